Source: an optimization exercise on an open RTL-to-GDS flow (aim: a short achievable clock period and few clock cycles). Production flows keep margins and buffers that such runs may drop.
RTL that was checked went through simulation tests only; none was proved equivalent to the original.
Runs are listed by start time; runs that overlapped did not see each other's results, and the first one shown may already differ from the original design.
The series may have gaps, and a smaller design here may also do less where the tests do not look.
The RTL of runs 3, 4, 6 and 7 was laid out without a check of its function.
Power and IR drop assume default switching activity.

==> flow/design.v <==
`timescale 1ns / 1ps
module ALU(
    input signed [31:0]a,b,
    input signed[3:0]s,
    output reg [31:0]y,
    output zero
    );
    parameter AND=4'b0000;
    parameter OR=4'b0001;
    parameter ADD=4'b0010;
    parameter SUB=4'b0110;
    parameter SLT=4'b0111;
    parameter NOR=4'b1100;
    parameter XOR=4'b1101;
    always @ (*)
    begin
        case(s)
            ADD:y=a+b;
            SUB:y=a+~b+1;
            AND:y=a&b;
            OR:y=a|b;
            XOR:y=a^b;
            NOR:y=~(a|b);
            SLT:y=(a<b)?1:0;
            default:y=0;
        endcase
    end
    assign zero = (y == 0) ? 1:0;
endmodule
`timescale 1ns / 1ps
module Control_Unit(
    input [5:0]op,
    input [5:0]funct,
    input [2:0]state,
    output PCWriteCond_E,PCWriteCond_NE,PCWrite,IorD,MemWrite,MemToReg,IRWrite,
    output [1:0]PCSource,
    output [3:0]ALUOp,
    output [1:0]ALUSrcB,
    output ALUSrcA,RegWrite,RegDst
    );
    parameter I=3'b000;
    parameter II=3'b001;
    parameter III=3'b010;
    parameter IV=3'b011;
    parameter V=3'b100;
    parameter AND=4'b0000;
    parameter OR=4'b0001;
    parameter ADD=4'b0010;
    parameter SUB=4'b0110;
    parameter SLT=4'b0111;
    parameter NOR=4'b1100;
    parameter XOR=4'b1101;
    parameter ADD_f=6'b100000;
    parameter AND_f=6'b100100;
    parameter NOR_f=6'b100111;
    parameter OR_f=6'b100101;
    parameter SLT_f=6'b101010;
    parameter XOR_f=6'b100110;
    parameter SUB_f=6'b100010;
    parameter SW=6'b101011;
    parameter LW=6'b100011;
    parameter Rtype=6'b000000;
    parameter BEQ=6'b000100;
    parameter BNE=6'b000101;
    parameter J=6'b000010;
    parameter ADDI=6'b001000;
    parameter ANDI=6'b001100;
    parameter ORI=6'b001101;
    parameter XORI=6'b001110;
    parameter SLTI=6'b001010;
    parameter Imm=3'b001;
    reg  [17:0]signal;
    assign {PCWriteCond_E,PCWriteCond_NE,PCWrite,IorD,MemWrite,MemToReg,IRWrite,ALUSrcA,RegWrite,RegDst,PCSource,ALUOp,ALUSrcB}=signal;
    always @ (*)
    begin
        if (state==I)
        begin
            signal=18'b001000100000001001;
        end
        else if (state==II)
        begin
            signal=18'b000000000000001011;
        end
        else if (state==III)
        begin
            if (op == LW || op == SW)
            begin
                signal=18'b000000010000001010;
            end
            else if (op[5:3]==Imm) 
            begin
                case(op)
                    ADDI:signal=18'b000000010000001010;
                    ANDI:signal=18'b000000010000000010;
                    ORI:signal=18'b000000010000000110;
                    XORI:signal=18'b000000010000110110;
                    SLTI:signal=18'b000000010000011110;
                    default:signal=18'd0;
                endcase
            end
            else if (op == Rtype)
            begin
                case(funct)
                    ADD_f:signal=18'b000000010000001000;
                    AND_f:signal=18'b000000010000000000;
                    NOR_f:signal=18'b000000010000110000;
                    OR_f:signal=18'b000000010000000100;
                    SLT_f:signal=18'b000000010000011100;
                    SUB_f:signal=18'b000000010000011000;
                    XOR_f:signal=18'b000000010000110100;
                    default:signal=18'd0;
                endcase
            end
            else if (op == BEQ)
            begin
                signal=18'b100000010001011000;
            end
            else if (op == BNE)
            begin
                signal=18'b010000010001011000;
            end
            else if (op == J) 
            begin
                signal=18'b001000000010001000;
            end
            else 
            begin
                signal=18'd0;
            end
        end
        else if (state==IV)
        begin
            if (op == LW)
            begin
                signal=18'b000100000000001000;
            end
            else if (op == SW)
            begin
                signal=18'b000110000000001000;
            end
            else if (op == Rtype) 
            begin
                signal=18'b000000001100001000;
            end
            else if (op[5:3] ==Imm) 
            begin
                signal=18'b000000001000001000;
            end
            else 
            begin
                signal=18'd0;
            end
        end
        else if (state==V)
        begin
            if (op == LW)
            begin
                signal=18'b000001001000001000;
            end
            else 
            begin
                signal=18'd0;
            end
        end
        else
        begin
            signal=18'd0;
        end
    end
endmodule
`timescale 1ns / 1ps
module Mux_2_5bits(
    input [4:0]in0,in1,
    input select,
    output [4:0]out
    );
    assign out = (select == 0) ? in0 : in1;
endmodule
`timescale 1ns / 1ps
module Mux_2(
    input [31:0]in0,in1,
    input select,
    output [31:0]out
    );
    assign out = (select == 0) ? in0 : in1;
endmodule
`timescale 1ns / 1ps
module Mux_4(
    input [31:0]in0,in1,in2,in3,
    input [1:0]select,
    output reg [31:0]out
    );
    always @ (*)
    begin
        case (select)
            2'b00:out=in0;
            2'b01:out=in1;
            2'b10:out=in2;
            2'b11:out=in3;
        endcase
    end
endmodule
`timescale 1ns / 1ps
module Reg_File(
    input [4:0]ra0,ra1,wa,
    input [31:0]wd,
    input we,rst,clk,
    output [31:0]rd0,rd1
    );
    reg [31:0]rf[31:0];
    always @ (posedge clk or posedge rst)
    begin
        if (rst)
        begin
            rf[0]=0;
            rf[1]=0;
            rf[2]=0;
            rf[3]=0;
            rf[4]=0;
            rf[5]=0;
            rf[6]=0;
            rf[7]=0;
            rf[8]=0;
            rf[9]=0;
            rf[10]=0;
            rf[11]=0;
            rf[12]=0;
            rf[13]=0;
            rf[14]=0;
            rf[15]=0;
            rf[16]=0;
            rf[17]=0;
            rf[18]=0;
            rf[19]=0;
            rf[20]=0;
            rf[21]=0;
            rf[22]=0;
            rf[23]=0;
            rf[24]=0;
            rf[25]=0;
            rf[26]=0;
            rf[27]=0;
            rf[28]=0;
            rf[29]=0;
            rf[30]=0;
            rf[31]=0;
        end
        else
        begin
            if (we)
            begin
                rf[wa]=wd;
                rf[0]=0;
            end
        end
    end
    assign rd0=rf[ra0];
    assign rd1=rf[ra1];
endmodule
`timescale 1ns / 1ps
module Register #(parameter WIDTH=32)(
    input [WIDTH-1:0]in,
    input clk,rst,we,
    output reg [WIDTH-1:0]out
    );
    always @ (posedge clk or posedge rst)
    begin
        if (rst)
            out<=0;
        else
        begin
            if (we)
                out<=in;
        end        
    end
endmodule
`timescale 1ns / 1ps
module SignExtend_Unit(
    input [15:0]in,
    output [31:0]out
    );
    assign out=(in[15]==0)?{16'h0000,in}:{16'hffff,in};
endmodule
`timescale 1ns / 1ps
module State_Machine(
    input clk,rst,
    output reg [2:0]state
    );
    always @ (posedge clk or posedge rst)
    begin
        if (rst)
            state<=3'b000;
        else
        begin
            if(state == 3'b100)
                state<=3'b000;
            else
                state<=state+1;
        end
    end
endmodule
`timescale 1ns / 1ps
module CPU(
    input clk,rst,
    input [31:0]mem_rdata,
    output [7:0]mem_addr,
    output [31:0]mem_wdata,
    output mem_we
    );
    wire PCWriteCond_E,PCWriteCond_NE,PCWrite,IorD,MemWrite,MemtoReg,IRWrite;
    wire [1:0]PCSource,ALUSrcB;
    wire [3:0]ALUOp;
    wire ALUSrcA,RegWrite,RegDst;
    wire zero,PC_WE;
    wire [31:0]ALU_out,PC_out,MEM_out,IR_out,DR_out;
    wire [31:0]RF1_out,RF2_out,A_out,B_out;
    wire [31:0]ALU_res;
    wire [31:0]PC_mux_out,ALUSrcA_mux_out;
    wire [31:0]Writedata,WriteData_mux_out,SignExtend_out,ALUSrcB_mux_out,PCSource_mux_out;
    wire [4:0]WriteReg_mux_out;
    wire [2:0]state;
    assign PC_WE=(((zero & PCWriteCond_E) | (~zero & PCWriteCond_NE)) | PCWrite);
    assign MEM_out=mem_rdata;
    assign mem_addr=PC_mux_out[7:0];
    assign mem_wdata=B_out;
    assign mem_we=MemWrite;
    Register PC (PCSource_mux_out,clk,rst,PC_WE,PC_out);
    Register IR (MEM_out,clk,rst,IRWrite,IR_out);
    Register DR (MEM_out,clk,rst,1,DR_out);
    Register A (RF1_out,clk,rst,1,A_out);
    Register B (RF2_out,clk,rst,1,B_out);
    Register ALUOut (ALU_res,clk,rst,1,ALU_out);
    Mux_2 PC_mux (PC_out,ALU_out,IorD,PC_mux_out);
    Mux_2 ALUSrcA_mux (PC_out,A_out,ALUSrcA,ALUSrcA_mux_out);
    Mux_2 WriteData_mux (ALU_out,DR_out,MemtoReg,WriteData_mux_out);
    Mux_2_5bits WriteRegister_mux (IR_out[20:16],IR_out[15:11],RegDst,WriteReg_mux_out);
    Mux_4 ALUSrcB_mux (B_out,1,SignExtend_out,SignExtend_out,ALUSrcB,ALUSrcB_mux_out);
    Mux_4 PCSource_mux (ALU_res,ALU_out,{PC_out[31:26],IR_out[25:0]},0,PCSource,PCSource_mux_out);
    State_Machine SM (clk,rst,state);
    Control_Unit CU (IR_out[31:26],IR_out[5:0],state,PCWriteCond_E,PCWriteCond_NE,PCWrite,IorD,MemWrite,MemtoReg,IRWrite,PCSource,ALUOp,ALUSrcB,ALUSrcA,RegWrite,RegDst); 
    Reg_File RF (IR_out[25:21],IR_out[20:16],WriteReg_mux_out,WriteData_mux_out,RegWrite,rst,clk,RF1_out,RF2_out);
    ALU alu (ALUSrcA_mux_out,ALUSrcB_mux_out,ALUOp,ALU_res,zero);
    SignExtend_Unit SEU (IR_out[15:0],SignExtend_out);
endmodule
==> flow/run.sh <==
#!/bin/bash
# synth_recipe.tcl (not shown) runs the flow's synth.tcl, then flattens the netlist and writes it again
# the make line also repeats each setting of config.mk as NAME=value (left out here)
make -C /OpenROAD-flow-scripts/flow DESIGN_CONFIG=/design/flow/config.mk WORK_HOME=/design/flow/orfs CLKGATE_MAP_FILE= SYNTH_SCRIPT=/design/flow/synth_recipe.tcl finish
==> flow/config.mk <==
export PLATFORM = sky130hd
export DESIGN_NAME = CPU
export DESIGN_NICKNAME = CPU
export VERILOG_FILES = /design/flow/design.v
export SDC_FILE = /design/flow/constraint.sdc
export NUM_CORES = 8
export LEC_CHECK = 0
export CAP_MARGIN = 20
export CORE_MARGIN = 2
export CORE_UTILIZATION = 30
export SLEW_MARGIN = 20
==> flow/constraint.sdc <==
create_clock -name core_clock -period 9.0 [get_ports {clk}]
set_input_delay 1.8000 -clock core_clock [delete_from_list [all_inputs] [get_ports {clk}]]
set_output_delay 1.8000 -clock core_clock [all_outputs]
set_load 0.01 [all_outputs]
==> run notes, run 1 <==
result of the run complete, no violations; antenna viol nets, final 0; routability congestion estimate about 0.96; # Max-Cap Violations 0; clk_skew 50.74 ps; IO Count 75; worst-path maximum fanout 26; Slew Viols, Final 0; post-CTS setup buffers 0; Die W approximately 450 µm; Final Hold Vio Count 0; Seq/Total Area, Yosys 0.4942; count of cell types in the netlist 100; RSZ-0062 raised after global routing no; syn avg cell area 9.197 µm²; number of synthesized flops with an enable pin 0; Crit Path Category flip-flop to flip-flop; power consumption 13.47 mW; core box area roughly 200000 µm²; DR vias/cell between 6 and 7; initial antenna violation count 22; post_cts resized 0; Combinational Power Share 0.145; worst min path class flip-flop to flip-flop; Pint around 9.5 mW; Final nets between 6000 and 7000; fraction of layout cells with a size suffix above 1 0.1002; Clk pwr share 0.419; total gr overflow 0; Routed wire per std cell between 30 and 40 µm; Synth async-reset ratio 1.000; synthesis-to-layout area growth 15.10%; # hold bufs at CTS 0; largest net degree at the start of global routing 164; switching power about 4 mW; H-tree Lvls 4; Pleak 30.04 nW; initial cell density of the core 0.3013; clk sinks between 1000 and 1500; number of setup violations in the final report 0; Switching Share 0.2969; synthesized flop and latch total approximately 1200; syn nets approximately 6700; crit path launch SM.state[0]; Reg-to-Reg Start SM.state[0]; hpwl dp ~180000 µm; clock tree from TritonCTS yes; hold wc startpoint SM.state[0]; worst hold slack a little over 500 ps; sequential share of power 0.436; die area between 200000 and 250000 µm²; WP data arrival 8860 ps; Syn. warnings 11; Vias just under 60000; Mapped Cells approximately 6500; clock latency on the worst-skew pair about 800 ps; IO Port Bufs 74; row count approximately 160; ys flop type dfrtp_1; First-pass DRT Iterations 13; CP Capture Type flip-flop; cell taking the most area after synthesis dfrtp_1; clock period minus final worst setup slack slightly above 8000 ps; die height ~450 µm; top cells by area, synth dfrtp_1, a22oi_1, a21oi_1; startpoint types flip-flop; Cell Area, Synth approximately 60000 µm²; top cell type's share of synthesized area 0.4942; vias in the first global route roughly 55000; Final TNS setup 0 ps; Max Freq roughly 120 MHz; final worst path period share 0.9124; initial DRC count 10180; All-Layer GR Usage 0.2944; Worst EP required about 9700 ps; Max Buffers Root-to-Sink 3; Num CTS Buffers ~130; Worst-path clk slew 60 ps; worst vdd ir about 200 µV; worst slew pin tran around 1300 ps; Slew headroom 0.1357; Root Driver clkbuf_16; Post-route DRC 0; Cell Pwr Density about 200 nW/µm²; final wirelength around 310000 µm; first-pass GRT wire length about 430000 µm
-- sequential cells by signal, summed over array words and instances (netlist names) --
name,count
A.out,32
B.out,32
RF.rf,992
PC.out,32
IR.out,32
SM.state,3
DR.out,32
ALUOut.out,32
-- through the flow --
stage            util  area [µm²]  instances  worst slack (ps)
2_1_floorplan       -       60100       6535             -9194
3_3_place_gp   0.3229       64410       8867              1159
3_5_place_dp   0.3230       64430       8868              1077
4_1_cts        0.3453       68870       9104              1007
5_1_grt        0.3465       69120       9120             471.3
6_report       0.3468       69180       9143             788.0
-- power groups by stage --
stage / combinational [mW] / sequential, mW / clock [mW]
global placement: 1.85 / 5.96 / 0
floorplan: 1.17 / 5.86 / 0
finish: 1.95 / 5.88 / 5.64
detailed placement: 1.85 / 5.96 / 0
CTS: 1.86 / 5.86 / 5.64
global route: 2.06 / 5.90 / 5.85
-- kinds of logic after synthesis --
family | count (synthesis) | share of synthesized area
xor gates and xnor gates | 25 | 0.003643
and+or+nand+nor | 1973 | 0.1448
adders and majority gates | 121 | 0.02544
muxes | 115 | 0.02165
DFF | 1187 | 0.4942
AOI/OAI and AO/OA | 2411 | 0.2651
buffers and inverters | 703 | 0.04518
-- final timing paths --
check | cells after the start | slack [ps] | end
setup / recovery | 23 | 790 | PC.out[20]
hold / removal | 1 | 500 | SM.state[0]
setup reg to reg | 23 | 790 | PC.out[20]
hold reg to reg | 1 | 500 | SM.state[0]
max in group asynchronous | 4 | 5840 | RF.rf[2][18]
min in group asynchronous | 2 | 1310 | DR.out[25]
-- per-layer routing --
layer  track usage  wire, µm  vias to the layer above
met2        0.4202    127300                     5331
met5      0.009328       276                        -
met3        0.1292     47040                     1624
met4        0.1782     24290                       24
li1              -         -                    23700
met1        0.3635    111500                    28850
-- Yosys cell counts (11+ instances only) --
master and number:
a211oi_1 22, a21o_1 16, a21oi_1 909, a221oi_1 170, a222oi_1 64, a22o_1 179, a22oi_1 609, a31oi_1 17
and3_1 12, buf_1 34, clkbuf_1 528, dfrtp_1 1187, ha_1 119, inv_1 126, mux2_2 40, mux2_4 20
mux2i_1 55, nand2_1 453, nand2b_1 23, nand3_1 197, nand4_1 112, nor2_1 964, nor2b_1 15, nor3_1 48
o211ai_1 14, o21ai_0 266, o22ai_1 11, o31ai_1 11, or3_1 30, or4_1 50, xnor2_1 22
-- layout make-up --
| cell class | instances | area, µm² |
|---|---|---|
| flip-flops and latches | 1187 | 29700 |
| multi-input cells | 4645 | 28730 |
| well taps | 2656 | 3323 |
| clock buffers | 182 | 3815 |
| fillers | 20180 | 130300 |
| clock inverters | 54 | 626.9 |
| inverters | 126 | 476.7 |
| repair buffers | 263 | 2427 |
| diodes | 30 | 75.07 |
-- critical path, stage by stage, from the launching register on --
cell and delay [ps]:
dfrtp_1 400, inv_1 90, ha_1 370, or4b_1 760, a21oi_4 330, buf_4 300
buf_4 310, mux2_2 410, ha_1 490, buf_4 220, nand4_1 250, nor3_1 400
nand4_1 360, nand3_1 200, nand2_1 120, o21bai_1 190, mux2_2 350, a221oi_1 800
inv_1 160, nor2_1 550, nand3_4 130, a31oi_4 220, buf_12 240, mux2_2 370
-- cell usage in the layout, fill, tap and decap left out, types with 40 or more instances in the layout --
cell type,n
inv_1,125
dfrtp_1,1187
a21oi_1,906
nor3_1,44
clkdlybuf4s50_1,74
buf_4,171
nand4_1,112
or4_1,50
mux2_2,40
a22o_1,179
ha_1,119
nor2_1,884
a221oi_1,170
clkbuf_16,135
a22oi_1,609
o21ai_0,266
nand2_1,450
nor2_4,77
nand3_1,195
a222oi_1,64
Testbench counts, summed over its fixed seeds: cycles 373,098.
==> inputs of run 2 (changes only) <==
==> flow/design.v (replaced) <==
`timescale 1ns / 1ps
module CPU(
    input clk,rst,
    input [31:0]mem_rdata,
    output [7:0]mem_addr,
    output [31:0]mem_wdata,
    output mem_we
    );
    reg  [7:0]  fpc;                  
    reg         vD;
    reg  [31:0] irD;
    reg  [7:0]  pcD;
    reg         ptD;                  
    reg         hitD;
    reg  [1:0]  ctrD;
    reg         x_add, x_sub, x_and, x_or, x_xor, x_nor, x_slt;
    reg         x_ld, x_st, x_beq, x_bne, x_j;
    reg  [31:1] x_wen;                
    reg         x_imm;                
    reg  [31:0] immX;
    reg  [31:0] aX, bX;
    reg         fwdA, fwdB;
    reg  [7:0]  pcX, tgtX, pc1X;
    reg         ptX;                  
    reg         hitX;
    reg  [1:0]  ctrX;
    reg  [31:0] lw_val;               
    wire [31:0] rf_wd;
    wire [32*32-1:0] rf_flat;
    assign rf_flat[31:0] = 32'd0;
    genvar g;
    generate
        for (g = 1; g < 32; g = g + 1) begin : R
            reg [31:0] r;
            always @(posedge clk or posedge rst)
                if (rst) r <= 32'd0;
                else if (x_wen[g]) r <= rf_wd;
            assign rf_flat[g*32 +: 32] = r;
        end
    endgenerate
    reg         btb_v   [0:31];
    reg  [2:0]  btb_tag [0:31];
    reg  [7:0]  btb_tgt [0:31];
    reg  [1:0]  btb_ctr [0:31];
    wire [4:0]  fidx = fpc[4:0];
    wire        f_hit = btb_v[fidx] && (btb_tag[fidx] == fpc[7:5]);
    wire [1:0]  f_ctr = btb_ctr[fidx];
    wire        f_pt  = f_hit && f_ctr[1];
    wire [7:0]  f_tgt = btb_tgt[fidx];
    wire [31:0] opA = fwdA ? lw_val : aX;
    wire [31:0] opBr = fwdB ? lw_val : bX;
    wire [31:0] opB = x_imm ? immX : opBr;
    wire [31:0] sum  = opA + (x_sub | x_slt ? ~opB : opB) + {31'd0, x_sub | x_slt};
    wire        lt   = (opA[31] != opB[31]) ? opA[31] : sum[31];
    wire [31:0] alu_res =
          ({32{x_add | x_sub}} & sum)
        | ({32{x_and}} & (opA & opB))
        | ({32{x_or }} & (opA | opB))
        | ({32{x_xor}} & (opA ^ opB))
        | ({32{x_nor}} & ~(opA | opB))
        | ({32{x_slt}} & {31'd0, lt});
    wire        x_mem = x_ld | x_st;
    wire [7:0]  daddr = opA[7:0] + immX[7:0];
    assign rf_wd = x_ld ? mem_rdata : alu_res;
    wire        x_wr = |x_wen;
    wire        eq = (opA == opBr);
    wire        x_br = x_beq | x_bne;
    wire        taken = (x_beq & eq) | (x_bne & ~eq);
    wire        x_redir = x_br & (taken != ptX);
    wire [7:0]  x_rtgt = taken ? tgtX : pc1X;
    assign mem_addr  = x_mem ? daddr : fpc;
    assign mem_wdata = opBr;
    assign mem_we    = x_st;
    wire [5:0]  op = irD[31:26];
    wire [5:0]  fn = irD[5:0];
    wire [4:0]  rs = irD[25:21];
    wire [4:0]  rt = irD[20:16];
    wire [4:0]  rd = irD[15:11];
    wire [31:0] imm = {{16{irD[15]}}, irD[15:0]};
    wire d_r    = (op == 6'h00);
    wire d_add  = (d_r & (fn == 6'h20)) | (op == 6'h08);
    wire d_sub  = (d_r & (fn == 6'h22));
    wire d_and  = (d_r & (fn == 6'h24)) | (op == 6'h0c);
    wire d_or   = (d_r & (fn == 6'h25)) | (op == 6'h0d);
    wire d_xor  = (d_r & (fn == 6'h26)) | (op == 6'h0e);
    wire d_nor  = (d_r & (fn == 6'h27));
    wire d_slt  = (d_r & (fn == 6'h2a)) | (op == 6'h0a);
    wire d_ld   = (op == 6'h23);
    wire d_st   = (op == 6'h2b);
    wire d_beq  = (op == 6'h04);
    wire d_bne  = (op == 6'h05);
    wire d_j    = (op == 6'h02);
    wire d_immop = (op == 6'h08) | (op == 6'h0c) | (op == 6'h0d) | (op == 6'h0e) | (op == 6'h0a);
    wire d_ralu = d_r & ((fn == 6'h20) | (fn == 6'h22) | (fn == 6'h24) | (fn == 6'h25) |
                         (fn == 6'h26) | (fn == 6'h27) | (fn == 6'h2a));
    wire [4:0] d_dst = d_ralu ? rd : rt;
    wire       d_wr  = d_ralu | d_immop | d_ld;
    wire [7:0] d_pc1 = pcD + 8'd1;
    wire [7:0] d_btgt = d_pc1 + irD[7:0];
    wire [7:0] d_jtgt = irD[7:0];
    wire [7:0] d_tgt = d_j ? d_jtgt : d_btgt;
    wire d_br = d_beq | d_bne;
    wire d_wantt = d_j | (d_br & irD[15]) | (d_br & ptD);
    wire d_redir = vD & (d_wantt != ptD);
    wire [7:0] d_rtgt = d_wantt ? d_tgt : d_pc1;
    wire [4:0] x_dst_now;
    function [4:0] enc32;
        input [31:1] v;
        integer k;
        begin
            enc32 = 5'd0;
            for (k = 1; k < 32; k = k + 1)
                if (v[k]) enc32 = enc32 | k[4:0];
        end
    endfunction
    assign x_dst_now = enc32(x_wen);
    wire [31:0] rf_a = rf_flat[rs*32 +: 32];
    wire [31:0] rf_b = rf_flat[rt*32 +: 32];
    wire fetch = ~x_mem;              
    wire [7:0] f_next = f_pt ? f_tgt : fpc + 8'd1;
    integer i;
    always @(posedge clk or posedge rst) begin
        if (rst) begin
            fpc  <= 8'd0;
            vD   <= 1'b0;
            {x_add, x_sub, x_and, x_or, x_xor, x_nor, x_slt} <= 7'd0;
            {x_ld, x_st, x_beq, x_bne, x_j} <= 5'd0;
            x_wen <= 31'd0;
            for (i = 0; i < 32; i = i + 1) btb_v[i] <= 1'b0;
        end else begin
            if (x_redir) begin
                fpc <= x_rtgt;
                vD  <= 1'b0;
            end else if (d_redir) begin
                fpc <= d_rtgt;
                vD  <= 1'b0;
            end else if (fetch) begin
                fpc <= f_next;
                vD  <= 1'b1;
            end else begin
                vD  <= 1'b0;
            end
            if (vD & ~x_redir) begin
                {x_add, x_sub, x_and, x_or, x_xor, x_nor, x_slt} <= {d_add, d_sub, d_and, d_or, d_xor, d_nor, d_slt};
                {x_ld, x_st, x_beq, x_bne, x_j} <= {d_ld, d_st, d_beq, d_bne, d_j};
                for (i = 1; i < 32; i = i + 1) x_wen[i] <= d_wr & (d_dst == i);
            end else begin
                {x_add, x_sub, x_and, x_or, x_xor, x_nor, x_slt} <= 7'd0;
                {x_ld, x_st, x_beq, x_bne, x_j} <= 5'd0;
                x_wen <= 31'd0;
            end
            if ((x_br & taken) | x_j)
                btb_v[pcX[4:0]] <= 1'b1;
        end
    end
    always @(posedge clk) begin
        if (fetch) begin
            irD  <= mem_rdata;
            pcD  <= fpc;
            ptD  <= f_pt;
            hitD <= f_hit;
            ctrD <= f_ctr;
        end
        x_imm <= d_immop | d_ld | d_st;
        immX  <= imm;
        aX    <= rf_a;
        bX    <= rf_b;
        fwdA  <= x_wr & (x_dst_now == rs);
        fwdB  <= x_wr & (x_dst_now == rt);
        pcX   <= pcD;
        tgtX  <= d_tgt;
        pc1X  <= d_pc1;
        ptX   <= d_wantt;
        hitX  <= hitD;
        ctrX  <= ctrD;
        if (x_wr)
            lw_val <= rf_wd;
        if ((x_br & taken) | x_j) begin
            btb_tag[pcX[4:0]] <= pcX[7:5];
            btb_tgt[pcX[4:0]] <= tgtX;
            btb_ctr[pcX[4:0]] <= x_j ? 2'd3 : (hitX ? (ctrX == 2'd3 ? 2'd3 : ctrX + 2'd1) : 2'd2);
        end else if (x_br & hitX) begin
            btb_ctr[pcX[4:0]] <= (ctrX == 2'd0) ? 2'd0 : ctrX - 2'd1;
        end
    end
endmodule
==> run 2 against run 1 <==
Critical path type is now flip-flop to output port. Synthesized area up 42%. Final cell count up 6.4%. Critical endpoint is now mem_addr[7]. Design area up 39%. Highest routed layer unchanged. Still clean. Register-to-register slack better by 2900 ps. Flip-flop and latch count up 492.
==> run notes, run 2 <==
initial antenna violation count 15 (was 22); ys flop type dfrtp_1 (unchanged); initial DRC count 5621 (was 10180); IO Count 75 (unchanged); final worst path period share 0.7524 (was 0.9124); Pint 14.70 mW (was 9.470 mW); Post-route DRC 0 (unchanged); RSZ-0062 raised after global routing no (unchanged); syn nets 6129 (was 6690); initial cell density of the core 0.3018 (was 0.3013); Die W 537.1 µm (was 451.6 µm); row count 195 (was 164); clk sinks 1679 (was 1187); clock latency on the worst-skew pair 860 ps (was 820 ps); Crit-path slowest cell clkdlybuf4s50_1 (was a221oi_1); most numerous cell in the Yosys netlist dfrtp_1 (unchanged); Cell Area, Synth 85270 µm² (was 60100 µm²); clock tree from TritonCTS yes (unchanged); CP cell instances buf_4, mux2i_1, inv_1, ha_1, inv_1, o21bai_1, a21oi_1, nor2_1, o21ai_0, nand2b_1, xnor2_1, o21ai_0, clkdlybuf4s50_1 (was inv_1, ha_1, or4b_1, a21oi_4, buf_4, buf_4, mux2_2, ha_1, buf_4, nand4_1, nor3_1, nand4_1, nand3_1, nand2_1, o21bai_1, mux2_2, a221oi_1, inv_1, nor2_1, nand3_4, a31oi_4, buf_12, mux2_2); first-pass GRT wire length 389300 µm (was 431600 µm); most common cell after layout, fill and taps aside dfrtp_1 (unchanged); Synth async-reset ratio 0.6409 (was 1.000); Max Buffers Root-to-Sink 3 (unchanged); fin util 0.3408 (was 0.3468); CP Capture Type output port (was flip-flop); largest net degree at the start of global routing 172 (was 164); top cells by area, synth dfrtp_1, mux4_2, edfxtp_1 (was dfrtp_1, a22oi_1, a21oi_1); vias in the first global route 55000 (was 55360); final wirelength 266400 µm (was 310400 µm); Root Driver clkbuf_16 (unchanged); synthesized flop and latch total 1679 (was 1187); Num CTS Buffers 182 (was 131); switching power 6.068 mW (was 3.998 mW); Final Hold Vio Count 0 (unchanged); syn avg cell area 14.28 µm² (was 9.197 µm²); fill count 27130 (was 20180); Clk pwr share 0.377 (was 0.419); number of synthesized flops with an enable pin 492 (was 0); post_cts resized 0 (unchanged); sequential share of power 0.433 (was 0.436); count of cell types in the netlist 100 (unchanged); worst hold stages 0 (was 1); H-tree Lvls 4 (unchanged); worst vdd ir 167.8 µV (was 203.0 µV); core box area 282500 µm² (was 199500 µm²); max reg flops 992 (unchanged); power consumption 20.77 mW (was 13.47 mW); fraction of layout cells with a size suffix above 1 0.3571 (was 0.1002); die area 288500 µm² (was 203900 µm²); Switching Share 0.2921 (was 0.2969); total gr overflow 0 (unchanged); Worst-path clk slew 60 ps (about the same); routability congestion estimate 0.8921 (was 0.9557); Finished Layout Cells 9728 (was 9143); worst min path class flip-flop to flip-flop (unchanged); CP max stage delay 680 ps (was 800 ps); Slew headroom 0.2193 (was 0.1357); # Max-Cap Violations 0 (unchanged); IO Port Bufs 74 (unchanged); Post-synth top cells dfrtp_1, mux2_2, mux4_2, edfxtp_1, clkbuf_1 (was dfrtp_1, nor2_1, a21oi_1, a22oi_1, clkbuf_1); DR vias/cell 5.538 (was 6.511); number of setup violations in the final report 0 (unchanged); Worst EP required 7200 ps (was 9650 ps); hpwl dp 160600 µm (was 177000 µm); Crit Path Category flip-flop to output port (was flip-flop to flip-flop); Seq/Total Area, Yosys 0.5151 (was 0.4942); result of the run complete, no violations (unchanged); clock period minus final worst setup slack 6772 ps (was 8212 ps); R2R depth 15 (was 23); Slew Viols, Final 0 (unchanged); Pleak 37.98 nW (was 30.04 nW); most frequent cells in the layout dfrtp_1, mux2_2, mux4_2 (was dfrtp_1, a21oi_1, nor2_1); Combinational Power Share 0.190 (was 0.145); antenna viol nets, final 0 (unchanged); cell taking the most area after synthesis dfrtp_1 (unchanged); die height 537.1 µm (was 451.6 µm); WP data arrival 4970 ps (was 8860 ps); # hold bufs at CTS 0 (unchanged); clk_skew 88.91 ps (was 50.74 ps); worst-path maximum fanout 33 (was 26); DP Cell Count 9375 (was 8868); Vias 53870 (was 59530); worst hold slack 296.7 ps (was 504.4 ps); worst slew pin tran 1171 ps (was 1292 ps); Cell Pwr Density 215.8 nW/µm² (was 194.7 nW/µm²); top cell type's share of synthesized area 0.3158 (was 0.4942); All-Layer GR Usage 0.1831 (was 0.2944); Routed wire per std cell 27.39 µm (was 33.95 µm); synthesis-to-layout area growth 12.91% (was 15.10%); post-CTS setup buffers 0 (unchanged); Final TNS setup 0 ps (unchanged); startpoint types flip-flop (unchanged); First-pass DRT Iterations 8 (was 13); Syn. warnings 2 (was 11); Mapped Cells 5972 (was 6535); Max Freq 147.7 MHz (was 121.8 MHz); Final nets 5975 (was 6509)
==> run 2: metal layers <==
layer,GRT usage,vias up,part of all wire
li1,-,22430,-
met1,0.2415,28750,0.41
met2,0.2961,2138,0.47
met3,0.02681,555,0.068
met4,0.08789,4,0.052
met5,0,-,0.000079
==> run 2: critical path, delay by kind of cell (launching register included) <==
| family | cells | cell delay (ps) |
|---|---|---|
| XOR/XNOR | 1 | 130 |
| AND/OR/NAND/NOR | 2 | 180 |
| multiplexers | 1 | 400 |
| buffers and inverters | 4 | 1530 |
| flip-flops | 1 | 420 |
| adder cells (fa/ha/maj) | 1 | 300 |
| AO/OA/AOI/OAI | 4 | 1140 |
==> run 2: kinds of logic (layout without fill, tap and decap cells) <==
group,after synthesis,after routing,share of synthesized area
AO/OA/AOI/OAI,789,789,0.06324
XOR/XNOR,157,157,0.01613
adder cells (fa/ha/maj),124,124,0.01843
buffers and inverters,720,726,0.03324
flip-flops,1679,1679,0.5151
multiplexers,1638,1638,0.3083
other,0,7,0
AND/OR/NAND/NOR,865,865,0.04556
==> run 2: path summary, 6_finish.rpt <==
path	slack (ps)	from	to
worst max-delay path	2230	fwdA	mem_addr[7]
worst min-delay path	300	ctrD[1]	ctrX[1]
worst max register to register	3700	fwdB	R[6].r[26]
worst min register to register	300	ctrD[1]	ctrX[1]
max in group asynchronous	5410	rst	R[20].r[31]
min in group asynchronous	1470	rst	R[8].r[20]
==> run 2: area by class of cell <==
type	count	area, µm²	area share
clock buffer	248	5096	0.05293
antenna	7	17.52	0.0001819
tap	3743	4683	0.04864
clock inverter	96	1175	0.01220
multi-input combinational	3573	38680	0.4018
timing repair buffer	203	1892	0.01965
inverter	179	675.6	0.007018
sequential	1679	44060	0.4576
==> run 2: power groups by stage <==
| stage | clock (mW) | combinational (mW) | sequential (mW) |
|---|---|---|---|
| CTS | 7.97 | 3.96 | 8.99 |
| finish | 7.83 | 3.95 | 8.99 |
| floorplan | 0 | 2.73 | 8.97 |
| global placement | 0 | 3.89 | 9.10 |
| global route | 8.28 | 4.22 | 9.05 |
| detailed placement | 0 | 3.95 | 9.13 |
==> run 2: stage by stage <==
stage | cell area, µm² | worst slack (ps)
after CTS | 96190 | 2151
after floorplan | 85270 | -7641
final | 96280 | 2228
after global placement | 89910 | 3006
after global routing | 96260 | 2004
after detailed placement | 89920 | 3102
Testbench counts for the RTL of run 2, summed over its fixed seeds: cycles 104,039.
==> inputs of run 3 (changes only) <==
==> flow/design.v (replaced) <==
`timescale 1ns / 1ps
module CPU(
    input clk,rst,
    input [31:0]mem_rdata,
    output [7:0]mem_addr,
    output [31:0]mem_wdata,
    output mem_we
    );
    reg  [7:0]  maddr;                
    reg         mwe;                  
    reg  [31:0] mwdata;
    reg         dcyc;                 
    reg  [7:0]  fpc;                  
    assign mem_addr  = maddr;
    assign mem_we    = mwe;
    assign mem_wdata = mwdata;
    reg         vD;
    reg  [31:0] irD;
    reg  [7:0]  pcD;
    reg         ptD;                  
    reg         hitD;
    reg  [1:0]  ctrD;
    reg         x_add, x_sub, x_and, x_or, x_xor, x_nor, x_slt;    
    reg         x_ld, x_beq, x_bne, x_j, x_wr;                     
    reg  [4:0]  x_dst;
    reg  [31:0] aX, bX;               
    reg  [7:0]  pcX, tgtX, pc1X;
    reg         ptX, hitX;
    reg  [1:0]  ctrX;
    reg         w_wr;
    reg  [4:0]  w_dst;
    reg  [31:0] resW;
    wire [32*32-1:0] rf_flat;
    assign rf_flat[31:0] = 32'd0;
    genvar g;
    generate
        for (g = 1; g < 32; g = g + 1) begin : R
            reg [31:0] r;
            always @(posedge clk or posedge rst)
                if (rst) r <= 32'd0;
                else if (w_wr && w_dst == g) r <= resW;
            assign rf_flat[g*32 +: 32] = r;
        end
    endgenerate
    reg         btb_v   [0:31];
    reg  [2:0]  btb_tag [0:31];
    reg  [7:0]  btb_tgt [0:31];
    reg  [1:0]  btb_ctr [0:31];
    wire [4:0]  fidx  = maddr[4:0];
    wire        f_hit = btb_v[fidx] && (btb_tag[fidx] == maddr[7:5]);
    wire [1:0]  f_ctr = btb_ctr[fidx];
    wire        f_pt  = f_hit && f_ctr[1];
    wire [7:0]  f_npc = f_pt ? btb_tgt[fidx] : maddr + 8'd1;
    wire        x_inv = x_sub | x_slt;
    wire [31:0] sum   = aX + bX + {31'd0, x_inv};
    wire        b31   = bX[31] ^ x_inv;                  
    wire        lt    = (aX[31] != b31) ? aX[31] : sum[31];
    wire [31:0] logic_res =
          ({32{x_and}} & (aX & bX))
        | ({32{x_or }} & (aX | bX))
        | ({32{x_xor}} & (aX ^ bX))
        | ({32{x_nor}} & ~(aX | bX))
        | ({32{x_slt}} & {31'd0, lt});
    wire [31:0] alu_res = ({32{x_add | x_sub}} & sum) | logic_res;
    wire [7:0]  sum8  = aX[7:0] + bX[7:0] + {7'd0, x_inv};
    wire [7:0]  alu8  = ({8{x_add | x_sub}} & sum8) | logic_res[7:0];
    wire [31:0] xres  = x_ld ? mem_rdata : alu_res;
    wire        eq    = (aX == bX);
    wire        x_br  = x_beq | x_bne;
    wire        taken = (x_beq & eq) | (x_bne & ~eq);
    wire        x_redir = x_br & (taken != ptX);
    wire [7:0]  x_rtgt  = taken ? tgtX : pc1X;
    wire [5:0]  op = irD[31:26];
    wire [5:0]  fn = irD[5:0];
    wire [4:0]  rs = irD[25:21];
    wire [4:0]  rt = irD[20:16];
    wire [4:0]  rd = irD[15:11];
    wire [31:0] imm = {{16{irD[15]}}, irD[15:0]};
    wire d_r    = (op == 6'h00);
    wire d_add  = (d_r & (fn == 6'h20)) | (op == 6'h08);
    wire d_sub  = (d_r & (fn == 6'h22));
    wire d_and  = (d_r & (fn == 6'h24)) | (op == 6'h0c);
    wire d_or   = (d_r & (fn == 6'h25)) | (op == 6'h0d);
    wire d_xor  = (d_r & (fn == 6'h26)) | (op == 6'h0e);
    wire d_nor  = (d_r & (fn == 6'h27));
    wire d_slt  = (d_r & (fn == 6'h2a)) | (op == 6'h0a);
    wire d_ld   = (op == 6'h23);
    wire d_st   = (op == 6'h2b);
    wire d_beq  = (op == 6'h04);
    wire d_bne  = (op == 6'h05);
    wire d_j    = (op == 6'h02);
    wire d_immop = (op == 6'h08) | (op == 6'h0c) | (op == 6'h0d) | (op == 6'h0e) | (op == 6'h0a);
    wire d_ralu = d_add | d_sub | d_and | d_or | d_xor | d_nor | d_slt;
    wire d_rtype = d_r & d_ralu;
    wire [4:0] d_dst = d_rtype ? rd : rt;
    wire       d_wr  = (d_ralu | d_ld) & (d_dst != 5'd0);
    wire       d_mem = d_ld | d_st;
    wire [7:0] d_pc1  = pcD + 8'd1;
    wire [7:0] d_btgt = d_pc1 + irD[7:0];
    wire [7:0] d_tgt  = d_j ? irD[7:0] : d_btgt;
    wire d_br    = d_beq | d_bne;
    wire d_wantt = d_j | (d_br & (irD[15] | ptD));
    wire d_redir = vD & (d_wantt != ptD);
    wire [7:0] d_rtgt = d_wantt ? d_tgt : d_pc1;
    wire fxa = x_wr & (x_dst == rs);
    wire fxb = x_wr & (x_dst == rt);
    wire fwa = w_wr & (w_dst == rs);
    wire fwb = w_wr & (w_dst == rt);
    wire [31:0] rf_a = rf_flat[rs*32 +: 32];
    wire [31:0] rf_b = rf_flat[rt*32 +: 32];
    wire [31:0] a_nx = fwa ? resW : rf_a;                
    wire [31:0] b_nx = fwb ? resW : rf_b;
    wire [31:0] valA = fxa ? xres : a_nx;
    wire [31:0] valB = fxb ? xres : b_nx;
    wire        d_inv = d_sub | d_slt;
    wire [31:0] b_sel = d_immop ? imm : valB;
    wire        stall = vD & d_mem & x_ld & fxa;
    wire [7:0]  base8 = (x_wr & (x_dst == rs) & ~x_ld) ? alu8 : a_nx[7:0];
    wire [7:0]  daddr = base8 + irD[7:0];
    wire fetch  = ~dcyc;
    wire go_mem = vD & d_mem & ~stall & ~x_redir;         
    wire [7:0] nf = x_redir ? x_rtgt :
                    d_redir ? d_rtgt :
                    fetch   ? f_npc  : fpc;
    wire x_next = vD & ~stall & ~x_redir;                 
    integer i;
    always @(posedge clk or posedge rst) begin
        if (rst) begin
            maddr <= 8'd0;
            mwe   <= 1'b0;
            dcyc  <= 1'b0;
            fpc   <= 8'd0;
            vD    <= 1'b0;
            {x_add, x_sub, x_and, x_or, x_xor, x_nor, x_slt} <= 7'd0;
            {x_ld, x_beq, x_bne, x_j, x_wr} <= 5'd0;
            w_wr  <= 1'b0;
            for (i = 0; i < 32; i = i + 1) btb_v[i] <= 1'b0;
        end else begin
            fpc   <= nf;
            maddr <= go_mem ? daddr : nf;
            mwe   <= go_mem & d_st;
            dcyc  <= go_mem;
            if (stall)
                vD <= 1'b1;
            else
                vD <= fetch & ~x_redir & ~d_redir;
            if (x_next) begin
                {x_add, x_sub, x_and, x_or, x_xor, x_nor, x_slt} <= {d_add, d_sub, d_and, d_or, d_xor, d_nor, d_slt};
                {x_ld, x_beq, x_bne, x_j, x_wr} <= {d_ld, d_beq, d_bne, d_j, d_wr};
            end else begin
                {x_add, x_sub, x_and, x_or, x_xor, x_nor, x_slt} <= 7'd0;
                {x_ld, x_beq, x_bne, x_j, x_wr} <= 5'd0;
            end
            w_wr <= x_wr;
            if ((x_br & taken) | x_j)
                btb_v[pcX[4:0]] <= 1'b1;
        end
    end
    always @(posedge clk) begin
        if (fetch & ~stall) begin
            irD  <= mem_rdata;
            pcD  <= maddr;
            ptD  <= f_pt;
            hitD <= f_hit;
            ctrD <= f_ctr;
        end
        mwdata <= valB;
        x_dst <= d_dst;
        aX    <= valA;
        bX    <= b_sel ^ {32{d_inv}};
        pcX   <= pcD;
        tgtX  <= d_tgt;
        pc1X  <= d_pc1;
        ptX   <= d_wantt;
        hitX  <= hitD;
        ctrX  <= ctrD;
        w_dst <= x_dst;
        resW  <= xres;
        if ((x_br & taken) | x_j) begin
            btb_tag[pcX[4:0]] <= pcX[7:5];
            btb_tgt[pcX[4:0]] <= tgtX;
            btb_ctr[pcX[4:0]] <= x_j ? 2'd3 : (hitX ? (ctrX == 2'd3 ? 2'd3 : ctrX + 2'd1) : 2'd2);
        end else if (x_br & hitX) begin
            btb_ctr[pcX[4:0]] <= (ctrX == 2'd0) ? 2'd0 : ctrX - 2'd1;
        end
    end
endmodule
--- a/flow/config.mk
+++ b/flow/config.mk
@@ -7,2 +7,3 @@
 export LEC_CHECK = 0
+export ABC_CLOCK_PERIOD_IN_PS = 3000
 export CAP_MARGIN = 20
@@ -10,2 +11,3 @@
 export CORE_UTILIZATION = 30
+export SETUP_SLACK_MARGIN = 5
 export SLEW_MARGIN = 20
==> run 3 against run 2 <==
Power down 5.2%. Sequential share of layout area down 0.58 points. First-iteration DRC count down 0.80%. Flip-flop and latch count up 3. Utilization up 0.50 points. Die area down 1.3%. Final cell count down 2.4%. Setup slack better by 2400 ps. Maximum frequency up 54%. Largest power group unchanged.
==> run notes, run 3 <==
Post-synth top cells mux2_2, dfrtp_1, mux4_2, edfxtp_1, clkbuf_1 (was dfrtp_1, mux2_2, mux4_2, edfxtp_1, clkbuf_1); fraction of layout cells with a size suffix above 1 0.4208 (was 0.3571); first-pass GRT wire length 391100 µm (was 389300 µm); worst vdd ir 173.9 µV (was 167.8 µV); Max Freq 227.7 MHz (was 147.7 MHz); All-Layer GR Usage 0.1863 (was 0.1831); Root Driver clkbuf_16 (unchanged); worst-path maximum fanout 7 (was 33); fin util 0.3457 (was 0.3408); DP Cell Count 9097 (was 9375); clk sinks 1682 (was 1679); Seq/Total Area, Yosys 0.5176 (was 0.5151); largest family of logic cells by synthesized area multiplexers (unchanged); storage element area 43610 µm² (was 44060 µm²); H-tree Lvls 4 (unchanged); RSZ-0062 raised after global routing yes (was no); # hold bufs at CTS 0 (unchanged); First-pass DRT Iterations 9 (was 8); DR vias/cell 5.589 (was 5.538); Worst EP required 9750 ps (was 7200 ps); Vias 53090 (was 53870); most frequent cells in the layout mux2_2, dfrtp_1, mux4_2 (was dfrtp_1, mux2_2, mux4_2); synthesis-to-layout area growth 14.67% (was 12.91%); Final nets 5740 (was 5975); clock tree from TritonCTS yes (unchanged); clk_skew 75.14 ps (was 88.91 ps); GR Util met3 0.03835 (was 0.02681); worst hold slack 343.4 ps (was 296.7 ps); Crit Path Category flip-flop to flip-flop (was flip-flop to output port); post-synthesis mux area share 0.3451 (was 0.3083); met1 global-route usage 0.2511 (was 0.2415); worst setup margin 4608 ps (was 2228 ps); Max Buffers Root-to-Sink 3 (unchanged); Crit-path slowest cell a2111oi_1 (was clkdlybuf4s50_1); Slew headroom 0.2309 (was 0.2193); M2 GR Usage 0.2964 (was 0.2961); clock period minus final worst setup slack 4392 ps (was 6772 ps); antenna viol nets, final 0 (unchanged); synthesized flop and latch total 1682 (was 1679); die height 533.7 µm (was 537.1 µm); row count 194 (was 195); Final TNS setup 0 ps (unchanged); initial DRC count 5576 (was 5621); syn nets 5790 (was 6129); most common cell after layout, fill and taps aside mux2_2 (was dfrtp_1); xor and xnor area share after synthesis 0.008741 (was 0.01613); vias in the first global route 53610 (was 55000); Final Hold Vio Count 0 (unchanged); worst slack at placement 3905 ps (was 3102 ps); Cell Pwr Density 204.0 nW/µm² (was 215.8 nW/µm²); initial antenna violation count 16 (was 15); Syn. warnings 2 (unchanged); Post-route DRC 0 (unchanged); fill count 26600 (was 27130); post-synthesis simple-gate area fraction 0.03975 (was 0.04556); top cell type's share of synthesized area 0.3140 (was 0.3158); syn avg cell area 14.85 µm² (was 14.28 µm²); routability congestion estimate 0.8745 (was 0.8921); Finished Layout Cells 9498 (was 9728); most numerous cell in the Yosys netlist mux2_2 (was dfrtp_1); result of the run complete, no violations (unchanged); Mapped Cells 5667 (was 5972); startpoint types flip-flop (unchanged); clock latency on the worst-skew pair 890 ps (was 860 ps); die area 284800 µm² (was 288500 µm²); Cell Area, Synth 84170 µm² (was 85270 µm²); CP cell instances inv_1, ha_1, a2111oi_1, o21ai_2, and3b_2, o2111ai_4, a21oi_2, or2_4, xor2_2, a211oi_2, a21oi_1, ha_2, a21o_1, a21oi_2, nor2b_1, o21a_1, o41ai_2, xnor2_1, xnor2_1, mux2_4 (was buf_4, mux2i_1, inv_1, ha_1, inv_1, o21bai_1, a21oi_1, nor2_1, o21ai_0, nand2b_1, xnor2_1, o21ai_0, clkdlybuf4s50_1); final worst path period share 0.4880 (was 0.7524); CP max stage delay 520 ps (was 680 ps); ys flop type dfrtp_1 (unchanged); WP data arrival 5140 ps (was 4970 ps); initial cell density of the core 0.3015 (was 0.3018); IO Count 75 (unchanged); total gr overflow 0 (unchanged); complex-gate fraction of the synthesized area 0.04637 (was 0.06324); Adder-Cell Fraction of Synth Area 0.01359 (was 0.01843); Worst-path clk slew 60 ps (about the same); worst min path class flip-flop to flip-flop (unchanged); Slew Viols, Final 0 (unchanged); Die W 533.7 µm (was 537.1 µm); Pleak 40.32 nW (was 37.98 nW); largest net degree at the start of global routing 174 (was 172); count of cell types in the netlist 82 (was 100); hpwl dp 159200 µm (was 160600 µm); CP Capture Type flip-flop (was output port); final wirelength 272300 µm (was 266400 µm); Routed wire per std cell 28.67 µm (was 27.39 µm); # Max-Cap Violations 0 (unchanged); layer with the highest usage met2 (unchanged); worst slew pin tran 1154 ps (was 1171 ps); max reg flops 992 (unchanged); IO Port Bufs 74 (unchanged); Num CTS Buffers 184 (was 182); Multi-input gate area 38890 µm² (was 38680 µm²); top cells by area, synth dfrtp_1, mux4_2, edfxtp_1 (unchanged); number of setup violations in the final report 0 (unchanged); Synth async-reset ratio 0.6278 (was 0.6409); core box area 279100 µm² (was 282500 µm²); cell taking the most area after synthesis dfrtp_1 (unchanged); number of synthesized flops with an enable pin 460 (was 492)
-- run 3: what timing repair did --
action | in CTS | in global routing
cloned | 4 | 6
setup endpoints to repair | 256 | 281
gates resized for setup | 81 | 56
buffers inserted | 21 | 24
pin swaps | 14 | 15
-- run 3: metal layers --
layer / part of all wire / vias up / routed length (µm)
li1: - / 21740 / -
met1: 0.41 / 28560 / 112900
met2: 0.47 / 2262 / 127500
met3: 0.077 / 520 / 20950
met4: 0.040 / 4 / 11010
met5: 0.000084 / - / 23
-- run 3: cell type report --
cell class	instances	area share
diodes	6	0.0001556
clock buffers	272	0.05384
clock inverters	65	0.01020
inverters	105	0.004123
multi-input cells	3377	0.4029
flip-flops and latches	1682	0.4518
well taps	3724	0.04828
repair buffers	267	0.02863
-- run 3: worst max-delay path: cells and delay by family, from the launching register on --
family | cells | cell delay (ps)
AO/OA/AOI/OAI | 10 | 2070
buffers and inverters | 1 | 50
adder cells (fa/ha/maj) | 2 | 590
multiplexers | 1 | 260
flip-flops | 1 | 340
XOR/XNOR | 3 | 410
AND/OR/NAND/NOR | 3 | 590
-- run 3: report_power, final --
group          total, mW  internal (mW)  switching, mW
Clock               7.69           4.37           3.33
Combinational       3.34           1.31           2.03
Sequential          8.65           8.33          0.321
-- run 3: final timing paths --
kind	start	to	slack, ps	depth (start not counted)
max in group asynchronous	rst	R[17].r[31]	5560	5
max	aX[6]	maddr[7]	4610	20
min in group asynchronous	rst	R[16].r[9]	1360	2
min reg2reg	ctrD[1]	ctrX[1]	340	0
max reg2reg	aX[6]	maddr[7]	4610	20
min	ctrD[1]	ctrX[1]	340	0
-- run 3: kinds of logic (layout without fill, tap and decap cells) --
| family | count (synthesis) | after routing |
|---|---|---|
| xor+xnor | 84 | 84 |
| mux | 1938 | 1938 |
| fa+ha+maj | 89 | 89 |
| flops | 1682 | 1682 |
| compound gates | 572 | 572 |
| buf+inv | 611 | 709 |
| simple gates | 691 | 694 |
| other cells | 0 | 6 |
-- run 3: through the flow --
step                      power, mW  instance area [µm²]
after floorplan               10.78                84240
after global placement        11.87                89080
after detailed placement      11.91                89090
after CTS                     19.72                95930
after global routing          20.34                96500
final                         19.69                96510
==> inputs of run 4 (changes only) <==
--- a/flow/design.v
+++ b/flow/design.v
@@ -48,7 +48,15 @@
     reg  [1:0]  btb_ctr [0:31];
-    wire [4:0]  fidx  = maddr[4:0];
-    wire        f_hit = btb_v[fidx] && (btb_tag[fidx] == maddr[7:5]);
+    wire [4:0]  fidx  = fpc[4:0];
+    wire        f_hit = btb_v[fidx] && (btb_tag[fidx] == fpc[7:5]);
     wire [1:0]  f_ctr = btb_ctr[fidx];
     wire        f_pt  = f_hit && f_ctr[1];
-    wire [7:0]  f_npc = f_pt ? btb_tgt[fidx] : maddr + 8'd1;
+    wire [7:0]  f_npc = f_pt ? btb_tgt[fidx] : fpc + 8'd1;
+    localparam CB = 5;
+    localparam CN = 1 << CB;
+    reg         ic_v   [0:CN-1];
+    reg  [7-CB:0] ic_tag [0:CN-1];
+    reg  [31:0] ic_d   [0:CN-1];
+    wire [CB-1:0] cidx = fpc[CB-1:0];
+    wire        c_hit = ic_v[cidx] && (ic_tag[cidx] == fpc[7:CB]);
+    wire [31:0] f_inst = dcyc ? ic_d[cidx] : mem_rdata;
     wire        x_inv = x_sub | x_slt;
@@ -119,3 +127,3 @@
     wire [7:0]  daddr = base8 + irD[7:0];
-    wire fetch  = ~dcyc;
+    wire fetch  = (~dcyc | c_hit) & ~stall;
     wire go_mem = vD & d_mem & ~stall & ~x_redir;         
@@ -137,2 +145,3 @@
             for (i = 0; i < 32; i = i + 1) btb_v[i] <= 1'b0;
+            for (i = 0; i < CN; i = i + 1) ic_v[i] <= 1'b0;
         end else begin
@@ -142,2 +151,3 @@
             dcyc  <= go_mem;
+            if (~dcyc) ic_v[cidx] <= 1'b1;
             if (stall)
@@ -159,5 +169,9 @@
     always @(posedge clk) begin
-        if (fetch & ~stall) begin
-            irD  <= mem_rdata;
-            pcD  <= maddr;
+        if (~dcyc) begin
+            ic_d[cidx]   <= mem_rdata;
+            ic_tag[cidx] <= fpc[7:CB];
+        end
+        if (fetch) begin
+            irD  <= f_inst;
+            pcD  <= fpc;
             ptD  <= f_pt;
==> run 4 against run 3 <==
Synthesized area is 52% higher. Final cell count rose by 43%. Critical path type unchanged. Synthesized cell count increased by 33%. Critical endpoint unchanged. Die area up 52%.
==> run notes, run 4 <==
result of the run complete, no violations (unchanged); initial DRC count 8140 (was 5576); CP max stage delay 490 ps (was 520 ps); routability congestion estimate 0.8551 (was 0.8745); Multi-input gate area 48240 µm² (was 38890 µm²); top cell type's share of synthesized area 0.3710 (was 0.3140); clock latency on the worst-skew pair 940 ps (was 890 ps); post-synthesis mux area share 0.2862 (was 0.3451); row count 239 (was 194); hold wc startpoint ctrD[0] (was ctrD[1]); final wirelength 391000 µm (was 272300 µm); number of setup violations in the final report 0 (unchanged); worst slack at placement 3449 ps (was 3905 ps); initial cell density of the core 0.3016 (was 0.3015); Slew headroom 0.2546 (was 0.2309); Synth async-reset ratio 0.3839 (was 0.6278); WP data arrival 5140 ps (about the same); All-Layer GR Usage 0.1768 (was 0.1863); family with the most delay on the worst path compound AO/OA/AOI/OAI gates (unchanged); Cell Area, Synth 127900 µm² (was 84170 µm²); worst hold stages 0 (unchanged); complex-gate fraction of the synthesized area 0.03588 (was 0.04637); post-layout instance area 148500 µm² (was 96510 µm²); worst-path maximum fanout 19 (was 7); fraction of layout cells with a size suffix above 1 0.4019 (was 0.4208); die area 431600 µm² (was 284800 µm²); hpwl dp 218500 µm (was 159200 µm); Reg2Reg Setup Slack 4670 ps (was 4610 ps); Cell Pwr Density 254.7 nW/µm² (was 204.0 nW/µm²); post-synthesis simple-gate area fraction 0.03100 (was 0.03975); clock tree from TritonCTS yes (unchanged); CP cell instances buf_12, buf_4, mux4_2, mux4_2, mux2i_1, nor2_1, a21oi_1, a21oi_2, ha_2, a21o_1, a21oi_2, nor2b_1, o21a_1, o41ai_2, xnor2_1, xnor2_1, o21ai_1, a22o_1 (was inv_1, ha_1, a2111oi_1, o21ai_2, and3b_2, o2111ai_4, a21oi_2, or2_4, xor2_2, a211oi_2, a21oi_1, ha_2, a21o_1, a21oi_2, nor2b_1, o21a_1, o41ai_2, xnor2_1, xnor2_1, mux2_4); IO Count 75 (unchanged); syn avg cell area 16.97 µm² (was 14.85 µm²); initial antenna violation count 23 (was 16); total gr overflow 0 (unchanged); max reg flops 1024 (was 992); worst vdd ir 215.5 µV (was 173.9 µV); Crit-path slowest cell mux4_2 (was a2111oi_1); most frequent cells in the layout edfxtp_1, mux2_2, dfrtp_1 (was mux2_2, dfrtp_1, mux4_2); Die W 656.9 µm (was 533.7 µm); die height 656.9 µm (was 533.7 µm); worst min path class flip-flop to flip-flop (unchanged); Slew Viols, Final 0 (unchanged); synthesis-to-layout area growth 16.13% (was 14.67%); CP Capture Type flip-flop (unchanged); cell taking the most area after synthesis edfxtp_1 (was dfrtp_1); IO Port Bufs 74 (unchanged); RR Endpoint maddr[7] (unchanged); fill count 39920 (was 26600); Post-synth top cells edfxtp_1, dfrtp_1, mux2_2, mux4_2, clkbuf_1 (was mux2_2, dfrtp_1, mux4_2, edfxtp_1, clkbuf_1); worst setup margin 4667 ps (was 4608 ps); RSZ-0062 raised after global routing yes (unchanged); Syn. warnings 3 (was 2); DP Cell Count 12870 (was 9097); ys flop type edfxtp_1 (was dfrtp_1); Seq/Total Area, Yosys 0.6098 (was 0.5176); antenna viol nets, final 0 (unchanged); most numerous cell in the Yosys netlist edfxtp_1 (was mux2_2); final worst path period share 0.4814 (was 0.4880); Crit Path Category flip-flop to flip-flop (unchanged); First-pass DRT Iterations 8 (was 9); clk_skew 81.28 ps (was 75.14 ps); Routed wire per std cell 28.82 µm (was 28.67 µm); core box area 424000 µm² (was 279100 µm²); vias in the first global route 76030 (was 53610); # hold bufs at CTS 0 (unchanged); synthesized flop and latch total 2834 (was 1682); Adder-Cell Fraction of Synth Area 0.008941 (was 0.01359); storage element area 78050 µm² (was 43610 µm²); top cells by area, synth edfxtp_1, dfrtp_1, mux4_2 (was dfrtp_1, mux4_2, edfxtp_1); worst slew pin tran 1118 ps (was 1154 ps); Cell Area, Placed 135700 µm² (was 89090 µm²); worst min-delay path endpoint ctrX[0] (was ctrX[1]); Root Driver clkbuf_16 (unchanged); CP Buf/Inv Count 2 (was 1); # Max-Cap Violations 0 (unchanged); Finished Layout Cells 13570 (was 9498); Reg-to-Reg Start irD[21] (was aX[6]); largest net degree at the start of global routing 161 (was 174); Max Buffers Root-to-Sink 4 (was 3); most common cell after layout, fill and taps aside edfxtp_1 (was mux2_2); Final nets 7768 (was 5740); Pleak 56.42 nW (was 40.32 nW); Worst EP required 9810 ps (was 9750 ps); H-tree Lvls 5 (was 4); clk sinks 2834 (was 1682); Post-route DRC 0 (unchanged); Final Hold Vio Count 0 (unchanged); Max Freq 230.8 MHz (was 227.7 MHz); Num CTS Buffers 308 (was 184); Worst-path clk slew 60 ps (about the same); power consumption 37.83 mW (was 19.69 mW); startpoint types flip-flop (unchanged); largest family of logic cells by synthesized area multiplexers (unchanged); number of synthesized flops with an enable pin 1580 (was 460); DR vias/cell 5.445 (was 5.589); xor and xnor area share after synthesis 0.005752 (was 0.008741); Final TNS setup 0 ps (unchanged); clock period minus final worst setup slack 4333 ps (was 4392 ps); count of cell types in the netlist 83 (was 82); Vias 73870 (was 53090); R2R depth 18 (was 20); syn nets 7660 (was 5790); first-pass GRT wire length 561600 µm (was 391100 µm); Mapped Cells 7537 (was 5667)
## run 4: power breakdown
part	switching, mW	leakage, nW	total, mW	internal [mW]
clock	5.35	5.02	12.9	7.59
sequential	0.669	30.6	15.7	15.1
combinational	5.37	20.8	9.16	3.79
total	11.4	56.4	37.8	26.4
## run 4: layout make-up
class                   count  area share
flip-flops and latches   2834      0.5255
repair buffers            400     0.02911
clock inverters           141     0.01079
multi-input cells        3985      0.3248
diodes                     13   0.0002190
well taps                5663     0.04771
inverters                 115    0.003218
repair inverters            1  0.00005897
clock buffers             414     0.05858
## run 4: routing by layer
metal | part of all wire | track usage | vias to the layer above | wire length [µm]
li1 | - | - | 30020 | -
met1 | 0.40 | 0.2333 | 39860 | 154700
met2 | 0.49 | 0.2971 | 3253 | 191500
met3 | 0.073 | 0.02426 | 742 | 28500
met4 | 0.042 | 0.06486 | 2 | 16340
met5 | 0.000033 | 0 | - | 13
## run 4: worst register-to-register path: stages (launching register included)
cell and delay [ps]:
edfxtp_1 410, buf_12 220, buf_4 160, mux4_2 490
mux4_2 470, mux2i_1 400, nor2_1 80, a21oi_1 310
a21oi_2 110, ha_2 190, a21o_1 160, a21oi_2 150
nor2b_1 60, o21a_1 190, o41ai_2 250, xnor2_1 180
xnor2_1 150, o21ai_1 80, a22o_1 190
## run 4: cells by family after synthesis
group,count (synthesis)
AOI/OAI and AO/OA,679
adders and majority gates,89
xor gates and xnor gates,84
muxes,2272
and+or+nand+nor,857
buffers and inverters,722
DFF,2834
## run 4: how the worst max path moves through the flow
| stage | from | endpoint | depth (start not counted) |
|---|---|---|---|
| 2_1_floorplan | rst | R[10].r[0] | 1 |
| 3_3_place_gp | irD[21] | maddr[7] | 17 |
| 3_5_place_dp | irD[21] | maddr[7] | 17 |
| 4_1_cts | x_sub | maddr[7] | 21 |
| 5_1_grt | x_sub | maddr[7] | 26 |
| 6_report | irD[21] | maddr[7] | 18 |
## run 4: what timing repair did
| item | CTS | global route |
|---|---|---|
| endpoints found under the setup margin | 1049 | 102 |
| pin swaps | 33 | 24 |
| resized for setup | 146 | 78 |
| buffers inserted | 84 | 23 |
| cloned | 13 | 6 |
## run 4: stage by stage
stage,util,hold WS (ps)
2_1_floorplan,-,323.3
3_3_place_gp,0.3199,328.1
3_5_place_dp,0.3200,329.4
4_1_cts,0.3487,351.1
5_1_grt,0.3502,360.3
6_report,0.3503,343.8
==> inputs of run 5 (changes only) <==
--- a/flow/design.v
+++ b/flow/design.v
@@ -8,2 +8,5 @@
     );
+    localparam CB  = 6;          
+    localparam CN  = 1 << CB;
+    localparam PFL = 48;          
     reg  [7:0]  maddr;                
@@ -12,3 +15,5 @@
     reg         dcyc;                 
+    reg         pfetch;               
     reg  [7:0]  fpc;                  
+    reg  [7:0]  pf;                   
     assign mem_addr  = maddr;
@@ -52,11 +57,20 @@
     wire        f_pt  = f_hit && f_ctr[1];
-    wire [7:0]  f_npc = f_pt ? btb_tgt[fidx] : fpc + 8'd1;
-    localparam CB = 5;
-    localparam CN = 1 << CB;
-    reg         ic_v   [0:CN-1];
+    wire [7:0]  f_tgt = btb_tgt[fidx];
+    wire [7:0]  f_seq = fpc + 8'd1;
+    wire [7:0]  f_npc = f_pt ? f_tgt : f_seq;
+    reg           ic_v   [0:CN-1];
     reg  [7-CB:0] ic_tag [0:CN-1];
-    reg  [31:0] ic_d   [0:CN-1];
-    wire [CB-1:0] cidx = fpc[CB-1:0];
-    wire        c_hit = ic_v[cidx] && (ic_tag[cidx] == fpc[7:CB]);
-    wire [31:0] f_inst = dcyc ? ic_d[cidx] : mem_rdata;
+    reg  [31:0]   ic_d   [0:CN-1];
+    function lookup;
+        input [7:0] a;
+        lookup = ic_v[a[CB-1:0]] && (ic_tag[a[CB-1:0]] == a[7:CB]);
+    endfunction
+    wire        c_hit  = lookup(fpc);
+    wire [31:0] f_inst = pfetch ? mem_rdata : ic_d[fpc[CB-1:0]];
+    wire        h_seq  = lookup(f_seq);
+    wire        h_btb  = lookup(f_tgt);
+    wire        h_pf   = lookup(pf);
+    wire        m_hit  = lookup(maddr);
+    wire [7:0]  pf_dist = pf - fpc;
+    wire        pf_ok  = (pf_dist < PFL);
     wire        x_inv = x_sub | x_slt;
@@ -125,5 +139,5 @@
     wire        stall = vD & d_mem & x_ld & fxa;
-    wire [7:0]  base8 = (x_wr & (x_dst == rs) & ~x_ld) ? alu8 : a_nx[7:0];
+    wire [7:0]  base8 = (fxa & ~x_ld) ? alu8 : a_nx[7:0];
     wire [7:0]  daddr = base8 + irD[7:0];
-    wire fetch  = (~dcyc | c_hit) & ~stall;
+    wire fetch  = (pfetch | c_hit) & ~stall;               
     wire go_mem = vD & d_mem & ~stall & ~x_redir;         
@@ -133,2 +147,12 @@
     wire x_next = vD & ~stall & ~x_redir;                 
+    wire h_xt = lookup(tgtX);
+    wire h_xp = lookup(pc1X);
+    wire h_dt = lookup(d_tgt);
+    wire h_dp = lookup(d_pc1);
+    wire nf_hit = x_redir ? (taken ? h_xt : h_xp) :
+                  d_redir ? (d_wantt ? h_dt : h_dp) :
+                  fetch   ? (f_pt ? h_btb : h_seq) : c_hit;
+    wire [7:0] pf_lead = pf - nf;                          
+    wire do_pre = ~go_mem & nf_hit & pf_ok & ~h_pf;       
+    wire ic_we  = ~dcyc | (mwe & m_hit);
     integer i;
@@ -136,10 +160,12 @@
         if (rst) begin
-            maddr <= 8'd0;
-            mwe   <= 1'b0;
-            dcyc  <= 1'b0;
-            fpc   <= 8'd0;
-            vD    <= 1'b0;
+            maddr  <= 8'd0;
+            mwe    <= 1'b0;
+            dcyc   <= 1'b0;
+            pfetch <= 1'b1;
+            fpc    <= 8'd0;
+            pf     <= 8'd0;
+            vD     <= 1'b0;
             {x_add, x_sub, x_and, x_or, x_xor, x_nor, x_slt} <= 7'd0;
             {x_ld, x_beq, x_bne, x_j, x_wr} <= 5'd0;
-            w_wr  <= 1'b0;
+            w_wr   <= 1'b0;
             for (i = 0; i < 32; i = i + 1) btb_v[i] <= 1'b0;
@@ -147,7 +173,13 @@
         end else begin
-            fpc   <= nf;
-            maddr <= go_mem ? daddr : nf;
-            mwe   <= go_mem & d_st;
-            dcyc  <= go_mem;
-            if (~dcyc) ic_v[cidx] <= 1'b1;
+            fpc    <= nf;
+            maddr  <= go_mem ? daddr : do_pre ? pf : nf;
+            mwe    <= go_mem & d_st;
+            dcyc   <= go_mem;
+            pfetch <= ~go_mem & ~do_pre;
+            if (~go_mem & ~nf_hit & ((pf_lead == 8'd0) | (pf_lead > PFL)))
+                pf <= nf + 8'd1;
+            else if (nf_hit & pf_ok & (do_pre | h_pf))
+                pf <= pf + 8'd1;
+            if (ic_we)
+                ic_v[maddr[CB-1:0]] <= 1'b1;
             if (stall)
@@ -169,5 +201,5 @@
     always @(posedge clk) begin
-        if (~dcyc) begin
-            ic_d[cidx]   <= mem_rdata;
-            ic_tag[cidx] <= fpc[7:CB];
+        if (ic_we) begin
+            ic_d[maddr[CB-1:0]]   <= dcyc ? mwdata : mem_rdata;
+            ic_tag[maddr[CB-1:0]] <= maddr[7:CB];
         end
==> run 5 against run 4 <==
Utilization rose by 2.9 points. Register-to-register slack worse by 2800 ps. Via count increased by 72%. Sequential power increased by 45%. Synthesized area is 45% higher. Global-route usage rose by 6.0 points. Largest cell class unchanged. Highest routed layer unchanged.
==> run notes, run 5 <==
Routed wire per std cell 39.03 µm (was 28.82 µm); initial antenna violation count 92 (was 23); final worst path period share 0.7958 (was 0.4814); DR vias/cell 6.207 (was 5.445); Final Hold Vio Count 0 (unchanged); hpwl dp 387200 µm (was 218500 µm); Clk pwr share 0.229 (was 0.342); fraction of layout cells with a size suffix above 1 0.4436 (was 0.4019); IO Count 75 (unchanged); row count 288 (was 239); Combinational Power Share 0.476 (was 0.242); final wirelength 800200 µm (was 391000 µm); Worst-path clk slew 70 ps (was 60 ps); Crit-path slowest cell dfrtp_4 (was mux4_2); # hold bufs at CTS 0 (unchanged); Final nets 12100 (was 7768); Switching Share 0.4004 (was 0.3010); Mapped Cells 10940 (was 7537); Vias 127300 (was 73870); most numerous cell in the Yosys netlist edfxtp_1 (unchanged); initial cell density of the core 0.3016 (about the same); DP Cell Count 18650 (was 12870); CP Capture Type flip-flop (unchanged); vias in the first global route 119000 (was 76030); IO Port Bufs 74 (unchanged); worst-path maximum fanout 6 (was 19); WP data arrival 8150 ps (was 5140 ps); Worst EP required 9980 ps (was 9810 ps); total gr overflow 0 (unchanged); Crit Path Category flip-flop to flip-flop (unchanged); Die W 790.8 µm (was 656.9 µm); syn nets 11090 (was 7660); number of synthesized flops with an enable pin 2636 (was 1580); Slew Viols, Final 0 (unchanged); worst vdd ir 449.7 µV (was 215.5 µV); worst slack at placement 652.0 ps (was 3449 ps); # Max-Cap Violations 0 (unchanged); top cells by area, synth edfxtp_1, mux4_2, dfrtp_1 (was edfxtp_1, dfrtp_1, mux4_2); worst min path class flip-flop to flip-flop (unchanged); All-Layer GR Usage 0.2365 (was 0.1768); synthesis-to-layout area growth 25.87% (was 16.13%); startpoint types flip-flop (unchanged); Finished Layout Cells 20500 (was 13570); syn avg cell area 16.97 µm² (about the same); RSZ-0062 raised after global routing yes (unchanged); Syn. warnings 3 (unchanged); clk_skew 135.5 ps (was 81.28 ps); first-pass GRT wire length 1033000 µm (was 561600 µm); sequential share of power 0.295 (was 0.416); clock period minus final worst setup slack 7162 ps (was 4333 ps); First-pass DRT Iterations 28 (was 8); Num CTS Buffers 404 (was 308); most frequent cells in the layout edfxtp_1, mux4_2, mux2_2 (was edfxtp_1, mux2_2, dfrtp_1); routability congestion estimate 1.026 (was 0.8551); Pint 46.29 mW (was 26.44 mW); initial DRC count 21330 (was 8140); Slew headroom 0.1975 (was 0.2546); Pleak 85.18 nW (was 56.42 nW); die height 790.8 µm (was 656.9 µm); worst slew pin tran 1202 ps (was 1118 ps); synthesized flop and latch total 3931 (was 2834); clock latency on the worst-skew pair 1170 ps (was 940 ps); max reg flops 2048 (was 1024); count of cell types in the netlist 110 (was 83); Max Buffers Root-to-Sink 4 (unchanged); clk sinks 3931 (was 2834); H-tree Lvls 5 (unchanged); worst setup margin 1838 ps (was 4667 ps); Cell Pwr Density 330.2 nW/µm² (was 254.7 nW/µm²); CP most frequent cell buf_4; CP max stage delay 500 ps (was 490 ps); most common cell after layout, fill and taps aside edfxtp_1 (unchanged); antenna viol nets, final 0 (unchanged); Root Driver clkbuf_16 (unchanged); Synth async-reset ratio 0.2872 (was 0.3839); largest net degree at the start of global routing 150 (was 161); ys flop type edfxtp_1 (unchanged); switching power 30.90 mW (was 11.39 mW); result of the run complete, no violations (unchanged); number of setup violations in the final report 0 (unchanged); Post-synth top cells edfxtp_1, mux4_2, mux2_2, dfrtp_1, clkbuf_1 (was edfxtp_1, dfrtp_1, mux2_2, mux4_2, clkbuf_1); Cell Area, Synth 185700 µm² (was 127900 µm²); Seq/Total Area, Yosys 0.5963 (was 0.6098); cell taking the most area after synthesis edfxtp_1 (unchanged); core box area 615800 µm² (was 424000 µm²); Post-route DRC 0 (unchanged); Max Freq 139.6 MHz (was 230.8 MHz); clock tree from TritonCTS yes (unchanged); top cell type's share of synthesized area 0.4262 (was 0.3710); die area 625300 µm² (was 431600 µm²); power consumption 77.19 mW (was 37.83 mW)
[run 5: cell count changes in the layout (fill, tap and decap cells not counted), moves of 85 or more]
cell	previous run	this run
buf_6	16	220
clkbuf_16	325	465
buf_12	35	329
buf_4	238	451
a22oi_1	28	113
edfxtp_1	1580	2636
buf_16	14	319
mux4_2	998	1631
[run 5: final cells by class]
type,count,area [µm²]
timing repair buffer,1540,24950
clock inverter,231,2512
clock buffer,521,11010
sequential,3931,110900
tap,8120,10160
antenna,84,210.2
inverter,171,696.9
fill,55090,382100
multi-input combinational,5905,73350
[run 5: routing by layer]
| layer | part of all wire | routed length [µm] | global-route usage |
|---|---|---|---|
| met5 | 0.0016 | 1251 | 0.01038 |
| met4 | 0.090 | 71650 | 0.1462 |
| met3 | 0.15 | 118500 | 0.09229 |
| met2 | 0.43 | 340300 | 0.3512 |
| met1 | 0.34 | 268400 | 0.2885 |
[run 5: metrics by stage]
step	hold WS (ps)	area (µm²)	util	TNS [ps]
2_1_floorplan	323.3	185700	-	-9458610
3_3_place_gp	335.3	197400	0.3206	0
3_5_place_dp	340.4	197700	0.3211	0
4_1_cts	354.8	228600	0.3712	0
5_1_grt	361.0	233600	0.3794	0
6_report	357.5	233800	0.3796	0
[run 5: power groups by stage]
stage / clock network (mW) / logic (mW) / registers, mW
6_report: 17.7 / 36.7 / 22.7
3_3_place_gp: 0 / 27.3 / 22.9
2_1_floorplan: 0 / 17.9 / 22.0
3_5_place_dp: 0 / 27.3 / 23.0
4_1_cts: 17.5 / 32.4 / 22.5
5_1_grt: 18.4 / 36.8 / 22.8
[run 5: logic make-up after synthesis]
family | count (synthesis) | share of synthesized area
buffers and inverters | 1114 | 0.02400
adders and majority gates | 109 | 0.007492
DFF | 3931 | 0.5963
and+or+nand+nor | 1320 | 0.03503
xor gates and xnor gates | 121 | 0.005821
muxes | 3083 | 0.2841
AOI/OAI and AO/OA | 1266 | 0.04733
[run 5: worst max-delay path: cells and delay by family, from the launching register on]
family	cells	cell delay [ps]
AOI/OAI and AO/OA	14	2530
adders and majority gates	2	390
buffers and inverters	8	1160
DFF	1	500
muxes	3	1100
and+or+nand+nor	7	1330
[run 5: worst paths after layout]
kind	from	end	slack [ps]	cells after the start
worst min-delay path	ctrD[0]	ctrX[0]	360	0
min in group asynchronous	rst	pf[5]	1150	2
worst max register to register	fpc[0]	pf[2]	1840	34
worst min register to register	ctrD[0]	ctrX[0]	360	0
max in group asynchronous	rst	R[19].r[23]	5950	4
worst max-delay path	fpc[0]	pf[2]	1840	34
[run 5: repair_timing]
item	CTS	global route
gates cloned	243	53
pin swaps	105	151
setup endpoints to repair	2867	2786
resized for setup	1346	453
buffers inserted	528	193
Testbench counts for the RTL of run 5, summed over its fixed seeds: cycles 86,014.
==> inputs of run 6 (changes only) <==
--- a/flow/design.v
+++ b/flow/design.v
@@ -76,3 +76,4 @@
     wire        x_inv = x_sub | x_slt;
-    wire [31:0] sum   = aX + bX + {31'd0, x_inv};
+    wire [31:0] sum;
+    ks_add #(32) u_add (.a(aX), .b(bX), .cin(x_inv), .s(sum));
     wire        b31   = bX[31] ^ x_inv;                  
@@ -86,4 +87,7 @@
     wire [31:0] alu_res = ({32{x_add | x_sub}} & sum) | logic_res;
-    wire [7:0]  sum8  = aX[7:0] + bX[7:0] + {7'd0, x_inv};
-    wire [7:0]  alu8  = ({8{x_add | x_sub}} & sum8) | logic_res[7:0];
+    wire [7:0]  logic8 =
+          ({8{x_and}} & (aX[7:0] & bX[7:0]))
+        | ({8{x_or }} & (aX[7:0] | bX[7:0]))
+        | ({8{x_xor}} & (aX[7:0] ^ bX[7:0]))
+        | ({8{x_nor}} & ~(aX[7:0] | bX[7:0]));
     wire [31:0] xres  = x_ld ? mem_rdata : alu_res;
@@ -138,5 +142,12 @@
     wire [31:0] b_sel = d_immop ? imm : valB;
-    wire        stall = vD & d_mem & x_ld & fxa;
-    wire [7:0]  base8 = (fxa & ~x_ld) ? alu8 : a_nx[7:0];
-    wire [7:0]  daddr = base8 + irD[7:0];
+    wire        stall = vD & d_mem & (x_ld | x_slt) & fxa;
+    wire [7:0]  imm8  = irD[7:0];
+    wire [7:0]  ad_nx, ad_lg, ad_as;
+    ks_add #(8) u_anx (.a(a_nx[7:0]), .b(imm8), .cin(1'b0), .s(ad_nx));
+    ks_add #(8) u_alg (.a(logic8), .b(imm8), .cin(1'b0), .s(ad_lg));
+    wire [7:0]  csa_s = aX[7:0] ^ bX[7:0] ^ imm8;
+    wire [7:0]  csa_c = (aX[7:0] & bX[7:0]) | (aX[7:0] & imm8) | (bX[7:0] & imm8);
+    ks_add #(8) u_aas (.a(csa_s), .b({csa_c[6:0], x_inv}), .cin(1'b0), .s(ad_as));
+    wire        x_as  = x_add | x_sub;
+    wire [7:0]  daddr = ~fxa ? ad_nx : x_as ? ad_as : ad_lg;
     wire fetch  = (pfetch | c_hit) & ~stall;               
@@ -233 +244,27 @@
 endmodule
+module ks_add #(parameter W = 32) (
+    input  [W-1:0] a, b,
+    input          cin,
+    output [W-1:0] s
+    );
+    localparam L = $clog2(W + 1);
+    wire [W:0] g [0:L];
+    wire [W:0] p [0:L];
+    assign g[0] = {a & b, cin};
+    assign p[0] = {a ^ b, 1'b0};
+    genvar k, i;
+    generate
+        for (k = 0; k < L; k = k + 1) begin : lv
+            for (i = 0; i <= W; i = i + 1) begin : bt
+                if (i >= (1 << k)) begin : c
+                    assign g[k+1][i] = g[k][i] | (p[k][i] & g[k][i - (1 << k)]);
+                    assign p[k+1][i] = p[k][i] & p[k][i - (1 << k)];
+                end else begin : n
+                    assign g[k+1][i] = g[k][i];
+                    assign p[k+1][i] = p[k][i];
+                end
+            end
+        end
+    endgenerate
+    assign s = p[0][W:1] ^ g[L][W-1:0];
+endmodule
==> run 6 against run 5 <==
Still clean. Non-clock buffer count rose by 37. Via count rose by 0.28%. Design area rose by 0.74%. Maximum frequency fell by 1.9%. Synthesized area rose by 0.66%. Worst hold slack got worse by 15 ps. Synthesized cell count rose by 2.3%. Clock-buffer cell count rose by 29. Global-route usage rose by 0.29 points. Clock power barely moved. Critical endpoint is now pf[6]. Largest power group unchanged. Highest routed layer unchanged.
==> run notes, run 6 <==
Crit Path Category flip-flop to flip-flop (unchanged); clock tree from TritonCTS yes (unchanged); DR vias/cell 6.101 (was 6.207); most common cell after layout, fill and taps aside edfxtp_1 (unchanged); Post-route DRC 0 (unchanged); max reg flops 2048 (unchanged); first-pass GRT wire length 1050000 µm (was 1033000 µm); xor and xnor area share after synthesis 0.006653 (was 0.005821); startpoint types flip-flop (unchanged); fill count 55650 (was 55090); CP Capture Type flip-flop (unchanged); number of synthesized flops with an enable pin 2636 (unchanged); largest family of logic cells by synthesized area multiplexers (unchanged); WP data arrival 8220 ps (was 8150 ps); count of cell types in the netlist 111 (was 110); vias in the first global route 120800 (was 119000); Pleak 85.84 nW (was 85.18 nW); # Max-Cap Violations 0 (unchanged); routability congestion estimate 1.015 (was 1.026); final worst path period share 0.8111 (was 0.7958); IO Port Bufs 74 (unchanged); top cells by area, synth edfxtp_1, mux4_2, dfrtp_1 (unchanged); row count 289 (was 288); synthesis-to-layout area growth 25.98% (was 25.87%); storage element area 110900 µm² (about the same); Post-synth top cells edfxtp_1, mux4_2, mux2_2, dfrtp_1, clkbuf_1 (unchanged); top cell type's share of synthesized area 0.4235 (was 0.4262); total gr overflow 0 (unchanged); post-synthesis mux area share 0.2797 (was 0.2841); hpwl dp 394000 µm (was 387200 µm); Die W 793.4 µm (was 790.8 µm); most numerous cell in the Yosys netlist edfxtp_1 (unchanged); Worst EP required 9920 ps (was 9980 ps); H-tree Lvls 5 (unchanged); Syn. warnings 5 (was 3); initial cell density of the core 0.3014 (was 0.3016); Vias 127600 (was 127300); initial antenna violation count 89 (was 92); worst setup margin 1700 ps (was 1838 ps); CP max stage delay 550 ps (was 500 ps); antenna viol nets, final 0 (unchanged); final wirelength 802400 µm (was 800200 µm); Multi-input gate area 74610 µm² (was 73350 µm²); Slew Viols, Final 0 (unchanged); worst min path class flip-flop to flip-flop (unchanged); complex-gate fraction of the synthesized area 0.04941 (was 0.04733); Adder-Cell Fraction of Synth Area 0.009237 (was 0.007492); synthesized flop and latch total 3931 (unchanged); cell taking the most area after synthesis edfxtp_1 (unchanged); number of setup violations in the final report 0 (unchanged); Worst-path clk slew 60 ps (was 70 ps); worst slew pin tran 1349 ps (was 1202 ps); fraction of layout cells with a size suffix above 1 0.4350 (was 0.4436); Root Driver clkbuf_16 (unchanged); IO Count 75 (unchanged); Final Hold Vio Count 0 (unchanged); Mapped Cells 11200 (was 10940); Crit-path slowest cell mux4_2 (was dfrtp_4); Max Buffers Root-to-Sink 4 (unchanged); initial DRC count 21920 (was 21330); ys flop type edfxtp_1 (unchanged); clk sinks 3931 (unchanged); Finished Layout Cells 20920 (was 20500); Cell Area, Placed 199800 µm² (was 197700 µm²); worst-path maximum fanout 7 (was 6); Seq/Total Area, Yosys 0.5924 (was 0.5963); largest net degree at the start of global routing 164 (was 150); clock period minus final worst setup slack 7300 ps (was 7162 ps); post-synthesis simple-gate area fraction 0.03783 (was 0.03503); most frequent cells in the layout edfxtp_1, mux4_2, mux2_2 (unchanged); First-pass DRT Iterations 14 (was 28); core box area 620100 µm² (was 615800 µm²); worst slack at placement 731.3 ps (was 652.0 ps); DP Cell Count 19100 (was 18650); power consumption 79.20 mW (was 77.19 mW); die height 793.4 µm (was 790.8 µm); die area 629400 µm² (was 625300 µm²); CP most frequent cell mux4_2 (was buf_4); post-layout instance area 235500 µm² (was 233800 µm²); Final nets 12390 (was 12100); clock latency on the worst-skew pair 1160 ps (was 1170 ps); Num CTS Buffers 407 (was 404); Routed wire per std cell 38.36 µm (was 39.03 µm); syn nets 11370 (was 11090); Cell Area, Synth 186900 µm² (was 185700 µm²); syn avg cell area 16.69 µm² (was 16.97 µm²); RSZ-0062 raised after global routing yes (unchanged); Slew headroom 0.09875 (was 0.1975); worst vdd ir 422.3 µV (was 449.7 µV); result of the run complete, no violations (unchanged); Synth async-reset ratio 0.2872 (unchanged); All-Layer GR Usage 0.2394 (was 0.2365); Max Freq 137.0 MHz (was 139.6 MHz); clk_skew 176.9 ps (was 135.5 ps); Cell Pwr Density 336.3 nW/µm² (was 330.2 nW/µm²)
## run 6: cells by family after synthesis
logic type,after synthesis
muxes,3045
adders and majority gates,131
DFF,3931
buffers and inverters,1157
AOI/OAI and AO/OA,1324
xor gates and xnor gates,142
and+or+nand+nor,1471
## run 6: final cells by class
type | instances | share of cell area
Tap cell | 8293 | 0.04406
Clock buffer | 550 | 0.04752
Clock inverter | 202 | 0.01006
Sequential cell | 3931 | 0.4708
Timing Repair Buffer | 1577 | 0.1066
Timing Repair inverter | 4 | 0.0001966
Inverter | 187 | 0.003310
Antenna cell | 60 | 0.0006376
Multi-Input combinational cell | 6114 | 0.3168
## run 6: timing repair
| action | CTS | global route |
|---|---|---|
| gates resized for setup | 1390 | 396 |
| endpoints found under the hold margin | 0 | 0 |
| hold buffers | 0 | 0 |
| pin swaps | 129 | 127 |
| gates cloned | 232 | 40 |
| setup buffers | 547 | 182 |
| endpoints found under the setup margin | 2880 | 2378 |
## run 6: metrics by stage
stage	setup TNS (ps)	utilization	hold slack, ps
2_1_floorplan	-9458580	-	323.3
5_1_grt	0	0.3795	359.5
3_5_place_dp	0	0.3222	330.7
3_3_place_gp	0	0.3214	346.0
4_1_cts	0	0.3723	343.6
6_report	0	0.3797	342.7
## run 6: worst max-delay path: cells and delay by family, from the launching register on
family	cells	cell delay, ps
buffers and inverters	6	940
DFF	1	520
AOI/OAI and AO/OA	6	1430
muxes	3	1540
adders and majority gates	2	510
and+or+nand+nor	10	2130
xor gates and xnor gates	1	140
## run 6: metal layers
layer  track usage  vias up  wire (µm)
li1              -    47450          -
met1        0.2879    66100     267400
met2        0.3561    10710     343100
met3       0.08561     3307     110800
met4        0.1714       48      80070
met5      0.004009        -       1013
## run 6: power by group
group	switching [mW]	leakage, nW	internal [mW]	total [mW]
logic	22.6	38.4	16.1	38.6
registers	1.59	40.8	21.2	22.8
clock network	7.80	6.62	10.0	17.8
## run 6: worst paths after layout
path                          endpoint    start  slack [ps]  cells after the start
setup reg to reg                 pf[6]   fpc[0]        1700                     28
hold reg to reg                ctrX[0]  ctrD[0]         340                      0
max in group asynchronous  R[10].r[25]      rst        5670                      4
setup / recovery                 pf[6]   fpc[0]        1700                     28
hold / removal                 ctrX[0]  ctrD[0]         340                      0
min in group asynchronous   R[21].r[5]      rst        1340                      2
==> inputs of run 7 (changes only) <==
--- a/flow/design.v
+++ b/flow/design.v
@@ -53,2 +53,6 @@
     reg  [1:0]  btb_ctr [0:31];
+    reg         btb_lp  [0:31];
+    reg         btb_lv  [0:31];
+    reg  [3:0]  btb_ltrip [0:31];
+    reg  [3:0]  btb_lcnt  [0:31];
     wire [4:0]  fidx  = fpc[4:0];
@@ -56,6 +60,6 @@
     wire [1:0]  f_ctr = btb_ctr[fidx];
-    wire        f_pt  = f_hit && f_ctr[1];
+    wire        f_lexit = btb_lp[fidx] && btb_lv[fidx] && (btb_lcnt[fidx] == btb_ltrip[fidx]);
+    wire        f_pt  = f_hit && f_ctr[1] && !f_lexit;
     wire [7:0]  f_tgt = btb_tgt[fidx];
     wire [7:0]  f_seq = fpc + 8'd1;
-    wire [7:0]  f_npc = f_pt ? f_tgt : f_seq;
     reg           ic_v   [0:CN-1];
@@ -73,5 +77,15 @@
     wire        m_hit  = lookup(maddr);
+    wire [5:0]  f_op   = f_inst[31:26];
+    wire        f_j    = (f_op == 6'h02);
+    wire        f_beq  = (f_op == 6'h04);
+    wire        f_bne  = (f_op == 6'h05);
+    wire        f_same = (f_inst[25:21] == f_inst[20:16]);
+    wire        f_st   = ~f_hit & (f_j | (f_beq & (f_inst[15] | f_same)) | (f_bne & (f_inst[15] | ~f_same)));
+    wire [7:0]  f_stgt = f_j ? f_inst[7:0] : f_seq + f_inst[7:0];
+    wire        f_ptk  = f_pt | f_st;                      
+    wire [7:0]  f_npc  = f_pt ? f_tgt : f_st ? f_stgt : f_seq;
     wire [7:0]  pf_dist = pf - fpc;
-    wire        pf_ok  = (pf_dist < PFL);
+    wire        pf_ok  = (pf_dist != 8'd0) & (pf_dist <= PFL);    
     wire        x_inv = x_sub | x_slt;
+    wire        x_as  = x_add | x_sub;
     wire [31:0] sum;
@@ -98,2 +112,3 @@
     wire [7:0]  x_rtgt  = taken ? tgtX : pc1X;
+    wire [3:0]  x_lcnt  = btb_lcnt[pcX[4:0]];
     wire [5:0]  op = irD[31:26];
@@ -127,5 +142,2 @@
     wire d_br    = d_beq | d_bne;
-    wire d_wantt = d_j | (d_br & (irD[15] | ptD));
-    wire d_redir = vD & (d_wantt != ptD);
-    wire [7:0] d_rtgt = d_wantt ? d_tgt : d_pc1;
     wire fxa = x_wr & (x_dst == rs);
@@ -142,2 +154,19 @@
     wire [31:0] b_sel = d_immop ? imm : valB;
+    wire [31:0] zk    = {aX[30:0] | bX[30:0], x_inv};
+    wire        xz_as = ~|(aX ^ bX ^ zk);                 
+    wire        xz_lg = ~|logic_res;
+    wire        wz    = ~|resW;
+    wire        x_asl = x_add | x_sub | x_and | x_or | x_xor | x_nor;
+    wire        xz    = x_as ? xz_as : xz_lg;
+    wire        d_same = (rs == rt);
+    wire        zo_a  = (rt == 5'd0);                     
+    wire        zo_b  = (rs == 5'd0);
+    wire        o_x   = zo_a ? fxa : fxb;
+    wire        o_w   = zo_a ? fwa : fwb;
+    wire        d_res = d_same | ((zo_a | zo_b) & (o_x ? x_asl : o_w));
+    wire        d_eq  = d_same | (o_x ? xz : wz);
+    wire        d_tk  = d_beq ? d_eq : ~d_eq;
+    wire d_wantt = d_j | (d_br & (d_res ? d_tk : ptD));
+    wire d_redir = vD & (d_wantt != ptD);
+    wire [7:0] d_rtgt = d_wantt ? d_tgt : d_pc1;
     wire        stall = vD & d_mem & (x_ld | x_slt) & fxa;
@@ -150,3 +179,2 @@
     ks_add #(8) u_aas (.a(csa_s), .b({csa_c[6:0], x_inv}), .cin(1'b0), .s(ad_as));
-    wire        x_as  = x_add | x_sub;
     wire [7:0]  daddr = ~fxa ? ad_nx : x_as ? ad_as : ad_lg;
@@ -164,4 +192,3 @@
                   d_redir ? (d_wantt ? h_dt : h_dp) :
-                  fetch   ? (f_pt ? h_btb : h_seq) : c_hit;
-    wire [7:0] pf_lead = pf - nf;                          
+                  fetch   ? (f_pt ? h_btb : ~f_st & h_seq) : c_hit;
     wire do_pre = ~go_mem & nf_hit & pf_ok & ~h_pf;       
@@ -189,3 +216,3 @@
             pfetch <= ~go_mem & ~do_pre;
-            if (~go_mem & ~nf_hit & ((pf_lead == 8'd0) | (pf_lead > PFL)))
+            if (~go_mem & ~nf_hit & ~pf_ok)
                 pf <= nf + 8'd1;
@@ -219,3 +246,3 @@
             pcD  <= fpc;
-            ptD  <= f_pt;
+            ptD  <= f_ptk;
             hitD <= f_hit;
@@ -235,3 +262,14 @@
         resW  <= xres;
+        if (x_br & (hitX | taken)) begin
+            if (taken) begin
+                btb_lcnt[pcX[4:0]] <= hitX ? (x_lcnt == 4'd15 ? 4'd15 : x_lcnt + 4'd1) : 4'd1;
+                if (~hitX) btb_lv[pcX[4:0]] <= 1'b0;
+            end else begin
+                btb_lcnt[pcX[4:0]]  <= 4'd0;
+                btb_ltrip[pcX[4:0]] <= x_lcnt;
+                btb_lv[pcX[4:0]]    <= 1'b1;
+            end
+        end
         if ((x_br & taken) | x_j) begin
+            btb_lp[pcX[4:0]]  <= x_br & (tgtX <= pcX);
             btb_tag[pcX[4:0]] <= pcX[7:5];
--- a/flow/config.mk
+++ b/flow/config.mk
@@ -11,3 +11,4 @@
 export CORE_UTILIZATION = 30
-export SETUP_SLACK_MARGIN = 5
+export SETUP_SLACK_MARGIN = 4.5
 export SLEW_MARGIN = 20
+export TNS_END_PERCENT = 20
==> run 7 against run 6 <==
First-iteration DRC count shrank 14%. Clock power hardly changed. Design area is 0.93% higher. Final cell count up 5.8%. Register-to-register slack improved by 1400 ps. Clock skew decreased by 26 ps. Critical path depth down 3. Critical path type unchanged.
==> run notes, run 7 <==
synthesized flop and latch total 4251 (was 3931); CP Capture Type flip-flop (unchanged); ys flop type edfxtp_1 (unchanged); vias in the first global route 125800 (was 120800); initial cell density of the core 0.3010 (was 0.3014); largest net degree at the start of global routing 165 (was 164); clock period minus final worst setup slack 5932 ps (was 7300 ps); Crit Path Category flip-flop to flip-flop (unchanged); RSZ-0062 raised after global routing yes (unchanged); Post-route DRC 0 (unchanged); power consumption 79.59 mW (was 79.20 mW); # Max-Cap Violations 0 (unchanged); Die W 825.0 µm (was 793.4 µm); antenna viol nets, final 0 (unchanged); Worst-path clk slew 60 ps (about the same); Vias 130300 (was 127600); Synth async-reset ratio 0.2656 (was 0.2872); fraction of layout cells with a size suffix above 1 0.3728 (was 0.4350); Num CTS Buffers 431 (was 407); top cell type's share of synthesized area 0.4389 (was 0.4235); Cell Area, Synth 202200 µm² (was 186900 µm²); syn nets 12650 (was 11370); Slew headroom 0.1739 (was 0.09875); Worst EP required 9880 ps (was 9920 ps); result of the run complete, no violations (unchanged); number of setup violations in the final report 0 (unchanged); Final nets 12970 (was 12390); IO Count 75 (unchanged); clk_skew 151.2 ps (was 176.9 ps); worst slew pin tran 1228 ps (was 1349 ps); synthesis-to-layout area growth 17.53% (was 25.98%); Finished Layout Cells 22130 (was 20920); Cell Pwr Density 334.9 nW/µm² (was 336.3 nW/µm²); final worst path period share 0.6591 (was 0.8111); Seq/Total Area, Yosys 0.5951 (was 0.5924); initial DRC count 18890 (was 21920); worst min path class flip-flop to flip-flop (unchanged); crit path launch fpc[1] (was fpc[0]); DP Cell Count 20920 (was 19100); routability congestion estimate 0.9773 (was 1.015); most frequent cells in the layout edfxtp_1, mux4_2, mux2_2 (unchanged); first-pass GRT wire length 1028000 µm (was 1050000 µm); count of cell types in the netlist 113 (was 111); worst-path maximum fanout 36 (was 7); All-Layer GR Usage 0.2118 (was 0.2394); RR Endpoint pf[6] (unchanged); Reg-to-Reg Start fpc[1] (was fpc[0]); First-pass DRT Iterations 8 (was 14); Slew Viols, Final 0 (unchanged); clock latency on the worst-skew pair 1120 ps (was 1160 ps); DR vias/cell 5.890 (was 6.101); Pleak 85.56 nW (was 85.84 nW); cell taking the most area after synthesis edfxtp_1 (unchanged); worst setup margin 3068 ps (was 1700 ps); initial antenna violation count 57 (was 89); Max Freq 168.6 MHz (was 137.0 MHz); startpoint types flip-flop (unchanged); most numerous cell in the Yosys netlist edfxtp_1 (unchanged); Final Hold Vio Count 0 (unchanged); Syn. warnings 5 (unchanged); R2R depth 25 (was 28); worst slack at placement 1073 ps (was 731.3 ps); clk sinks 4251 (was 3931); Mapped Cells 12480 (was 11200); H-tree Lvls 5 (unchanged); Worst Setup EP pf[6] (unchanged); max reg flops 2048 (unchanged); Routed wire per std cell 34.05 µm (was 38.36 µm); syn avg cell area 16.21 µm² (was 16.69 µm²); # hold bufs at CTS 0 (unchanged); number of synthesized flops with an enable pin 2956 (was 2636); IO Port Bufs 74 (unchanged); total gr overflow 0 (unchanged); most common cell after layout, fill and taps aside edfxtp_1 (unchanged); top cells by area, synth edfxtp_1, mux4_2, dfrtp_1 (unchanged); clock tree from TritonCTS yes (unchanged); core box area 671900 µm² (was 620100 µm²); die height 825.0 µm (was 793.4 µm); final wirelength 753300 µm (was 802400 µm); Reg2Reg Setup Slack 3070 ps (was 1700 ps); Post-synth top cells edfxtp_1, mux4_2, mux2_2, dfrtp_1, clkbuf_1 (unchanged); hpwl dp 440500 µm (was 394000 µm); worst vdd ir 365.6 µV (was 422.3 µV); Root Driver clkbuf_16 (unchanged); Max Buffers Root-to-Sink 4 (unchanged); row count 301 (was 289); WP data arrival 6820 ps (was 8220 ps); die area 680700 µm² (was 629400 µm²); worst hold slack 346.2 ps (was 342.7 ps)
## run 7: cell types whose count changed after synthesis, sizes merged, moves of 54 or more
cell    change
a211oi     +63
a22oi      +69
mux2i     +101
nor2      +121
nand2     +181
edfxtp    +320
buf        +75
nand3      +54
and3       +80
## run 7: worst min path at each step
stage	from	endpoint	slack [ps]	depth (start not counted)
2_1_floorplan	ctrD[0]	ctrX[0]	320	0
3_3_place_gp	ctrD[0]	ctrX[0]	330	0
3_5_place_dp	hitD	hitX	330	0
4_1_cts	ctrD[1]	ctrX[1]	350	0
5_1_grt	hitD	hitX	360	0
6_report	ctrD[1]	ctrX[1]	350	0
## run 7: layout make-up
| class | count | area, µm² |
|---|---|---|
| Fill cell | 63070 | 434200 |
| Sequential cell | 4251 | 120400 |
| Multi-Input combinational cell | 6960 | 79820 |
| Clock buffer | 573 | 11700 |
| Timing Repair Buffer | 938 | 11210 |
| Tap cell | 8938 | 11180 |
| Clock inverter | 214 | 2355 |
| Inverter | 214 | 862.1 |
| Antenna cell | 37 | 92.59 |
| Timing Repair inverter | 1 | 8.758 |
## run 7: kinds of logic after synthesis
family / count (synthesis) / synth area share
AND/OR/NAND/NOR: 1954 / 0.04599
XOR/XNOR: 193 / 0.008359
flip-flops: 4251 / 0.5951
AO/OA/AOI/OAI: 1530 / 0.05299
buffers and inverters: 1270 / 0.02624
multiplexers: 3134 / 0.2620
adder cells (fa/ha/maj): 143 / 0.009306
## run 7: where the power goes
| part | switching [mW] | internal (mW) | leakage, nW |
|---|---|---|---|
| logic | 21.9 | 14.7 | 35.2 |
| clock network | 8.01 | 10.1 | 6.79 |
| registers | 1.78 | 23.0 | 43.6 |
| total | 31.7 | 47.9 | 85.6 |
## run 7: repair_timing
item                        CTS  global route
setup endpoints to repair  2585          2183
setup buffers               202           113
pin swaps                   108            96
resized for setup           510           217
gates cloned                 51            20
## run 7: routing by layer
metal  vias to the layer above  routed length (µm)  track usage  part of all wire
met1                     68870              282100       0.2778              0.37
met5                         -                 168            0           0.00022
li1                      50730                   -            -                 -
met3                      2164               87420      0.05697              0.12
met2                      8528              332500       0.3215              0.44
met4                        24               51090       0.1118             0.068
## run 7: stage by stage
step	instance area, µm²	util	TNS [ps]
after floorplan	202200	-	-9458580
after global placement	215200	0.3203	0
after detailed placement	215300	0.3204	0
after CTS	235100	0.3500	0
after global routing	237600	0.3536	0
final	237700	0.3537	0
## run 7: worst max-delay path, cell delays in order, from the launching register on
cell and delay, ps:
dfrtp_4 540, buf_12 190, buf_16 130, ha_4 130, buf_4 400, nor2b_2 530, a221oi_1 190, a31oi_1 200
o22a_1 160, a211oi_1 90, a211oi_2 360, o21ai_1 100, buf_4 190, nor2_4 320, nand4b_1 180, mux2i_2 250
o221ai_4 240, buf_6 190, a21o_4 220, and2_4 170, o21ai_4 150, ha_4 180, inv_2 50, o22ai_2 180
nor4b_2 240, o311ai_1 110
==> inputs of run 8 (changes only) <==
--- a/flow/design.v
+++ b/flow/design.v
@@ -8,6 +8,8 @@
     );
-    localparam CB  = 6;          
+    localparam CB  = 6;               
     localparam CN  = 1 << CB;
-    localparam PFL = 48;          
+    localparam PFL = 48;              
     reg  [7:0]  maddr;                
+    reg  [7:0]  maddr_n;              
+    wire [7:0]  ma = ~maddr_n;
     reg         mwe;                  
@@ -18,2 +20,3 @@
     reg  [7:0]  pf;                   
+    reg         pf_rst;               
     assign mem_addr  = maddr;
@@ -23,2 +26,3 @@
     reg  [31:0] irD;
+    reg  [31:1] rsD_oh, rtD_oh;       
     reg  [7:0]  pcD;
@@ -28,3 +32,3 @@
     reg         x_add, x_sub, x_and, x_or, x_xor, x_nor, x_slt;    
-    reg         x_ld, x_beq, x_bne, x_j, x_wr;                     
+    reg         x_ld, x_beq, x_bne, x_wr;                          
     reg  [4:0]  x_dst;
@@ -49,17 +53,31 @@
     endgenerate
-    reg         btb_v   [0:31];
-    reg  [2:0]  btb_tag [0:31];
-    reg  [7:0]  btb_tgt [0:31];
-    reg  [1:0]  btb_ctr [0:31];
-    reg         btb_lp  [0:31];
-    reg         btb_lv  [0:31];
-    reg  [3:0]  btb_ltrip [0:31];
-    reg  [3:0]  btb_lcnt  [0:31];
-    wire [4:0]  fidx  = fpc[4:0];
-    wire        f_hit = btb_v[fidx] && (btb_tag[fidx] == fpc[7:5]);
-    wire [1:0]  f_ctr = btb_ctr[fidx];
-    wire        f_lexit = btb_lp[fidx] && btb_lv[fidx] && (btb_lcnt[fidx] == btb_ltrip[fidx]);
-    wire        f_pt  = f_hit && f_ctr[1] && !f_lexit;
-    wire [7:0]  f_tgt = btb_tgt[fidx];
-    wire [7:0]  f_seq = fpc + 8'd1;
+    reg         bh_v     [0:31];
+    reg  [2:0]  bh_tag   [0:31];
+    reg  [1:0]  bh_ctr   [0:31];
+    reg         bh_lp    [0:31];
+    reg         bh_lv    [0:31];
+    reg  [3:0]  bh_ltrip [0:31];
+    reg  [3:0]  bh_lcnt  [0:31];
+    wire [4:0]  fidx    = fpc[4:0];
+    wire        f_hit   = bh_v[fidx] && (bh_tag[fidx] == fpc[7:5]);
+    wire [1:0]  f_ctr   = bh_ctr[fidx];
+    wire        f_lexit = bh_lp[fidx] && bh_lv[fidx] && (bh_lcnt[fidx] == bh_ltrip[fidx]);
+    wire [7:0]  f_seq   = fpc + 8'd1;
+    function [11:0] predecode;
+        input [31:0] w;
+        input [7:0]  a;
+        reg j, br, beq, bne, same, bk, st;
+        reg [7:0] a1;
+        begin
+            j    = (w[31:26] == 6'h02);
+            beq  = (w[31:26] == 6'h04);
+            bne  = (w[31:26] == 6'h05);
+            br   = beq | bne;
+            same = (w[25:21] == w[20:16]);
+            a1   = a + 8'd1;
+            bk   = j ? (w[7:0] <= a) : w[15];
+            st   = j | (beq & (bk | same)) | (bne & (bk | ~same));
+            predecode = {j, br, st, bk, j ? w[7:0] : a1 + w[7:0]};
+        end
+    endfunction
     reg           ic_v   [0:CN-1];
@@ -67,2 +85,3 @@
     reg  [31:0]   ic_d   [0:CN-1];
+    reg  [11:0]   ic_pd  [0:CN-1];
     function lookup;
@@ -73,17 +92,16 @@
     wire [31:0] f_inst = pfetch ? mem_rdata : ic_d[fpc[CB-1:0]];
+    wire [11:0] f_pd   = pfetch ? predecode(mem_rdata, fpc) : ic_pd[fpc[CB-1:0]];
+    wire        f_j    = f_pd[11];
+    wire        f_br   = f_pd[10];
+    wire        f_st   = f_pd[9];
+    wire        f_bk   = f_pd[8];
+    wire [7:0]  f_tgt  = f_pd[7:0];
+    wire        f_ptk  = f_j | (f_br & (f_hit ? (f_ctr[1] & ~f_lexit) : f_st));
+    wire [7:0]  f_npc  = f_ptk ? f_tgt : f_seq;
     wire        h_seq  = lookup(f_seq);
-    wire        h_btb  = lookup(f_tgt);
-    wire        h_pf   = lookup(pf);
-    wire        m_hit  = lookup(maddr);
-    wire [5:0]  f_op   = f_inst[31:26];
-    wire        f_j    = (f_op == 6'h02);
-    wire        f_beq  = (f_op == 6'h04);
-    wire        f_bne  = (f_op == 6'h05);
-    wire        f_same = (f_inst[25:21] == f_inst[20:16]);
-    wire        f_st   = ~f_hit & (f_j | (f_beq & (f_inst[15] | f_same)) | (f_bne & (f_inst[15] | ~f_same)));
-    wire [7:0]  f_stgt = f_j ? f_inst[7:0] : f_seq + f_inst[7:0];
-    wire        f_ptk  = f_pt | f_st;                      
-    wire [7:0]  f_npc  = f_pt ? f_tgt : f_st ? f_stgt : f_seq;
+    reg         sw_p;
+    reg  [7:0]  sw_a;
+    wire        sw_hit = sw_p & lookup(sw_a);
     wire [7:0]  pf_dist = pf - fpc;
-    wire        pf_ok  = (pf_dist != 8'd0) & (pf_dist <= PFL);    
+    wire        pf_ok  = ~pf_rst & (pf_dist != 8'd0) & (pf_dist <= PFL);    
     wire        x_inv = x_sub | x_slt;
@@ -91,3 +109,3 @@
     wire [31:0] sum;
-    ks_add #(32) u_add (.a(aX), .b(bX), .cin(x_inv), .s(sum));
+    ks_add #(32, 6) u_add (.a(aX), .b(bX), .cin(x_inv), .s(sum));
     wire        b31   = bX[31] ^ x_inv;                  
@@ -100,3 +118,3 @@
         | ({32{x_slt}} & {31'd0, lt});
-    wire [31:0] alu_res = ({32{x_add | x_sub}} & sum) | logic_res;
+    wire [31:0] alu_res = ({32{x_as}} & sum) | logic_res;
     wire [7:0]  logic8 =
@@ -112,3 +130,3 @@
     wire [7:0]  x_rtgt  = taken ? tgtX : pc1X;
-    wire [3:0]  x_lcnt  = btb_lcnt[pcX[4:0]];
+    wire [3:0]  x_lcnt  = bh_lcnt[pcX[4:0]];
     wire [5:0]  op = irD[31:26];
@@ -138,2 +156,3 @@
     wire       d_mem = d_ld | d_st;
+    wire       d_br  = d_beq | d_bne;
     wire [7:0] d_pc1  = pcD + 8'd1;
@@ -141,3 +160,2 @@
     wire [7:0] d_tgt  = d_j ? irD[7:0] : d_btgt;
-    wire d_br    = d_beq | d_bne;
     wire fxa = x_wr & (x_dst == rs);
@@ -146,4 +164,12 @@
     wire fwb = w_wr & (w_dst == rt);
-    wire [31:0] rf_a = rf_flat[rs*32 +: 32];
-    wire [31:0] rf_b = rf_flat[rt*32 +: 32];
+    reg  [31:0] rf_a, rf_b;
+    integer q;
+    always @(*) begin
+        rf_a = 32'd0;
+        rf_b = 32'd0;
+        for (q = 1; q < 32; q = q + 1) begin
+            rf_a = rf_a | ({32{rsD_oh[q]}} & rf_flat[q*32 +: 32]);
+            rf_b = rf_b | ({32{rtD_oh[q]}} & rf_flat[q*32 +: 32]);
+        end
+    end
     wire [31:0] a_nx = fwa ? resW : rf_a;                
@@ -158,3 +184,3 @@
     wire        wz    = ~|resW;
-    wire        x_asl = x_add | x_sub | x_and | x_or | x_xor | x_nor;
+    wire        x_asl = x_as | x_and | x_or | x_xor | x_nor;
     wire        xz    = x_as ? xz_as : xz_lg;
@@ -174,7 +200,7 @@
     wire [7:0]  ad_nx, ad_lg, ad_as;
-    ks_add #(8) u_anx (.a(a_nx[7:0]), .b(imm8), .cin(1'b0), .s(ad_nx));
-    ks_add #(8) u_alg (.a(logic8), .b(imm8), .cin(1'b0), .s(ad_lg));
+    ks_add #(8, 4) u_anx (.a(a_nx[7:0]), .b(imm8), .cin(1'b0), .s(ad_nx));
+    ks_add #(8, 4) u_alg (.a(logic8), .b(imm8), .cin(1'b0), .s(ad_lg));
     wire [7:0]  csa_s = aX[7:0] ^ bX[7:0] ^ imm8;
     wire [7:0]  csa_c = (aX[7:0] & bX[7:0]) | (aX[7:0] & imm8) | (bX[7:0] & imm8);
-    ks_add #(8) u_aas (.a(csa_s), .b({csa_c[6:0], x_inv}), .cin(1'b0), .s(ad_as));
+    ks_add #(8, 4) u_aas (.a(csa_s), .b({csa_c[6:0], x_inv}), .cin(1'b0), .s(ad_as));
     wire [7:0]  daddr = ~fxa ? ad_nx : x_as ? ad_as : ad_lg;
@@ -186,11 +212,7 @@
     wire x_next = vD & ~stall & ~x_redir;                 
-    wire h_xt = lookup(tgtX);
-    wire h_xp = lookup(pc1X);
-    wire h_dt = lookup(d_tgt);
-    wire h_dp = lookup(d_pc1);
-    wire nf_hit = x_redir ? (taken ? h_xt : h_xp) :
-                  d_redir ? (d_wantt ? h_dt : h_dp) :
-                  fetch   ? (f_pt ? h_btb : ~f_st & h_seq) : c_hit;
-    wire do_pre = ~go_mem & nf_hit & pf_ok & ~h_pf;       
-    wire ic_we  = ~dcyc | (mwe & m_hit);
+    wire nf_hit = (x_redir | d_redir) ? 1'b0 :
+                  fetch ? (f_ptk ? f_bk : h_seq) : c_hit;
+    wire do_pre = ~go_mem & nf_hit & pf_ok;               
+    wire ic_we  = ~dcyc;                                  
+    wire [31:0] ic_wd = mem_rdata;
     integer i;
@@ -199,2 +221,3 @@
             maddr  <= 8'd0;
+            maddr_n <= 8'hff;
             mwe    <= 1'b0;
@@ -204,7 +227,9 @@
             pf     <= 8'd0;
+            pf_rst <= 1'b1;
+            sw_p   <= 1'b0;
             vD     <= 1'b0;
             {x_add, x_sub, x_and, x_or, x_xor, x_nor, x_slt} <= 7'd0;
-            {x_ld, x_beq, x_bne, x_j, x_wr} <= 5'd0;
+            {x_ld, x_beq, x_bne, x_wr} <= 4'd0;
             w_wr   <= 1'b0;
-            for (i = 0; i < 32; i = i + 1) btb_v[i] <= 1'b0;
+            for (i = 0; i < 32; i = i + 1) bh_v[i] <= 1'b0;
             for (i = 0; i < CN; i = i + 1) ic_v[i] <= 1'b0;
@@ -213,2 +238,3 @@
             maddr  <= go_mem ? daddr : do_pre ? pf : nf;
+            maddr_n <= ~(go_mem ? daddr : do_pre ? pf : nf);
             mwe    <= go_mem & d_st;
@@ -216,8 +242,12 @@
             pfetch <= ~go_mem & ~do_pre;
-            if (~go_mem & ~nf_hit & ~pf_ok)
-                pf <= nf + 8'd1;
-            else if (nf_hit & pf_ok & (do_pre | h_pf))
+            pf_rst <= ~go_mem & ~nf_hit & ~pf_ok;
+            if (pf_rst)
+                pf <= f_seq;
+            else if (do_pre)
                 pf <= pf + 8'd1;
+            sw_p <= mwe;
+            if (sw_hit)
+                ic_v[sw_a[CB-1:0]] <= 1'b0;
             if (ic_we)
-                ic_v[maddr[CB-1:0]] <= 1'b1;
+                ic_v[ma[CB-1:0]] <= 1'b1;
             if (stall)
@@ -228,10 +258,10 @@
                 {x_add, x_sub, x_and, x_or, x_xor, x_nor, x_slt} <= {d_add, d_sub, d_and, d_or, d_xor, d_nor, d_slt};
-                {x_ld, x_beq, x_bne, x_j, x_wr} <= {d_ld, d_beq, d_bne, d_j, d_wr};
+                {x_ld, x_beq, x_bne, x_wr} <= {d_ld, d_beq, d_bne, d_wr};
             end else begin
                 {x_add, x_sub, x_and, x_or, x_xor, x_nor, x_slt} <= 7'd0;
-                {x_ld, x_beq, x_bne, x_j, x_wr} <= 5'd0;
+                {x_ld, x_beq, x_bne, x_wr} <= 4'd0;
             end
             w_wr <= x_wr;
-            if ((x_br & taken) | x_j)
-                btb_v[pcX[4:0]] <= 1'b1;
+            if (x_br)
+                bh_v[pcX[4:0]] <= 1'b1;
         end
@@ -239,5 +269,7 @@
     always @(posedge clk) begin
+        sw_a <= ma;
         if (ic_we) begin
-            ic_d[maddr[CB-1:0]]   <= dcyc ? mwdata : mem_rdata;
-            ic_tag[maddr[CB-1:0]] <= maddr[7:CB];
+            ic_d[ma[CB-1:0]]   <= ic_wd;
+            ic_pd[ma[CB-1:0]]  <= predecode(ic_wd, ma);
+            ic_tag[ma[CB-1:0]] <= ma[7:CB];
         end
@@ -245,2 +277,6 @@
             irD  <= f_inst;
+            for (i = 1; i < 32; i = i + 1) begin
+                rsD_oh[i] <= (f_inst[25:21] == i);
+                rtD_oh[i] <= (f_inst[20:16] == i);
+            end
             pcD  <= fpc;
@@ -262,23 +298,22 @@
         resW  <= xres;
-        if (x_br & (hitX | taken)) begin
+        if (x_br) begin
+            bh_tag[pcX[4:0]] <= pcX[7:5];
+            bh_lp[pcX[4:0]]  <= (tgtX <= pcX);
+            if (hitX)
+                bh_ctr[pcX[4:0]] <= taken ? (ctrX == 2'd3 ? 2'd3 : ctrX + 2'd1)
+                                          : (ctrX == 2'd0 ? 2'd0 : ctrX - 2'd1);
+            else
+                bh_ctr[pcX[4:0]] <= taken ? 2'd2 : 2'd1;
             if (taken) begin
-                btb_lcnt[pcX[4:0]] <= hitX ? (x_lcnt == 4'd15 ? 4'd15 : x_lcnt + 4'd1) : 4'd1;
-                if (~hitX) btb_lv[pcX[4:0]] <= 1'b0;
+                bh_lcnt[pcX[4:0]] <= ~hitX ? 4'd1 : (x_lcnt == 4'd15) ? 4'd15 : x_lcnt + 4'd1;
+                if (~hitX) bh_lv[pcX[4:0]] <= 1'b0;
             end else begin
-                btb_lcnt[pcX[4:0]]  <= 4'd0;
-                btb_ltrip[pcX[4:0]] <= x_lcnt;
-                btb_lv[pcX[4:0]]    <= 1'b1;
+                bh_lcnt[pcX[4:0]]  <= 4'd0;
+                bh_ltrip[pcX[4:0]] <= x_lcnt;
+                bh_lv[pcX[4:0]]    <= hitX;
             end
         end
-        if ((x_br & taken) | x_j) begin
-            btb_lp[pcX[4:0]]  <= x_br & (tgtX <= pcX);
-            btb_tag[pcX[4:0]] <= pcX[7:5];
-            btb_tgt[pcX[4:0]] <= tgtX;
-            btb_ctr[pcX[4:0]] <= x_j ? 2'd3 : (hitX ? (ctrX == 2'd3 ? 2'd3 : ctrX + 2'd1) : 2'd2);
-        end else if (x_br & hitX) begin
-            btb_ctr[pcX[4:0]] <= (ctrX == 2'd0) ? 2'd0 : ctrX - 2'd1;
-        end
     end
 endmodule
-module ks_add #(parameter W = 32) (
+module ks_add #(parameter W = 32, parameter L = 6) (
     input  [W-1:0] a, b,
@@ -287,3 +322,2 @@
     );
-    localparam L = $clog2(W + 1);
     wire [W:0] g [0:L];
--- a/flow/config.mk
+++ b/flow/config.mk
@@ -11,4 +11,4 @@
 export CORE_UTILIZATION = 30
-export SETUP_SLACK_MARGIN = 4.5
+export SETUP_SLACK_MARGIN = 5
 export SLEW_MARGIN = 20
-export TNS_END_PERCENT = 20
+export TNS_END_PERCENT = 100
==> run 8 against run 7 <==
Still clean on timing, DRC and antenna. Worst hold slack got worse by 31 ps. Global-route usage up 0.52 points. Critical path depth is 10 lower. Maximum frequency grew 25%. Largest cell class unchanged.
==> run notes, run 8 <==
hpwl dp 431800 µm (was 440500 µm); Pint 50.86 mW (was 47.85 mW); initial antenna violation count 69 (was 57); result of the run complete, no violations (unchanged); Num CTS Buffers 526 (was 431); Cell Pwr Density 324.1 nW/µm² (was 334.9 nW/µm²); H-tree Lvls 6 (was 5); most frequent cells in the layout edfxtp_1, mux4_2, dfrtp_1 (was edfxtp_1, mux4_2, mux2_2); final worst path period share 0.5284 (was 0.6591); clk sinks 4842 (was 4251); Vias 134300 (was 130300); post-layout instance area 246100 µm² (was 237700 µm²); Clk pwr share 0.272 (was 0.227); antenna viol nets, final 0 (unchanged); CP Buf/Inv Count 2 (was 6); vias in the first global route 128900 (was 125800); CP max stage delay 930 ps (was 540 ps); storage element area 138000 µm² (was 120400 µm²); Max Freq 210.3 MHz (was 168.6 MHz); Worst EP required 9980 ps (was 9880 ps); worst min path class flip-flop to flip-flop (unchanged); Crit-path slowest cell edfxtp_1 (was dfrtp_4); clock period minus final worst setup slack 4756 ps (was 5932 ps); Pleak 86.73 nW (was 85.56 nW); Die W 837.4 µm (was 825.0 µm); total gr overflow 0 (unchanged); worst min-delay path endpoint w_dst[2] (was ctrX[1]); Combinational Power Share 0.369 (was 0.461); worst slack at placement 2122 ps (was 1073 ps); top cell type's share of synthesized area 0.5087 (was 0.4389); Final nets 12920 (was 12970); IO Port Bufs 74 (unchanged); ys flop type edfxtp_1 (unchanged); DR vias/cell 5.984 (was 5.890); most common cell after layout, fill and taps aside edfxtp_1 (unchanged); Post-synth top cells edfxtp_1, dfrtp_1, mux4_2, mux2_2, clkbuf_1 (was edfxtp_1, mux4_2, mux2_2, dfrtp_1, clkbuf_1); IO Count 75 (unchanged); top cells by area, synth edfxtp_1, dfrtp_1, mux4_2 (was edfxtp_1, mux4_2, dfrtp_1); family with the most delay on the worst path compound AO/OA/AOI/OAI gates (unchanged); die area 701300 µm² (was 680700 µm²); number of synthesized flops with an enable pin 3530 (was 2956); die height 837.4 µm (was 825.0 µm); row count 306 (was 301); final wirelength 793100 µm (was 753300 µm); clock tree from TritonCTS yes (unchanged); count of cell types in the netlist 98 (was 113); synthesis-to-layout area growth 18.08% (was 17.53%); syn avg cell area 17.05 µm² (was 16.21 µm²); Root Driver clkbuf_16 (unchanged); cell taking the most area after synthesis edfxtp_1 (unchanged); Seq/Total Area, Yosys 0.6621 (was 0.5951); Slew headroom 0.1927 (was 0.1739); Mapped Cells 12220 (was 12480); fin util 0.3549 (was 0.3537); max reg flops 2048 (unchanged); CP cell instances buf_4, buf_4, a22oi_1, nand3_1, nor3_2, a21oi_2, ha_1, a21oi_1, o21bai_1, a21oi_1, xnor2_1, nand2_1, o31ai_1, o22ai_1, a41o_1; WP data arrival 5730 ps (was 6820 ps); worst slew pin tran 1211 ps (was 1228 ps); R2R depth 15 (was 25); Switching Share 0.3621 (was 0.3988); sequential share of power 0.359 (was 0.312); Final TNS setup 0 ps (unchanged); clk_skew 118.7 ps (was 151.2 ps); CP Capture Type flip-flop (unchanged); fill count 64520 (was 63070); # Max-Cap Violations 0 (unchanged); worst setup margin 4244 ps (was 3068 ps); Max Buffers Root-to-Sink 4 (unchanged); RR Endpoint maddr[7] (was pf[6]); number of setup violations in the final report 0 (unchanged); core box area 693400 µm² (was 671900 µm²); worst vdd ir 251.6 µV (was 365.6 µV); initial DRC count 23290 (was 18890); Worst-path clk slew 60 ps (about the same); largest net degree at the start of global routing 148 (was 165); RSZ-0062 raised after global routing yes (unchanged); most numerous cell in the Yosys netlist edfxtp_1 (unchanged); Reg2Reg Setup Slack 4240 ps (was 3070 ps); Routed wire per std cell 35.33 µm (was 34.05 µm); worst hold stages 0 (unchanged); Post-route DRC 0 (unchanged); initial cell density of the core 0.3005 (was 0.3010); syn nets 12420 (was 12650); Cell Area, Synth 208400 µm² (was 202200 µm²); Cell Area, Placed 221600 µm² (was 215300 µm²); first-pass GRT wire length 1078000 µm (was 1028000 µm); fraction of layout cells with a size suffix above 1 0.3245 (was 0.3728); clock latency on the worst-skew pair 1110 ps (was 1120 ps); Reg-to-Reg Start rsD_oh[1] (was fpc[1]); First-pass DRT Iterations 9 (was 8); hold wc startpoint x_dst[2] (was ctrD[1]); Synth async-reset ratio 0.2350 (was 0.2656); synthesized flop and latch total 4842 (was 4251); Final Hold Vio Count 0 (unchanged); routability congestion estimate 0.9276 (was 0.9773); All-Layer GR Usage 0.2170 (was 0.2118); Crit Path Category flip-flop to flip-flop (unchanged); switching power 28.88 mW (was 31.74 mW); startpoint types flip-flop (unchanged); worst-path maximum fanout 20 (was 36); Multi-input gate area 68760 µm² (was 79820 µm²); Slew Viols, Final 0 (unchanged); worst hold slack 315.0 ps (was 346.2 ps); Syn. warnings 5 (unchanged)
run 8: cell count changes after synthesis, moves of 67 or more:
| cell | delta |
|---|---|
| a211oi_1 | -73 |
| a21oi_1 | -109 |
| a221oi_1 | +299 |
| a222oi_1 | +68 |
| a22o_1 | +244 |
| a22oi_1 | +152 |
| clkbuf_1 | -67 |
| edfxtp_1 | +574 |
| mux2_2 | -124 |
| mux2i_1 | -260 |
| mux4_2 | -487 |
| nand2_1 | -176 |
| nand4_1 | +117 |
| nor2_1 | -113 |
run 8: how the worst max path moves through the flow:
stage / from / to / slack [ps] / depth (start not counted)
after global routing: fpc[0] / maddr_n[2] / 4340 / 21
after CTS: fpc[0] / maddr[3] / 4560 / 19
after detailed placement: mem_rdata[29] / maddr[4] / 2120 / 17
after global placement: mem_rdata[29] / maddr[4] / 1580 / 17
final: rsD_oh[1] / maddr[7] / 4240 / 15
after floorplan: rst / R[10].r[0] / -8500 / 1
run 8: power by group through the flow:
stage / Clock [mW] / Combinational [mW] / Sequential [mW]
2_1_floorplan: 0 / 15.2 / 28.4
6_report: 21.7 / 29.4 / 28.6
5_1_grt: 22.8 / 30.0 / 28.7
4_1_cts: 21.9 / 27.7 / 28.6
3_5_place_dp: 0 / 24.3 / 29.1
3_3_place_gp: 0 / 24.2 / 29.1
run 8: timing repair:
action                      CTS  global route
setup endpoints to repair  1142           499
gates cloned                 59            16
hold buffers                  0             0
setup buffers               147            64
pin swaps                    71            84
resized for setup           515           211
run 8: routing by layer:
layer  global-route usage  wire (µm)  vias to the layer above
met5            0.0002710        286                        -
met4               0.1108      50760                       38
met3              0.06554     102400                     2481
met2               0.3197     341200                    10220
met1               0.2899     298400                    70590
li1                     -          -                    50990
run 8: worst register-to-register path: stages, from the launching register on:
cell and delay (ps):
edfxtp_1 930, buf_4 390, buf_4 600, a22oi_1 210, nand3_1 140, nor3_2 70
a21oi_2 500, ha_1 390, a21oi_1 240, o21bai_1 100, a21oi_1 180, xnor2_1 130
nand2_1 70, o31ai_1 200, o22ai_1 210, a41o_1 250
run 8: kinds of logic (layout without fill, tap and decap cells):
family,Yosys count,in the layout,synth area share
other,0,64,0
AOI/OAI and AO/OA,2014,2017,0.07318
xor gates and xnor gates,179,179,0.007523
buffers and inverters,1099,2012,0.02268
and+or+nand+nor,1632,1635,0.03766
adders and majority gates,161,161,0.01017
DFF,4842,4842,0.6621
muxes,2296,2296,0.1867
run 8: layout make-up:
class	count	area share
inverters	189	0.003239
flip-flops and latches	4842	0.5610
multi-input cells	6288	0.2795
diodes	64	0.0006509
clock buffers	692	0.05802
repair buffers	872	0.03906
repair inverters	3	0.00007628
clock inverters	256	0.01149
well taps	9240	0.04699
run 8: through the flow:
step | total power, mW | std cells
after floorplan | 43.60 | 12220
after global placement | 53.27 | 21140
after detailed placement | 53.40 | 21150
after CTS | 78.19 | 22300
after global routing | 81.46 | 22410
final | 79.74 | 22450
Testbench counts for the RTL of run 8, summed over its fixed seeds: cycles 82,359.
==> inputs of run 9 (changes only) <==
--- a/flow/design.v
+++ b/flow/design.v
@@ -19,2 +19,7 @@
     reg  [7:0]  fpc;                  
+    reg  [7:0]  fpc_t;                
+    reg  [7:0]  fpc_pn;               
+    reg  [7:0]  fpc_dn;               
+    wire [7:0]  fpc_p = ~fpc_pn;
+    wire [7:0]  fpc_d = ~fpc_dn;
     reg  [7:0]  pf;                   
@@ -60,4 +65,4 @@
     reg  [3:0]  bh_lcnt  [0:31];
-    wire [4:0]  fidx    = fpc[4:0];
-    wire        f_hit   = bh_v[fidx] && (bh_tag[fidx] == fpc[7:5]);
+    wire [4:0]  fidx    = fpc_p[4:0];
+    wire        f_hit   = bh_v[fidx] && (bh_tag[fidx] == fpc_p[7:5]);
     wire [1:0]  f_ctr   = bh_ctr[fidx];
@@ -90,5 +95,5 @@
     endfunction
-    wire        c_hit  = lookup(fpc);
-    wire [31:0] f_inst = pfetch ? mem_rdata : ic_d[fpc[CB-1:0]];
-    wire [11:0] f_pd   = pfetch ? predecode(mem_rdata, fpc) : ic_pd[fpc[CB-1:0]];
+    wire        c_hit  = lookup(fpc_t);
+    wire [31:0] f_inst = pfetch ? mem_rdata : ic_d[fpc_d[CB-1:0]];
+    wire [11:0] f_pd   = pfetch ? predecode(mem_rdata, fpc) : ic_pd[fpc_p[CB-1:0]];
     wire        f_j    = f_pd[11];
@@ -100,3 +105,14 @@
     wire [7:0]  f_npc  = f_ptk ? f_tgt : f_seq;
-    wire        h_seq  = lookup(f_seq);
+    wire [CB-1:0] nidx  = fpc[CB-1:0];
+    wire [7-CB:0] ntag  = (&nidx) ? fpc[7:CB] + 1'b1 : fpc[7:CB];
+    wire [CN-1:0]         v_rot;
+    wire [(8-CB)*CN-1:0]  t_rot;
+    genvar k;
+    generate
+        for (k = 0; k < CN; k = k + 1) begin : rot
+            assign v_rot[k] = ic_v[(k + 1) % CN];
+            assign t_rot[k*(8-CB) +: (8-CB)] = ic_tag[(k + 1) % CN];
+        end
+    endgenerate
+    wire        h_seq  = v_rot[nidx] && (t_rot[nidx*(8-CB) +: (8-CB)] == ntag);
     reg         sw_p;
@@ -226,2 +242,3 @@
             fpc    <= 8'd0;
+            fpc_dn <= 8'hff;
             pf     <= 8'd0;
@@ -237,2 +254,3 @@
             fpc    <= nf;
+            fpc_dn <= ~nf;
             maddr  <= go_mem ? daddr : do_pre ? pf : nf;
@@ -270,2 +288,4 @@
         sw_a <= ma;
+        fpc_t  <= nf;
+        fpc_pn <= ~nf;
         if (ic_we) begin
==> run 9 against run 8 <==
First-iteration DRC count decreased by 6.7%. Global-route usage shrank 0.25 points. Non-clock buffer count up 10. Design area is 0.90% lower. Final cell count is 1.4% lower. Critical path depth did not move. Still clean on timing, DRC and antenna. Via count is 2.0% lower. Sequential share of layout area grew 0.72 points. Largest power group is now sequential cells. Largest cell class unchanged. Wire length is 1.6% lower. Critical path type unchanged.
==> run notes, run 9 <==
antenna viol nets, final 0 (unchanged); Synth async-reset ratio 0.2352 (was 0.2350); Reg2Reg Setup Slack 4500 ps (was 4240 ps); startpoint types flip-flop (unchanged); crit path launch rsD_oh[17] (was rsD_oh[1]); syn nets 12160 (was 12420); top cell type's share of synthesized area 0.5111 (was 0.5087); synthesized flop and latch total 4864 (was 4842); Routed wire per std cell 35.26 µm (was 35.33 µm); RR Endpoint maddr[7] (unchanged); synthesis-to-layout area growth 17.56% (was 18.08%); top cells by area, synth edfxtp_1, dfrtp_1, mux4_2 (unchanged); hpwl dp 430900 µm (was 431800 µm); worst hold stages 0 (unchanged); H-tree Lvls 5 (was 6); DP Cell Count 20930 (was 21150); core box area 689200 µm² (was 693400 µm²); result of the run complete, no violations (unchanged); worst-path maximum fanout 18 (was 20); Slew Viols, Final 0 (unchanged); Post-synth top cells edfxtp_1, mux4_2, dfrtp_1, mux2_2, clkbuf_1 (was edfxtp_1, dfrtp_1, mux4_2, mux2_2, clkbuf_1); clk_skew 155.1 ps (was 118.7 ps); Max Freq 222.1 MHz (was 210.3 MHz); vias in the first global route 126700 (was 128900); WP data arrival 5420 ps (was 5730 ps); Final Hold Vio Count 0 (unchanged); die area 698100 µm² (was 701300 µm²); Mapped Cells 11970 (was 12220); ys flop type edfxtp_1 (unchanged); Final nets 12670 (was 12920); Cell Area, Synth 207400 µm² (was 208400 µm²); clock tree from TritonCTS yes (unchanged); Crit Path Category flip-flop to flip-flop (unchanged); clk sinks 4864 (was 4842); number of synthesized flops with an enable pin 3530 (unchanged); final wirelength 780200 µm (was 793100 µm); # Max-Cap Violations 0 (unchanged); initial cell density of the core 0.3010 (was 0.3005); CP Capture Type flip-flop (unchanged); cell taking the most area after synthesis edfxtp_1 (unchanged); total gr overflow 0 (unchanged); die height 835.5 µm (was 837.4 µm); Max Buffers Root-to-Sink 4 (unchanged); Post-route DRC 0 (unchanged); worst hold slack 347.6 ps (was 315.0 ps); Worst EP required 9910 ps (was 9980 ps); worst slack at placement 2752 ps (was 2122 ps); routability congestion estimate 0.9310 (was 0.9276); Syn. warnings 5 (unchanged); Worst-path clk slew 70 ps (was 60 ps); most numerous cell in the Yosys netlist edfxtp_1 (unchanged); largest net degree at the start of global routing 149 (was 148); fin util 0.3538 (was 0.3549); Die W 835.5 µm (was 837.4 µm); DR vias/cell 5.947 (was 5.984); count of cell types in the netlist 99 (was 98); worst setup margin 4497 ps (was 4244 ps); power consumption 76.44 mW (was 79.74 mW); number of setup violations in the final report 0 (unchanged); RSZ-0062 raised after global routing yes (unchanged); most frequent cells in the layout edfxtp_1, mux4_2, dfrtp_1 (unchanged); Num CTS Buffers 472 (was 526); worst slew pin tran 1208 ps (was 1211 ps); most common cell after layout, fill and taps aside edfxtp_1 (unchanged); Reg-to-Reg Start rsD_oh[17] (was rsD_oh[1]); clock latency on the worst-skew pair 1120 ps (was 1110 ps); IO Port Bufs 74 (unchanged); row count 305 (was 306); syn avg cell area 17.33 µm² (was 17.05 µm²); IO Count 75 (unchanged); initial DRC count 21730 (was 23290); clock period minus final worst setup slack 4503 ps (was 4756 ps); first-pass GRT wire length 1062000 µm (was 1078000 µm); post-layout instance area 243800 µm² (was 246100 µm²); Finished Layout Cells 22130 (was 22450); Cell Area, Placed 221400 µm² (was 221600 µm²); Final TNS setup 0 ps (unchanged); Seq/Total Area, Yosys 0.6675 (was 0.6621); Slew headroom 0.1948 (was 0.1927); fraction of layout cells with a size suffix above 1 0.3333 (was 0.3245); R2R depth 15 (unchanged); worst min path class flip-flop to flip-flop (unchanged); Root Driver clkbuf_16 (unchanged); final worst path period share 0.5003 (was 0.5284); initial antenna violation count 48 (was 69); Vias 131600 (was 134300); First-pass DRT Iterations 10 (was 9); Pleak 86.82 nW (was 86.73 nW); max reg flops 2048 (unchanged); All-Layer GR Usage 0.2145 (was 0.2170); worst vdd ir 318.0 µV (was 251.6 µV); Worst Setup EP maddr[7] (unchanged); Cell Pwr Density 313.5 nW/µm² (was 324.1 nW/µm²)
## run 9: cell count changes after synthesis, sizes merged, moves of 15 or more
cell	delta
o21ai	-139
a22oi	+77
nand2	-64
a21o	+63
buf	-62
a22o	-53
a221oi	-47
mux2	+45
a21oi	-40
o221ai	-37
dfxtp	+16
mux2i	+15
nand4	+15
## run 9: how the worst min path moves through the flow
stage,slack [ps],start,to
final,350,ctrD[0],ctrX[0]
after detailed placement,340,ctrD[0],ctrX[0]
after floorplan,320,ctrD[0],ctrX[0]
after CTS,350,ctrD[0],ctrX[0]
after global placement,330,ctrD[1],ctrX[1]
after global routing,360,ctrD[0],ctrX[0]
## run 9: logic make-up (layout without fill, tap and decap cells)
family / Yosys count / after routing / synth area share
buf+inv: 1033 / 1938 / 0.01964
compound gates: 1798 / 1798 / 0.06674
xor+xnor: 193 / 193 / 0.008150
fa+ha+maj: 155 / 155 / 0.009857
simple gates: 1560 / 1562 / 0.03644
other cells: 0 / 41 / 0
flops: 4864 / 4864 / 0.6675
mux: 2369 / 2369 / 0.1917
## run 9: what timing repair did
| item | in CTS | in global routing |
|---|---|---|
| cloned | 55 | 14 |
| setup buffers | 153 | 66 |
| endpoints found under the setup margin | 1086 | 487 |
| gates resized for setup | 482 | 217 |
| pin swaps | 76 | 82 |
| endpoints found under the hold margin | 0 | 0 |
| hold buffers | 0 | 0 |
## run 9: worst max-delay path, cell delays in order (launching register included)
cell and delay (ps):
edfxtp_1 320, buf_4 540, buf_4 560, a22o_1 200
a221oi_1 50, nand4_1 150, nor3_2 100, a21oi_1 660
ha_1 400, a21oi_1 220, o21bai_1 120, a21oi_1 180
xnor2_1 90, a21oi_2 360, xnor2_2 140, mux2_4 290
## run 9: routing by layer
metal,wire length (µm),part of all wire,GRT usage
met1,288500,0.37,0.2812
met2,344600,0.44,0.3255
met4,47590,0.061,0.1033
met5,225,0.00029,0
met3,99310,0.13,0.06431
## run 9: final cells by class
class                   count  area [µm²]
clock buffers             631       12910
well taps                9210       11520
repair buffers            882        9821
inverters                 186       725.7
fillers                 64630      445400
flip-flops and latches   4864      138600
repair inverters            1       8.758
multi-input cells        6077       67770
diodes                     41       102.6
clock inverters           238        2414
## run 9: where the power goes
part	internal (mW)	total [mW]	switching, mW
Combinational	10.9	27.7	16.8
Sequential	27.2	28.6	1.46
Clock	11.1	20.1	8.97
Total	49.2	76.4	27.3
Testbench counts for the RTL of run 9, summed over its fixed seeds: cycles 82,359.
==> inputs of run 10 (changes only) <==
--- a/flow/design.v
+++ b/flow/design.v
@@ -10,3 +10,3 @@
     localparam CN  = 1 << CB;
-    localparam PFL = 48;              
+    localparam PFL = 60;              
     reg  [7:0]  maddr;                
@@ -25,3 +25,5 @@
     reg  [7:0]  pf;                   
+    reg         pf_adv;               
     reg         pf_rst;               
+    wire [7:0]  pfa = pf_adv ? pf + 8'd1 : pf;      
     assign mem_addr  = maddr;
@@ -29,9 +31,8 @@
     assign mem_wdata = mwdata;
-    reg         vD;
-    reg  [31:0] irD;
+    reg         vD, vD1;              
+    reg  [31:0] irD, irD1;
     reg  [31:1] rsD_oh, rtD_oh;       
-    reg  [7:0]  pcD;
-    reg         ptD;                  
-    reg         hitD;
-    reg  [1:0]  ctrD;
+    reg  [31:1] rsD1_oh, rtD1_oh;
+    reg  [7:0]  pcD;                  
+    reg         ptD, ptD1;            
     reg         x_add, x_sub, x_and, x_or, x_xor, x_nor, x_slt;    
@@ -41,7 +42,12 @@
     reg  [7:0]  pcX, tgtX, pc1X;
-    reg         ptX, hitX;
-    reg  [1:0]  ctrX;
-    reg         w_wr;
-    reg  [4:0]  w_dst;
-    reg  [31:0] resW;
+    reg         ptX;
+    reg         y_add, y_sub, y_and, y_or, y_xor, y_nor, y_slt;    
+    reg         y_beq, y_bne, y_wr;
+    reg  [4:0]  y_dst;
+    reg  [31:0] aY, bY;
+    reg  [7:0]  tgtY, pc1Y;
+    reg         ptY;
+    reg         w_wr, v_wr;
+    reg  [4:0]  w_dst, v_dst;
+    reg  [31:0] resW, resV;           
     wire [32*32-1:0] rf_flat;
@@ -54,2 +60,3 @@
                 if (rst) r <= 32'd0;
+                else if (v_wr && v_dst == g) r <= resV;
                 else if (w_wr && w_dst == g) r <= resW;
@@ -58,4 +65,14 @@
     endgenerate
+    function [31:0] rf_read;
+        input [31:1] oh;
+        input [32*32-1:0] f;
+        integer q;
+        begin
+            rf_read = 32'd0;
+            for (q = 1; q < 32; q = q + 1)
+                rf_read = rf_read | ({32{oh[q]}} & f[q*32 +: 32]);
+        end
+    endfunction
     reg         bh_v     [0:31];
-    reg  [2:0]  bh_tag   [0:31];
+    reg         bh_pt    [0:31];      
     reg  [1:0]  bh_ctr   [0:31];
@@ -66,6 +83,16 @@
     wire [4:0]  fidx    = fpc_p[4:0];
-    wire        f_hit   = bh_v[fidx] && (bh_tag[fidx] == fpc_p[7:5]);
-    wire [1:0]  f_ctr   = bh_ctr[fidx];
-    wire        f_lexit = bh_lp[fidx] && bh_lv[fidx] && (bh_lcnt[fidx] == bh_ltrip[fidx]);
+    wire        f_hit   = bh_v[fidx];
+    wire        f_bpt   = bh_pt[fidx];
+    wire [31:0] bhv_rot, bhp_rot;
+    genvar m;
+    generate
+        for (m = 0; m < 32; m = m + 1) begin : bhrot
+            assign bhv_rot[m] = bh_v[(m + 1) % 32];
+            assign bhp_rot[m] = bh_pt[(m + 1) % 32];
+        end
+    endgenerate
+    wire        f_hit1  = bhv_rot[fidx];
+    wire        f_bpt1  = bhp_rot[fidx];
     wire [7:0]  f_seq   = fpc + 8'd1;
+    wire [7:0]  f_seq2  = fpc + 8'd2;
     function [11:0] predecode;
@@ -87,2 +114,37 @@
     endfunction
+    function [4:0] iclass;
+        input [31:0] w;
+        reg [5:0] op, fn;
+        reg ralu, ialu;
+        begin
+            op = w[31:26];
+            fn = w[5:0];
+            ralu = (op == 6'h00) & ((fn == 6'h20) | (fn == 6'h22) | (fn == 6'h24) | (fn == 6'h25) |
+                                    (fn == 6'h26) | (fn == 6'h27) | (fn == 6'h2a));
+            ialu = (op == 6'h08) | (op == 6'h0c) | (op == 6'h0d) | (op == 6'h0e) | (op == 6'h0a);
+            iclass = {ralu | ialu, op == 6'h23, op == 6'h2b, (op == 6'h04) | (op == 6'h05), op == 6'h02};
+        end
+    endfunction
+    function [4:0] idst;
+        input [31:0] w;
+        reg [4:0] c;
+        begin
+            c = iclass(w);
+            idst = (c[4] & (w[31:26] == 6'h00)) ? w[15:11] : (c[4] | c[3]) ? w[20:16] : 5'd0;
+        end
+    endfunction
+    function pairable;
+        input [31:0] w0, w1;
+        reg [4:0] c0, c1, d0, d1;
+        reg rt1;
+        begin
+            c0 = iclass(w0);
+            c1 = iclass(w1);
+            d0 = idst(w0);
+            d1 = idst(w1);
+            rt1 = (w1[31:26] == 6'h00) | c1[1];                  
+            pairable = (c0[4] | c0[3] | c0[2]) & (c1[4] | c1[1] | c1[0]) &
+                       ((d0 == 5'd0) | ((d0 != w1[25:21] | c1[0]) & (d0 != w1[20:16] | ~rt1) & (d0 != d1)));
+        end
+    endfunction
     reg           ic_v   [0:CN-1];
@@ -90,3 +152,5 @@
     reg  [31:0]   ic_d   [0:CN-1];
+    reg  [9:0]    ic_rn  [0:CN-1];    
     reg  [11:0]   ic_pd  [0:CN-1];
+    reg           ic_pr  [0:CN-1];    
     function lookup;
@@ -95,16 +159,7 @@
     endfunction
-    wire        c_hit  = lookup(fpc_t);
-    wire [31:0] f_inst = pfetch ? mem_rdata : ic_d[fpc_d[CB-1:0]];
-    wire [11:0] f_pd   = pfetch ? predecode(mem_rdata, fpc) : ic_pd[fpc_p[CB-1:0]];
-    wire        f_j    = f_pd[11];
-    wire        f_br   = f_pd[10];
-    wire        f_st   = f_pd[9];
-    wire        f_bk   = f_pd[8];
-    wire [7:0]  f_tgt  = f_pd[7:0];
-    wire        f_ptk  = f_j | (f_br & (f_hit ? (f_ctr[1] & ~f_lexit) : f_st));
-    wire [7:0]  f_npc  = f_ptk ? f_tgt : f_seq;
-    wire [CB-1:0] nidx  = fpc[CB-1:0];
-    wire [7-CB:0] ntag  = (&nidx) ? fpc[7:CB] + 1'b1 : fpc[7:CB];
-    wire [CN-1:0]         v_rot;
-    wire [(8-CB)*CN-1:0]  t_rot;
+    wire [CN-1:0]        v_rot1, v_rot2;
+    wire [(8-CB)*CN-1:0] t_rot1, t_rot2;
+    wire [32*CN-1:0]     d_rot1;
+    wire [12*CN-1:0]     pd_rot1;
+    wire [10*CN-1:0]     rn_rot1;
     genvar k;
@@ -112,7 +167,30 @@
         for (k = 0; k < CN; k = k + 1) begin : rot
-            assign v_rot[k] = ic_v[(k + 1) % CN];
-            assign t_rot[k*(8-CB) +: (8-CB)] = ic_tag[(k + 1) % CN];
+            assign v_rot1[k] = ic_v[(k + 1) % CN];
+            assign t_rot1[k*(8-CB) +: (8-CB)] = ic_tag[(k + 1) % CN];
+            assign v_rot2[k] = ic_v[(k + 2) % CN];
+            assign t_rot2[k*(8-CB) +: (8-CB)] = ic_tag[(k + 2) % CN];
+            assign d_rot1[k*32 +: 32] = ic_d[(k + 1) % CN];
+            assign pd_rot1[k*12 +: 12] = ic_pd[(k + 1) % CN];
+            assign rn_rot1[k*10 +: 10] = ic_rn[(k + 1) % CN];
         end
     endgenerate
-    wire        h_seq  = v_rot[nidx] && (t_rot[nidx*(8-CB) +: (8-CB)] == ntag);
+    wire        c_hit  = lookup(fpc_t);
+    wire [CB-1:0] tidx = fpc_t[CB-1:0];
+    wire [CB-1:0] didx = fpc_d[CB-1:0];
+    wire [CB-1:0] pidx = fpc_p[CB-1:0];
+    wire [7:0]  s1t    = fpc_t + 8'd1;
+    wire [7:0]  s2t    = fpc_t + 8'd2;
+    wire        h_seq  = v_rot1[tidx] && (t_rot1[tidx*(8-CB) +: (8-CB)] == s1t[7:CB]);
+    wire        h_seq2 = v_rot2[tidx] && (t_rot2[tidx*(8-CB) +: (8-CB)] == s2t[7:CB]);
+    wire        f_pr   = ic_pr[pidx];
+    wire [31:0] f_inst  = pfetch ? mem_rdata : ic_d[didx];
+    wire [31:0] f_inst1 = d_rot1[didx*32 +: 32];
+    wire [9:0]  f_rr    = pfetch ? mem_rdata[25:16] : ~ic_rn[pidx];
+    wire [9:0]  f_rr1   = ~rn_rot1[pidx*10 +: 10];
+    wire [11:0] f_pd    = pfetch ? predecode(mem_rdata, fpc) : ic_pd[pidx];
+    wire [11:0] f_pd1   = pd_rot1[pidx*12 +: 12];
+    wire        f_ptk   = f_pd[11] | (f_pd[10] & (f_hit ? f_bpt : f_pd[9]));
+    wire        f_ptk1  = f_pd1[11] | (f_pd1[10] & (f_hit1 ? f_bpt1 : f_pd1[9]));
+    wire [7:0]  f_npc   = f_ptk ? f_pd[7:0] : f_seq;
+    wire [7:0]  f_npc1  = f_ptk1 ? f_pd1[7:0] : f_seq2;
     reg         sw_p;
@@ -120,4 +198,10 @@
     wire        sw_hit = sw_p & lookup(sw_a);
-    wire [7:0]  pf_dist = pf - fpc;
+    wire [7:0]  pf_dist = pfa - fpc;
     wire        pf_ok  = ~pf_rst & (pf_dist != 8'd0) & (pf_dist <= PFL);    
+    reg         lf_v;
+    reg  [7:0]  lf_a;
+    reg  [31:0] lf_w;
+    wire [7:0]  lf_a1 = lf_a + 8'd1;
+    wire        lf_pair = lf_v & (lf_a1 == ma) & pairable(lf_w, mem_rdata);
+    wire        m_same  = lookup(ma);                     
     wire        x_inv = x_sub | x_slt;
@@ -141,8 +225,47 @@
     wire [31:0] xres  = x_ld ? mem_rdata : alu_res;
-    wire        eq    = (aX == bX);
+    wire        y_inv = y_sub | y_slt;
+    wire        y_as  = y_add | y_sub;
+    wire [31:0] sumY;
+    ks_add #(32, 6) u_addy (.a(aY), .b(bY), .cin(y_inv), .s(sumY));
+    wire        b31Y  = bY[31] ^ y_inv;
+    wire        ltY   = (aY[31] != b31Y) ? aY[31] : sumY[31];
+    wire [31:0] logic_resY =
+          ({32{y_and}} & (aY & bY))
+        | ({32{y_or }} & (aY | bY))
+        | ({32{y_xor}} & (aY ^ bY))
+        | ({32{y_nor}} & ~(aY | bY))
+        | ({32{y_slt}} & {31'd0, ltY});
+    wire [31:0] yres  = ({32{y_as}} & sumY) | logic_resY;
+    wire [7:0]  logic8Y =
+          ({8{y_and}} & (aY[7:0] & bY[7:0]))
+        | ({8{y_or }} & (aY[7:0] | bY[7:0]))
+        | ({8{y_xor}} & (aY[7:0] ^ bY[7:0]))
+        | ({8{y_nor}} & ~(aY[7:0] | bY[7:0]));
+    reg  [31:0] cAn, cBn, cAYn, cBYn;
+    wire [31:0] dX    = cAn ^ cBn;                        
+    wire [31:0] dY    = cAYn ^ cBYn;                      
+    wire        eqX   = ~|dX;
+    wire        eqY   = ~|dY;
     wire        x_br  = x_beq | x_bne;
-    wire        taken = (x_beq & eq) | (x_bne & ~eq);
-    wire        x_redir = x_br & (taken != ptX);
-    wire [7:0]  x_rtgt  = taken ? tgtX : pc1X;
-    wire [3:0]  x_lcnt  = bh_lcnt[pcX[4:0]];
+    wire        y_br  = y_beq | y_bne;
+    wire        takenX = (x_beq & eqX) | (x_bne & ~eqX);
+    wire        takenY = (y_beq & eqY) | (y_bne & ~eqY);
+    wire        taken = takenX | takenY;
+    wire        x_redir = (x_br & (takenX != ptX)) | (y_br & (takenY != ptY));
+    wire [7:0]  x_rtgt  = y_br ? (takenY ? tgtY : pc1Y) : (takenX ? tgtX : pc1X);
+    wire        b_any   = x_br | y_br;
+    wire [7:0]  b_pc    = y_br ? pcX + 8'd1 : pcX;
+    wire [7:0]  b_tgt   = y_br ? tgtY : tgtX;
+    wire [4:0]  xi      = b_pc[4:0];
+    wire        xh_v    = bh_v[xi];
+    wire [1:0]  xh_ctr  = bh_ctr[xi];
+    wire [3:0]  xh_lcnt = bh_lcnt[xi];
+    wire [1:0]  nh_ctr  = ~xh_v ? (taken ? 2'd2 : 2'd1) :
+                          taken ? (xh_ctr == 2'd3 ? 2'd3 : xh_ctr + 2'd1)
+                                : (xh_ctr == 2'd0 ? 2'd0 : xh_ctr - 2'd1);
+    wire        nh_lp   = (b_tgt <= b_pc);
+    wire [3:0]  nh_lcnt = ~taken ? 4'd0 : ~xh_v ? 4'd1 : (xh_lcnt == 4'd15) ? 4'd15 : xh_lcnt + 4'd1;
+    wire [3:0]  nh_ltrip = taken ? bh_ltrip[xi] : xh_lcnt;
+    wire        nh_lv   = taken ? (xh_v & bh_lv[xi]) : xh_v;
+    wire        nh_pt   = nh_ctr[1] & ~(nh_lp & nh_lv & (nh_lcnt == nh_ltrip));
     wire [5:0]  op = irD[31:26];
@@ -176,42 +299,88 @@
     wire [7:0] d_tgt  = d_j ? irD[7:0] : d_btgt;
-    wire fxa = x_wr & (x_dst == rs);
-    wire fxb = x_wr & (x_dst == rt);
-    wire fwa = w_wr & (w_dst == rs);
-    wire fwb = w_wr & (w_dst == rt);
-    reg  [31:0] rf_a, rf_b;
-    integer q;
-    always @(*) begin
-        rf_a = 32'd0;
-        rf_b = 32'd0;
-        for (q = 1; q < 32; q = q + 1) begin
-            rf_a = rf_a | ({32{rsD_oh[q]}} & rf_flat[q*32 +: 32]);
-            rf_b = rf_b | ({32{rtD_oh[q]}} & rf_flat[q*32 +: 32]);
+    wire [5:0]  op1 = irD1[31:26];
+    wire [5:0]  fn1 = irD1[5:0];
+    wire [4:0]  rs1 = irD1[25:21];
+    wire [4:0]  rt1 = irD1[20:16];
+    wire [4:0]  rd1 = irD1[15:11];
+    wire [31:0] imm1 = {{16{irD1[15]}}, irD1[15:0]};
+    wire e_r    = (op1 == 6'h00);
+    wire e_add  = (e_r & (fn1 == 6'h20)) | (op1 == 6'h08);
+    wire e_sub  = (e_r & (fn1 == 6'h22));
+    wire e_and  = (e_r & (fn1 == 6'h24)) | (op1 == 6'h0c);
+    wire e_or   = (e_r & (fn1 == 6'h25)) | (op1 == 6'h0d);
+    wire e_xor  = (e_r & (fn1 == 6'h26)) | (op1 == 6'h0e);
+    wire e_nor  = (e_r & (fn1 == 6'h27));
+    wire e_slt  = (e_r & (fn1 == 6'h2a)) | (op1 == 6'h0a);
+    wire e_beq  = (op1 == 6'h04);
+    wire e_bne  = (op1 == 6'h05);
+    wire e_j    = (op1 == 6'h02);
+    wire e_immop = (op1 == 6'h08) | (op1 == 6'h0c) | (op1 == 6'h0d) | (op1 == 6'h0e) | (op1 == 6'h0a);
+    wire e_ralu = e_add | e_sub | e_and | e_or | e_xor | e_nor | e_slt;
+    wire e_rtype = e_r & e_ralu;
+    wire [4:0] e_dst = e_rtype ? rd1 : rt1;
+    wire       e_wr  = e_ralu & (e_dst != 5'd0);
+    wire       e_br  = e_beq | e_bne;
+    wire [7:0] e_pc1  = pcD + 8'd2;
+    wire [7:0] e_btgt = e_pc1 + irD1[7:0];
+    wire [7:0] e_tgt  = e_j ? irD1[7:0] : e_btgt;
+    reg  [3:0] sa0, sb0, sa1, sb1;
+    wire       nx1_wr = x_next & vD1 & e_wr;                
+    wire       nx0_wr = x_next & d_wr;
+    function [3:0] fwnext;
+        input [4:0] r;
+        begin
+            fwnext[3] = nx1_wr & (e_dst == r);
+            fwnext[2] = nx0_wr & (d_dst == r) & ~fwnext[3];
+            fwnext[1] = y_wr & (y_dst == r) & ~fwnext[3] & ~fwnext[2];
+            fwnext[0] = x_wr & (x_dst == r) & ~fwnext[3] & ~fwnext[2] & ~fwnext[1];
         end
-    end
-    wire [31:0] a_nx = fwa ? resW : rf_a;                
-    wire [31:0] b_nx = fwb ? resW : rf_b;
-    wire [31:0] valA = fxa ? xres : a_nx;
-    wire [31:0] valB = fxb ? xres : b_nx;
+    endfunction
+    wire [31:0] rf_a0 = rf_read(rsD_oh, rf_flat);
+    wire [31:0] rf_b0 = rf_read(rtD_oh, rf_flat);
+    wire [31:0] rf_a1 = rf_read(rsD1_oh, rf_flat);
+    wire [31:0] rf_b1 = rf_read(rtD1_oh, rf_flat);
+    wire [31:0] a_nx  = sa0[1] ? resV : sa0[0] ? resW : rf_a0;
+    wire [31:0] b_nx  = sb0[1] ? resV : sb0[0] ? resW : rf_b0;
+    wire [31:0] a1_nx = sa1[1] ? resV : sa1[0] ? resW : rf_a1;
+    wire [31:0] b1_nx = sb1[1] ? resV : sb1[0] ? resW : rf_b1;
+    wire [31:0] valA  = sa0[3] ? yres : sa0[2] ? xres : a_nx;
+    wire [31:0] valB  = sb0[3] ? yres : sb0[2] ? xres : b_nx;
+    wire [31:0] valA1 = sa1[3] ? yres : sa1[2] ? xres : a1_nx;
+    wire [31:0] valB1 = sb1[3] ? yres : sb1[2] ? xres : b1_nx;
     wire        d_inv = d_sub | d_slt;
-    wire [31:0] b_sel = d_immop ? imm : valB;
-    wire [31:0] zk    = {aX[30:0] | bX[30:0], x_inv};
-    wire        xz_as = ~|(aX ^ bX ^ zk);                 
-    wire        xz_lg = ~|logic_res;
+    wire        e_inv = e_sub | e_slt;
+    wire [31:0] b_sel  = d_immop ? imm : valB;
+    wire [31:0] b1_sel = e_immop ? imm1 : valB1;
+    wire [31:0] zk    = {~(cAn[30:0] & cBn[30:0]), x_inv};            
+    wire        xz    = ~|(dX ^ zk);                                  
+    wire [31:0] zkY   = {~(cAYn[30:0] & cBYn[30:0]), y_inv};
+    wire        yz    = ~|(dY ^ zkY);                                 
+    wire        x_asl = x_as;
+    wire        y_asl = y_as;
+    wire        vz    = ~|resV;
     wire        wz    = ~|resW;
-    wire        x_asl = x_as | x_and | x_or | x_xor | x_nor;
-    wire        xz    = x_as ? xz_as : xz_lg;
+    function [1:0] zres;              
+        input [3:0] sel;
+        begin
+            zres[1] = (sel[3] & y_asl) | (sel[2] & x_asl) | sel[1] | sel[0];
+            zres[0] = sel[3] ? yz : sel[2] ? xz : sel[1] ? vz : wz;
+        end
+    endfunction
+    wire [1:0]  z0    = zres((rt == 5'd0) ? sa0 : sb0);
+    wire [1:0]  z1    = zres((rt1 == 5'd0) ? sa1 : sb1);
     wire        d_same = (rs == rt);
-    wire        zo_a  = (rt == 5'd0);                     
-    wire        zo_b  = (rs == 5'd0);
-    wire        o_x   = zo_a ? fxa : fxb;
-    wire        o_w   = zo_a ? fwa : fwb;
-    wire        d_res = d_same | ((zo_a | zo_b) & (o_x ? x_asl : o_w));
-    wire        d_eq  = d_same | (o_x ? xz : wz);
-    wire        d_tk  = d_beq ? d_eq : ~d_eq;
-    wire d_wantt = d_j | (d_br & (d_res ? d_tk : ptD));
-    wire d_redir = vD & (d_wantt != ptD);
-    wire [7:0] d_rtgt = d_wantt ? d_tgt : d_pc1;
-    wire        stall = vD & d_mem & (x_ld | x_slt) & fxa;
+    wire        e_same = (rs1 == rt1);
+    wire        d_res = d_same | (((rs == 5'd0) | (rt == 5'd0)) & z0[1]);
+    wire        e_res = e_same | (((rs1 == 5'd0) | (rt1 == 5'd0)) & z1[1]);
+    wire        d_eq  = d_same | z0[0];
+    wire        e_eq  = e_same | z1[0];
+    wire d_wantt  = d_j | (d_br & (d_res ? (d_beq ? d_eq : ~d_eq) : ptD));
+    wire e_wantt  = e_j | (e_br & (e_res ? (e_beq ? e_eq : ~e_eq) : ptD1));
+    wire d_redir0 = vD & (d_wantt != ptD);
+    wire d_redir1 = vD1 & (e_wantt != ptD1);
+    wire d_redir  = d_redir0 | d_redir1;
+    wire [7:0] d_rtgt = d_redir0 ? (d_wantt ? d_tgt : d_pc1) : (e_wantt ? e_tgt : e_pc1);
+    wire        stall = vD & d_mem & ((sa0[2] & (x_ld | x_slt)) | (sa0[3] & y_slt));
     wire [7:0]  imm8  = irD[7:0];
-    wire [7:0]  ad_nx, ad_lg, ad_as;
+    wire [7:0]  ad_nx, ad_lg, ad_as, ad_lgY, ad_asY;
     ks_add #(8, 4) u_anx (.a(a_nx[7:0]), .b(imm8), .cin(1'b0), .s(ad_nx));
@@ -221,4 +390,10 @@
     ks_add #(8, 4) u_aas (.a(csa_s), .b({csa_c[6:0], x_inv}), .cin(1'b0), .s(ad_as));
-    wire [7:0]  daddr = ~fxa ? ad_nx : x_as ? ad_as : ad_lg;
+    ks_add #(8, 4) u_algy (.a(logic8Y), .b(imm8), .cin(1'b0), .s(ad_lgY));
+    wire [7:0]  csa_sY = aY[7:0] ^ bY[7:0] ^ imm8;
+    wire [7:0]  csa_cY = (aY[7:0] & bY[7:0]) | (aY[7:0] & imm8) | (bY[7:0] & imm8);
+    ks_add #(8, 4) u_aasy (.a(csa_sY), .b({csa_cY[6:0], y_inv}), .cin(1'b0), .s(ad_asY));
+    wire [7:0]  daddr = sa0[3] ? (y_as ? ad_asY : ad_lgY) :
+                        sa0[2] ? (x_as ? ad_as : ad_lg) : ad_nx;
     wire fetch  = (pfetch | c_hit) & ~stall;               
+    wire dual   = fetch & c_hit & h_seq & f_pr;            
     wire go_mem = vD & d_mem & ~stall & ~x_redir;         
@@ -226,2 +401,3 @@
                     d_redir ? d_rtgt :
+                    dual    ? f_npc1 :
                     fetch   ? f_npc  : fpc;
@@ -229,3 +405,4 @@
     wire nf_hit = (x_redir | d_redir) ? 1'b0 :
-                  fetch ? (f_ptk ? f_bk : h_seq) : c_hit;
+                  dual  ? (f_ptk1 ? f_pd1[8] : h_seq2) :
+                  fetch ? (f_ptk ? f_pd[8] : h_seq) : c_hit;
     wire do_pre = ~go_mem & nf_hit & pf_ok;               
@@ -233,2 +410,3 @@
     wire [31:0] ic_wd = mem_rdata;
+    wire [7:0]  mnext = go_mem ? daddr : do_pre ? pfa : nf;
     integer i;
@@ -244,8 +422,14 @@
             pf     <= 8'd0;
+            pf_adv <= 1'b0;
             pf_rst <= 1'b1;
             sw_p   <= 1'b0;
+            lf_v   <= 1'b0;
             vD     <= 1'b0;
+            vD1    <= 1'b0;
             {x_add, x_sub, x_and, x_or, x_xor, x_nor, x_slt} <= 7'd0;
             {x_ld, x_beq, x_bne, x_wr} <= 4'd0;
+            {y_add, y_sub, y_and, y_or, y_xor, y_nor, y_slt} <= 7'd0;
+            {y_beq, y_bne, y_wr} <= 3'd0;
             w_wr   <= 1'b0;
+            v_wr   <= 1'b0;
             for (i = 0; i < 32; i = i + 1) bh_v[i] <= 1'b0;
@@ -255,4 +439,4 @@
             fpc_dn <= ~nf;
-            maddr  <= go_mem ? daddr : do_pre ? pf : nf;
-            maddr_n <= ~(go_mem ? daddr : do_pre ? pf : nf);
+            maddr  <= mnext;
+            maddr_n <= ~mnext;
             mwe    <= go_mem & d_st;
@@ -261,6 +445,4 @@
             pf_rst <= ~go_mem & ~nf_hit & ~pf_ok;
-            if (pf_rst)
-                pf <= f_seq;
-            else if (do_pre)
-                pf <= pf + 8'd1;
+            pf     <= pf_rst ? f_seq : pfa;
+            pf_adv <= do_pre;
             sw_p <= mwe;
@@ -270,6 +452,10 @@
                 ic_v[ma[CB-1:0]] <= 1'b1;
-            if (stall)
-                vD <= 1'b1;
-            else
-                vD <= fetch & ~x_redir & ~d_redir;
+            if (ic_we)
+                lf_v <= 1'b1;
+            if (stall & ~x_redir) begin
+                vD  <= 1'b1;
+            end else begin
+                vD  <= fetch & ~x_redir & ~d_redir;
+                vD1 <= dual & ~x_redir & ~d_redir;
+            end
             if (x_next) begin
@@ -281,5 +467,13 @@
             end
+            if (x_next & vD1) begin
+                {y_add, y_sub, y_and, y_or, y_xor, y_nor, y_slt} <= {e_add, e_sub, e_and, e_or, e_xor, e_nor, e_slt};
+                {y_beq, y_bne, y_wr} <= {e_beq, e_bne, e_wr};
+            end else begin
+                {y_add, y_sub, y_and, y_or, y_xor, y_nor, y_slt} <= 7'd0;
+                {y_beq, y_bne, y_wr} <= 3'd0;
+            end
             w_wr <= x_wr;
-            if (x_br)
-                bh_v[pcX[4:0]] <= 1'b1;
+            v_wr <= y_wr;
+            if (b_any)
+                bh_v[xi] <= 1'b1;
         end
@@ -287,3 +481,3 @@
     always @(posedge clk) begin
-        sw_a <= ma;
+        sw_a   <= ma;
         fpc_t  <= nf;
@@ -291,5 +485,14 @@
         if (ic_we) begin
+            lf_a <= ma;
+            lf_w <= mem_rdata;
+        end
+        if (ic_we) begin
             ic_d[ma[CB-1:0]]   <= ic_wd;
+            ic_rn[ma[CB-1:0]]  <= ~ic_wd[25:16];
             ic_pd[ma[CB-1:0]]  <= predecode(ic_wd, ma);
             ic_tag[ma[CB-1:0]] <= ma[7:CB];
+            if (~m_same)
+                ic_pr[ma[CB-1:0]] <= 1'b0;
+            if (lf_pair)
+                ic_pr[lf_a[CB-1:0]] <= 1'b1;
         end
@@ -297,10 +500,22 @@
             irD  <= f_inst;
-            for (i = 1; i < 32; i = i + 1) begin
-                rsD_oh[i] <= (f_inst[25:21] == i);
-                rtD_oh[i] <= (f_inst[20:16] == i);
-            end
+            irD1 <= f_inst1;
             pcD  <= fpc;
             ptD  <= f_ptk;
-            hitD <= f_hit;
-            ctrD <= f_ctr;
+            ptD1 <= f_ptk1;
+            sa0  <= fwnext(f_rr[9:5]);
+            sb0  <= fwnext(f_rr[4:0]);
+            sa1  <= fwnext(f_rr1[9:5]);
+            sb1  <= fwnext(f_rr1[4:0]);
+            for (i = 1; i < 32; i = i + 1) begin
+                rsD_oh[i]  <= (f_rr[9:5] == i);
+                rtD_oh[i]  <= (f_rr[4:0] == i);
+                rsD1_oh[i] <= (f_rr1[9:5] == i);
+                rtD1_oh[i] <= (f_rr1[4:0] == i);
+            end
+        end
+        if (stall) begin
+            sa0 <= {2'b00, sa0[3:2]};
+            sb0 <= {2'b00, sb0[3:2]};
+            sa1 <= {2'b00, sa1[3:2]};
+            sb1 <= {2'b00, sb1[3:2]};
         end
@@ -310,2 +525,4 @@
         bX    <= b_sel ^ {32{d_inv}};
+        cAn   <= ~valA;
+        cBn   <= ~(b_sel ^ {32{d_inv}});
         pcX   <= pcD;
@@ -314,22 +531,21 @@
         ptX   <= d_wantt;
-        hitX  <= hitD;
-        ctrX  <= ctrD;
+        y_dst <= e_dst;
+        aY    <= valA1;
+        bY    <= b1_sel ^ {32{e_inv}};
+        cAYn  <= ~valA1;
+        cBYn  <= ~(b1_sel ^ {32{e_inv}});
+        tgtY  <= e_tgt;
+        pc1Y  <= e_pc1;
+        ptY   <= e_wantt;
         w_dst <= x_dst;
         resW  <= xres;
-        if (x_br) begin
-            bh_tag[pcX[4:0]] <= pcX[7:5];
-            bh_lp[pcX[4:0]]  <= (tgtX <= pcX);
-            if (hitX)
-                bh_ctr[pcX[4:0]] <= taken ? (ctrX == 2'd3 ? 2'd3 : ctrX + 2'd1)
-                                          : (ctrX == 2'd0 ? 2'd0 : ctrX - 2'd1);
-            else
-                bh_ctr[pcX[4:0]] <= taken ? 2'd2 : 2'd1;
-            if (taken) begin
-                bh_lcnt[pcX[4:0]] <= ~hitX ? 4'd1 : (x_lcnt == 4'd15) ? 4'd15 : x_lcnt + 4'd1;
-                if (~hitX) bh_lv[pcX[4:0]] <= 1'b0;
-            end else begin
-                bh_lcnt[pcX[4:0]]  <= 4'd0;
-                bh_ltrip[pcX[4:0]] <= x_lcnt;
-                bh_lv[pcX[4:0]]    <= hitX;
-            end
+        v_dst <= y_dst;
+        resV  <= yres;
+        if (b_any) begin
+            bh_ctr[xi]   <= nh_ctr;
+            bh_lp[xi]    <= nh_lp;
+            bh_lcnt[xi]  <= nh_lcnt;
+            bh_ltrip[xi] <= nh_ltrip;
+            bh_lv[xi]    <= nh_lv;
+            bh_pt[xi]    <= nh_pt;
         end
--- a/flow/config.mk
+++ b/flow/config.mk
@@ -9,4 +9,6 @@
 export CAP_MARGIN = 20
+export CELL_PAD_IN_SITES_DETAIL_PLACEMENT = 1
 export CORE_MARGIN = 2
 export CORE_UTILIZATION = 30
+export PLACE_DENSITY = 0.45
 export SETUP_SLACK_MARGIN = 5
==> run 10 against run 9 <==
The layout now fails its checks (antenna violations, max-capacitance violations, max-slew violations). Flip-flop and latch count grew 1005. Final cell count grew 63%. Setup slack lost 420 ps. Power grew 64%. Sequential share of layout area shrank 11 points. Non-clock buffer count grew 866. Clock power grew 44%. Synthesized cell count grew 77%. Highest routed layer unchanged. Utilization grew 0.74 points.
==> run notes, run 10 <==
result of the run complete, but fails checks (was complete, no violations); Fail Reasons antenna violations, max-capacitance violations, max-slew violations; Combinational Power Share 0.479 (was 0.363); Worst-path clk slew 60 ps (was 70 ps); Finished Layout Cells 36050 (was 22130); Crit-path slowest cell a2111oi_4 (was a21oi_1); Reg2Reg Setup Slack 4080 ps (was 4500 ps); syn avg cell area 14.33 µm² (was 17.33 µm²); clk sinks 5869 (was 4864); IO Port Bufs 74 (unchanged); max reg flops 2048 (unchanged); row count 369 (was 305); core box area 1009000 µm² (was 689200 µm²); ys flop type edfxtp_1 (unchanged); most numerous cell in the Yosys netlist edfxtp_1 (unchanged); Clk pwr share 0.230 (was 0.263); clock period minus final worst setup slack 4919 ps (was 4503 ps); die area 1020000 µm² (was 698100 µm²); startpoint types flip-flop (unchanged); cell taking the most area after synthesis edfxtp_1 (unchanged); Post-route DRC 0 (unchanged); worst-path maximum fanout 6 (was 18); vias in the first global route 234600 (was 126700); final worst path period share 0.5466 (was 0.5003); synthesized flop and latch total 5869 (was 4864); First-pass DRT Iterations 15 (was 10); worst min path class flip-flop to flip-flop (unchanged); crit path launch fpc_t[0] (was rsD_oh[17]); Crit Path Category flip-flop to flip-flop (unchanged); Final nets 22090 (was 12670); Worst EP required 10070 ps (was 9910 ps); synthesis-to-layout area growth 20.06% (was 17.56%); worst slew pin tran 1719 ps (was 1208 ps); CP max stage delay 600 ps (was 660 ps); Die W 1010 µm (was 835.5 µm); die height 1010 µm (was 835.5 µm); Pleak 128.3 nW (was 86.82 nW); CP Capture Type flip-flop (unchanged); sequential share of power 0.291 (was 0.374); routability congestion estimate 1.009 (was 0.9310); Pint 73.99 mW (was 49.19 mW); Final Hold Vio Count 0 (unchanged); All-Layer GR Usage 0.3289 (was 0.2145); total gr overflow 0 (unchanged); clk_skew 172.1 ps (was 155.1 ps); Vias 248400 (was 131600); number of synthesized flops with an enable pin 4204 (was 3530); count of cell types in the netlist 94 (was 99); R2R depth 18 (was 15); most frequent cells in the layout edfxtp_1, mux4_2, mux2i_1 (was edfxtp_1, mux4_2, dfrtp_1); initial DRC count 44750 (was 21730); antenna viol nets, final 4 (was 0); H-tree Lvls 6 (was 5); most common cell after layout, fill and taps aside edfxtp_1 (unchanged); Syn. warnings 5 (unchanged); Num CTS Buffers 687 (was 472); worst vdd ir 277.5 µV (was 318.0 µV); Routed wire per std cell 48.18 µm (was 35.26 µm); # hold bufs at CTS 0 (unchanged); Cell Pwr Density 344.3 nW/µm² (was 313.5 nW/µm²); hpwl dp 976300 µm (was 430900 µm); top cells by area, synth edfxtp_1, mux4_2, dfrtp_1 (was edfxtp_1, dfrtp_1, mux4_2); initial antenna violation count 216 (was 48); fin util 0.3612 (was 0.3538); number of setup violations in the final report 0 (unchanged); Post-synth top cells edfxtp_1, mux4_2, clkbuf_1, mux2i_1, nand2_1 (was edfxtp_1, mux4_2, dfrtp_1, mux2_2, clkbuf_1); first-pass GRT wire length 2273000 µm (was 1062000 µm); Switching Share 0.4105 (was 0.3565); Mapped Cells 21190 (was 11970); switching power 51.53 mW (was 27.25 mW); CP cell instances buf_12, buf_12, buf_4, mux2_2, o2bb2ai_1, a2111oi_4, a2111oi_4, or3_4, a2111oi_4, buf_4, a21oi_4, buf_12, inv_16, o211a_1, o31a_1, or3b_4, mux2i_2, mux2_4 (was buf_4, buf_4, a22o_1, a221oi_1, nand4_1, nor3_2, a21oi_1, ha_1, a21oi_1, o21bai_1, a21oi_1, xnor2_1, a21oi_2, xnor2_2, mux2_4); Root Driver clkbuf_16 (unchanged); worst setup margin 4081 ps (was 4497 ps); largest net degree at the start of global routing 123 (was 149); Final TNS setup 0 ps (unchanged); clock tree from TritonCTS yes (unchanged); RSZ-0062 raised after global routing yes (unchanged); fraction of layout cells with a size suffix above 1 0.2884 (was 0.3333); worst hold stages 0 (unchanged); Worst Setup EP maddr[4] (was maddr[7]); fill count 102900 (was 64630); worst hold slack 425.1 ps (was 347.6 ps); Cell Area, Synth 303600 µm² (was 207400 µm²); DP Cell Count 33700 (was 20930); Slew Viols, Final 45 (was 0); clock latency on the worst-skew pair 1280 ps (was 1120 ps); Max Freq 203.3 MHz (was 222.1 MHz); Multi-input gate area 135400 µm² (was 67770 µm²); initial cell density of the core 0.3009 (was 0.3010); RR Endpoint maddr[4] (was maddr[7]); Slew headroom -0.1459 (was 0.1948); worst slack at placement 2166 ps (was 2752 ps); Max Buffers Root-to-Sink 5 (was 4); Reg-to-Reg Start fpc_t[0] (was rsD_oh[17]); Synth async-reset ratio 0.1973 (was 0.2352); syn nets 21540 (was 12160); top cell type's share of synthesized area 0.4158 (was 0.5111); DR vias/cell 6.891 (was 5.947); storage element area 165600 µm² (was 138600 µm²); Seq/Total Area, Yosys 0.5447 (was 0.6675); IO Count 75 (unchanged); final wirelength 1737000 µm (was 780200 µm); # Max-Cap Violations 1 (was 0); WP data arrival 5990 ps (was 5420 ps)
run 10: power groups by stage:
| stage | sequential (mW) | clock (mW) | combinational [mW] |
|---|---|---|---|
| final | 36.5 | 28.9 | 60.1 |
| after global routing | 36.7 | 30.0 | 61.0 |
| after CTS | 36.4 | 29.0 | 56.4 |
| after detailed placement | 37.3 | 0 | 48.6 |
| after global placement | 37.3 | 0 | 48.2 |
| after floorplan | 35.2 | 0 | 30.0 |
run 10: logic make-up after synthesis:
family | after synthesis | share of synthesized area
muxes | 3910 | 0.2340
AOI/OAI and AO/OA | 4850 | 0.1122
DFF | 5869 | 0.5447
adders and majority gates | 318 | 0.01371
and+or+nand+nor | 3503 | 0.05248
buffers and inverters | 2307 | 0.03038
xor gates and xnor gates | 432 | 0.01246
run 10: metrics by stage:
stage / area, µm² / total power [mW]
2_1_floorplan: 303800 / 65.21
3_3_place_gp: 324000 / 85.42
4_1_cts: 359600 / 121.8
3_5_place_dp: 324300 / 85.91
5_1_grt: 363800 / 127.6
6_report: 364600 / 125.5
run 10: area by class of cell:
cell class / count / share of cell area
Timing Repair Buffer: 1748 / 0.06007
Multi-Input combinational cell: 13020 / 0.3713
Clock buffer: 874 / 0.05075
Clock inverter: 376 / 0.01051
Timing Repair inverter: 4 / 0.0001236
Antenna cell: 388 / 0.002663
Sequential cell: 5869 / 0.4542
Tap cell: 13360 / 0.04584
Inverter: 409 / 0.004589
run 10: timing repair:
item                        CTS  global route
setup endpoints to repair  4657          1263
gates resized for setup    1268           568
buffers inserted            395           156
cloned                      140            13
pin swaps                   177           163
hold endpoints to repair      0             0
run 10: worst min path at each step:
stage                        start       end
after CTS                     x_wr      w_wr
after floorplan           x_dst[1]  w_dst[1]
after global placement        x_wr      w_wr
final                         x_wr      w_wr
after detailed placement      x_wr      w_wr
after global routing          x_wr      w_wr
run 10: critical path, delay by kind of cell, from the launching register on:
| family | cells | cell delay [ps] |
|---|---|---|
| flip-flops | 1 | 370 |
| multiplexers | 3 | 830 |
| buffers and inverters | 6 | 920 |
| AND/OR/NAND/NOR | 2 | 920 |
| AO/OA/AOI/OAI | 7 | 1750 |
run 10: metal layers:
metal  global-route usage  vias up  wire length (µm)
li1                     -    87820                 -
met3               0.1380     7396            215600
met5              0.02814        -              3819
met1               0.4007   131100            633000
met2               0.4760    21960            735200
met4               0.2127      130            149200
Testbench counts for the RTL of run 10, summed over its fixed seeds: cycles 65,852.
==> inputs of run 11 (changes only) <==
==> flow/design.v (replaced) <==
`timescale 1ns / 1ps
module CPU(
    input clk,rst,
    input [31:0]mem_rdata,
    output [7:0]mem_addr,
    output [31:0]mem_wdata,
    output mem_we
    );
    localparam CB  = 6;               
    localparam CN  = 1 << CB;
    localparam PFL = 48;              
    reg  [7:0]  maddr;                
    reg  [7:0]  maddr_n;              
    wire [7:0]  ma = ~maddr_n;
    reg         mwe;                  
    reg  [31:0] mwdata;
    reg         dcyc;                 
    reg         pfetch;               
    reg  [7:0]  fpc;                  
    reg  [7:0]  fpc_t;                
    reg  [7:0]  fpc_pn;               
    reg  [7:0]  fpc_dn;               
    wire [7:0]  fpc_p = ~fpc_pn;
    wire [7:0]  fpc_d = ~fpc_dn;
    reg  [7:0]  pf;                   
    reg         pf_rst;               
    assign mem_addr  = maddr;
    assign mem_we    = mwe;
    assign mem_wdata = mwdata;
    reg         vD;
    reg  [31:0] irD;
    reg  [31:1] rsD_oh, rtD_oh;       
    reg  [7:0]  pcD;
    reg         ptD;                  
    reg         x_add, x_sub, x_and, x_or, x_xor, x_nor, x_slt;    
    reg         x_ld, x_beq, x_bne, x_wr;                          
    reg  [4:0]  x_dst;
    reg  [31:0] aX, bX;               
    reg  [7:0]  pcX, tgtX, pc1X;
    reg         ptX;
    reg         w_wr;
    reg  [4:0]  w_dst;
    reg  [31:0] resW;
    wire [32*32-1:0] rf_flat;
    assign rf_flat[31:0] = 32'd0;
    genvar g;
    generate
        for (g = 1; g < 32; g = g + 1) begin : R
            reg [31:0] r;
            always @(posedge clk or posedge rst)
                if (rst) r <= 32'd0;
                else if (w_wr && w_dst == g) r <= resW;
            assign rf_flat[g*32 +: 32] = r;
        end
    endgenerate
    reg         bh_v     [0:31];
    reg         bh_pt    [0:31];      
    reg  [1:0]  bh_ctr   [0:31];
    reg         bh_lp    [0:31];
    reg         bh_lv    [0:31];
    reg  [3:0]  bh_ltrip [0:31];
    reg  [3:0]  bh_lcnt  [0:31];
    wire [4:0]  fidx    = fpc_p[4:0];
    wire        f_hit   = bh_v[fidx];
    wire [7:0]  f_seq   = fpc + 8'd1;
    function [11:0] predecode;
        input [31:0] w;
        input [7:0]  a;
        reg j, br, beq, bne, same, bk, st;
        reg [7:0] a1;
        begin
            j    = (w[31:26] == 6'h02);
            beq  = (w[31:26] == 6'h04);
            bne  = (w[31:26] == 6'h05);
            br   = beq | bne;
            same = (w[25:21] == w[20:16]);
            a1   = a + 8'd1;
            bk   = j ? (w[7:0] <= a) : w[15];
            st   = j | (beq & (bk | same)) | (bne & (bk | ~same));
            predecode = {j, br, st, bk, j ? w[7:0] : a1 + w[7:0]};
        end
    endfunction
    reg           ic_v   [0:CN-1];
    reg  [7-CB:0] ic_tag [0:CN-1];
    reg  [31:0]   ic_d   [0:CN-1];
    reg  [11:0]   ic_pd  [0:CN-1];
    function lookup;
        input [7:0] a;
        lookup = ic_v[a[CB-1:0]] && (ic_tag[a[CB-1:0]] == a[7:CB]);
    endfunction
    wire        c_hit  = lookup(fpc_t);
    wire [31:0] f_inst = pfetch ? mem_rdata : ic_d[fpc_d[CB-1:0]];
    wire [11:0] f_pd   = pfetch ? predecode(mem_rdata, fpc) : ic_pd[fpc_p[CB-1:0]];
    wire        f_j    = f_pd[11];
    wire        f_br   = f_pd[10];
    wire        f_st   = f_pd[9];
    wire        f_bk   = f_pd[8];
    wire [7:0]  f_tgt  = f_pd[7:0];
    wire        f_ptk  = f_j | (f_br & (f_hit ? bh_pt[fidx] : f_st));
    wire [7:0]  f_npc  = f_ptk ? f_tgt : f_seq;
    wire [CB-1:0] nidx  = fpc[CB-1:0];
    wire [7-CB:0] ntag  = (&nidx) ? fpc[7:CB] + 1'b1 : fpc[7:CB];
    wire [CN-1:0]         v_rot;
    wire [(8-CB)*CN-1:0]  t_rot;
    genvar k;
    generate
        for (k = 0; k < CN; k = k + 1) begin : rot
            assign v_rot[k] = ic_v[(k + 1) % CN];
            assign t_rot[k*(8-CB) +: (8-CB)] = ic_tag[(k + 1) % CN];
        end
    endgenerate
    wire        h_seq  = v_rot[nidx] && (t_rot[nidx*(8-CB) +: (8-CB)] == ntag);
    reg         sw_p;
    reg  [7:0]  sw_a;
    wire        sw_hit = sw_p & lookup(sw_a);
    wire [7:0]  pf_dist = pf - fpc;
    wire        pf_ok  = ~pf_rst & (pf_dist != 8'd0) & (pf_dist <= PFL);    
    wire        x_inv = x_sub | x_slt;
    wire        x_as  = x_add | x_sub;
    wire [31:0] sum;
    ks_add #(32, 6) u_add (.a(aX), .b(bX), .cin(x_inv), .s(sum));
    wire        b31   = bX[31] ^ x_inv;                  
    wire        lt    = (aX[31] != b31) ? aX[31] : sum[31];
    wire [31:0] logic_res =
          ({32{x_and}} & (aX & bX))
        | ({32{x_or }} & (aX | bX))
        | ({32{x_xor}} & (aX ^ bX))
        | ({32{x_nor}} & ~(aX | bX))
        | ({32{x_slt}} & {31'd0, lt});
    wire [31:0] alu_res = ({32{x_as}} & sum) | logic_res;
    wire [7:0]  logic8 =
          ({8{x_and}} & (aX[7:0] & bX[7:0]))
        | ({8{x_or }} & (aX[7:0] | bX[7:0]))
        | ({8{x_xor}} & (aX[7:0] ^ bX[7:0]))
        | ({8{x_nor}} & ~(aX[7:0] | bX[7:0]));
    wire [31:0] xres  = x_ld ? mem_rdata : alu_res;
    reg  [31:0] cAn, cBn;
    wire [31:0] dX    = cAn ^ cBn;                        
    wire        eq    = ~|dX;
    wire        x_br  = x_beq | x_bne;
    wire        taken = (x_beq & eq) | (x_bne & ~eq);
    wire        x_redir = x_br & (taken != ptX);
    wire [7:0]  x_rtgt  = taken ? tgtX : pc1X;
    wire [4:0]  xi      = pcX[4:0];
    wire        xh_v    = bh_v[xi];
    wire [1:0]  xh_ctr  = bh_ctr[xi];
    wire [3:0]  xh_lcnt = bh_lcnt[xi];
    wire [1:0]  nh_ctr  = ~xh_v ? (taken ? 2'd2 : 2'd1) :
                          taken ? (xh_ctr == 2'd3 ? 2'd3 : xh_ctr + 2'd1)
                                : (xh_ctr == 2'd0 ? 2'd0 : xh_ctr - 2'd1);
    wire        nh_lp   = (tgtX <= pcX);
    wire [3:0]  nh_lcnt = ~taken ? 4'd0 : ~xh_v ? 4'd1 : (xh_lcnt == 4'd15) ? 4'd15 : xh_lcnt + 4'd1;
    wire [3:0]  nh_ltrip = taken ? bh_ltrip[xi] : xh_lcnt;
    wire        nh_lv   = taken ? (xh_v & bh_lv[xi]) : xh_v;
    wire        nh_pt   = nh_ctr[1] & ~(nh_lp & nh_lv & (nh_lcnt == nh_ltrip));
    wire [5:0]  op = irD[31:26];
    wire [5:0]  fn = irD[5:0];
    wire [4:0]  rs = irD[25:21];
    wire [4:0]  rt = irD[20:16];
    wire [4:0]  rd = irD[15:11];
    wire [31:0] imm = {{16{irD[15]}}, irD[15:0]};
    wire d_r    = (op == 6'h00);
    wire d_add  = (d_r & (fn == 6'h20)) | (op == 6'h08);
    wire d_sub  = (d_r & (fn == 6'h22));
    wire d_and  = (d_r & (fn == 6'h24)) | (op == 6'h0c);
    wire d_or   = (d_r & (fn == 6'h25)) | (op == 6'h0d);
    wire d_xor  = (d_r & (fn == 6'h26)) | (op == 6'h0e);
    wire d_nor  = (d_r & (fn == 6'h27));
    wire d_slt  = (d_r & (fn == 6'h2a)) | (op == 6'h0a);
    wire d_ld   = (op == 6'h23);
    wire d_st   = (op == 6'h2b);
    wire d_beq  = (op == 6'h04);
    wire d_bne  = (op == 6'h05);
    wire d_j    = (op == 6'h02);
    wire d_immop = (op == 6'h08) | (op == 6'h0c) | (op == 6'h0d) | (op == 6'h0e) | (op == 6'h0a);
    wire d_ralu = d_add | d_sub | d_and | d_or | d_xor | d_nor | d_slt;
    wire d_rtype = d_r & d_ralu;
    wire [4:0] d_dst = d_rtype ? rd : rt;
    wire       d_wr  = (d_ralu | d_ld) & (d_dst != 5'd0);
    wire       d_mem = d_ld | d_st;
    wire       d_br  = d_beq | d_bne;
    wire [7:0] d_pc1  = pcD + 8'd1;
    wire [7:0] d_btgt = d_pc1 + irD[7:0];
    wire [7:0] d_tgt  = d_j ? irD[7:0] : d_btgt;
    wire fxa = x_wr & (x_dst == rs);
    wire fxb = x_wr & (x_dst == rt);
    wire fwa = w_wr & (w_dst == rs);
    wire fwb = w_wr & (w_dst == rt);
    reg  [31:0] rf_a, rf_b;
    integer q;
    always @(*) begin
        rf_a = 32'd0;
        rf_b = 32'd0;
        for (q = 1; q < 32; q = q + 1) begin
            rf_a = rf_a | ({32{rsD_oh[q]}} & rf_flat[q*32 +: 32]);
            rf_b = rf_b | ({32{rtD_oh[q]}} & rf_flat[q*32 +: 32]);
        end
    end
    wire [31:0] a_nx = fwa ? resW : rf_a;                
    wire [31:0] b_nx = fwb ? resW : rf_b;
    wire [31:0] valA = fxa ? xres : a_nx;
    wire [31:0] valB = fxb ? xres : b_nx;
    wire        d_inv = d_sub | d_slt;
    wire [31:0] b_sel = d_immop ? imm : valB;
    wire [31:0] zk    = {~(cAn[30:0] & cBn[30:0]), x_inv};    
    wire        xz_as = ~|(dX ^ zk);                      
    wire        wz    = ~|resW;
    wire        x_asl = x_as;
    wire        xz    = xz_as;
    wire        d_same = (rs == rt);
    wire        zo_a  = (rt == 5'd0);                     
    wire        zo_b  = (rs == 5'd0);
    wire        o_x   = zo_a ? fxa : fxb;
    wire        o_w   = zo_a ? fwa : fwb;
    wire        d_res = d_same | ((zo_a | zo_b) & (o_x ? x_asl : o_w));
    wire        d_eq  = d_same | (o_x ? xz : wz);
    wire        d_tk  = d_beq ? d_eq : ~d_eq;
    wire d_wantt = d_j | (d_br & (d_res ? d_tk : ptD));
    wire d_redir = vD & (d_wantt != ptD);
    wire [7:0] d_rtgt = d_wantt ? d_tgt : d_pc1;
    wire        stall = vD & d_mem & (x_ld | x_slt) & fxa;
    wire [7:0]  imm8  = irD[7:0];
    wire [7:0]  ad_nx, ad_lg, ad_as;
    ks_add #(8, 4) u_anx (.a(a_nx[7:0]), .b(imm8), .cin(1'b0), .s(ad_nx));
    ks_add #(8, 4) u_alg (.a(logic8), .b(imm8), .cin(1'b0), .s(ad_lg));
    wire [7:0]  csa_s = aX[7:0] ^ bX[7:0] ^ imm8;
    wire [7:0]  csa_c = (aX[7:0] & bX[7:0]) | (aX[7:0] & imm8) | (bX[7:0] & imm8);
    ks_add #(8, 4) u_aas (.a(csa_s), .b({csa_c[6:0], x_inv}), .cin(1'b0), .s(ad_as));
    wire [7:0]  daddr = ~fxa ? ad_nx : x_as ? ad_as : ad_lg;
    wire fetch  = (pfetch | c_hit) & ~stall;               
    wire go_mem = vD & d_mem & ~stall & ~x_redir;         
    wire [7:0] nf = x_redir ? x_rtgt :
                    d_redir ? d_rtgt :
                    fetch   ? f_npc  : fpc;
    wire x_next = vD & ~stall & ~x_redir;                 
    wire nf_hit = (x_redir | d_redir) ? 1'b0 :
                  fetch ? (f_ptk ? f_bk : h_seq) : c_hit;
    wire do_pre = ~go_mem & nf_hit & pf_ok;               
    wire ic_we  = ~dcyc;                                  
    wire [31:0] ic_wd = mem_rdata;
    integer i;
    always @(posedge clk or posedge rst) begin
        if (rst) begin
            maddr  <= 8'd0;
            maddr_n <= 8'hff;
            mwe    <= 1'b0;
            dcyc   <= 1'b0;
            pfetch <= 1'b1;
            fpc    <= 8'd0;
            fpc_dn <= 8'hff;
            pf     <= 8'd0;
            pf_rst <= 1'b1;
            sw_p   <= 1'b0;
            vD     <= 1'b0;
            {x_add, x_sub, x_and, x_or, x_xor, x_nor, x_slt} <= 7'd0;
            {x_ld, x_beq, x_bne, x_wr} <= 4'd0;
            w_wr   <= 1'b0;
            for (i = 0; i < 32; i = i + 1) bh_v[i] <= 1'b0;
            for (i = 0; i < CN; i = i + 1) ic_v[i] <= 1'b0;
        end else begin
            fpc    <= nf;
            fpc_dn <= ~nf;
            maddr  <= go_mem ? daddr : do_pre ? pf : nf;
            maddr_n <= ~(go_mem ? daddr : do_pre ? pf : nf);
            mwe    <= go_mem & d_st;
            dcyc   <= go_mem;
            pfetch <= ~go_mem & ~do_pre;
            pf_rst <= ~go_mem & ~nf_hit & ~pf_ok;
            if (pf_rst)
                pf <= f_seq;
            else if (do_pre)
                pf <= pf + 8'd1;
            sw_p <= mwe;
            if (sw_hit)
                ic_v[sw_a[CB-1:0]] <= 1'b0;
            if (ic_we)
                ic_v[ma[CB-1:0]] <= 1'b1;
            if (stall)
                vD <= 1'b1;
            else
                vD <= fetch & ~x_redir & ~d_redir;
            if (x_next) begin
                {x_add, x_sub, x_and, x_or, x_xor, x_nor, x_slt} <= {d_add, d_sub, d_and, d_or, d_xor, d_nor, d_slt};
                {x_ld, x_beq, x_bne, x_wr} <= {d_ld, d_beq, d_bne, d_wr};
            end else begin
                {x_add, x_sub, x_and, x_or, x_xor, x_nor, x_slt} <= 7'd0;
                {x_ld, x_beq, x_bne, x_wr} <= 4'd0;
            end
            w_wr <= x_wr;
            if (x_br)
                bh_v[pcX[4:0]] <= 1'b1;
        end
    end
    always @(posedge clk) begin
        sw_a <= ma;
        fpc_t  <= nf;
        fpc_pn <= ~nf;
        if (ic_we) begin
            ic_d[ma[CB-1:0]]   <= ic_wd;
            ic_pd[ma[CB-1:0]]  <= predecode(ic_wd, ma);
            ic_tag[ma[CB-1:0]] <= ma[7:CB];
        end
        if (fetch) begin
            irD  <= f_inst;
            for (i = 1; i < 32; i = i + 1) begin
                rsD_oh[i] <= (f_inst[25:21] == i);
                rtD_oh[i] <= (f_inst[20:16] == i);
            end
            pcD  <= fpc;
            ptD  <= f_ptk;
        end
        mwdata <= valB;
        x_dst <= d_dst;
        aX    <= valA;
        bX    <= b_sel ^ {32{d_inv}};
        cAn   <= ~valA;
        cBn   <= ~(b_sel ^ {32{d_inv}});
        pcX   <= pcD;
        tgtX  <= d_tgt;
        pc1X  <= d_pc1;
        ptX   <= d_wantt;
        w_dst <= x_dst;
        resW  <= xres;
        if (x_br) begin
            bh_ctr[xi]   <= nh_ctr;
            bh_lp[xi]    <= nh_lp;
            bh_lcnt[xi]  <= nh_lcnt;
            bh_ltrip[xi] <= nh_ltrip;
            bh_lv[xi]    <= nh_lv;
            bh_pt[xi]    <= nh_pt;
        end
    end
endmodule
module ks_add #(parameter W = 32, parameter L = 6) (
    input  [W-1:0] a, b,
    input          cin,
    output [W-1:0] s
    );
    wire [W:0] g [0:L];
    wire [W:0] p [0:L];
    assign g[0] = {a & b, cin};
    assign p[0] = {a ^ b, 1'b0};
    genvar k, i;
    generate
        for (k = 0; k < L; k = k + 1) begin : lv
            for (i = 0; i <= W; i = i + 1) begin : bt
                if (i >= (1 << k)) begin : c
                    assign g[k+1][i] = g[k][i] | (p[k][i] & g[k][i - (1 << k)]);
                    assign p[k+1][i] = p[k][i] & p[k][i - (1 << k)];
                end else begin : n
                    assign g[k+1][i] = g[k][i];
                    assign p[k+1][i] = p[k][i];
                end
            end
        end
    endgenerate
    assign s = p[0][W:1] ^ g[L][W-1:0];
endmodule
--- a/flow/config.mk
+++ b/flow/config.mk
@@ -9,6 +9,4 @@
 export CAP_MARGIN = 20
-export CELL_PAD_IN_SITES_DETAIL_PLACEMENT = 1
 export CORE_MARGIN = 2
 export CORE_UTILIZATION = 30
-export PLACE_DENSITY = 0.45
 export SETUP_SLACK_MARGIN = 5
==> run 11 against run 10 <==
Now clean on timing, DRC and antenna. Wire length decreased by 56%. Maximum frequency increased by 15%. Critical endpoint is now maddr[2]. Power decreased by 42%. Register-to-register slack improved by 660 ps. Sequential power decreased by 22%. Clock-buffer cell count decreased by 249. Global-route usage decreased by 12 points. Final cell count decreased by 39%. Setup slack improved by 620 ps. Clock power decreased by 31%. Worst hold slack got worse by 23 ps.
==> run notes, run 11 <==
result of the run complete, no violations (was complete, but fails checks); Die W 829.8 µm (was 1010 µm); clk_skew 149.2 ps (was 172.1 ps); Final Hold Vio Count 0 (unchanged); syn nets 12090 (was 21540); most common cell after layout, fill and taps aside edfxtp_1 (unchanged); die height 829.8 µm (was 1010 µm); Seq/Total Area, Yosys 0.6679 (was 0.5447); Switching Share 0.3451 (was 0.4105); First-pass DRT Iterations 13 (was 15); final wirelength 763000 µm (was 1737000 µm); Syn. warnings 5 (unchanged); initial antenna violation count 63 (was 216); Cell Pwr Density 302.9 nW/µm² (was 344.3 nW/µm²); clk sinks 4824 (was 5869); antenna viol nets, final 0 (was 4); ys flop type edfxtp_1 (unchanged); die area 688600 µm² (was 1020000 µm²); Root Driver clkbuf_16 (unchanged); top cells by area, synth edfxtp_1, dfrtp_1, mux4_2 (was edfxtp_1, mux4_2, dfrtp_1); fraction of layout cells with a size suffix above 1 0.3256 (was 0.2884); clock tree from TritonCTS yes (unchanged); number of setup violations in the final report 0 (unchanged); first-pass GRT wire length 1034000 µm (was 2273000 µm); Reg-to-Reg Start fpc_t[0] (unchanged); IO Port Bufs 74 (unchanged); most numerous cell in the Yosys netlist edfxtp_1 (unchanged); max reg flops 2048 (unchanged); initial cell density of the core 0.3008 (was 0.3009); Final TNS setup 0 ps (unchanged); Pint 47.59 mW (was 73.99 mW); Finished Layout Cells 21810 (was 36050); synthesized flop and latch total 4824 (was 5869); Max Freq 232.8 MHz (was 203.3 MHz); CP Capture Type flip-flop (unchanged); Cell Area, Synth 204600 µm² (was 303600 µm²); startpoint types input port (was flip-flop); Post-route DRC 0 (unchanged); Slew Viols, Final 0 (was 45); sequential share of power 0.389 (was 0.291); worst hold slack 401.7 ps (was 425.1 ps); Crit Path Category input port to flip-flop (was flip-flop to flip-flop); synthesis-to-layout area growth 17.26% (was 20.06%); Worst EP required 9980 ps (was 10070 ps); Reg2Reg Setup Slack 4740 ps (was 4080 ps); routability congestion estimate 0.9123 (was 1.009); Mapped Cells 11870 (was 21190); largest net degree at the start of global routing 163 (was 123); top cell type's share of synthesized area 0.5036 (was 0.4158); most frequent cells in the layout edfxtp_1, dfrtp_1, mux4_2 (was edfxtp_1, mux4_2, mux2i_1); row count 303 (was 369); H-tree Lvls 5 (was 6); IO Count 75 (unchanged); worst hold stages 0 (unchanged); worst min path class flip-flop to flip-flop (unchanged); hpwl dp 420200 µm (was 976300 µm); final worst path period share 0.4773 (was 0.5466); WP data arrival 5270 ps (was 5990 ps); Synth async-reset ratio 0.2371 (was 0.1973); clock period minus final worst setup slack 4295 ps (was 4919 ps); hold wc startpoint x_dst[2] (was x_wr); Max Buffers Root-to-Sink 4 (was 5); number of synthesized flops with an enable pin 3431 (was 4204); Pleak 85.20 nW (was 128.3 nW); Worst-path clk slew 70 ps (was 60 ps); # Max-Cap Violations 0 (was 1); count of cell types in the netlist 103 (was 94); power consumption 72.67 mW (was 125.5 mW); vias in the first global route 124100 (was 234600); Combinational Power Share 0.338 (was 0.479); switching power 25.08 mW (was 51.53 mW); Slew headroom 0.1526 (was -0.1459); All-Layer GR Usage 0.2115 (was 0.3289); RSZ-0062 raised after global routing yes (unchanged); R2R depth 14 (was 18); fin util 0.3527 (was 0.3612); Routed wire per std cell 34.98 µm (was 48.18 µm); fill count 63730 (was 102900); DP Cell Count 20570 (was 33700); worst-path maximum fanout 6 (unchanged); worst vdd ir 271.6 µV (was 277.5 µV); Vias 129600 (was 248400); cell taking the most area after synthesis edfxtp_1 (unchanged); Num CTS Buffers 462 (was 687); clock latency on the worst-skew pair 1120 ps (was 1280 ps); initial DRC count 21250 (was 44750); RR Endpoint maddr[7] (was maddr[4]); worst min-delay path endpoint w_dst[2] (was w_wr); core box area 680100 µm² (was 1009000 µm²); Final nets 12550 (was 22090); Clk pwr share 0.273 (was 0.230); worst slew pin tran 1264 ps (was 1719 ps); total gr overflow 0 (unchanged); DR vias/cell 5.944 (was 6.891); syn avg cell area 17.24 µm² (was 14.33 µm²); Post-synth top cells edfxtp_1, dfrtp_1, mux2_2, mux4_2, clkbuf_1 (was edfxtp_1, mux4_2, clkbuf_1, mux2i_1, nand2_1)
run 11: cell types whose count changed in the layout (fill, tap and decap cells not counted), moves of 338 or more:
cell,change
a22oi_1,-402
o21ai_0,-476
mux2_2,+951
mux2i_1,-1059
nor2_1,-701
nand2_1,-851
mux4_2,-1451
a21oi_1,-755
a22o_1,-338
buf_4,-477
edfxtp_1,-773
run 11: how the worst max path moves through the flow:
stage	startpoint	endpoint	slack, ps	cells after the start
6_report	mem_rdata[31]	maddr[2]	4700	18
5_1_grt	fpc_t[0]	maddr[7]	4690	14
4_1_cts	fpc_dn[0]	rtD_oh[8]	4780	10
3_5_place_dp	mem_rdata[31]	maddr[7]	2580	14
3_3_place_gp	mem_rdata[31]	maddr[7]	2530	14
2_1_floorplan	rst	R[10].r[0]	-8580	1
run 11: repair_timing:
action | in CTS | in global routing
gates cloned | 46 | 16
buffers inserted | 153 | 78
pin swaps | 83 | 61
hold buffers | 0 | 0
gates resized for setup | 414 | 232
endpoints found under the setup margin | 1484 | 578
run 11: power by group through the flow:
stage / logic, mW / clock network (mW) / registers (mW)
final: 24.6 / 19.8 / 28.3
after global routing: 25.1 / 20.8 / 28.4
after CTS: 23.1 / 20.0 / 28.2
after detailed placement: 20.6 / 0 / 29.1
after global placement: 20.5 / 0 / 29.0
after floorplan: 13.4 / 0 / 27.9
run 11: final cells by class:
| cell class | count | area [µm²] | share of cell area |
|---|---|---|---|
| tap | 8997 | 11260 | 0.04692 |
| sequential | 4824 | 136800 | 0.5702 |
| clock inverter | 225 | 2417 | 0.01008 |
| clock buffer | 625 | 12710 | 0.05297 |
| inverter | 209 | 840.8 | 0.003505 |
| antenna | 95 | 237.7 | 0.0009909 |
| multi-input combinational | 6005 | 66390 | 0.2767 |
| timing repair buffer | 828 | 9268 | 0.03863 |
| timing repair inverter | 1 | 7.507 | 0.00003129 |
run 11: worst max-delay path: stages:
cell and delay (ps):
buf_12 100, buf_12 120, or3_4 420, or4b_4 520, buf_12 160, clkinv_8 50
nor2_4 30, a31oi_4 200, o221ai_2 130, nor3b_4 170, buf_12 140, buf_12 120
nor2_4 200, buf_6 160, nor2_2 30, o21a_1 180, a221o_1 400, a211o_1 320
run 11: cell families (layout without fill, tap and decap cells):
| logic type | after synthesis | after routing | synth area share |
|---|---|---|---|
| multiplexers | 2329 | 2329 | 0.1868 |
| other | 0 | 95 | 0 |
| XOR/XNOR | 197 | 197 | 0.008433 |
| AO/OA/AOI/OAI | 1898 | 1901 | 0.07061 |
| adder cells (fa/ha/maj) | 186 | 186 | 0.01189 |
| AND/OR/NAND/NOR | 1391 | 1392 | 0.03385 |
| flip-flops | 4824 | 4824 | 0.6679 |
| buffers and inverters | 1046 | 1888 | 0.02053 |
run 11: metal layers:
metal / vias to the layer above / part of all wire / wire length [µm] / global-route usage
li1: 49410 / - / - / -
met3: 2359 / 0.13 / 95400 / 0.06526
met1: 68400 / 0.38 / 287600 / 0.2791
met5: - / 0.00057 / 436 / 0
met2: 9425 / 0.44 / 337400 / 0.3227
met4: 42 / 0.055 / 42140 / 0.09044
run 11: stage by stage:
| step | area [µm²] | setup slack [ps] |
|---|---|---|
| 4_1_cts | 237600 | 4776 |
| 3_3_place_gp | 217800 | 2533 |
| 3_5_place_dp | 218000 | 2579 |
| 6_report | 239900 | 4705 |
| 2_1_floorplan | 204700 | -8579 |
| 5_1_grt | 239800 | 4685 |
Testbench counts for the RTL of run 11, summed over its fixed seeds: cycles 82,516.

[static timing again, ports no longer ideal]
The results above use ideal ports. As a check the final layouts listed here were re-extracted and re-timed, cells and wires unchanged.
Step 1 (the two cells are an assumption about what drives the block):
set clk [get_ports {clk}]
set_driving_cell -lib_cell sky130_fd_sc_hd__clkbuf_16 $clk
set_driving_cell -lib_cell sky130_fd_sc_hd__buf_2 [delete_from_list [all_inputs] $clk]
Step 2 adds t to the input delays and takes it off the output delays; t is the mean of the earliest and latest rising clock arrival at the registers after step 1. Input paths then give back, and output paths get back, about the clock's delay inside the block.
a / b / c = ideal / step 1 / step 2; a / b = the first two.
| run | t (ns) | setup slack, ns | worst data-port slew with drivers (ns) |
|---|---|---|---|
| run 1 | 0.884 | 0.788 / 0.788 / 0.788 | 0.14 |
| run 2 | 0.913 | 2.228 / 2.132 / 3.046 | 0.18 |
| run 3 | 0.942 | 4.608 / 4.608 / 4.608 | 0.20 |
| run 4 | 0.999 | 4.667 / 4.667 / 4.629 | 0.11 |
| run 5 | 1.239 | 1.838 / 1.838 / 1.838 | 0.32 |
| run 6 | 1.206 | 1.700 / 1.700 / 1.700 | 0.23 |
| run 7 | 1.180 | 3.068 / 3.068 / 2.262 | 0.47 |
| run 8 | 1.203 | 4.244 / 4.244 / 3.288 | 0.35 |
| run 9 | 1.164 | 4.497 / 4.497 / 3.483 | 0.16 |
| run 10 | 1.355 | 4.081 / 4.081 / 3.232 | 0.23 |
| run 11 | 1.145 | 4.705 / 4.736 / 3.616 | 0.29 |
The setup slack of run 11, which loses most, moves by +0.031 ns with the drivers and by -1.089 ns with both steps. The worst setup slack also covers recovery checks on asynchronous resets.
